Source: an optimization exercise on an open RTL-to-GDS flow (aim: small area and a short achievable clock period). Production flows keep margins and buffers that such runs may drop.
The RTL was checked by simulation tests, not by an equivalence proof against the original design.
The runs stand in the order in which they began. Some may have run side by side, so a run need not build on the results above it, and the first need not be the original design.
The series may have gaps, and a smaller design here may also do less where the tests do not look.
Power is estimated from default activity; no workload was simulated.

**run.sh**
```bash
#!/bin/bash
# synth_recipe.tcl (not shown) runs the flow's synth.tcl, then flattens the netlist and writes it again
# the make line also repeats each setting of config.mk as NAME=value (left out here)
make -C /OpenROAD-flow-scripts/flow DESIGN_CONFIG=/design/flow/config.mk WORK_HOME=/design/flow/orfs CLKGATE_MAP_FILE= SYNTH_SCRIPT=/design/flow/synth_recipe.tcl finish
```
**config.mk**
```make
export PLATFORM = sky130hd
export DESIGN_NAME = top_riscv_cpu
export DESIGN_NICKNAME = top_riscv_cpu
export VERILOG_FILES = /design/flow/design.v
export SDC_FILE = /design/flow/constraint.sdc
export NUM_CORES = 4
export LEC_CHECK = 0
export CAP_MARGIN = 20
export CORE_MARGIN = 2
export CORE_UTILIZATION = 40
export SETUP_SLACK_MARGIN = 0.3
export SLEW_MARGIN = 20
```
**constraint.sdc**
```tcl
create_clock -name core_clock -period 15.0 [get_ports {clk}]
set_input_delay 3.0000 -clock core_clock [delete_from_list [all_inputs] [get_ports {clk}]]
set_output_delay 3.0000 -clock core_clock [all_outputs]
set_load 0.01 [all_outputs]
```
**design.v**
```verilog
module adder #(parameter WIDTH = 32) (
    input       [WIDTH-1:0] a, b,
    output      [WIDTH-1:0] sum
);
assign sum = a + b;
endmodule
module mux2 #(parameter WIDTH = 8) (
    input       [WIDTH-1:0] d0, d1,
    input       sel,
    output      [WIDTH-1:0] y
);
assign y = sel ? d1 : d0;
endmodule
module mux4 #(parameter WIDTH = 8) (
    input       [WIDTH-1:0] d0, d1, d2, d3,
    input       [1:0] sel,
    output      [WIDTH-1:0] y
);
assign y = sel[1] ? (sel[0] ? d3 : d2) : (sel[0] ? d1 : d0);
endmodule
module reset_ff #(parameter WIDTH = 8) (
    input       clk, rst,
    input       [WIDTH-1:0] d,
    output reg  [WIDTH-1:0] q
);
always @(posedge clk or posedge rst) begin
    if (rst) q <= 0;
    else     q <= d;
end
endmodule
module alu #(parameter WIDTH = 32) (
    input       [WIDTH-1:0] a, b,        
    input       [3:0] alu_ctrl,          
    output reg  [WIDTH-1:0] alu_out,     
    output      zero                     
);
always @(a, b, alu_ctrl) begin
    case (alu_ctrl)
        4'b0000:  alu_out <= a + b;        
        4'b0001:  alu_out <= a + ~b + 1;   
        4'b0010:  alu_out <= a & b;        
        4'b0011:  alu_out <= a | b;        
        4'b0100:  alu_out <= a ^ b;        
        4'b0101:  begin                    
                     if (a[31] != b[31]) alu_out <= a[31] ? 1 : 0;
                     else alu_out <= a < b ? 1 : 0;
                 end
		  4'b0111:  alu_out <= a >> b[4:0];  
        4'b1001: alu_out <= $signed(a) >>> b[4:0]; 
        4'b0110:  alu_out <= a << b[4:0];  
        4'b1000: alu_out <= a < b ? 1 : 0; 
        default: alu_out = 0;
    endcase
end
assign zero = (alu_out == 0) ? 1'b1 : 1'b0;
endmodule
module imm_extend (
    input  [31:7]     instr,
    input  [ 1:0]     immsrc,
    output reg [31:0] immext
);
always @(*) begin
    case(immsrc)
        2'b00:   immext = {{20{instr[31]}}, instr[31:20]};
        2'b01:   immext = {{20{instr[31]}}, instr[31:25], instr[11:7]};
        2'b10:   immext = {{20{instr[31]}}, instr[7], instr[30:25], instr[11:8], 1'b0};
        2'b11:   immext = {{12{instr[31]}}, instr[19:12], instr[20], instr[30:21], 1'b0};
        default: immext = 32'bx;  
    endcase
end
endmodule
module reg_file #(parameter DATA_WIDTH = 32) (
    input       clk,
    input       wr_en,
    input       [4:0] rd_addr1, rd_addr2, wr_addr,
    input       [DATA_WIDTH-1:0] wr_data,
    output      [DATA_WIDTH-1:0] rd_data1, rd_data2
);
reg [DATA_WIDTH-1:0] reg_file_arr [0:31];
always @(posedge clk) begin
    if (wr_en) reg_file_arr[wr_addr] <= wr_data;
end
assign rd_data1 = ( rd_addr1 != 0 ) ? reg_file_arr[rd_addr1] : 0;
assign rd_data2 = ( rd_addr2 != 0 ) ? reg_file_arr[rd_addr2] : 0;
endmodule
module alu_decoder (
    input            opb5,
    input [2:0]      funct3,
    input            funct7b5,
    input [1:0]      ALUOp,
    output reg [3:0] ALUControl
);
always @(*) begin
    case (ALUOp)
        2'b00: ALUControl = 4'b0000;              
        2'b01: ALUControl = 4'b0001;              
        default:
            case (funct3)  
                3'b000: begin
                    if   (funct7b5 & opb5) ALUControl = 4'b0001;  
                    else ALUControl = 4'b0000;  
                end
                3'b010:  ALUControl = 4'b0101;  
					 3'b011:  ALUControl = 4'b1000;  
                3'b110:  ALUControl = 4'b0011;  
                3'b111:  ALUControl = 4'b0010;  
					 3'b100:  ALUControl = 4'b0100;  
                3'b001:  ALUControl = 4'b0110;  
                3'b101: begin if (funct7b5 == 0) ALUControl =  4'b0111; 
                        else ALUControl = 4'b1001;  
                        end
                default: ALUControl = 4'bxxxx;  
            endcase
    endcase
end
endmodule
module main_decoder (
    input  [6:0] op,
	 input [2:0] funct3,
	 input 		 Zero,LtS,LtU,
    output [1:0] ResultSrc,
    output       MemWrite, Branch, ALUSrc,
    output       RegWrite, Jump,Jalr,
    output [1:0] ImmSrc,
    output [1:0] ALUOp
);
reg [10:0] controls;
reg TakeBranch;
always @(*) begin
	 TakeBranch=0;
    casez (op)
        7'b0000011: controls = 11'b1_00_1_0_01_00_0_0;  
        7'b0100011: controls = 11'b0_01_1_1_00_00_0_0;  
        7'b0110011: controls = 11'b1_xx_0_0_00_10_0_0;  
        7'b1100011: begin  
				controls = 11'b0_10_0_0_00_01_0_0;
				case (funct3)
					3'b000:TakeBranch=Zero;
					3'b001:TakeBranch=!Zero;
					3'b100:TakeBranch=LtS;
					3'b101:TakeBranch=!LtS;
					3'b110:TakeBranch=LtU;
					3'b111:TakeBranch=!LtU;
				endcase
				end
        7'b0010011: controls = 11'b1_00_1_0_00_10_0_0;  
        7'b1101111: controls = 11'b1_11_0_0_10_00_1_0;  
		  7'b1100111: controls = 11'b1_00_1_0_10_00_0_1;  
		  7'b0?10111: controls = 11'b1_xx_x_0_11_xx_0_0;  
        default:    controls = 11'bx_xx_x_x_xx_xx_x_x;  
    endcase
end
assign Branch =TakeBranch;
assign {RegWrite, ImmSrc, ALUSrc, MemWrite, ResultSrc, ALUOp, Jump,Jalr} = controls;
endmodule
module controller (
    input [6:0]  op,
    input [2:0]  funct3,
    input        funct7b5,
    input        Zero,LtS,LtU,
    output       [1:0] ResultSrc,
    output       MemWrite,
    output       PCSrc, ALUSrc,
    output       RegWrite, Jump, Jalr,
    output [1:0] ImmSrc,
    output [3:0] ALUControl
);
wire [1:0] ALUOp;
wire       Branch;
main_decoder    md (op, funct3,Zero,LtS,LtU, ResultSrc, MemWrite, Branch,
                    ALUSrc, RegWrite, Jump,Jalr, ImmSrc, ALUOp);
alu_decoder     ad (op[5], funct3, funct7b5, ALUOp, ALUControl);
assign PCSrc = Branch  | Jump;
endmodule
module datapath (
    input         clk, reset,
    input [1:0]   ResultSrc,
    input         PCSrc, ALUSrc,
    input         RegWrite,
    input [1:0]   ImmSrc,
    input [3:0]   ALUControl,
	 input 			Jalr,
    output        Zero,LtS,LtU,
    output [31:0] PC,
    input  [31:0] Instr,
    output [31:0] Mem_WrAddr, Mem_WrData,
    input  [31:0] ReadData,
    output [31:0] Result
);
wire [31:0] PCNext,PCJalr, PCPlus4, PCTarget,AuiPC,lAuiPC;
wire [31:0] ImmExt, SrcA, SrcB, WriteData, ALUResult;
mux2 #(32)     pcmux(PCPlus4, PCTarget, PCSrc, PCNext);
mux2 #(32)     jalrmux(PCNext, ALUResult, Jalr, PCJalr);
reset_ff #(32) pcreg(clk, reset, PCJalr, PC);
adder          pcadd4(PC, 32'd4, PCPlus4);
adder          pcaddbranch(PC, ImmExt, PCTarget);
reg_file       rf (clk, RegWrite & ~reset, Instr[19:15], Instr[24:20], Instr[11:7], Result, SrcA, WriteData);
imm_extend     ext (Instr[31:7], ImmSrc, ImmExt);
mux2 #(32)     srcbmux(WriteData, ImmExt, ALUSrc, SrcB);
alu            alu (SrcA, SrcB, ALUControl, ALUResult, Zero);
adder #(32) auipcadder ({Instr[31:12],12'b0},PC,AuiPC);
mux2 #(32) lauipcmux (AuiPC,{Instr[31:12],12'b0}, Instr[5], lAuiPC);
mux4 #(32)     resultmux(ALUResult, ReadData, PCPlus4,lAuiPC, ResultSrc, Result);
assign LtS = $signed(SrcA) < $signed(SrcB);
assign LtU = SrcA < SrcB;
assign Mem_WrData = WriteData;
assign Mem_WrAddr = ALUResult;
endmodule
module riscv_cpu (
    input         clk, reset,
    output [31:0] PC,
    input  [31:0] Instr,
    output        MemWrite,
    output [31:0] Mem_WrAddr, Mem_WrData,
    input  [31:0] ReadData,
    output [31:0] Result
);
wire        ALUSrc, RegWrite, Jump,Jalr, Zero , LtS, LtU, PCSrc;
wire [1:0]  ResultSrc, ImmSrc;
wire [3:0]  ALUControl;
controller  c   (Instr[6:0], Instr[14:12], Instr[30], Zero,LtS,LtU,
                ResultSrc, MemWrite, PCSrc, ALUSrc, RegWrite, Jump, Jalr,
                ImmSrc, ALUControl);
datapath    dp  (clk, reset, ResultSrc, PCSrc,
                ALUSrc, RegWrite, ImmSrc, ALUControl,Jalr,
                Zero, LtS,LtU,PC, Instr, Mem_WrAddr, Mem_WrData, ReadData, Result);
endmodule
module data_mem #(parameter DATA_WIDTH = 32, ADDR_WIDTH = 32, MEM_SIZE = 64) (
    input       clk, wr_en,
    input 		 [2:0] funct3,
    input       [ADDR_WIDTH-1:0] wr_addr, wr_data,
    output   reg   [DATA_WIDTH-1:0] rd_data_mem
);
reg [DATA_WIDTH-1:0] data_ram [0:MEM_SIZE-1];
wire [ADDR_WIDTH-1:0] word_addr = wr_addr[DATA_WIDTH-1:2]%64;
always @(posedge clk) begin
    if (wr_en) begin
	   case (funct3) 
			3'b000: begin  
					  case (wr_addr[1:0])
							2'b00:data_ram[word_addr][7:0] =wr_data[7:0];
							2'b01:data_ram[word_addr][15:8] =wr_data[7:0];
							2'b10:data_ram[word_addr][23:16] =wr_data[7:0];
							2'b11:data_ram[word_addr][31:24] =wr_data[7:0];
					  endcase
					  end
			3'b010: data_ram[word_addr] <= wr_data;  
			3'b001: begin  
                case (wr_addr[1:0])
                    2'b00: data_ram[word_addr][15:0] = wr_data[15:0]; 
                    2'b10: data_ram[word_addr][31:16] = wr_data[15:0];  
                endcase
                end
		endcase
	end
end
always @ (*) begin
	rd_data_mem = 32'b0;
	case (funct3)
		3'b000: begin  
				case (wr_addr[1:0])
					2'b00:rd_data_mem = {{24{data_ram[word_addr][7]}},data_ram[word_addr][7:0]};
					2'b01:rd_data_mem = {{24{data_ram[word_addr][15]}},data_ram[word_addr][15:8]};
					2'b10:rd_data_mem = {{24{data_ram[word_addr][23]}},data_ram[word_addr][23:16]};
					2'b11:rd_data_mem = {{24{data_ram[word_addr][31]}},data_ram[word_addr][31:24]};
				endcase
				end
		3'b100:begin  
				case (wr_addr[1:0])
					2'b00:rd_data_mem = {24'b0,data_ram[word_addr][7:0]};
					2'b01:rd_data_mem = {24'b0,data_ram[word_addr][15:8]};
					2'b10:rd_data_mem = {24'b0,data_ram[word_addr][23:16]};
					2'b11:rd_data_mem = {24'b0,data_ram[word_addr][31:24]};
					default: rd_data_mem = 32'b0;
				endcase
				end
		3'b010:rd_data_mem=data_ram[word_addr]; 
		3'b001: begin  
            case (wr_addr[1:0])
                2'b00: rd_data_mem = {{16{data_ram[word_addr][15]}}, data_ram[word_addr][15:0]};   
                2'b10: rd_data_mem = {{16{data_ram[word_addr][31]}}, data_ram[word_addr][31:16]};   
                default: rd_data_mem = 32'b0;
            endcase
        end
		3'b101:begin  
				case(wr_addr[1:0])
					2'b00: rd_data_mem = {16'b0,data_ram[word_addr][15:0]};
					2'b10: rd_data_mem = {16'b0,data_ram[word_addr][31:16]};
					default: rd_data_mem=32'b0;
				endcase
				end
		endcase
end
endmodule
module top_riscv_cpu (
    input         clk, reset,
    input         Ext_MemWrite,
    input  [31:0] Ext_WriteData, Ext_DataAdr,
    input  [31:0] Instr,
    output        MemWrite,
    output [31:0] WriteData, DataAdr, ReadData,
    output [31:0] PC, Result
);
wire [31:0] DataAdr_rv32, WriteData_rv32;
wire        MemWrite_rv32;
riscv_cpu rvcpu    (clk, reset, PC, Instr,
                    MemWrite_rv32, DataAdr_rv32,
                    WriteData_rv32, ReadData, Result);
data_mem  datamem  (clk, MemWrite, reset ? 3'b010 : Instr [14:12], DataAdr, WriteData, ReadData);
assign MemWrite  = reset ? Ext_MemWrite : MemWrite_rv32;
assign WriteData = (Ext_MemWrite && reset) ? Ext_WriteData : WriteData_rv32;
assign DataAdr   = reset ? Ext_DataAdr : DataAdr_rv32;
endmodule
```
==> results of run 1 <==
[cells in the final DEF (no fill, tap or decap), types with 90 or more instances in the layout]
master,instances
buf_4,1038
buf_12,130
ha_1,148
mux4_2,433
clkbuf_16,339
mux2i_1,437
nand3_1,165
a211oi_1,95
inv_1,139
clkdlybuf4s50_1,242
nor3_1,178
a22oi_1,147
nand2_1,557
o221ai_1,90
o22ai_1,740
o21ai_0,236
a21oi_1,298
nor2_1,524
edfxtp_1,3072
[worst register-to-register path, delay by kind of cell (launching register included)]
kind                       cells  cell delay (ps)
and+or+nand+nor                6             1650
DFF                            1              400
AOI/OAI and AO/OA             14             4090
muxes                          2              560
adders and majority gates      2              630
buffers and inverters          9             2050
[worst paths after layout]
kind,startpoint,end
hold / removal,rvcpu.dp.pcreg.q[0],rvcpu.dp.pcreg.q[0]
setup reg to reg,rvcpu.dp.rf.reg_file_arr[3][0],datamem.data_ram[34][0]
setup / recovery,Instr[12],Result[25]
max in group asynchronous,reset,rvcpu.dp.pcreg.q[18]
hold reg to reg,rvcpu.dp.pcreg.q[0],rvcpu.dp.pcreg.q[0]
min in group asynchronous,reset,rvcpu.dp.pcreg.q[3]
[area by class of cell]
| class | count | area (µm²) | area share, % |
|---|---|---|---|
| Antenna cell | 26 | 65.1 | 0.0383 |
| Clock buffer | 399 | 8610 | 5.07 |
| Clock inverter | 184 | 1890 | 1.11 |
| Inverter | 161 | 623 | 0.367 |
| Multi-Input combinational cell | 5707 | 46100 | 27.2 |
| Sequential cell | 3104 | 93000 | 54.8 |
| Tap cell | 4730 | 5920 | 3.49 |
| Timing Repair Buffer | 1447 | 13500 | 7.94 |
[power breakdown]
group	switching, mW	total [mW]	internal (mW)
Clock	3.48	8.06	4.57
Sequential	0.139	10.1	10.0
Combinational	4.01	6.26	2.25
Total	7.64	24.5	16.8
[through the flow]
stage / setup WS [ps] / power, mW / util (%) / TNS, ps
after global routing: 291 / 25.0 / 48.1 / 0
after floorplan: 361 / 12.9 / - / 0
after detailed placement: -735 / 16.3 / 44.9 / -23760
final: 316 / 24.5 / 48.1 / 0
after global placement: -908 / 16.3 / 44.9 / -31720
after CTS: 305 / 24.3 / 47.9 / 0
[cell usage after synthesis, drive strengths merged, types with 59 or more instances]
cell	count
nor4	74
nor3	192
mux2	83
a221oi	59
ha	148
a22oi	148
nand3	167
a21oi	314
edfxtp	3072
inv	157
and3	63
and2	63
clkbuf	263
a211oi	101
buf	417
nand4	60
or3	62
nor2	618
o41ai	72
nand2	567
o22ai	752
mux2i	441
mux4	434
a21o	67
o221ai	103
o211ai	59
o21ai	273
[sequential cells by signal, indices dropped and copies added, names as in the netlist]
register	flops
datamem.data_ram	2048
rvcpu.dp.rf.reg_file_arr	1024
rvcpu.dp.pcreg.q	32
[what timing repair did]
item | in CTS | in global routing
cloned | 0 | 6
pin swaps | 5 | 9
resized for setup | 31 | 42
setup buffers | 8 | 6
setup endpoints to repair | 58 | 43
[cells by family after synthesis]
kind of cell | Yosys count | share of synthesized area, %
adders and majority gates | 152 | 1.36
DFF | 3104 | 65.6
muxes | 958 | 10.7
buffers and inverters | 841 | 2.90
and+or+nand+nor | 2058 | 6.92
AOI/OAI and AO/OA | 2459 | 12.1
xor gates and xnor gates | 80 | 0.494
[per-layer routing]
layer / global-route usage, % / wire length (µm) / vias to the layer above
met5: 0 / 159 / -
met4: 21.6 / 47800 / 22
met3: 7.17 / 60600 / 1656
met2: 51.4 / 277000 / 6823
met1: 40.8 / 219000 / 53100
li1: - / - / 41500
==> metrics.md, run 1 <==
| Metric | Value |
|---|---|
| DP HPWL | 422,000 µm |
| Non-Filler Instances | between 15,000 and 20,000 |
| Initial antenna violation count | 38 |
| CTS sink count | 3,104 |
| Area contributors post-synth | edfxtp_1 (65%), mux4_2 (6.9%), o22ai_1 (3.3%), mux2i_1 (3.1%), nor2_1 (1.6%) |
| Worst-margin pin slew | 1280 ps |
| Initial core utilization | ~40% |
| Hold_ws | 739 ps |
| Placed cell areas | 0.158 mm² |
| Min Clock Period, post-route | around 15,000 ps |
| Vias post-DR | 103,000 |
| Asr flop ratio synth | between 1 and 1.5% |
| Worst-Skew Late Latency | 990 ps |
| Final Instance Area | 0.170 mm² |
| Vias in the first global route | about 99,000 |
| Num rows | ~220 |
| CP top delay family | buffers and inverters |
| Worst path max stage delay | between 900 and 1000 ps |
| CTS buffer count | 327 |
| Max VDD drop | 0.119 mV |
| Max FO, Critical Path | 42 |
| Die W | 600 µm |
| Synth warn | 7 |
| ANT nets after route | 0 |
| CTS H-tree depth | 5 |
| Vias per cell | 6.55 |
| GRT Total Usage | 32.7% |
| Drt drc | 0 |
| FILL cells | 30,500 |
| P per Cell Area | between 100 and 150 mW/mm² |
| Required @ worst endpoint | 12,000 ps |
| Rel. slew slack | approximately 15% |
| CTS tree | built |
| RD Place Congestion | approximately 1.1 |
| Core Region | 0.353 mm² |
| FF+latch count, synth | 3,104 |
| I/O Buffers | ~260 |
| Register area share after synthesis | 65.6% |
| Part of the cycle the worst path needs | a little over nine tenths |
| Critical Path Source Type | input port |
| Area grow syn2layout | 19.6% |
| Crit path buf inv count | 11 |
| Final Max Slew Viols | 0 |
| Placed cells | around 15,000 |
| Clock-pin slew on the worst setup and hold paths | 70 ps |
| Post-Syn Instances | 9,652 |
| Crit-path slowest cell | clkdlybuf4s50_1 |
| Clock Skews | a little over 100 ps |
| Final WL | 604,000 µm |
| Most used DFF post-synth | edfxtp_1 |
| Final nets | 11,000 |
| Syn Std Cell Area | 0.142 mm² |
| Avg Inst Size Synth | 14.7 µm² |
| Share of post-route cells with drive strength above 1 | a little under a quarter |
| EDFF count, synth | 3,072 |
| Die Y | 600 µm |
| Yosys cell types | 131 |
| Area share of the largest cell type after synthesis | between 60 and 70% |
| Hold buffers post-CTS | 0 |
| WS Path Type | in2out |
| HP Class | reg2reg |
| WP data arrival | about 12,000 ps |
| R2R depth | 33 |
| Leakage power | 58.3 nW |
| Max_cap viols | 0 |
| Drt initial violations | around 15,000 |
| DRT Pass-1 Iters | 9 |
| Max Root-Sink Buffers | 4 |
| Status | finished clean |
| Area leader, netlist | edfxtp_1 |
| Root buf cell | clkbuf_16 |
| I/O pin cnt | between 200 and 300 |
| Levels on crit path | 27 |
| Area of the die | 0.360 mm² |
| Fmax | 68.1 MHz |
| CP dominant cell by count | buf_4 |
| GRT overflow | 0 |
| R2r setup slk | ~5200 ps |
| RSZ-0062 raised after global routing | yes |
| Largest net degree at the start of global routing | 85 |
| Hold path cells | 2 |
| Final Hold Viols | 0 |
| Routed WL per cell | approximately 38 µm |
| # setup viols final | 0 |
| First-pass GRT wire length | 817,000 µm |
| Critical path endpoint category | output pin |
==> run 2: changes to the inputs <==
==> design.v (replaced) <==
module top_riscv_cpu (
    input         clk, reset,
    input         Ext_MemWrite,
    input  [31:0] Ext_WriteData, Ext_DataAdr,
    input  [31:0] Instr,
    output        MemWrite,
    output [31:0] WriteData, DataAdr, ReadData,
    output [31:0] PC, Result
);
wire [2:0] f3 = Instr[14:12];
wire [4:0] rd = Instr[11:7];
wire [4:0] a1 = Instr[19:15];
wire [4:0] a2 = Instr[24:20];
wire i2 = Instr[2], i3 = Instr[3], i4 = Instr[4], i5 = Instr[5], i6 = Instr[6];
wire is_load   = ~i6 & ~i4 & ~i5;
wire is_store  = ~i6 & ~i4 &  i5;
wire is_alu    = ~i6 &  i4 & ~i2;           
wire is_op     = is_alu & i5;
wire is_lui    = ~i6 &  i4 &  i2 &  i5;
wire is_auipc  = ~i6 &  i4 &  i2 & ~i5;
wire is_branch =  i6 & ~i2;
wire is_jal    =  i6 &  i3;
wire is_jalr   =  i6 &  i2 & ~i3;
wire is_jump   =  i6 &  i2;
wire reg_write = ~is_store & ~is_branch;
wire [31:0] imm_i = {{20{Instr[31]}}, Instr[31:20]};
wire [31:0] imm_s = {{20{Instr[31]}}, Instr[31:25], Instr[11:7]};
wire [31:0] imm_b = {{20{Instr[31]}}, Instr[7], Instr[30:25], Instr[11:8], 1'b0};
wire [31:0] imm_j = {{12{Instr[31]}}, Instr[19:12], Instr[20], Instr[30:21], 1'b0};
wire [31:0] imm_u = {Instr[31:12], 12'b0};
wire [31:0] imm_ls = is_store ? imm_s : imm_i;
reg  [31:0] pc_q;
reg  [31:0] rf   [1:31];
reg  [31:0] dmem [0:63];
wire [31:0] rs1, rs2;
wire [31:1] sel1, sel2;
genvar r, b, w, k;
generate
    for (r = 1; r < 32; r = r + 1) begin : g_rsel
        assign sel1[r] = (a1 == r);
        assign sel2[r] = (a2 == r);
    end
    for (b = 0; b < 32; b = b + 1) begin : g_rread
        wire [31:1] t1, t2;
        for (r = 1; r < 32; r = r + 1) begin : g_t
            assign t1[r] = sel1[r] & rf[r][b];
            assign t2[r] = sel2[r] & rf[r][b];
        end
        assign rs1[b] = |t1;
        assign rs2[b] = |t2;
    end
endgenerate
wire use_rs2 = (i5 & i4) | is_branch;
wire [31:0] opb = use_rs2 ? rs2 : imm_ls;
wire sub = (is_alu & ((f3[2:1] == 2'b01) | (i5 & (f3 == 3'b000) & Instr[30]))) | is_branch;
wire [32:0] sum33 = {1'b0, rs1} + {1'b0, opb ^ {32{sub}}} + {32'b0, sub};
wire [31:0] sum = sum33[31:0];
wire ltu = ~sum33[32];
wire lts = (rs1[31] ^ opb[31]) ? rs1[31] : ltu;
wire eq  = (sum == 32'b0);
wire        sll = ~f3[2];
wire [4:0]  shamt = opb[4:0];
wire [31:0] rs1_rev;
generate
    for (b = 0; b < 32; b = b + 1) begin : g_rev
        assign rs1_rev[b] = rs1[31-b];
    end
endgenerate
wire [31:0] sh_in = sll ? rs1_rev : rs1;
wire        sh_fill = ~sll & Instr[30] & rs1[31];
wire [63:0] sh_ext = {{32{sh_fill}}, sh_in};
wire [31:0] sh_r = sh_ext >> shamt;
wire [31:0] sh_rev;
generate
    for (b = 0; b < 32; b = b + 1) begin : g_rev2
        assign sh_rev[b] = sh_r[31-b];
    end
endgenerate
wire [31:0] sh_out = sll ? sh_rev : sh_r;
reg [31:0] alu_out;
always @(*) begin
    case (f3)
        3'b000: alu_out = sum;
        3'b001: alu_out = sh_out;
        3'b010: alu_out = {31'b0, lts};
        3'b011: alu_out = {31'b0, ltu};
        3'b100: alu_out = rs1 ^ opb;
        3'b101: alu_out = sh_out;
        3'b110: alu_out = rs1 | opb;
        default: alu_out = rs1 & opb;
    endcase
end
wire [31:0] pc4     = pc_q + 32'd4;
wire [31:0] imm_pc  = i2 ? (i3 ? imm_j : imm_u) : imm_b;
wire [31:0] pc_imm  = pc_q + imm_pc;
wire        cmp     = f3[2] ? (f3[1] ? ltu : lts) : eq;
wire        taken   = is_jal | (is_branch & (cmp ^ f3[0]));
wire [31:0] pc_next = is_jalr ? sum : (taken ? pc_imm : pc4);
always @(posedge clk or posedge reset) begin
    if (reset) pc_q <= 32'b0;
    else       pc_q <= pc_next;
end
wire [1:0] alo = rs1[1:0];
wire [1:0] blo = imm_ls[1:0];
wire [1:0] byte_off = alo + blo;
wire       c2 = (alo[1] & blo[1]) | ((alo[1] ^ blo[1]) & alo[0] & blo[0]);
wire [5:0] A = rs1[7:2];
wire [5:0] B = imm_ls[7:2];
wire [63:0] rsel;
generate
    for (w = 0; w < 64; w = w + 1) begin : g_sam
        localparam [5:0] K = w;
        wire [5:0] ok;
        assign ok[0] = (A[0] ^ B[0] ^ K[0]) == c2;
        for (k = 1; k < 6; k = k + 1) begin : g_b
            assign ok[k] = (A[k] ^ B[k] ^ K[k]) ==
                           ((A[k-1] & B[k-1]) | ((A[k-1] | B[k-1]) & ~K[k-1]));
        end
        assign rsel[w] = &ok;
    end
endgenerate
wire [31:0] word;
generate
    for (b = 0; b < 32; b = b + 1) begin : g_mread
        wire [63:0] t;
        for (w = 0; w < 64; w = w + 1) begin : g_t
            assign t[w] = rsel[w] & dmem[w][b];
        end
        assign word[b] = |t;
    end
endgenerate
reg [7:0] ld_byte;
always @(*) begin
    case (byte_off)
        2'b00: ld_byte = word[7:0];
        2'b01: ld_byte = word[15:8];
        2'b10: ld_byte = word[23:16];
        default: ld_byte = word[31:24];
    endcase
end
wire [15:0] ld_half = byte_off[1] ? word[31:16] : word[15:0];
wire        sgn = ~f3[2];
reg  [31:0] ld_data;
always @(*) begin
    if (f3[1])      ld_data = word;
    else if (f3[0]) ld_data = byte_off[0] ? 32'b0 : {{16{sgn & ld_half[15]}}, ld_half};
    else            ld_data = {{24{sgn & ld_byte[7]}}, ld_byte};
end
wire [31:0] wdata = reset ? Ext_WriteData : rs2;
wire [7:0]  lane0 = wdata[7:0];
wire [7:0]  lane1 = (f3[1] | f3[0] | reset) ? wdata[15:8] : wdata[7:0];
wire [7:0]  lane2 = (f3[1] | reset) ? wdata[23:16] : wdata[7:0];
wire [7:0]  lane3 = (f3[1] | reset) ? wdata[31:24] : ((f3[0]) ? wdata[15:8] : wdata[7:0]);
wire [3:0] be_core = f3[1] ? 4'b1111 :
                     f3[0] ? (byte_off == 2'b00 ? 4'b0011 : byte_off == 2'b10 ? 4'b1100 : 4'b0000) :
                             (4'b0001 << byte_off);
wire [5:0] ext_w = Ext_DataAdr[7:2];
generate
    for (w = 0; w < 64; w = w + 1) begin : g_mwrite
        wire wsel_ext  = reset & Ext_MemWrite & (ext_w == w);
        wire wsel_core = ~reset & is_store & rsel[w];
        always @(posedge clk) begin
            if (wsel_ext | (wsel_core & be_core[0])) dmem[w][7:0]   <= lane0;
            if (wsel_ext | (wsel_core & be_core[1])) dmem[w][15:8]  <= lane1;
            if (wsel_ext | (wsel_core & be_core[2])) dmem[w][23:16] <= lane2;
            if (wsel_ext | (wsel_core & be_core[3])) dmem[w][31:24] <= lane3;
        end
    end
endgenerate
reg [31:0] res;
always @(*) begin
    if (is_load)       res = ld_data;
    else if (is_alu)   res = alu_out;
    else if (is_lui)   res = imm_u;
    else if (is_auipc) res = pc_imm;
    else               res = pc4;
end
generate
    for (r = 1; r < 32; r = r + 1) begin : g_rwrite
        always @(posedge clk) begin
            if (~reset & reg_write & (rd == r)) rf[r] <= res;
        end
    end
endgenerate
assign PC        = pc_q;
assign Result    = res;
assign ReadData  = ld_data;
assign MemWrite  = reset ? Ext_MemWrite : is_store;
assign DataAdr   = reset ? Ext_DataAdr : sum;
assign WriteData = reset ? Ext_WriteData : rs2;
endmodule
==> metrics.md, run 2 <==
| Metric | Value |
|---|---|
| Syn Std Cell Area | 0.132 mm² (-6.9%) |
| Max Root-Sink Buffers | 4 (unchanged) |
| Setup ws final | -9.64 ps (-325 ps) |
| CTS H-tree depth | 5 (unchanged) |
| Die Y | 579 µm (-3.5%) |
| Most common cell in the netlist | edfxtp_1 |
| Top post-synthesis cells by count | edfxtp_1 (3,040), a22oi_1 (735), nand2_1 (525) |
| Synth Area in XOR/XNOR | 0.936% (+0.44 points) |
| Synth warn | 3 (-4) |
| Area grow syn2layout | 20.0% |
| EDFF count, synth | 3,040 (-1.0%) |
| SO Viols | setup timing |
| Crit path buf inv count | 8 (-3) |
| Largest family of logic cells by synthesized area | compound AO/OA/AOI/OAI gates |
| Worst R2R End | pc_q[7] |
| RR Startpoint | rf[30][1] |
| Final WL | 705,000 µm (+17%) |
| Commonest non-fill, non-tap cell in the layout | edfxtp_1 |
| Max FO, Critical Path | 22 (-48%) |
| Num rows | 211 (-3.2%) |
| Root buf cell | clkbuf_16 |
| Vias in the first global route | 97,900 (-1.2%) |
| Adder-Cell Fraction of Synth Area | 1.34% (-0.024 points) |
| Crit-path slowest cell | a311oi_4 |
| Final Instance Area | 0.159 mm² (-6.6%) |
| P per Cell Area | 158 mW/mm² (+9.3%) |
| Drt initial violations | 22,000 (+49%) |
| DP HPWL | 470,000 µm (+11%) |
| Die W | 579 µm (-3.5%) |
| Asr flop ratio synth | 1.04% (+0.011 points) |
| Status | complete, but fails checks |
| HP Class | reg2reg |
| Sum Neg Setup Slack | -9.64 ps (-9.64 ps) |
| Critical Path Source Type | input port |
| Clock-pin slew on the worst setup and hold paths | 60 ps (about the same) |
| Total power | 25.0 mW (+2.1%) |
| Max VDD drop | 0.114 mV (-4.4%) |
| Required @ worst endpoint | 12,000 ps (about the same) |
| Post-synthesis mux area share | 1.80% (-8.9 points) |
| Initial antenna violation count | 71 (+87%) |
| Area contributors post-synth | edfxtp_1 (69%), a22oi_1 (4.2%), a22o_1 (2.1%), a221oi_1 (2.1%), o21ai_0 (1.8%) |
| Worst-margin pin slew | 1260 ps (-12.6 ps) |
| Seq. cell area | 0.0921 mm² (-1.0%) |
| Register area share after synthesis | 69.7% (+4.1 points) |
| Final Hold Viols | 0 (unchanged) |
| Worst path max stage delay | 740 ps (-200 ps) |
| # setup viols final | 1 (+1) |
| Most frequent cells in the layout | edfxtp_1 (3,040), buf_4 (939), a22oi_1 (734) |
| Most used DFF post-synth | edfxtp_1 |
| Routed WL per cell | 47.6 µm (+24%) |
| Synth Area in Compound Gates | 15.3% (+3.2 points) |
| CP top delay family | buffers and inverters |
| Final Max Slew Viols | 0 (unchanged) |
| Fmax | 66.6 MHz (-2.2%) |
| Post-Syn Instances | 9,220 (-4.5%) |
| I/O pin cnt | 260 (unchanged) |
| Yosys cell types | 97 (-26%) |
| Hold path cells | 1 (-1) |
| Clock Skews | 90.8 ps (-11.5 ps) |
| GRT Total Usage | 41.0% (+8.3 points) |
| Max_cap viols | 0 (unchanged) |
| Hold Path Origin | pc_q[0] |
| CP dominant cell by count | buf_4 |
| Vias post-DR | 107,000 (+3.4%) |
| Min Clock Period, post-route | 15,010 ps (+325 ps) |
| Area of the die | 0.335 mm² (-6.8%) |
| WS Path Type | in2out |
| Vias per cell | 7.21 (+10%) |
| CTS sink count | 3,072 (-1.0%) |
| Drt drc | 0 (unchanged) |
| WP data arrival | 12,010 ps (+330 ps) |
| CTS tree | built |
| Rel. slew slack | 15.7% (+0.84 points) |
| Area share of the largest cell type after synthesis | 69.1% (+4.1 points) |
| I/O Buffers | 257 (-0.77%) |
| Leakage power | 53.3 nW (-8.6%) |
| Part of the cycle the worst path needs | 100% (+2.2 points) |
| Multi-input gate area | 0.0389 mm² (-16%) |
| Max FFs per register | 2,048 (unchanged) |
| Initial core utilization | 40.1% (-0.13 points) |
| Top Registers | dmem (2048), rf (992), pc_q (32) |
| RSZ-0062 raised after global routing | no |
| Avg Inst Size Synth | 14.3 µm² (-2.5%) |
| Largest net degree at the start of global routing | 66 (-22%) |
| Hold-critical path endpoint | pc_q[0] |
| FILL cells | 28,600 (-6.4%) |
| Area leader, netlist | edfxtp_1 |
| ANT nets after route | 0 (unchanged) |
| Share of post-route cells with drive strength above 1 | 19.1% (-3.6 points) |
| R2r setup slk | 6950 ps (+1770 ps) |
| Placed cell areas | 0.148 mm² (-6.6%) |
| Worst-Skew Late Latency | 990 ps (about the same) |
| Final nets | 10,400 (-5.5%) |
| Critical path endpoint category | output pin |
| First-pass GRT wire length | 917,000 µm (+12%) |
| Core Region | 0.330 mm² (-6.6%) |
| CTS buffer count | 330 (+0.92%) |
| R2R depth | 28 (-15%) |
| FF+latch count, synth | 3,072 (-1.0%) |
| Simple-gate area share of the yosys netlist | 8.53% (+1.6 points) |
| RD Place Congestion | 1.02 (-3.3%) |
| DRT Pass-1 Iters | 9 (unchanged) |
| Top reg by flops | dmem |
| GRT overflow | 0 (unchanged) |
[run 2: cell count changes after synthesis, moves of 234 or more]
cell | before | now
a221oi_1 | 43 | 317
a22o_1 | 29 | 320
a22oi_1 | 147 | 735
mux2i_1 | 439 | 92
mux4_2 | 433 | 31
nand3_1 | 167 | 421
nand4_1 | 59 | 293
nor2_1 | 613 | 276
o22ai_1 | 750 | 15
[run 2: kinds of logic after synthesis]
| logic type | Yosys count |
|---|---|
| AOI/OAI and AO/OA | 2706 |
| DFF | 3072 |
| and+or+nand+nor | 2185 |
| xor gates and xnor gates | 135 |
| muxes | 191 |
| adders and majority gates | 140 |
| buffers and inverters | 791 |
[run 2: layout make-up]
| type | count | share of cell area (%) |
|---|---|---|
| clock buffers | 397 | 5.43 |
| repair buffers | 1280 | 7.13 |
| multi-input cells | 5357 | 24.6 |
| well taps | 4366 | 3.44 |
| clock inverters | 191 | 1.05 |
| diodes | 26 | 0.0410 |
| flip-flops and latches | 3072 | 58.1 |
| inverters | 110 | 0.262 |
[run 2: worst max-delay path by stage]
stage | end | slack, ps | cells past startpoint | from
finish | Result[8] | -10 | 27 | Instr[16]
global route | Result[8] | 310 | 27 | Instr[16]
CTS | Result[4] | 300 | 26 | Instr[19]
detailed placement | Result[4] | -50 | 23 | Instr[17]
global placement | Result[4] | -8 | 25 | Instr[16]
floorplan | Result[0] | 1820 | 29 | Instr[24]
[run 2: power breakdown]
part / total, mW / switching (mW) / internal [mW]
clock: 8.01 / 3.56 / 4.45
sequential: 10.2 / 0.123 / 10.1
combinational: 6.76 / 4.69 / 2.07
[run 2: metrics by stage]
step	util [%]	worst slack, ps	hold WS, ps	instances
after global placement	44.9	-8.19	576	14200
after CTS	48.0	304	602	14800
after floorplan	-	1820	572	9220
final	48.1	-9.64	619	14800
after global routing	48.1	312	643	14800
after detailed placement	44.9	-46.1	589	14200
[run 2: layer usage]
| layer | vias to the layer above | wire length [µm] | track usage, % |
|---|---|---|---|
| met5 | - | 319 | 0 |
| met4 | 32 | 56700 | 26.7 |
| met3 | 2106 | 104000 | 13.2 |
| met2 | 10500 | 291000 | 58.5 |
| met1 | 54100 | 253000 | 53.6 |
| li1 | 40000 | - | - |
[run 2: repair_timing]
action | in CTS | in global routing
buffers inserted | 0 | 0
hold buffers | 0 | 0
gates resized for setup | 13 | 22
pin swaps | 0 | 1
setup endpoints to repair | 27 | 59
==> run 3: changes to the inputs <==
--- a/config.mk
+++ b/config.mk
@@ -9,4 +9,4 @@
 export CORE_MARGIN = 2
 export CORE_UTILIZATION = 40
-export SETUP_SLACK_MARGIN = 0.3
+export SETUP_SLACK_MARGIN = 5
 export SLEW_MARGIN = 20
==> metrics.md, run 3 <==
| Metric | Value |
|---|---|
| RSZ-0062 raised after global routing | yes |
| Worst R2R End | pc_q[31] |
| Simple-gate area share of the yosys netlist | 8.53% (unchanged) |
| CTS H-tree depth | 5 (unchanged) |
| Root buf cell | clkbuf_16 |
| Critical path endpoint category | output pin |
| Vias in the first global route | 102,000 (+4.5%) |
| CTS tree | built |
| CTS buffer count | 329 (-0.30%) |
| Routed WL per cell | 47.2 µm (-0.86%) |
| Final Max Slew Viols | 0 (unchanged) |
| Rel. slew slack | 14.7% (-1.0 points) |
| RR Startpoint | rf[1][0] |
| Area of the die | 0.335 mm² (unchanged) |
| EDFF count, synth | 3,040 (unchanged) |
| Final Hold Viols | 0 (unchanged) |
| Post-Syn Instances | 9,220 (unchanged) |
| Worst-margin pin slew | 1270 ps (+4.52 ps) |
| Area grow syn2layout | 31.5% |
| Crit-path slowest cell | or4_4 |
| Placed cells | 14,200 (-0.23%) |
| Vias per cell | 7.14 (-0.95%) |
| Area contributors post-synth | edfxtp_1 (69%), a22oi_1 (4.2%), a22o_1 (2.1%), a221oi_1 (2.1%), o21ai_0 (1.8%) |
| Initial antenna violation count | 50 (-30%) |
| Hold path cells | 1 (unchanged) |
| DRT Pass-1 Iters | 14 (+5) |
| Max FO, Critical Path | 5 (-77%) |
| Non-Filler Instances | 15,600 (+5.3%) |
| Crit path buf inv count | 14 (+6) |
| Hold buffers post-CTS | 0 (unchanged) |
| Max Root-Sink Buffers | 4 (unchanged) |
| Max_cap viols | 0 (unchanged) |
| Asr flop ratio synth | 1.04% (unchanged) |
| Die Y | 579 µm (unchanged) |
| Commonest non-fill, non-tap cell in the layout | edfxtp_1 |
| GRT overflow | 0 (unchanged) |
| Syn Std Cell Area | 0.132 mm² (unchanged) |
| DP HPWL | 476,000 µm (+1.2%) |
| I/O Buffers | 257 (unchanged) |
| Most frequent cells in the layout | edfxtp_1 (3,040), buf_4 (1,234), a22oi_1 (693) |
| GRT Total Usage | 42.8% (+1.8 points) |
| Top reg by flops | dmem |
| Max VDD drop | 0.116 mV (+2.3%) |
| Area share of the largest cell type after synthesis | 69.1% (unchanged) |
| Most common cell in the netlist | edfxtp_1 |
| Yosys cell types | 97 (unchanged) |
| Core Region | 0.330 mm² (unchanged) |
| Clock Skews | 82.0 ps (-8.71 ps) |
| Final nets | 11,200 (+7.5%) |
| Worst path max stage delay | 610 ps (-130 ps) |
| Vias post-DR | 111,000 (+4.3%) |
| CP dominant cell by count | buf_6 |
| Die W | 579 µm (unchanged) |
| Sum Neg Setup Slack | 0 ps (+9.64 ps) |
| Drt initial violations | 22,100 (+0.23%) |
| Core Util, Final | 52.7% (+4.6 points) |
| Min Clock Period, post-route | 12,510 ps (-2500 ps) |
| Top Registers | dmem (2048), rf (992), pc_q (32) |
| Hold Path Origin | pc_q[0] |
| Largest family of logic cells by synthesized area | compound AO/OA/AOI/OAI gates |
| ANT nets after route | 0 (unchanged) |
| Max FFs per register | 2,048 (unchanged) |
| First-pass GRT wire length | 958,000 µm (+4.5%) |
| Leakage power | 60.1 nW (+13%) |
| Register area share after synthesis | 69.7% (unchanged) |
| Synth Area in XOR/XNOR | 0.936% (unchanged) |
| Fmax | 79.9 MHz (+20%) |
| CP top delay family | simple AND/OR/NAND/NOR gates |
| Post-synthesis mux area share | 1.80% (unchanged) |
| WS Path Type | in2out |
| Avg Inst Size Synth | 14.3 µm² (unchanged) |
| Adder-Cell Fraction of Synth Area | 1.34% (unchanged) |
| Initial core utilization | 40.1% (unchanged) |
| Synth warn | 3 (unchanged) |
| Worst-Skew Late Latency | 1000 ps (about the same) |
| Critical Path Source Type | input port |
| Area leader, netlist | edfxtp_1 |
| R2R depth | 31 (+11%) |
| WP data arrival | 9510 ps (-2500 ps) |
| Clock-pin slew on the worst setup and hold paths | 70 ps (about the same) |
| P per Cell Area | 155 mW/mm² (-1.5%) |
| Hold-critical path endpoint | pc_q[0] |
| Drt drc | 0 (unchanged) |
| FF+latch count, synth | 3,072 (unchanged) |
| Top post-synthesis cells by count | edfxtp_1 (3,040), a22oi_1 (735), nand2_1 (525) |
| CTS sink count | 3,072 (unchanged) |
| Hold_ws | 573 ps (-46.6 ps) |
| R2r setup slk | 7290 ps (+340 ps) |
| HP Class | reg2reg |
| Synth Area in Compound Gates | 15.3% (unchanged) |
| # setup viols final | 0 (-1) |
| Worst Setup SP | Instr[18] |
| Share of post-route cells with drive strength above 1 | 31.0% (+12 points) |
| Part of the cycle the worst path needs | 83.4% (-17 points) |
| Status | finished clean |
| Required @ worst endpoint | 12,000 ps (about the same) |
| Final WL | 736,000 µm (+4.4%) |
| RD Place Congestion | 1.00 (-1.7%) |
| Most used DFF post-synth | edfxtp_1 |
| Largest net degree at the start of global routing | 65 (-1.5%) |
| I/O pin cnt | 260 (unchanged) |
| Num rows | 211 (unchanged) |
[run 3: cell counts after synthesis]
No cell type changed its count.
[run 3: what timing repair did]
action                     4_1_cts  5_1_grt
pin swaps                      352      227
cloned                          37        3
setup endpoints to repair     1151      112
setup buffers                  645      130
resized for setup             1382      325
[run 3: worst reg2reg max path: cells and delay by family (launching register included)]
kind	cells	cell delay, ps
fa+ha+maj	1	270
compound gates	10	2600
xor+xnor	1	190
simple gates	7	1860
mux	3	940
flops	1	460
buf+inv	9	1280
[run 3: logic make-up after synthesis]
| family | Yosys count |
|---|---|
| mux | 191 |
| xor+xnor | 135 |
| flops | 3072 |
| simple gates | 2185 |
| compound gates | 2706 |
| buf+inv | 791 |
| fa+ha+maj | 140 |
[run 3: cell type report]
class                           instances  area [µm²]
Fill cell                           27100      156000
Tap cell                             4366        5460
Clock buffer                          387        8560
Inverter                              110         447
Sequential cell                      3072       92100
Clock inverter                        200        2010
Antenna cell                           31        77.6
Timing Repair Buffer                 2052       21300
Multi-Input combinational cell       5366       43800
[run 3: how the worst max path moves through the flow]
| stage | to | slack, ps | cells past startpoint |
|---|---|---|---|
| final | Result[12] | 2490 | 33 |
| after global routing | Result[12] | 2530 | 34 |
| after CTS | Result[8] | 2740 | 29 |
| after detailed placement | Result[8] | 210 | 24 |
| after global placement | Result[28] | 220 | 25 |
| after floorplan | Result[28] | 3620 | 27 |
[run 3: stage by stage]
step	cell area [µm²]	setup WS, ps	total power, mW
finish	174000	2490	27.0
global placement	149000	217	17.0
CTS	171000	2740	26.2
global route	174000	2530	27.3
detailed placement	149000	213	17.0
floorplan	135000	3620	13.2
[run 3: power breakdown]
| group | leakage [nW] | total, mW | switching [mW] | internal (mW) |
|---|---|---|---|---|
| Sequential | 27.8 | 10.2 | 0.108 | 10.1 |
| Combinational | 27.1 | 8.54 | 5.28 | 3.25 |
| Clock | 5.15 | 8.22 | 3.57 | 4.66 |
[run 3: layer usage]
layer / vias to the layer above / wire length [µm] / track usage, %
met1: 55900 / 250000 / 52.9
met3: 2866 / 99100 / 12.2
met2: 10900 / 313000 / 63.0
met4: 36 / 72700 / 33.7
li1: 41600 / - / -
met5: - / 253 / 0
==> run 4: changes to the inputs <==
--- a/design.v
+++ b/design.v
@@ -34,4 +34,5 @@
 reg  [31:0] dmem [0:63];
 wire [31:0] rs1, rs2;
+wire [7:0]  rs1n_lo;      
 wire [31:1] sel1, sel2;
 genvar r, b, w, k;
@@ -42,11 +43,34 @@
     end
     for (b = 0; b < 32; b = b + 1) begin : g_rread
-        wire [31:1] t1, t2;
-        for (r = 1; r < 32; r = r + 1) begin : g_t
-            assign t1[r] = sel1[r] & rf[r][b];
-            assign t2[r] = sel2[r] & rf[r][b];
+        wire [31:1] c;
+        wire n1, n2;
+        for (r = 1; r < 32; r = r + 1) begin : g_c
+            assign c[r] = rf[r][b];
+        end
+        sel31 u2 (.sel(sel2), .d(c), .yn(n2));
+        assign rs2[b] = ~n2;
+        if (b < 8) begin : g_fast
+            wire [15:0] l1;
+            wire [7:0]  l2;
+            wire [3:0]  l3;
+            wire [1:0]  l4;
+            for (k = 0; k < 16; k = k + 1) begin : g_l1
+                g_mux2i u (.d0(k == 0 ? 1'b0 : c[(k == 0) ? 1 : 2*k]), .d1(c[2*k+1]), .s(a1[0]), .y(l1[k]));
+            end
+            for (k = 0; k < 8; k = k + 1) begin : g_l2
+                g_mux2i u (.d0(l1[2*k]), .d1(l1[2*k+1]), .s(a1[1]), .y(l2[k]));
+            end
+            for (k = 0; k < 4; k = k + 1) begin : g_l3
+                g_mux2i u (.d0(l2[2*k]), .d1(l2[2*k+1]), .s(a1[2]), .y(l3[k]));
+            end
+            for (k = 0; k < 2; k = k + 1) begin : g_l4
+                g_mux2i u (.d0(l3[2*k]), .d1(l3[2*k+1]), .s(a1[3]), .y(l4[k]));
+            end
+            g_mux2i u5 (.d0(l4[0]), .d1(l4[1]), .s(a1[4]), .y(rs1n_lo[b]));
+            assign rs1[b] = ~rs1n_lo[b];
+        end else begin : g_slow
+            sel31 u1 (.sel(sel1), .d(c), .yn(n1));
+            assign rs1[b] = ~n1;
         end
-        assign rs1[b] = |t1;
-        assign rs2[b] = |t2;
     end
 endgenerate
@@ -54,7 +78,8 @@
 wire [31:0] opb = use_rs2 ? rs2 : imm_ls;
 wire sub = (is_alu & ((f3[2:1] == 2'b01) | (i5 & (f3 == 3'b000) & Instr[30]))) | is_branch;
-wire [32:0] sum33 = {1'b0, rs1} + {1'b0, opb ^ {32{sub}}} + {32'b0, sub};
-wire [31:0] sum = sum33[31:0];
-wire ltu = ~sum33[32];
+wire [31:0] sum;
+wire        cout;
+add32 u_add (.a(rs1), .b(opb ^ {32{sub}}), .cin(sub), .s(sum), .cout(cout));
+wire ltu = ~cout;
 wire lts = (rs1[31] ^ opb[31]) ? rs1[31] : ltu;
 wire eq  = (sum == 32'b0);
@@ -78,17 +103,8 @@
 endgenerate
 wire [31:0] sh_out = sll ? sh_rev : sh_r;
-reg [31:0] alu_out;
-always @(*) begin
-    case (f3)
-        3'b000: alu_out = sum;
-        3'b001: alu_out = sh_out;
-        3'b010: alu_out = {31'b0, lts};
-        3'b011: alu_out = {31'b0, ltu};
-        3'b100: alu_out = rs1 ^ opb;
-        3'b101: alu_out = sh_out;
-        3'b110: alu_out = rs1 | opb;
-        default: alu_out = rs1 & opb;
-    endcase
-end
+wire sadd = is_alu & (f3 == 3'b000);
+wire ssh  = is_alu & (f3[1:0] == 2'b01);
+wire sslt = is_alu & (f3[2:1] == 2'b01);
+wire lt   = f3[0] ? ltu : lts;
 wire [31:0] pc4     = pc_q + 32'd4;
 wire [31:0] imm_pc  = i2 ? (i3 ? imm_j : imm_u) : imm_b;
@@ -101,50 +117,86 @@
     else       pc_q <= pc_next;
 end
+wire [31:0] early = ({32{is_alu & (f3 == 3'b100)}} & (rs1 ^ opb)) |
+                    ({32{is_alu & (f3 == 3'b110)}} & (rs1 | opb)) |
+                    ({32{is_alu & (f3 == 3'b111)}} & (rs1 & opb)) |
+                    ({32{is_lui}}   & imm_u) |
+                    ({32{is_auipc}} & pc_imm) |
+                    ({32{is_jump}}  & pc4);
 wire [1:0] alo = rs1[1:0];
 wire [1:0] blo = imm_ls[1:0];
 wire [1:0] byte_off = alo + blo;
-wire       c2 = (alo[1] & blo[1]) | ((alo[1] ^ blo[1]) & alo[0] & blo[0]);
 wire [5:0] A = rs1[7:2];
 wire [5:0] B = imm_ls[7:2];
 wire [63:0] rsel;
+wire [1:0] ok0;
+sam_lo u_samlo (.an(rs1n_lo[2:0]), .b(imm_ls[2:0]), .ok(ok0));
+sam64 u_sam (.An(rs1n_lo[7:2]), .B(B), .Bn(~B), .ok0(ok0), .sel(rsel));
+wire [31:0] word;
 generate
-    for (w = 0; w < 64; w = w + 1) begin : g_sam
-        localparam [5:0] K = w;
-        wire [5:0] ok;
-        assign ok[0] = (A[0] ^ B[0] ^ K[0]) == c2;
-        for (k = 1; k < 6; k = k + 1) begin : g_b
-            assign ok[k] = (A[k] ^ B[k] ^ K[k]) ==
-                           ((A[k-1] & B[k-1]) | ((A[k-1] | B[k-1]) & ~K[k-1]));
+    for (b = 0; b < 32; b = b + 1) begin : g_mread
+        wire [63:0] c;
+        for (w = 0; w < 64; w = w + 1) begin : g_c
+            assign c[w] = dmem[w][b];
         end
-        assign rsel[w] = &ok;
+        sel64 u (.sel(rsel), .d(c), .y(word[b]));
     end
 endgenerate
-wire [31:0] word;
+wire [31:0] res;
+wire        ld  = is_load;
+wire        nld = ~is_load;
+wire        lw  = ld & f3[1];
+wire        lbs = ld & ~f3[1] & ~f3[0] & ~f3[2];    
+wire        lhs = ld & ~f3[1] &  f3[0] & ~f3[2];    
+wire        lb  = ld & ~f3[1] & ~f3[0];             
+wire        lh  = ld & ~f3[1] &  f3[0];             
+wire [3:0]  off = 4'b0001 << byte_off;
+wire s_lo0 = lw | ((lb | lh) & off[0]);
+wire s_lo1 = lb & off[1];
+wire s_lo2 = (lb | lh) & off[2];
+wire s_lo3 = lb & off[3];
+wire s_mi0 = lw | (lh & off[0]);
+wire s_mi2 = lh & off[2];
+wire sb7  = lbs & off[0];
+wire sb15 = lbs & off[1];
+wire sb23 = lbs & off[2];
+wire sb31 = lbs & off[3];
+wire sg7  = lbs & off[0];
+wire sg15 = (lbs & off[1]) | (lhs & off[0]);
+wire sg23 = lbs & off[2];
+wire sg31 = (lbs & off[3]) | (lhs & off[2]);
 generate
-    for (b = 0; b < 32; b = b + 1) begin : g_mread
-        wire [63:0] t;
-        for (w = 0; w < 64; w = w + 1) begin : g_t
-            assign t[w] = rsel[w] & dmem[w][b];
-        end
-        assign word[b] = |t;
+    for (b = 0; b < 8; b = b + 1) begin : g_res0
+        wire p0, p1, p2, p3;
+        g_aoi22  u0 (.a(s_lo0), .b(word[b]),    .c(s_lo1), .d(word[8+b]),  .y(p0));
+        g_aoi22  u1 (.a(s_lo2), .b(word[16+b]), .c(s_lo3), .d(word[24+b]), .y(p1));
+        g_aoi221 u2 (.a1(sadd), .a2(sum[b]), .b1(ssh), .b2(sh_out[b]), .c1(early[b]), .y(p2));
+        if (b == 0) begin : g_slt
+            g_nand2 u3 (.a(sslt), .b(lt), .y(p3));
+        end else begin : g_noslt
+            assign p3 = 1'b1;
+        end
+        if (b == 0) begin : g_n4
+            g_nand4 u4 (.a(p0), .b(p1), .c(p2), .d(p3), .y(res[b]));
+        end else begin : g_n3
+            g_nand3 u4 (.a(p0), .b(p1), .c(p2), .y(res[b]));
+        end
+    end
+    for (b = 8; b < 16; b = b + 1) begin : g_res1
+        wire p0, p1, p2, p3;
+        g_aoi22  u0 (.a(s_mi0), .b(word[b]),  .c(s_mi2), .d(word[16+b]), .y(p0));
+        g_aoi22  u1 (.a(sb7),   .b(word[7]),  .c(sb15),  .d(word[15]),   .y(p1));
+        g_aoi22  u2 (.a(sb23),  .b(word[23]), .c(sb31),  .d(word[31]),   .y(p2));
+        g_aoi221 u3 (.a1(sadd), .a2(sum[b]), .b1(ssh), .b2(sh_out[b]), .c1(early[b]), .y(p3));
+        g_nand4  u4 (.a(p0), .b(p1), .c(p2), .d(p3), .y(res[b]));
+    end
+    for (b = 16; b < 32; b = b + 1) begin : g_res2
+        wire p0, p1, p2, p3;
+        g_aoi22 u0 (.a(lw),   .b(word[b]),  .c(sg7),  .d(word[7]),  .y(p0));
+        g_aoi22 u1 (.a(sg15), .b(word[15]), .c(sg23), .d(word[23]), .y(p1));
+        g_aoi22 u2 (.a(sg31), .b(word[31]), .c(ssh),  .d(sh_out[b]), .y(p2));
+        g_aoi21 u3 (.a1(sadd), .a2(sum[b]), .b1(early[b]), .y(p3));
+        g_nand4 u4 (.a(p0), .b(p1), .c(p2), .d(p3), .y(res[b]));
     end
 endgenerate
-reg [7:0] ld_byte;
-always @(*) begin
-    case (byte_off)
-        2'b00: ld_byte = word[7:0];
-        2'b01: ld_byte = word[15:8];
-        2'b10: ld_byte = word[23:16];
-        default: ld_byte = word[31:24];
-    endcase
-end
-wire [15:0] ld_half = byte_off[1] ? word[31:16] : word[15:0];
-wire        sgn = ~f3[2];
-reg  [31:0] ld_data;
-always @(*) begin
-    if (f3[1])      ld_data = word;
-    else if (f3[0]) ld_data = byte_off[0] ? 32'b0 : {{16{sgn & ld_half[15]}}, ld_half};
-    else            ld_data = {{24{sgn & ld_byte[7]}}, ld_byte};
-end
 wire [31:0] wdata = reset ? Ext_WriteData : rs2;
 wire [7:0]  lane0 = wdata[7:0];
@@ -168,12 +220,4 @@
     end
 endgenerate
-reg [31:0] res;
-always @(*) begin
-    if (is_load)       res = ld_data;
-    else if (is_alu)   res = alu_out;
-    else if (is_lui)   res = imm_u;
-    else if (is_auipc) res = pc_imm;
-    else               res = pc4;
-end
 generate
     for (r = 1; r < 32; r = r + 1) begin : g_rwrite
@@ -185,7 +229,664 @@
 assign PC        = pc_q;
 assign Result    = res;
-assign ReadData  = ld_data;
+assign ReadData  = res;          
 assign MemWrite  = reset ? Ext_MemWrite : is_store;
 assign DataAdr   = reset ? Ext_DataAdr : sum;
 assign WriteData = reset ? Ext_WriteData : rs2;
 endmodule
+module g_nor2 (input a, b, output y);
+assign y = ~(a | b);
+endmodule
+module g_aoi222 (input a, b, c, d, e, f, output y);
+assign y = ~((a & b) | (c & d) | (e & f));
+endmodule
+module g_nand4 (input a, b, c, d, output y);
+assign y = ~(a & b & c & d);
+endmodule
+module g_nand3 (input a, b, c, output y);
+assign y = ~(a & b & c);
+endmodule
+module g_nor3 (input a, b, c, output y);
+assign y = ~(a | b | c);
+endmodule
+module g_nand2 (input a, b, output y);
+assign y = ~(a & b);
+endmodule
+module sel31 (input [31:1] sel, input [31:1] d, output yn);
+wire [10:0] p;
+wire [2:0]  q;
+genvar i;
+generate
+    for (i = 0; i < 10; i = i + 1) begin : g_p
+        g_aoi222 u (.a(sel[3*i+1]), .b(d[3*i+1]), .c(sel[3*i+2]), .d(d[3*i+2]),
+                    .e(sel[3*i+3]), .f(d[3*i+3]), .y(p[i]));
+    end
+endgenerate
+g_nand2 u_p10 (.a(sel[31]), .b(d[31]), .y(p[10]));
+g_nand4 u_q0 (.a(p[0]), .b(p[1]), .c(p[2]), .d(p[3]), .y(q[0]));
+g_nand4 u_q1 (.a(p[4]), .b(p[5]), .c(p[6]), .d(p[7]), .y(q[1]));
+g_nand3 u_q2 (.a(p[8]), .b(p[9]), .c(p[10]), .y(q[2]));
+g_nor3  u_o  (.a(q[0]), .b(q[1]), .c(q[2]), .y(yn));
+endmodule
+module sel64 (input [63:0] sel, input [63:0] d, output y);
+wire [7:0] q;
+wire [3:0] n;
+genvar i;
+generate
+    for (i = 0; i < 8; i = i + 1) begin : g_q
+        ao8 u (.s(sel[8*i+7:8*i]), .d(d[8*i+7:8*i]), .y(q[i]));
+    end
+    for (i = 0; i < 4; i = i + 1) begin : g_n
+        g_nor2 u (.a(q[2*i]), .b(q[2*i+1]), .y(n[i]));
+    end
+endgenerate
+g_nand4 u_o (.a(n[0]), .b(n[1]), .c(n[2]), .d(n[3]), .y(y));
+endmodule
+module ao8 (input [7:0] s, input [7:0] d, output y);
+assign y = |(s & d);
+endmodule
+module g_aoi22 (input a, b, c, d, output y);
+assign y = ~((a & b) | (c & d));
+endmodule
+module g_aoi221 (input a1, a2, b1, b2, c1, output y);
+assign y = ~((a1 & a2) | (b1 & b2) | c1);
+endmodule
+module g_aoi21 (input a1, a2, b1, output y);
+assign y = ~((a1 & a2) | b1);
+endmodule
+module g_oai21 (input a1, a2, b1, output y);
+assign y = ~((a1 | a2) & b1);
+endmodule
+module g_and2 (input a, b, output y);
+assign y = a & b;
+endmodule
+module g_or2 (input a, b, output y);
+assign y = a | b;
+endmodule
+module g_xor2 (input a, b, output y);
+assign y = a ^ b;
+endmodule
+module g_xnor2 (input a, b, output y);
+assign y = ~(a ^ b);
+endmodule
+module g_inv (input a, output y);
+assign y = ~a;
+endmodule
+module g_maj3 (input a, b, c, output y);
+assign y = (a & b) | (a & c) | (b & c);
+endmodule
+module add32 (input [31:0] a, b, input cin, output [31:0] s, output cout);
+    wire n1, n2, n3, n4, n5, n6, n7, n8, n9, n10, n11, n12, n13, n14, n15, n16, n17, n18, n19, n20, n21, n22, n23, n24, n25, n26, n27, n28, n29, n30, n31, n32, n33, n34, n35, n36, n37, n38, n39, n40, n41, n42, n43, n44, n45, n46, n47, n48, n49, n50, n51, n52, n53, n54, n55, n56, n57, n58, n59, n60, n61, n62, n63, n64, n65, n66, n67, n68, n69, n70, n71, n72, n73, n74, n75, n76, n77, n78, n79, n80, n81, n82, n83, n84, n85, n86, n87, n88, n89, n90, n91, n92, n93, n94, n95, n96, n97, n98, n99, n100, n101, n102, n103, n104, n105, n106, n107, n108, n109, n110, n111, n112, n113, n114, n115, n116, n117, n118, n119, n120, n121, n122, n123, n124, n125, n126, n127, n128, n129, n130, n131, n132, n133, n134, n135, n136, n137, n138, n139, n140, n141, n142, n143, n144, n145, n146, n147, n148, n149, n150, n151, n152, n153, n154, n155, n156, n157, n158, n159, n160, n161, n162, n163, n164, n165, n166, n167, n168, n169, n170, n171, n172, n173, n174, n175, n176, n177, n178, n179, n180, n181, n182, n183, n184, n185, n186, n187, n188, n189, n190, n191, n192, n193, n194, n195, n196, n197, n198, n199, n200, n201, n202, n203, n204, n205, n206, n207, n208, n209, n210, n211, n212, n213, n214, n215, n216, n217, n218, n219, n220, n221, n222, n223, n224, n225, n226, n227, n228, n229, n230, n231, n232, n233, n234, n235, n236, n237, n238, n239, n240, n241, n242, n243, n244, n245, n246, n247, n248, n249, n250, n251, n252, n253, n254, n255, n256, n257, n258, n259, n260, n261, n262, n263, n264, n265, n266, n267, n268, n269, n270, n271, n272, n273, n274, n275, n276, n277, n278, n279, n280, n281, n282, n283, n284, n285, n286, n287, n288, n289, n290, n291, n292, n293, n294, n295, n296, n297, n298, n299, n300;
+    g_xor2 u_n1 (.a(a[0]), .b(b[0]), .y(n1));
+    g_xor2 u_n2 (.a(a[1]), .b(b[1]), .y(n2));
+    g_xor2 u_n3 (.a(a[2]), .b(b[2]), .y(n3));
+    g_xor2 u_n4 (.a(a[3]), .b(b[3]), .y(n4));
+    g_xor2 u_n5 (.a(a[4]), .b(b[4]), .y(n5));
+    g_xor2 u_n6 (.a(a[5]), .b(b[5]), .y(n6));
+    g_xor2 u_n7 (.a(a[6]), .b(b[6]), .y(n7));
+    g_xor2 u_n8 (.a(a[7]), .b(b[7]), .y(n8));
+    g_xor2 u_n9 (.a(a[8]), .b(b[8]), .y(n9));
+    g_xor2 u_n10 (.a(a[9]), .b(b[9]), .y(n10));
+    g_xor2 u_n11 (.a(a[10]), .b(b[10]), .y(n11));
+    g_xor2 u_n12 (.a(a[11]), .b(b[11]), .y(n12));
+    g_xor2 u_n13 (.a(a[12]), .b(b[12]), .y(n13));
+    g_xor2 u_n14 (.a(a[13]), .b(b[13]), .y(n14));
+    g_xor2 u_n15 (.a(a[14]), .b(b[14]), .y(n15));
+    g_xor2 u_n16 (.a(a[15]), .b(b[15]), .y(n16));
+    g_xor2 u_n17 (.a(a[16]), .b(b[16]), .y(n17));
+    g_xor2 u_n18 (.a(a[17]), .b(b[17]), .y(n18));
+    g_xor2 u_n19 (.a(a[18]), .b(b[18]), .y(n19));
+    g_xor2 u_n20 (.a(a[19]), .b(b[19]), .y(n20));
+    g_xor2 u_n21 (.a(a[20]), .b(b[20]), .y(n21));
+    g_xor2 u_n22 (.a(a[21]), .b(b[21]), .y(n22));
+    g_xor2 u_n23 (.a(a[22]), .b(b[22]), .y(n23));
+    g_xor2 u_n24 (.a(a[23]), .b(b[23]), .y(n24));
+    g_xor2 u_n25 (.a(a[24]), .b(b[24]), .y(n25));
+    g_xor2 u_n26 (.a(a[25]), .b(b[25]), .y(n26));
+    g_xor2 u_n27 (.a(a[26]), .b(b[26]), .y(n27));
+    g_xor2 u_n28 (.a(a[27]), .b(b[27]), .y(n28));
+    g_xor2 u_n29 (.a(a[28]), .b(b[28]), .y(n29));
+    g_xor2 u_n30 (.a(a[29]), .b(b[29]), .y(n30));
+    g_xor2 u_n31 (.a(a[30]), .b(b[30]), .y(n31));
+    g_xor2 u_n32 (.a(a[31]), .b(b[31]), .y(n32));
+    g_maj3 u_n33 (.a(a[0]), .b(b[0]), .c(cin), .y(n33));
+    g_and2 u_n34 (.a(a[1]), .b(b[1]), .y(n34));
+    g_and2 u_n35 (.a(a[2]), .b(b[2]), .y(n35));
+    g_and2 u_n36 (.a(a[3]), .b(b[3]), .y(n36));
+    g_and2 u_n37 (.a(a[4]), .b(b[4]), .y(n37));
+    g_and2 u_n38 (.a(a[5]), .b(b[5]), .y(n38));
+    g_and2 u_n39 (.a(a[6]), .b(b[6]), .y(n39));
+    g_and2 u_n40 (.a(a[7]), .b(b[7]), .y(n40));
+    g_and2 u_n41 (.a(a[8]), .b(b[8]), .y(n41));
+    g_and2 u_n42 (.a(a[9]), .b(b[9]), .y(n42));
+    g_and2 u_n43 (.a(a[10]), .b(b[10]), .y(n43));
+    g_and2 u_n44 (.a(a[11]), .b(b[11]), .y(n44));
+    g_and2 u_n45 (.a(a[12]), .b(b[12]), .y(n45));
+    g_and2 u_n46 (.a(a[13]), .b(b[13]), .y(n46));
+    g_and2 u_n47 (.a(a[14]), .b(b[14]), .y(n47));
+    g_and2 u_n48 (.a(a[15]), .b(b[15]), .y(n48));
+    g_and2 u_n49 (.a(a[16]), .b(b[16]), .y(n49));
+    g_and2 u_n50 (.a(a[17]), .b(b[17]), .y(n50));
+    g_and2 u_n51 (.a(a[18]), .b(b[18]), .y(n51));
+    g_and2 u_n52 (.a(a[19]), .b(b[19]), .y(n52));
+    g_and2 u_n53 (.a(a[20]), .b(b[20]), .y(n53));
+    g_and2 u_n54 (.a(a[21]), .b(b[21]), .y(n54));
+    g_and2 u_n55 (.a(a[22]), .b(b[22]), .y(n55));
+    g_and2 u_n56 (.a(a[23]), .b(b[23]), .y(n56));
+    g_and2 u_n57 (.a(a[24]), .b(b[24]), .y(n57));
+    g_and2 u_n58 (.a(a[25]), .b(b[25]), .y(n58));
+    g_and2 u_n59 (.a(a[26]), .b(b[26]), .y(n59));
+    g_and2 u_n60 (.a(a[27]), .b(b[27]), .y(n60));
+    g_and2 u_n61 (.a(a[28]), .b(b[28]), .y(n61));
+    g_and2 u_n62 (.a(a[29]), .b(b[29]), .y(n62));
+    g_and2 u_n63 (.a(a[30]), .b(b[30]), .y(n63));
+    g_and2 u_n64 (.a(a[31]), .b(b[31]), .y(n64));
+    g_aoi21 u_n65 (.a1(n2), .a2(n33), .b1(n34), .y(n65));
+    g_aoi21 u_n66 (.a1(n3), .a2(n34), .b1(n35), .y(n66));
+    g_nand2 u_n67 (.a(n3), .b(n2), .y(n67));
+    g_aoi21 u_n68 (.a1(n4), .a2(n35), .b1(n36), .y(n68));
+    g_nand2 u_n69 (.a(n4), .b(n3), .y(n69));
+    g_aoi21 u_n70 (.a1(n5), .a2(n36), .b1(n37), .y(n70));
+    g_nand2 u_n71 (.a(n5), .b(n4), .y(n71));
+    g_aoi21 u_n72 (.a1(n6), .a2(n37), .b1(n38), .y(n72));
+    g_nand2 u_n73 (.a(n6), .b(n5), .y(n73));
+    g_aoi21 u_n74 (.a1(n7), .a2(n38), .b1(n39), .y(n74));
+    g_nand2 u_n75 (.a(n7), .b(n6), .y(n75));
+    g_aoi21 u_n76 (.a1(n8), .a2(n39), .b1(n40), .y(n76));
+    g_nand2 u_n77 (.a(n8), .b(n7), .y(n77));
+    g_aoi21 u_n78 (.a1(n9), .a2(n40), .b1(n41), .y(n78));
+    g_nand2 u_n79 (.a(n9), .b(n8), .y(n79));
+    g_aoi21 u_n80 (.a1(n10), .a2(n41), .b1(n42), .y(n80));
+    g_nand2 u_n81 (.a(n10), .b(n9), .y(n81));
+    g_aoi21 u_n82 (.a1(n11), .a2(n42), .b1(n43), .y(n82));
+    g_nand2 u_n83 (.a(n11), .b(n10), .y(n83));
+    g_aoi21 u_n84 (.a1(n12), .a2(n43), .b1(n44), .y(n84));
+    g_nand2 u_n85 (.a(n12), .b(n11), .y(n85));
+    g_aoi21 u_n86 (.a1(n13), .a2(n44), .b1(n45), .y(n86));
+    g_nand2 u_n87 (.a(n13), .b(n12), .y(n87));
+    g_aoi21 u_n88 (.a1(n14), .a2(n45), .b1(n46), .y(n88));
+    g_nand2 u_n89 (.a(n14), .b(n13), .y(n89));
+    g_aoi21 u_n90 (.a1(n15), .a2(n46), .b1(n47), .y(n90));
+    g_nand2 u_n91 (.a(n15), .b(n14), .y(n91));
+    g_aoi21 u_n92 (.a1(n16), .a2(n47), .b1(n48), .y(n92));
+    g_nand2 u_n93 (.a(n16), .b(n15), .y(n93));
+    g_aoi21 u_n94 (.a1(n17), .a2(n48), .b1(n49), .y(n94));
+    g_nand2 u_n95 (.a(n17), .b(n16), .y(n95));
+    g_aoi21 u_n96 (.a1(n18), .a2(n49), .b1(n50), .y(n96));
+    g_nand2 u_n97 (.a(n18), .b(n17), .y(n97));
+    g_aoi21 u_n98 (.a1(n19), .a2(n50), .b1(n51), .y(n98));
+    g_nand2 u_n99 (.a(n19), .b(n18), .y(n99));
+    g_aoi21 u_n100 (.a1(n20), .a2(n51), .b1(n52), .y(n100));
+    g_nand2 u_n101 (.a(n20), .b(n19), .y(n101));
+    g_aoi21 u_n102 (.a1(n21), .a2(n52), .b1(n53), .y(n102));
+    g_nand2 u_n103 (.a(n21), .b(n20), .y(n103));
+    g_aoi21 u_n104 (.a1(n22), .a2(n53), .b1(n54), .y(n104));
+    g_nand2 u_n105 (.a(n22), .b(n21), .y(n105));
+    g_aoi21 u_n106 (.a1(n23), .a2(n54), .b1(n55), .y(n106));
+    g_nand2 u_n107 (.a(n23), .b(n22), .y(n107));
+    g_aoi21 u_n108 (.a1(n24), .a2(n55), .b1(n56), .y(n108));
+    g_nand2 u_n109 (.a(n24), .b(n23), .y(n109));
+    g_aoi21 u_n110 (.a1(n25), .a2(n56), .b1(n57), .y(n110));
+    g_nand2 u_n111 (.a(n25), .b(n24), .y(n111));
+    g_aoi21 u_n112 (.a1(n26), .a2(n57), .b1(n58), .y(n112));
+    g_nand2 u_n113 (.a(n26), .b(n25), .y(n113));
+    g_aoi21 u_n114 (.a1(n27), .a2(n58), .b1(n59), .y(n114));
+    g_nand2 u_n115 (.a(n27), .b(n26), .y(n115));
+    g_aoi21 u_n116 (.a1(n28), .a2(n59), .b1(n60), .y(n116));
+    g_nand2 u_n117 (.a(n28), .b(n27), .y(n117));
+    g_aoi21 u_n118 (.a1(n29), .a2(n60), .b1(n61), .y(n118));
+    g_nand2 u_n119 (.a(n29), .b(n28), .y(n119));
+    g_aoi21 u_n120 (.a1(n30), .a2(n61), .b1(n62), .y(n120));
+    g_nand2 u_n121 (.a(n30), .b(n29), .y(n121));
+    g_aoi21 u_n122 (.a1(n31), .a2(n62), .b1(n63), .y(n122));
+    g_nand2 u_n123 (.a(n31), .b(n30), .y(n123));
+    g_aoi21 u_n124 (.a1(n32), .a2(n63), .b1(n64), .y(n124));
+    g_nand2 u_n125 (.a(n32), .b(n31), .y(n125));
+    g_inv u_n126 (.a(n33), .y(n126));
+    g_oai21 u_n127 (.a1(n67), .a2(n126), .b1(n66), .y(n127));
+    g_oai21 u_n128 (.a1(n69), .a2(n65), .b1(n68), .y(n128));
+    g_oai21 u_n129 (.a1(n71), .a2(n66), .b1(n70), .y(n129));
+    g_nor2 u_n130 (.a(n71), .b(n67), .y(n130));
+    g_oai21 u_n131 (.a1(n73), .a2(n68), .b1(n72), .y(n131));
+    g_nor2 u_n132 (.a(n73), .b(n69), .y(n132));
+    g_oai21 u_n133 (.a1(n75), .a2(n70), .b1(n74), .y(n133));
+    g_nor2 u_n134 (.a(n75), .b(n71), .y(n134));
+    g_oai21 u_n135 (.a1(n77), .a2(n72), .b1(n76), .y(n135));
+    g_nor2 u_n136 (.a(n77), .b(n73), .y(n136));
+    g_oai21 u_n137 (.a1(n79), .a2(n74), .b1(n78), .y(n137));
+    g_nor2 u_n138 (.a(n79), .b(n75), .y(n138));
+    g_oai21 u_n139 (.a1(n81), .a2(n76), .b1(n80), .y(n139));
+    g_nor2 u_n140 (.a(n81), .b(n77), .y(n140));
+    g_oai21 u_n141 (.a1(n83), .a2(n78), .b1(n82), .y(n141));
+    g_nor2 u_n142 (.a(n83), .b(n79), .y(n142));
+    g_oai21 u_n143 (.a1(n85), .a2(n80), .b1(n84), .y(n143));
+    g_nor2 u_n144 (.a(n85), .b(n81), .y(n144));
+    g_oai21 u_n145 (.a1(n87), .a2(n82), .b1(n86), .y(n145));
+    g_nor2 u_n146 (.a(n87), .b(n83), .y(n146));
+    g_oai21 u_n147 (.a1(n89), .a2(n84), .b1(n88), .y(n147));
+    g_nor2 u_n148 (.a(n89), .b(n85), .y(n148));
+    g_oai21 u_n149 (.a1(n91), .a2(n86), .b1(n90), .y(n149));
+    g_nor2 u_n150 (.a(n91), .b(n87), .y(n150));
+    g_oai21 u_n151 (.a1(n93), .a2(n88), .b1(n92), .y(n151));
+    g_nor2 u_n152 (.a(n93), .b(n89), .y(n152));
+    g_oai21 u_n153 (.a1(n95), .a2(n90), .b1(n94), .y(n153));
+    g_nor2 u_n154 (.a(n95), .b(n91), .y(n154));
+    g_oai21 u_n155 (.a1(n97), .a2(n92), .b1(n96), .y(n155));
+    g_nor2 u_n156 (.a(n97), .b(n93), .y(n156));
+    g_oai21 u_n157 (.a1(n99), .a2(n94), .b1(n98), .y(n157));
+    g_nor2 u_n158 (.a(n99), .b(n95), .y(n158));
+    g_oai21 u_n159 (.a1(n101), .a2(n96), .b1(n100), .y(n159));
+    g_nor2 u_n160 (.a(n101), .b(n97), .y(n160));
+    g_oai21 u_n161 (.a1(n103), .a2(n98), .b1(n102), .y(n161));
+    g_nor2 u_n162 (.a(n103), .b(n99), .y(n162));
+    g_oai21 u_n163 (.a1(n105), .a2(n100), .b1(n104), .y(n163));
+    g_nor2 u_n164 (.a(n105), .b(n101), .y(n164));
+    g_oai21 u_n165 (.a1(n107), .a2(n102), .b1(n106), .y(n165));
+    g_nor2 u_n166 (.a(n107), .b(n103), .y(n166));
+    g_oai21 u_n167 (.a1(n109), .a2(n104), .b1(n108), .y(n167));
+    g_nor2 u_n168 (.a(n109), .b(n105), .y(n168));
+    g_oai21 u_n169 (.a1(n111), .a2(n106), .b1(n110), .y(n169));
+    g_nor2 u_n170 (.a(n111), .b(n107), .y(n170));
+    g_oai21 u_n171 (.a1(n113), .a2(n108), .b1(n112), .y(n171));
+    g_nor2 u_n172 (.a(n113), .b(n109), .y(n172));
+    g_oai21 u_n173 (.a1(n115), .a2(n110), .b1(n114), .y(n173));
+    g_nor2 u_n174 (.a(n115), .b(n111), .y(n174));
+    g_oai21 u_n175 (.a1(n117), .a2(n112), .b1(n116), .y(n175));
+    g_nor2 u_n176 (.a(n117), .b(n113), .y(n176));
+    g_oai21 u_n177 (.a1(n119), .a2(n114), .b1(n118), .y(n177));
+    g_nor2 u_n178 (.a(n119), .b(n115), .y(n178));
+    g_oai21 u_n179 (.a1(n121), .a2(n116), .b1(n120), .y(n179));
+    g_nor2 u_n180 (.a(n121), .b(n117), .y(n180));
+    g_oai21 u_n181 (.a1(n123), .a2(n118), .b1(n122), .y(n181));
+    g_nor2 u_n182 (.a(n123), .b(n119), .y(n182));
+    g_oai21 u_n183 (.a1(n125), .a2(n120), .b1(n124), .y(n183));
+    g_nor2 u_n184 (.a(n125), .b(n121), .y(n184));
+    g_aoi21 u_n185 (.a1(n130), .a2(n33), .b1(n129), .y(n185));
+    g_inv u_n186 (.a(n65), .y(n186));
+    g_aoi21 u_n187 (.a1(n132), .a2(n186), .b1(n131), .y(n187));
+    g_aoi21 u_n188 (.a1(n134), .a2(n127), .b1(n133), .y(n188));
+    g_aoi21 u_n189 (.a1(n136), .a2(n128), .b1(n135), .y(n189));
+    g_aoi21 u_n190 (.a1(n138), .a2(n129), .b1(n137), .y(n190));
+    g_nand2 u_n191 (.a(n138), .b(n130), .y(n191));
+    g_aoi21 u_n192 (.a1(n140), .a2(n131), .b1(n139), .y(n192));
+    g_nand2 u_n193 (.a(n140), .b(n132), .y(n193));
+    g_aoi21 u_n194 (.a1(n142), .a2(n133), .b1(n141), .y(n194));
+    g_nand2 u_n195 (.a(n142), .b(n134), .y(n195));
+    g_aoi21 u_n196 (.a1(n144), .a2(n135), .b1(n143), .y(n196));
+    g_nand2 u_n197 (.a(n144), .b(n136), .y(n197));
+    g_aoi21 u_n198 (.a1(n146), .a2(n137), .b1(n145), .y(n198));
+    g_nand2 u_n199 (.a(n146), .b(n138), .y(n199));
+    g_aoi21 u_n200 (.a1(n148), .a2(n139), .b1(n147), .y(n200));
+    g_nand2 u_n201 (.a(n148), .b(n140), .y(n201));
+    g_aoi21 u_n202 (.a1(n150), .a2(n141), .b1(n149), .y(n202));
+    g_nand2 u_n203 (.a(n150), .b(n142), .y(n203));
+    g_aoi21 u_n204 (.a1(n152), .a2(n143), .b1(n151), .y(n204));
+    g_nand2 u_n205 (.a(n152), .b(n144), .y(n205));
+    g_aoi21 u_n206 (.a1(n154), .a2(n145), .b1(n153), .y(n206));
+    g_nand2 u_n207 (.a(n154), .b(n146), .y(n207));
+    g_aoi21 u_n208 (.a1(n156), .a2(n147), .b1(n155), .y(n208));
+    g_nand2 u_n209 (.a(n156), .b(n148), .y(n209));
+    g_aoi21 u_n210 (.a1(n158), .a2(n149), .b1(n157), .y(n210));
+    g_nand2 u_n211 (.a(n158), .b(n150), .y(n211));
+    g_aoi21 u_n212 (.a1(n160), .a2(n151), .b1(n159), .y(n212));
+    g_nand2 u_n213 (.a(n160), .b(n152), .y(n213));
+    g_aoi21 u_n214 (.a1(n162), .a2(n153), .b1(n161), .y(n214));
+    g_nand2 u_n215 (.a(n162), .b(n154), .y(n215));
+    g_aoi21 u_n216 (.a1(n164), .a2(n155), .b1(n163), .y(n216));
+    g_nand2 u_n217 (.a(n164), .b(n156), .y(n217));
+    g_aoi21 u_n218 (.a1(n166), .a2(n157), .b1(n165), .y(n218));
+    g_nand2 u_n219 (.a(n166), .b(n158), .y(n219));
+    g_aoi21 u_n220 (.a1(n168), .a2(n159), .b1(n167), .y(n220));
+    g_nand2 u_n221 (.a(n168), .b(n160), .y(n221));
+    g_aoi21 u_n222 (.a1(n170), .a2(n161), .b1(n169), .y(n222));
+    g_nand2 u_n223 (.a(n170), .b(n162), .y(n223));
+    g_aoi21 u_n224 (.a1(n172), .a2(n163), .b1(n171), .y(n224));
+    g_nand2 u_n225 (.a(n172), .b(n164), .y(n225));
+    g_aoi21 u_n226 (.a1(n174), .a2(n165), .b1(n173), .y(n226));
+    g_nand2 u_n227 (.a(n174), .b(n166), .y(n227));
+    g_aoi21 u_n228 (.a1(n176), .a2(n167), .b1(n175), .y(n228));
+    g_nand2 u_n229 (.a(n176), .b(n168), .y(n229));
+    g_aoi21 u_n230 (.a1(n178), .a2(n169), .b1(n177), .y(n230));
+    g_nand2 u_n231 (.a(n178), .b(n170), .y(n231));
+    g_aoi21 u_n232 (.a1(n180), .a2(n171), .b1(n179), .y(n232));
+    g_nand2 u_n233 (.a(n180), .b(n172), .y(n233));
+    g_aoi21 u_n234 (.a1(n182), .a2(n173), .b1(n181), .y(n234));
+    g_nand2 u_n235 (.a(n182), .b(n174), .y(n235));
+    g_aoi21 u_n236 (.a1(n184), .a2(n175), .b1(n183), .y(n236));
+    g_nand2 u_n237 (.a(n184), .b(n176), .y(n237));
+    g_oai21 u_n238 (.a1(n191), .a2(n126), .b1(n190), .y(n238));
+    g_oai21 u_n239 (.a1(n193), .a2(n65), .b1(n192), .y(n239));
+    g_inv u_n240 (.a(n127), .y(n240));
+    g_oai21 u_n241 (.a1(n195), .a2(n240), .b1(n194), .y(n241));
+    g_inv u_n242 (.a(n128), .y(n242));
+    g_oai21 u_n243 (.a1(n197), .a2(n242), .b1(n196), .y(n243));
+    g_oai21 u_n244 (.a1(n199), .a2(n185), .b1(n198), .y(n244));
+    g_oai21 u_n245 (.a1(n201), .a2(n187), .b1(n200), .y(n245));
+    g_oai21 u_n246 (.a1(n203), .a2(n188), .b1(n202), .y(n246));
+    g_oai21 u_n247 (.a1(n205), .a2(n189), .b1(n204), .y(n247));
+    g_oai21 u_n248 (.a1(n207), .a2(n190), .b1(n206), .y(n248));
+    g_nor2 u_n249 (.a(n207), .b(n191), .y(n249));
+    g_oai21 u_n250 (.a1(n209), .a2(n192), .b1(n208), .y(n250));
+    g_nor2 u_n251 (.a(n209), .b(n193), .y(n251));
+    g_oai21 u_n252 (.a1(n211), .a2(n194), .b1(n210), .y(n252));
+    g_nor2 u_n253 (.a(n211), .b(n195), .y(n253));
+    g_oai21 u_n254 (.a1(n213), .a2(n196), .b1(n212), .y(n254));
+    g_nor2 u_n255 (.a(n213), .b(n197), .y(n255));
+    g_oai21 u_n256 (.a1(n215), .a2(n198), .b1(n214), .y(n256));
+    g_nor2 u_n257 (.a(n215), .b(n199), .y(n257));
+    g_oai21 u_n258 (.a1(n217), .a2(n200), .b1(n216), .y(n258));
+    g_nor2 u_n259 (.a(n217), .b(n201), .y(n259));
+    g_oai21 u_n260 (.a1(n219), .a2(n202), .b1(n218), .y(n260));
+    g_nor2 u_n261 (.a(n219), .b(n203), .y(n261));
+    g_oai21 u_n262 (.a1(n221), .a2(n204), .b1(n220), .y(n262));
+    g_nor2 u_n263 (.a(n221), .b(n205), .y(n263));
+    g_oai21 u_n264 (.a1(n223), .a2(n206), .b1(n222), .y(n264));
+    g_nor2 u_n265 (.a(n223), .b(n207), .y(n265));
+    g_oai21 u_n266 (.a1(n225), .a2(n208), .b1(n224), .y(n266));
+    g_nor2 u_n267 (.a(n225), .b(n209), .y(n267));
+    g_oai21 u_n268 (.a1(n227), .a2(n210), .b1(n226), .y(n268));
+    g_nor2 u_n269 (.a(n227), .b(n211), .y(n269));
+    g_oai21 u_n270 (.a1(n229), .a2(n212), .b1(n228), .y(n270));
+    g_nor2 u_n271 (.a(n229), .b(n213), .y(n271));
+    g_oai21 u_n272 (.a1(n231), .a2(n214), .b1(n230), .y(n272));
+    g_nor2 u_n273 (.a(n231), .b(n215), .y(n273));
+    g_oai21 u_n274 (.a1(n233), .a2(n216), .b1(n232), .y(n274));
+    g_nor2 u_n275 (.a(n233), .b(n217), .y(n275));
+    g_oai21 u_n276 (.a1(n235), .a2(n218), .b1(n234), .y(n276));
+    g_nor2 u_n277 (.a(n235), .b(n219), .y(n277));
+    g_oai21 u_n278 (.a1(n237), .a2(n220), .b1(n236), .y(n278));
+    g_nor2 u_n279 (.a(n237), .b(n221), .y(n279));
+    g_aoi21 u_n280 (.a1(n249), .a2(n33), .b1(n248), .y(n280));
+    g_aoi21 u_n281 (.a1(n251), .a2(n186), .b1(n250), .y(n281));
+    g_aoi21 u_n282 (.a1(n253), .a2(n127), .b1(n252), .y(n282));
+    g_aoi21 u_n283 (.a1(n255), .a2(n128), .b1(n254), .y(n283));
+    g_inv u_n284 (.a(n185), .y(n284));
+    g_aoi21 u_n285 (.a1(n257), .a2(n284), .b1(n256), .y(n285));
+    g_inv u_n286 (.a(n187), .y(n286));
+    g_aoi21 u_n287 (.a1(n259), .a2(n286), .b1(n258), .y(n287));
+    g_inv u_n288 (.a(n188), .y(n288));
+    g_aoi21 u_n289 (.a1(n261), .a2(n288), .b1(n260), .y(n289));
+    g_inv u_n290 (.a(n189), .y(n290));
+    g_aoi21 u_n291 (.a1(n263), .a2(n290), .b1(n262), .y(n291));
+    g_aoi21 u_n292 (.a1(n265), .a2(n238), .b1(n264), .y(n292));
+    g_aoi21 u_n293 (.a1(n267), .a2(n239), .b1(n266), .y(n293));
+    g_aoi21 u_n294 (.a1(n269), .a2(n241), .b1(n268), .y(n294));
+    g_aoi21 u_n295 (.a1(n271), .a2(n243), .b1(n270), .y(n295));
+    g_aoi21 u_n296 (.a1(n273), .a2(n244), .b1(n272), .y(n296));
+    g_aoi21 u_n297 (.a1(n275), .a2(n245), .b1(n274), .y(n297));
+    g_aoi21 u_n298 (.a1(n277), .a2(n246), .b1(n276), .y(n298));
+    g_aoi21 u_n299 (.a1(n279), .a2(n247), .b1(n278), .y(n299));
+    g_inv u_n300 (.a(n299), .y(n300));
+    g_xor2 u_s0 (.a(n1), .b(cin), .y(s[0]));
+    g_xor2 u_s1 (.a(n2), .b(n33), .y(s[1]));
+    g_xnor2 u_s2 (.a(n3), .b(n65), .y(s[2]));
+    g_xor2 u_s3 (.a(n4), .b(n127), .y(s[3]));
+    g_xor2 u_s4 (.a(n5), .b(n128), .y(s[4]));
+    g_xnor2 u_s5 (.a(n6), .b(n185), .y(s[5]));
+    g_xnor2 u_s6 (.a(n7), .b(n187), .y(s[6]));
+    g_xnor2 u_s7 (.a(n8), .b(n188), .y(s[7]));
+    g_xnor2 u_s8 (.a(n9), .b(n189), .y(s[8]));
+    g_xor2 u_s9 (.a(n10), .b(n238), .y(s[9]));
+    g_xor2 u_s10 (.a(n11), .b(n239), .y(s[10]));
+    g_xor2 u_s11 (.a(n12), .b(n241), .y(s[11]));
+    g_xor2 u_s12 (.a(n13), .b(n243), .y(s[12]));
+    g_xor2 u_s13 (.a(n14), .b(n244), .y(s[13]));
+    g_xor2 u_s14 (.a(n15), .b(n245), .y(s[14]));
+    g_xor2 u_s15 (.a(n16), .b(n246), .y(s[15]));
+    g_xor2 u_s16 (.a(n17), .b(n247), .y(s[16]));
+    g_xnor2 u_s17 (.a(n18), .b(n280), .y(s[17]));
+    g_xnor2 u_s18 (.a(n19), .b(n281), .y(s[18]));
+    g_xnor2 u_s19 (.a(n20), .b(n282), .y(s[19]));
+    g_xnor2 u_s20 (.a(n21), .b(n283), .y(s[20]));
+    g_xnor2 u_s21 (.a(n22), .b(n285), .y(s[21]));
+    g_xnor2 u_s22 (.a(n23), .b(n287), .y(s[22]));
+    g_xnor2 u_s23 (.a(n24), .b(n289), .y(s[23]));
+    g_xnor2 u_s24 (.a(n25), .b(n291), .y(s[24]));
+    g_xnor2 u_s25 (.a(n26), .b(n292), .y(s[25]));
+    g_xnor2 u_s26 (.a(n27), .b(n293), .y(s[26]));
+    g_xnor2 u_s27 (.a(n28), .b(n294), .y(s[27]));
+    g_xnor2 u_s28 (.a(n29), .b(n295), .y(s[28]));
+    g_xnor2 u_s29 (.a(n30), .b(n296), .y(s[29]));
+    g_xnor2 u_s30 (.a(n31), .b(n297), .y(s[30]));
+    g_xnor2 u_s31 (.a(n32), .b(n298), .y(s[31]));
+    assign cout = n300;
+endmodule
+module sam64 (input [5:0] An, B, Bn, input [1:0] ok0, output [63:0] sel);
+    wire n1, n2, n3, n4, n5, n6, n7, n8, n9, n10, n11, n12, n13, n14, n15, n16, n17, n18, n19, n20, n21, n22, n23, n24, n25, n26, n27, n28, n29, n30, n31, n32, n33, n34, n35, n36, n37, n38, n39, n40, n41, n42, n43, n44, n45, n46, n47, n48, n49, n50, n51, n52, n53, n54, n55, n56, n57, n58, n59, n60, n61, n62, n63, n64, n65, n66, n67, n68, n69, n70, n71, n72, n73, n74, n75, n76, n77, n78, n79, n80, n81, n82, n83, n84, n85, n86, n87, n88, n89, n90, n91, n92, n93, n94, n95, n96, n97, n98, n99, n100, n101, n102, n103, n104, n105, n106, n107, n108, n109, n110, n111, n112, n113, n114, n115, n116, n117, n118, n119, n120, n121, n122, n123, n124, n125, n126, n127, n128, n129, n130, n131, n132, n133, n134, n135, n136, n137, n138, n139, n140, n141, n142, n143, n144, n145, n146, n147, n148, n149, n150, n151, n152, n153, n154, n155, n156, n157, n158, n159, n160, n161, n162, n163, n164;
+    g_xnor2 u_n1 (.a(An[0]), .b(B[0]), .y(n1));
+    g_xnor2 u_n2 (.a(An[1]), .b(B[1]), .y(n2));
+    g_xnor2 u_n3 (.a(An[2]), .b(B[2]), .y(n3));
+    g_xnor2 u_n4 (.a(An[3]), .b(B[3]), .y(n4));
+    g_xnor2 u_n5 (.a(An[4]), .b(B[4]), .y(n5));
+    g_xnor2 u_n6 (.a(An[5]), .b(B[5]), .y(n6));
+    g_nor2 u_n7 (.a(An[0]), .b(Bn[0]), .y(n7));
+    g_nand2 u_n8 (.a(An[0]), .b(Bn[0]), .y(n8));
+    g_xnor2 u_n9 (.a(n2), .b(n7), .y(n9));
+    g_xor2 u_n10 (.a(n2), .b(n7), .y(n10));
+    g_xnor2 u_n11 (.a(n2), .b(n8), .y(n11));
+    g_xor2 u_n12 (.a(n2), .b(n8), .y(n12));
+    g_nor2 u_n13 (.a(An[1]), .b(Bn[1]), .y(n13));
+    g_nand2 u_n14 (.a(An[1]), .b(Bn[1]), .y(n14));
+    g_xnor2 u_n15 (.a(n3), .b(n13), .y(n15));
+    g_xor2 u_n16 (.a(n3), .b(n13), .y(n16));
+    g_xnor2 u_n17 (.a(n3), .b(n14), .y(n17));
+    g_xor2 u_n18 (.a(n3), .b(n14), .y(n18));
+    g_nor2 u_n19 (.a(An[2]), .b(Bn[2]), .y(n19));
+    g_nand2 u_n20 (.a(An[2]), .b(Bn[2]), .y(n20));
+    g_xnor2 u_n21 (.a(n4), .b(n19), .y(n21));
+    g_xor2 u_n22 (.a(n4), .b(n19), .y(n22));
+    g_xnor2 u_n23 (.a(n4), .b(n20), .y(n23));
+    g_xor2 u_n24 (.a(n4), .b(n20), .y(n24));
+    g_nor2 u_n25 (.a(An[3]), .b(Bn[3]), .y(n25));
+    g_nand2 u_n26 (.a(An[3]), .b(Bn[3]), .y(n26));
+    g_xnor2 u_n27 (.a(n5), .b(n25), .y(n27));
+    g_xor2 u_n28 (.a(n5), .b(n25), .y(n28));
+    g_xnor2 u_n29 (.a(n5), .b(n26), .y(n29));
+    g_xor2 u_n30 (.a(n5), .b(n26), .y(n30));
+    g_nor2 u_n31 (.a(An[4]), .b(Bn[4]), .y(n31));
+    g_nand2 u_n32 (.a(An[4]), .b(Bn[4]), .y(n32));
+    g_xnor2 u_n33 (.a(n6), .b(n31), .y(n33));
+    g_xor2 u_n34 (.a(n6), .b(n31), .y(n34));
+    g_xnor2 u_n35 (.a(n6), .b(n32), .y(n35));
+    g_xor2 u_n36 (.a(n6), .b(n32), .y(n36));
+    g_nand3 u_n37 (.a(ok0[0]), .b(n11), .c(n17), .y(n37));
+    g_nand3 u_n38 (.a(n23), .b(n29), .c(n35), .y(n38));
+    g_nand3 u_n39 (.a(ok0[1]), .b(n9), .c(n17), .y(n39));
+    g_nand3 u_n40 (.a(n23), .b(n29), .c(n35), .y(n40));
+    g_nand3 u_n41 (.a(ok0[0]), .b(n12), .c(n15), .y(n41));
+    g_nand3 u_n42 (.a(n23), .b(n29), .c(n35), .y(n42));
+    g_nand3 u_n43 (.a(ok0[1]), .b(n10), .c(n15), .y(n43));
+    g_nand3 u_n44 (.a(n23), .b(n29), .c(n35), .y(n44));
+    g_nand3 u_n45 (.a(ok0[0]), .b(n11), .c(n18), .y(n45));
+    g_nand3 u_n46 (.a(n21), .b(n29), .c(n35), .y(n46));
+    g_nand3 u_n47 (.a(ok0[1]), .b(n9), .c(n18), .y(n47));
+    g_nand3 u_n48 (.a(n21), .b(n29), .c(n35), .y(n48));
+    g_nand3 u_n49 (.a(ok0[0]), .b(n12), .c(n16), .y(n49));
+    g_nand3 u_n50 (.a(n21), .b(n29), .c(n35), .y(n50));
+    g_nand3 u_n51 (.a(ok0[1]), .b(n10), .c(n16), .y(n51));
+    g_nand3 u_n52 (.a(n21), .b(n29), .c(n35), .y(n52));
+    g_nand3 u_n53 (.a(ok0[0]), .b(n11), .c(n17), .y(n53));
+    g_nand3 u_n54 (.a(n24), .b(n27), .c(n35), .y(n54));
+    g_nand3 u_n55 (.a(ok0[1]), .b(n9), .c(n17), .y(n55));
+    g_nand3 u_n56 (.a(n24), .b(n27), .c(n35), .y(n56));
+    g_nand3 u_n57 (.a(ok0[0]), .b(n12), .c(n15), .y(n57));
+    g_nand3 u_n58 (.a(n24), .b(n27), .c(n35), .y(n58));
+    g_nand3 u_n59 (.a(ok0[1]), .b(n10), .c(n15), .y(n59));
+    g_nand3 u_n60 (.a(n24), .b(n27), .c(n35), .y(n60));
+    g_nand3 u_n61 (.a(ok0[0]), .b(n11), .c(n18), .y(n61));
+    g_nand3 u_n62 (.a(n22), .b(n27), .c(n35), .y(n62));
+    g_nand3 u_n63 (.a(ok0[1]), .b(n9), .c(n18), .y(n63));
+    g_nand3 u_n64 (.a(n22), .b(n27), .c(n35), .y(n64));
+    g_nand3 u_n65 (.a(ok0[0]), .b(n12), .c(n16), .y(n65));
+    g_nand3 u_n66 (.a(n22), .b(n27), .c(n35), .y(n66));
+    g_nand3 u_n67 (.a(ok0[1]), .b(n10), .c(n16), .y(n67));
+    g_nand3 u_n68 (.a(n22), .b(n27), .c(n35), .y(n68));
+    g_nand3 u_n69 (.a(ok0[0]), .b(n11), .c(n17), .y(n69));
+    g_nand3 u_n70 (.a(n23), .b(n30), .c(n33), .y(n70));
+    g_nand3 u_n71 (.a(ok0[1]), .b(n9), .c(n17), .y(n71));
+    g_nand3 u_n72 (.a(n23), .b(n30), .c(n33), .y(n72));
+    g_nand3 u_n73 (.a(ok0[0]), .b(n12), .c(n15), .y(n73));
+    g_nand3 u_n74 (.a(n23), .b(n30), .c(n33), .y(n74));
+    g_nand3 u_n75 (.a(ok0[1]), .b(n10), .c(n15), .y(n75));
+    g_nand3 u_n76 (.a(n23), .b(n30), .c(n33), .y(n76));
+    g_nand3 u_n77 (.a(ok0[0]), .b(n11), .c(n18), .y(n77));
+    g_nand3 u_n78 (.a(n21), .b(n30), .c(n33), .y(n78));
+    g_nand3 u_n79 (.a(ok0[1]), .b(n9), .c(n18), .y(n79));
+    g_nand3 u_n80 (.a(n21), .b(n30), .c(n33), .y(n80));
+    g_nand3 u_n81 (.a(ok0[0]), .b(n12), .c(n16), .y(n81));
+    g_nand3 u_n82 (.a(n21), .b(n30), .c(n33), .y(n82));
+    g_nand3 u_n83 (.a(ok0[1]), .b(n10), .c(n16), .y(n83));
+    g_nand3 u_n84 (.a(n21), .b(n30), .c(n33), .y(n84));
+    g_nand3 u_n85 (.a(ok0[0]), .b(n11), .c(n17), .y(n85));
+    g_nand3 u_n86 (.a(n24), .b(n28), .c(n33), .y(n86));
+    g_nand3 u_n87 (.a(ok0[1]), .b(n9), .c(n17), .y(n87));
+    g_nand3 u_n88 (.a(n24), .b(n28), .c(n33), .y(n88));
+    g_nand3 u_n89 (.a(ok0[0]), .b(n12), .c(n15), .y(n89));
+    g_nand3 u_n90 (.a(n24), .b(n28), .c(n33), .y(n90));
+    g_nand3 u_n91 (.a(ok0[1]), .b(n10), .c(n15), .y(n91));
+    g_nand3 u_n92 (.a(n24), .b(n28), .c(n33), .y(n92));
+    g_nand3 u_n93 (.a(ok0[0]), .b(n11), .c(n18), .y(n93));
+    g_nand3 u_n94 (.a(n22), .b(n28), .c(n33), .y(n94));
+    g_nand3 u_n95 (.a(ok0[1]), .b(n9), .c(n18), .y(n95));
+    g_nand3 u_n96 (.a(n22), .b(n28), .c(n33), .y(n96));
+    g_nand3 u_n97 (.a(ok0[0]), .b(n12), .c(n16), .y(n97));
+    g_nand3 u_n98 (.a(n22), .b(n28), .c(n33), .y(n98));
+    g_nand3 u_n99 (.a(ok0[1]), .b(n10), .c(n16), .y(n99));
+    g_nand3 u_n100 (.a(n22), .b(n28), .c(n33), .y(n100));
+    g_nand3 u_n101 (.a(ok0[0]), .b(n11), .c(n17), .y(n101));
+    g_nand3 u_n102 (.a(n23), .b(n29), .c(n36), .y(n102));
+    g_nand3 u_n103 (.a(ok0[1]), .b(n9), .c(n17), .y(n103));
+    g_nand3 u_n104 (.a(n23), .b(n29), .c(n36), .y(n104));
+    g_nand3 u_n105 (.a(ok0[0]), .b(n12), .c(n15), .y(n105));
+    g_nand3 u_n106 (.a(n23), .b(n29), .c(n36), .y(n106));
+    g_nand3 u_n107 (.a(ok0[1]), .b(n10), .c(n15), .y(n107));
+    g_nand3 u_n108 (.a(n23), .b(n29), .c(n36), .y(n108));
+    g_nand3 u_n109 (.a(ok0[0]), .b(n11), .c(n18), .y(n109));
+    g_nand3 u_n110 (.a(n21), .b(n29), .c(n36), .y(n110));
+    g_nand3 u_n111 (.a(ok0[1]), .b(n9), .c(n18), .y(n111));
+    g_nand3 u_n112 (.a(n21), .b(n29), .c(n36), .y(n112));
+    g_nand3 u_n113 (.a(ok0[0]), .b(n12), .c(n16), .y(n113));
+    g_nand3 u_n114 (.a(n21), .b(n29), .c(n36), .y(n114));
+    g_nand3 u_n115 (.a(ok0[1]), .b(n10), .c(n16), .y(n115));
+    g_nand3 u_n116 (.a(n21), .b(n29), .c(n36), .y(n116));
+    g_nand3 u_n117 (.a(ok0[0]), .b(n11), .c(n17), .y(n117));
+    g_nand3 u_n118 (.a(n24), .b(n27), .c(n36), .y(n118));
+    g_nand3 u_n119 (.a(ok0[1]), .b(n9), .c(n17), .y(n119));
+    g_nand3 u_n120 (.a(n24), .b(n27), .c(n36), .y(n120));
+    g_nand3 u_n121 (.a(ok0[0]), .b(n12), .c(n15), .y(n121));
+    g_nand3 u_n122 (.a(n24), .b(n27), .c(n36), .y(n122));
+    g_nand3 u_n123 (.a(ok0[1]), .b(n10), .c(n15), .y(n123));
+    g_nand3 u_n124 (.a(n24), .b(n27), .c(n36), .y(n124));
+    g_nand3 u_n125 (.a(ok0[0]), .b(n11), .c(n18), .y(n125));
+    g_nand3 u_n126 (.a(n22), .b(n27), .c(n36), .y(n126));
+    g_nand3 u_n127 (.a(ok0[1]), .b(n9), .c(n18), .y(n127));
+    g_nand3 u_n128 (.a(n22), .b(n27), .c(n36), .y(n128));
+    g_nand3 u_n129 (.a(ok0[0]), .b(n12), .c(n16), .y(n129));
+    g_nand3 u_n130 (.a(n22), .b(n27), .c(n36), .y(n130));
+    g_nand3 u_n131 (.a(ok0[1]), .b(n10), .c(n16), .y(n131));
+    g_nand3 u_n132 (.a(n22), .b(n27), .c(n36), .y(n132));
+    g_nand3 u_n133 (.a(ok0[0]), .b(n11), .c(n17), .y(n133));
+    g_nand3 u_n134 (.a(n23), .b(n30), .c(n34), .y(n134));
+    g_nand3 u_n135 (.a(ok0[1]), .b(n9), .c(n17), .y(n135));
+    g_nand3 u_n136 (.a(n23), .b(n30), .c(n34), .y(n136));
+    g_nand3 u_n137 (.a(ok0[0]), .b(n12), .c(n15), .y(n137));
+    g_nand3 u_n138 (.a(n23), .b(n30), .c(n34), .y(n138));
+    g_nand3 u_n139 (.a(ok0[1]), .b(n10), .c(n15), .y(n139));
+    g_nand3 u_n140 (.a(n23), .b(n30), .c(n34), .y(n140));
+    g_nand3 u_n141 (.a(ok0[0]), .b(n11), .c(n18), .y(n141));
+    g_nand3 u_n142 (.a(n21), .b(n30), .c(n34), .y(n142));
+    g_nand3 u_n143 (.a(ok0[1]), .b(n9), .c(n18), .y(n143));
+    g_nand3 u_n144 (.a(n21), .b(n30), .c(n34), .y(n144));
+    g_nand3 u_n145 (.a(ok0[0]), .b(n12), .c(n16), .y(n145));
+    g_nand3 u_n146 (.a(n21), .b(n30), .c(n34), .y(n146));
+    g_nand3 u_n147 (.a(ok0[1]), .b(n10), .c(n16), .y(n147));
+    g_nand3 u_n148 (.a(n21), .b(n30), .c(n34), .y(n148));
+    g_nand3 u_n149 (.a(ok0[0]), .b(n11), .c(n17), .y(n149));
+    g_nand3 u_n150 (.a(n24), .b(n28), .c(n34), .y(n150));
+    g_nand3 u_n151 (.a(ok0[1]), .b(n9), .c(n17), .y(n151));
+    g_nand3 u_n152 (.a(n24), .b(n28), .c(n34), .y(n152));
+    g_nand3 u_n153 (.a(ok0[0]), .b(n12), .c(n15), .y(n153));
+    g_nand3 u_n154 (.a(n24), .b(n28), .c(n34), .y(n154));
+    g_nand3 u_n155 (.a(ok0[1]), .b(n10), .c(n15), .y(n155));
+    g_nand3 u_n156 (.a(n24), .b(n28), .c(n34), .y(n156));
+    g_nand3 u_n157 (.a(ok0[0]), .b(n11), .c(n18), .y(n157));
+    g_nand3 u_n158 (.a(n22), .b(n28), .c(n34), .y(n158));
+    g_nand3 u_n159 (.a(ok0[1]), .b(n9), .c(n18), .y(n159));
+    g_nand3 u_n160 (.a(n22), .b(n28), .c(n34), .y(n160));
+    g_nand3 u_n161 (.a(ok0[0]), .b(n12), .c(n16), .y(n161));
+    g_nand3 u_n162 (.a(n22), .b(n28), .c(n34), .y(n162));
+    g_nand3 u_n163 (.a(ok0[1]), .b(n10), .c(n16), .y(n163));
+    g_nand3 u_n164 (.a(n22), .b(n28), .c(n34), .y(n164));
+    g_nor2 u_sel0 (.a(n37), .b(n38), .y(sel[0]));
+    g_nor2 u_sel1 (.a(n39), .b(n40), .y(sel[1]));
+    g_nor2 u_sel2 (.a(n41), .b(n42), .y(sel[2]));
+    g_nor2 u_sel3 (.a(n43), .b(n44), .y(sel[3]));
+    g_nor2 u_sel4 (.a(n45), .b(n46), .y(sel[4]));
+    g_nor2 u_sel5 (.a(n47), .b(n48), .y(sel[5]));
+    g_nor2 u_sel6 (.a(n49), .b(n50), .y(sel[6]));
+    g_nor2 u_sel7 (.a(n51), .b(n52), .y(sel[7]));
+    g_nor2 u_sel8 (.a(n53), .b(n54), .y(sel[8]));
+    g_nor2 u_sel9 (.a(n55), .b(n56), .y(sel[9]));
+    g_nor2 u_sel10 (.a(n57), .b(n58), .y(sel[10]));
+    g_nor2 u_sel11 (.a(n59), .b(n60), .y(sel[11]));
+    g_nor2 u_sel12 (.a(n61), .b(n62), .y(sel[12]));
+    g_nor2 u_sel13 (.a(n63), .b(n64), .y(sel[13]));
+    g_nor2 u_sel14 (.a(n65), .b(n66), .y(sel[14]));
+    g_nor2 u_sel15 (.a(n67), .b(n68), .y(sel[15]));
+    g_nor2 u_sel16 (.a(n69), .b(n70), .y(sel[16]));
+    g_nor2 u_sel17 (.a(n71), .b(n72), .y(sel[17]));
+    g_nor2 u_sel18 (.a(n73), .b(n74), .y(sel[18]));
+    g_nor2 u_sel19 (.a(n75), .b(n76), .y(sel[19]));
+    g_nor2 u_sel20 (.a(n77), .b(n78), .y(sel[20]));
+    g_nor2 u_sel21 (.a(n79), .b(n80), .y(sel[21]));
+    g_nor2 u_sel22 (.a(n81), .b(n82), .y(sel[22]));
+    g_nor2 u_sel23 (.a(n83), .b(n84), .y(sel[23]));
+    g_nor2 u_sel24 (.a(n85), .b(n86), .y(sel[24]));
+    g_nor2 u_sel25 (.a(n87), .b(n88), .y(sel[25]));
+    g_nor2 u_sel26 (.a(n89), .b(n90), .y(sel[26]));
+    g_nor2 u_sel27 (.a(n91), .b(n92), .y(sel[27]));
+    g_nor2 u_sel28 (.a(n93), .b(n94), .y(sel[28]));
+    g_nor2 u_sel29 (.a(n95), .b(n96), .y(sel[29]));
+    g_nor2 u_sel30 (.a(n97), .b(n98), .y(sel[30]));
+    g_nor2 u_sel31 (.a(n99), .b(n100), .y(sel[31]));
+    g_nor2 u_sel32 (.a(n101), .b(n102), .y(sel[32]));
+    g_nor2 u_sel33 (.a(n103), .b(n104), .y(sel[33]));
+    g_nor2 u_sel34 (.a(n105), .b(n106), .y(sel[34]));
+    g_nor2 u_sel35 (.a(n107), .b(n108), .y(sel[35]));
+    g_nor2 u_sel36 (.a(n109), .b(n110), .y(sel[36]));
+    g_nor2 u_sel37 (.a(n111), .b(n112), .y(sel[37]));
+    g_nor2 u_sel38 (.a(n113), .b(n114), .y(sel[38]));
+    g_nor2 u_sel39 (.a(n115), .b(n116), .y(sel[39]));
+    g_nor2 u_sel40 (.a(n117), .b(n118), .y(sel[40]));
+    g_nor2 u_sel41 (.a(n119), .b(n120), .y(sel[41]));
+    g_nor2 u_sel42 (.a(n121), .b(n122), .y(sel[42]));
+    g_nor2 u_sel43 (.a(n123), .b(n124), .y(sel[43]));
+    g_nor2 u_sel44 (.a(n125), .b(n126), .y(sel[44]));
+    g_nor2 u_sel45 (.a(n127), .b(n128), .y(sel[45]));
+    g_nor2 u_sel46 (.a(n129), .b(n130), .y(sel[46]));
+    g_nor2 u_sel47 (.a(n131), .b(n132), .y(sel[47]));
+    g_nor2 u_sel48 (.a(n133), .b(n134), .y(sel[48]));
+    g_nor2 u_sel49 (.a(n135), .b(n136), .y(sel[49]));
+    g_nor2 u_sel50 (.a(n137), .b(n138), .y(sel[50]));
+    g_nor2 u_sel51 (.a(n139), .b(n140), .y(sel[51]));
+    g_nor2 u_sel52 (.a(n141), .b(n142), .y(sel[52]));
+    g_nor2 u_sel53 (.a(n143), .b(n144), .y(sel[53]));
+    g_nor2 u_sel54 (.a(n145), .b(n146), .y(sel[54]));
+    g_nor2 u_sel55 (.a(n147), .b(n148), .y(sel[55]));
+    g_nor2 u_sel56 (.a(n149), .b(n150), .y(sel[56]));
+    g_nor2 u_sel57 (.a(n151), .b(n152), .y(sel[57]));
+    g_nor2 u_sel58 (.a(n153), .b(n154), .y(sel[58]));
+    g_nor2 u_sel59 (.a(n155), .b(n156), .y(sel[59]));
+    g_nor2 u_sel60 (.a(n157), .b(n158), .y(sel[60]));
+    g_nor2 u_sel61 (.a(n159), .b(n160), .y(sel[61]));
+    g_nor2 u_sel62 (.a(n161), .b(n162), .y(sel[62]));
+    g_nor2 u_sel63 (.a(n163), .b(n164), .y(sel[63]));
+endmodule
+module g_mux2i (input d0, d1, s, output y);
+assign y = ~(s ? d1 : d0);
+endmodule
+module sam_lo (input [2:0] an, input [2:0] b, output [1:0] ok);
+wire [2:0] a = ~an;
+wire c2 = (a[1] & b[1]) | ((a[1] | b[1]) & a[0] & b[0]);
+assign ok[0] = ~(a[2] ^ b[2] ^ c2);
+assign ok[1] =  (a[2] ^ b[2] ^ c2);
+endmodule
==> flow/run.sh (new file) <==
#!/bin/bash
# Standard ORFS layout (standard.sh) with three changes:
#  - ports buffered with buf_2 instead of the default delay-buffer cell,
#  - CTS with larger sink clusters and no dummy loads,
#  - resizer free to swap cells of different footprints.
set -uo pipefail
cat >> config.mk <<'EOF'
export BUFFER_PORTS_ARGS = -buffer_cell sky130_fd_sc_hd__buf_2
export CTS_ARGS = -sink_clustering_enable -repair_clock_nets -dont_use_dummy_load -buf_list sky130_fd_sc_hd__clkbuf_16 -sink_clustering_size 20 -sink_clustering_max_diameter 100
EOF
sed -E 's#"\$\{@:-finish\}"#MATCH_CELL_FOOTPRINT=0 "${@:-finish}"#' standard.sh > my_standard.sh
bash my_standard.sh > flow_make.log 2>&1
==> standard.sh (new file) <==
#!/bin/bash
# synth_recipe.tcl (not shown) runs the flow's synth.tcl, then flattens the netlist and writes it again
# the make line also repeats each setting of config.mk as NAME=value (left out here)
make -C /OpenROAD-flow-scripts/flow DESIGN_CONFIG=/design/flow/config.mk WORK_HOME=/design/flow/orfs CLKGATE_MAP_FILE= SYNTH_SCRIPT=/design/flow/synth_recipe.tcl "${@:-finish}"
--- a/config.mk
+++ b/config.mk
@@ -8,5 +8,8 @@
 export CAP_MARGIN = 20
 export CORE_MARGIN = 2
-export CORE_UTILIZATION = 40
+export CORE_UTILIZATION = 55
 export SETUP_SLACK_MARGIN = 5
 export SLEW_MARGIN = 20
+export SYNTH_HIERARCHICAL = 1
+export BUFFER_PORTS_ARGS = -buffer_cell sky130_fd_sc_hd__buf_2
+export CTS_ARGS = -sink_clustering_enable -repair_clock_nets -dont_use_dummy_load -buf_list sky130_fd_sc_hd__clkbuf_16 -sink_clustering_size 20 -sink_clustering_max_diameter 100
removed: run.sh
==> metrics.md, run 4 <==
| Metric | Value |
|---|---|
| Status | finished clean |
| CTS tree | built |
| Levels on crit path | 24 (-27%) |
| Clock-pin slew on the worst setup and hold paths | 80 ps (about the same) |
| Hold_ws | 621 ps (+47.9 ps) |
| GRT Total Usage | 42.8% (about the same) |
| Critical Path Source Type | input port |
| Routed WL per cell | 39.5 µm (-16%) |
| Placed cell areas | 0.140 mm² (-6.2%) |
| Most common cell in the netlist | edfxtp_1 |
| CTS sink count | 3,072 (unchanged) |
| Fmax | 89.1 MHz (+11%) |
| Post-Syn Instances | 8,434 (-8.5%) |
| GRT overflow | 0 (unchanged) |
| RR Startpoint | rf[19][1] |
| CP Cell Sequence | buf_16 -> buf_12 -> mux2i_1 -> mux2i_1 -> mux2i_1 -> mux2i_4 -> nor2b_4 -> maj3_4 -> xor2_4 -> clkbuf_16 -> buf_4 -> nand3_1 -> nor2_4 -> buf_4 -> a22oi_1 -> nand4_1 -> nor2_1 -> nand4_1 -> buf_6 -> buf_12 -> a22oi_2 -> nand4_1 -> buf_6 -> buf_2 |
| Final Hold Viols | 0 (unchanged) |
| Total power | 22.2 mW (-18%) |
| DP Worst Slack | 1460 ps (+1240 ps) |
| Max VDD drop | 0.124 mV (+6.8%) |
| R2r setup slk | 5910 ps (-1380 ps) |
| Top post-synthesis cells by count | edfxtp_1 (3,040), a22oi_1 (1,037), a222oi_1 (579) |
| Max_cap viols | 0 (unchanged) |
| Avg Inst Size Synth | 15.4 µm² (+7.1%) |
| Most used DFF post-synth | edfxtp_1 |
| # setup viols final | 0 (unchanged) |
| CP top delay family | buffers and inverters |
| Critical path endpoint category | output pin |
| Vias post-DR | 97,200 (-13%) |
| R2R depth | 53 (+71%) |
| CTS H-tree depth | 4 (-1) |
| Drt drc | 0 (unchanged) |
| Setup ws final | 3780 ps (+1290 ps) |
| I/O Buffers | 257 (unchanged) |
| Largest net degree at the start of global routing | 70 (+7.7%) |
| P per Cell Area | 140 mW/mm² (-9.7%) |
| Crit-path slowest cell | a22oi_2 |
| Area grow syn2layout | 22.2% |
| Rel. slew slack | 15.2% (+0.50 points) |
| Hold buffers post-CTS | 0 (unchanged) |
| Synth warn | 9 (+6) |
| Top Registers | dmem (2048), rf (992), pc_q (32) |
| ANT nets after route | 0 (unchanged) |
| Initial core utilization | 55.2% (+15 points) |
| Vias per cell | 7.33 (+2.6%) |
| RD Place Congestion | 1.03 (+2.6%) |
| Part of the cycle the worst path needs | 74.8% (-8.6 points) |
| Core Region | 0.235 mm² (-29%) |
| Max Root-Sink Buffers | 3 (-1) |
| Min Clock Period, post-route | 11,220 ps (-1290 ps) |
| Area contributors post-synth | edfxtp_1 (71%), a22oi_1 (6.0%), a222oi_1 (4.5%), mux2i_1 (2.6%), nand4_1 (2.1%) |
| EDFF count, synth | 3,040 (unchanged) |
| Asr flop ratio synth | 1.04% (unchanged) |
| WP data arrival | 8220 ps (-1290 ps) |
| Non-Filler Instances | 13,300 (-15%) |
| Yosys cell types | 85 (-12%) |
| Die W | 489 µm (-15%) |
| Area share of the largest cell type after synthesis | 70.5% (+1.4 points) |
| Worst path max stage delay | 640 ps (+30 ps) |
| DRT Pass-1 Iters | 13 (-1) |
| Vias in the first global route | 89,300 (-13%) |
| First-pass GRT wire length | 706,000 µm (-26%) |
| Syn Std Cell Area | 0.129 mm² (-2.0%) |
| Leakage power | 52.5 nW (-13%) |
| WS Path Type | in2out |
| Most frequent cells in the layout | edfxtp_1 (3,040), buf_4 (1,016), a22oi_1 (950) |
| Worst R2R End | rf[6][3] |
| Max FO, Critical Path | 7 (+2) |
| Hold-critical path endpoint | pc_q[1] |
| Area leader, netlist | edfxtp_1 |
| Final nets | 10,300 (-8.0%) |
| Commonest non-fill, non-tap cell in the layout | edfxtp_1 |
| Final Instance Area | 0.158 mm² (-8.9%) |
| Die Y | 489 µm (-15%) |
| DP HPWL | 334,000 µm (-30%) |
| Required @ worst endpoint | 12,000 ps (about the same) |
| Hold Path Origin | pc_q[1] |
| Root buf cell | clkbuf_16 |
| Worst-margin pin slew | 1270 ps (+2.99 ps) |
| FILL cells | 16,600 (-39%) |
| Final Max Slew Viols | 0 (unchanged) |
| Register area share after synthesis | 71.1% (+1.5 points) |
| Max FFs per register | 2,048 (unchanged) |
| HP Class | reg2reg |
| Placed cells | 12,200 (-14%) |
| Area of the die | 0.239 mm² (-29%) |
| Sum Neg Setup Slack | 0 ps (unchanged) |
| RSZ-0062 raised after global routing | yes |
| I/O pin cnt | 260 (unchanged) |
| Initial antenna violation count | 47 (-6.0%) |
| Top reg by flops | dmem |
| Hold path cells | 2 (+1) |
| Clock Skews | 138 ps (+56.1 ps) |
| Final WL | 524,000 µm (-29%) |
| CTS buffer count | 174 (-47%) |
| Share of post-route cells with drive strength above 1 | 28.5% (-2.5 points) |
| Num rows | 178 (-16%) |
| Core Util, Final | 67.4% (+15 points) |
| FF+latch count, synth | 3,072 (unchanged) |
| Crit path buf inv count | 9 (-5) |
| Drt initial violations | 18,600 (-16%) |
| Worst-Skew Late Latency | 910 ps (-90 ps) |
run 4: worst max path at each step:
stage                         start  slack, ps            to
after floorplan            Instr[5]       4080    Result[28]
after global placement    Instr[15]       1550  ReadData[24]
after detailed placement  Instr[15]       1460  ReadData[24]
after CTS                 Instr[20]       4190  ReadData[15]
after global routing      Instr[20]       3790  ReadData[15]
final                     Instr[16]       3780  ReadData[19]
run 4: worst register-to-register path, delay by kind of cell (launching register included):
family	cells	cell delay, ps
buf+inv	38	4800
simple gates	6	1410
mux	5	980
compound gates	2	580
flops	1	430
fa+ha+maj	1	390
xor+xnor	1	250
run 4: layout make-up:
class / instances / area [µm²] / area share [%]
inverters: 108 / 460 / 0.291
repair inverters: 3 / 25.0 / 0.0158
diodes: 42 / 105 / 0.0664
repair buffers: 1618 / 15000 / 9.49
well taps: 3150 / 3940 / 2.49
clock buffers: 174 / 4350 / 2.75
multi-input cells: 5099 / 42300 / 26.7
flip-flops and latches: 3072 / 92100 / 58.2
run 4: repair_timing:
action / in CTS / in global routing
setup buffers: 646 / 110
setup endpoints to repair: 176 / 110
gates resized for setup: 1066 / 213
pin swaps: 438 / 215
cloned: 65 / 4
run 4: kinds of logic after synthesis:
group                      Yosys count  synth area share, %
DFF                               3072                 71.1
AOI/OAI and AO/OA                 2556                 15.5
and+or+nand+nor                   1837                 7.00
muxes                              393                 3.19
buffers and inverters              293                0.992
xor gates and xnor gates           182                 1.23
adders and majority gates          100                0.970
other                                1              0.00290
run 4: power by group:
group / internal (mW) / switching, mW / leakage, nW / total [mW]
clock network: 2.05 / 2.65 / 2.14 / 4.70
registers: 9.95 / 0.103 / 28.0 / 10.0
logic: 2.60 / 4.80 / 22.3 / 7.41
run 4: metal layers:
| layer | GRT usage, % | part of all wire [%] | wire, µm |
|---|---|---|---|
| met1 | 58.9 | 36 | 190000 |
| met2 | 60.8 | 42 | 220000 |
| met5 | 0.201 | 0.053 | 280 |
| met4 | 21.9 | 6.6 | 34400 |
| met3 | 14.1 | 15 | 78400 |
run 4: per-module statistics from Yosys (local to each module, per instance), excerpt:
| module | area [µm²] | flops+latches | copies in the design |
|---|---|---|---|
| g_and2 | 6.26 | 0 | 31 |
| g_oai21 | 5.00 | 0 | 54 |
| g_aoi221 | 15.0 | 0 | 16 |
| g_nor2 | 3.75 | 0 | 241 |
| g_inv | 3.75 | 0 | 9 |
| g_mux2i | 10.0 | 0 | 248 |
| sam_lo | 55.1 | 0 | 1 |
| g_aoi222 | 10.0 | 0 | 560 |
| g_aoi22 | 12.5 | 0 | 88 |
| g_xor2 | 8.76 | 0 | 54 |
| g_nand4 | 6.26 | 0 | 169 |
| top_riscv_cpu | 105000 | 3072 | 1 |
| ao8 | 36.3 | 0 | 256 |
| g_aoi21 | 8.76 | 0 | 91 |
| g_maj3 | 11.3 | 0 | 1 |
==> run 5: changes to the inputs <==
--- a/design.v
+++ b/design.v
@@ -36,10 +36,9 @@
 wire [7:0]  rs1n_lo;      
 wire [31:1] sel1, sel2;
+wire [31:0] rs2n;           
+dec31 u_dec1 (.a(a1), .sel(sel1));
+dec31 u_dec2 (.a(a2), .sel(sel2));
 genvar r, b, w, k;
 generate
-    for (r = 1; r < 32; r = r + 1) begin : g_rsel
-        assign sel1[r] = (a1 == r);
-        assign sel2[r] = (a2 == r);
-    end
     for (b = 0; b < 32; b = b + 1) begin : g_rread
         wire [31:1] c;
@@ -50,4 +49,5 @@
         sel31 u2 (.sel(sel2), .d(c), .yn(n2));
         assign rs2[b] = ~n2;
+        assign rs2n[b] = n2;
         if (b < 8) begin : g_fast
             wire [15:0] l1;
@@ -80,5 +80,12 @@
 wire [31:0] sum;
 wire        cout;
-add32 u_add (.a(rs1), .b(opb ^ {32{sub}}), .cin(sub), .s(sum), .cout(cout));
+wire [31:0] bx;              
+wire [31:0] immx = imm_ls ^ {32{sub}};
+generate
+    for (b = 0; b < 32; b = b + 1) begin : g_bx
+        g_bsel u (.s(use_rs2), .yn(rs2n[b]), .sub(sub), .d(immx[b]), .y(bx[b]));
+    end
+endgenerate
+add32 u_add (.a(rs1), .b(bx), .cin(sub), .s(sum), .cout(cout));
 wire ltu = ~cout;
 wire lts = (rs1[31] ^ opb[31]) ? rs1[31] : ltu;
@@ -129,8 +136,10 @@
 wire [5:0] B = imm_ls[7:2];
 wire [63:0] rsel;
-wire [1:0] ok0;
-sam_lo u_samlo (.an(rs1n_lo[2:0]), .b(imm_ls[2:0]), .ok(ok0));
-sam64 u_sam (.An(rs1n_lo[7:2]), .B(B), .Bn(~B), .ok0(ok0), .sel(rsel));
+wire [1:0] ok0a, ok0b;
+sam_lo u_samlo_a (.an(rs1n_lo[2:0]), .b(imm_ls[2:0]), .ok(ok0a));
+sam_lo u_samlo_b (.an(rs1n_lo[2:0]), .b(imm_ls[2:0]), .ok(ok0b));
+sam64 u_sam (.An(rs1n_lo[7:2]), .B(B), .Bn(~B), .ok0a(ok0a), .ok0b(ok0b), .sel(rsel));
 wire [31:0] word;
+wire [3:0]  wsg1, wsg2;      
 generate
     for (b = 0; b < 32; b = b + 1) begin : g_mread
@@ -139,5 +148,9 @@
             assign c[w] = dmem[w][b];
         end
-        sel64 u (.sel(rsel), .d(c), .y(word[b]));
+        if (b % 8 == 7) begin : g_sgn
+            sel64x u (.sel(rsel), .d(c), .y(word[b]), .y2(wsg1[b/8]), .y3(wsg2[b/8]));
+        end else begin : g_plain
+            sel64 u (.sel(rsel), .d(c), .y(word[b]));
+        end
     end
 endgenerate
@@ -185,6 +198,6 @@
         wire p0, p1, p2, p3;
         g_aoi22  u0 (.a(s_mi0), .b(word[b]),  .c(s_mi2), .d(word[16+b]), .y(p0));
-        g_aoi22  u1 (.a(sb7),   .b(word[7]),  .c(sb15),  .d(word[15]),   .y(p1));
-        g_aoi22  u2 (.a(sb23),  .b(word[23]), .c(sb31),  .d(word[31]),   .y(p2));
+        g_aoi22  u1 (.a(sb7),   .b(wsg1[0]),  .c(sb15),  .d(wsg1[1]),   .y(p1));
+        g_aoi22  u2 (.a(sb23),  .b(wsg1[2]),  .c(sb31),  .d(wsg1[3]),   .y(p2));
         g_aoi221 u3 (.a1(sadd), .a2(sum[b]), .b1(ssh), .b2(sh_out[b]), .c1(early[b]), .y(p3));
         g_nand4  u4 (.a(p0), .b(p1), .c(p2), .d(p3), .y(res[b]));
@@ -192,7 +205,7 @@
     for (b = 16; b < 32; b = b + 1) begin : g_res2
         wire p0, p1, p2, p3;
-        g_aoi22 u0 (.a(lw),   .b(word[b]),  .c(sg7),  .d(word[7]),  .y(p0));
-        g_aoi22 u1 (.a(sg15), .b(word[15]), .c(sg23), .d(word[23]), .y(p1));
-        g_aoi22 u2 (.a(sg31), .b(word[31]), .c(ssh),  .d(sh_out[b]), .y(p2));
+        g_aoi22 u0 (.a(lw),   .b(word[b]),  .c(sg7),  .d(wsg2[0]),  .y(p0));
+        g_aoi22 u1 (.a(sg15), .b(wsg2[1]),  .c(sg23), .d(wsg2[2]),  .y(p1));
+        g_aoi22 u2 (.a(sg31), .b(wsg2[3]),  .c(ssh),  .d(sh_out[b]), .y(p2));
         g_aoi21 u3 (.a1(sadd), .a2(sum[b]), .b1(early[b]), .y(p3));
         g_nand4 u4 (.a(p0), .b(p1), .c(p2), .d(p3), .y(res[b]));
@@ -253,20 +266,26 @@
 endmodule
 module sel31 (input [31:1] sel, input [31:1] d, output yn);
-wire [10:0] p;
-wire [2:0]  q;
+wire [3:0] q;
+ao8 u0 (.s({sel[7:1], 1'b0}), .d({d[7:1], 1'b0}), .y(q[0]));
+ao8 u1 (.s(sel[15:8]),  .d(d[15:8]),  .y(q[1]));
+ao8 u2 (.s(sel[23:16]), .d(d[23:16]), .y(q[2]));
+ao8 u3 (.s(sel[31:24]), .d(d[31:24]), .y(q[3]));
+g_nor4 u_o (.a(q[0]), .b(q[1]), .c(q[2]), .d(q[3]), .y(yn));
+endmodule
+module sel64 (input [63:0] sel, input [63:0] d, output y);
+wire [7:0] q;
+wire [3:0] n;
 genvar i;
 generate
-    for (i = 0; i < 10; i = i + 1) begin : g_p
-        g_aoi222 u (.a(sel[3*i+1]), .b(d[3*i+1]), .c(sel[3*i+2]), .d(d[3*i+2]),
-                    .e(sel[3*i+3]), .f(d[3*i+3]), .y(p[i]));
+    for (i = 0; i < 8; i = i + 1) begin : g_q
+        ao8 u (.s(sel[8*i+7:8*i]), .d(d[8*i+7:8*i]), .y(q[i]));
+    end
+    for (i = 0; i < 4; i = i + 1) begin : g_n
+        g_nor2 u (.a(q[2*i]), .b(q[2*i+1]), .y(n[i]));
     end
 endgenerate
-g_nand2 u_p10 (.a(sel[31]), .b(d[31]), .y(p[10]));
-g_nand4 u_q0 (.a(p[0]), .b(p[1]), .c(p[2]), .d(p[3]), .y(q[0]));
-g_nand4 u_q1 (.a(p[4]), .b(p[5]), .c(p[6]), .d(p[7]), .y(q[1]));
-g_nand3 u_q2 (.a(p[8]), .b(p[9]), .c(p[10]), .y(q[2]));
-g_nor3  u_o  (.a(q[0]), .b(q[1]), .c(q[2]), .y(yn));
+g_nand4 u_o (.a(n[0]), .b(n[1]), .c(n[2]), .d(n[3]), .y(y));
 endmodule
-module sel64 (input [63:0] sel, input [63:0] d, output y);
+module sel64x (input [63:0] sel, input [63:0] d, output y, y2, y3);
 wire [7:0] q;
 wire [3:0] n;
@@ -280,5 +299,7 @@
     end
 endgenerate
-g_nand4 u_o (.a(n[0]), .b(n[1]), .c(n[2]), .d(n[3]), .y(y));
+g_nand4 u_o  (.a(n[0]), .b(n[1]), .c(n[2]), .d(n[3]), .y(y));
+g_nand4 u_o2 (.a(n[0]), .b(n[1]), .c(n[2]), .d(n[3]), .y(y2));
+g_nand4 u_o3 (.a(n[0]), .b(n[1]), .c(n[2]), .d(n[3]), .y(y3));
 endmodule
 module ao8 (input [7:0] s, input [7:0] d, output y);
@@ -651,5 +672,5 @@
     assign cout = n300;
 endmodule
-module sam64 (input [5:0] An, B, Bn, input [1:0] ok0, output [63:0] sel);
+module sam64 (input [5:0] An, B, Bn, input [1:0] ok0a, ok0b, output [63:0] sel);
     wire n1, n2, n3, n4, n5, n6, n7, n8, n9, n10, n11, n12, n13, n14, n15, n16, n17, n18, n19, n20, n21, n22, n23, n24, n25, n26, n27, n28, n29, n30, n31, n32, n33, n34, n35, n36, n37, n38, n39, n40, n41, n42, n43, n44, n45, n46, n47, n48, n49, n50, n51, n52, n53, n54, n55, n56, n57, n58, n59, n60, n61, n62, n63, n64, n65, n66, n67, n68, n69, n70, n71, n72, n73, n74, n75, n76, n77, n78, n79, n80, n81, n82, n83, n84, n85, n86, n87, n88, n89, n90, n91, n92, n93, n94, n95, n96, n97, n98, n99, n100, n101, n102, n103, n104, n105, n106, n107, n108, n109, n110, n111, n112, n113, n114, n115, n116, n117, n118, n119, n120, n121, n122, n123, n124, n125, n126, n127, n128, n129, n130, n131, n132, n133, n134, n135, n136, n137, n138, n139, n140, n141, n142, n143, n144, n145, n146, n147, n148, n149, n150, n151, n152, n153, n154, n155, n156, n157, n158, n159, n160, n161, n162, n163, n164;
     g_xnor2 u_n1 (.a(An[0]), .b(B[0]), .y(n1));
@@ -689,131 +710,131 @@
     g_xnor2 u_n35 (.a(n6), .b(n32), .y(n35));
     g_xor2 u_n36 (.a(n6), .b(n32), .y(n36));
-    g_nand3 u_n37 (.a(ok0[0]), .b(n11), .c(n17), .y(n37));
+    g_nand3 u_n37 (.a(ok0a[0]), .b(n11), .c(n17), .y(n37));
     g_nand3 u_n38 (.a(n23), .b(n29), .c(n35), .y(n38));
-    g_nand3 u_n39 (.a(ok0[1]), .b(n9), .c(n17), .y(n39));
+    g_nand3 u_n39 (.a(ok0a[1]), .b(n9), .c(n17), .y(n39));
     g_nand3 u_n40 (.a(n23), .b(n29), .c(n35), .y(n40));
-    g_nand3 u_n41 (.a(ok0[0]), .b(n12), .c(n15), .y(n41));
+    g_nand3 u_n41 (.a(ok0a[0]), .b(n12), .c(n15), .y(n41));
     g_nand3 u_n42 (.a(n23), .b(n29), .c(n35), .y(n42));
-    g_nand3 u_n43 (.a(ok0[1]), .b(n10), .c(n15), .y(n43));
+    g_nand3 u_n43 (.a(ok0a[1]), .b(n10), .c(n15), .y(n43));
     g_nand3 u_n44 (.a(n23), .b(n29), .c(n35), .y(n44));
-    g_nand3 u_n45 (.a(ok0[0]), .b(n11), .c(n18), .y(n45));
+    g_nand3 u_n45 (.a(ok0a[0]), .b(n11), .c(n18), .y(n45));
     g_nand3 u_n46 (.a(n21), .b(n29), .c(n35), .y(n46));
-    g_nand3 u_n47 (.a(ok0[1]), .b(n9), .c(n18), .y(n47));
+    g_nand3 u_n47 (.a(ok0a[1]), .b(n9), .c(n18), .y(n47));
     g_nand3 u_n48 (.a(n21), .b(n29), .c(n35), .y(n48));
-    g_nand3 u_n49 (.a(ok0[0]), .b(n12), .c(n16), .y(n49));
+    g_nand3 u_n49 (.a(ok0a[0]), .b(n12), .c(n16), .y(n49));
     g_nand3 u_n50 (.a(n21), .b(n29), .c(n35), .y(n50));
-    g_nand3 u_n51 (.a(ok0[1]), .b(n10), .c(n16), .y(n51));
+    g_nand3 u_n51 (.a(ok0a[1]), .b(n10), .c(n16), .y(n51));
     g_nand3 u_n52 (.a(n21), .b(n29), .c(n35), .y(n52));
-    g_nand3 u_n53 (.a(ok0[0]), .b(n11), .c(n17), .y(n53));
+    g_nand3 u_n53 (.a(ok0a[0]), .b(n11), .c(n17), .y(n53));
     g_nand3 u_n54 (.a(n24), .b(n27), .c(n35), .y(n54));
-    g_nand3 u_n55 (.a(ok0[1]), .b(n9), .c(n17), .y(n55));
+    g_nand3 u_n55 (.a(ok0a[1]), .b(n9), .c(n17), .y(n55));
     g_nand3 u_n56 (.a(n24), .b(n27), .c(n35), .y(n56));
-    g_nand3 u_n57 (.a(ok0[0]), .b(n12), .c(n15), .y(n57));
+    g_nand3 u_n57 (.a(ok0a[0]), .b(n12), .c(n15), .y(n57));
     g_nand3 u_n58 (.a(n24), .b(n27), .c(n35), .y(n58));
-    g_nand3 u_n59 (.a(ok0[1]), .b(n10), .c(n15), .y(n59));
+    g_nand3 u_n59 (.a(ok0a[1]), .b(n10), .c(n15), .y(n59));
     g_nand3 u_n60 (.a(n24), .b(n27), .c(n35), .y(n60));
-    g_nand3 u_n61 (.a(ok0[0]), .b(n11), .c(n18), .y(n61));
+    g_nand3 u_n61 (.a(ok0a[0]), .b(n11), .c(n18), .y(n61));
     g_nand3 u_n62 (.a(n22), .b(n27), .c(n35), .y(n62));
-    g_nand3 u_n63 (.a(ok0[1]), .b(n9), .c(n18), .y(n63));
+    g_nand3 u_n63 (.a(ok0a[1]), .b(n9), .c(n18), .y(n63));
     g_nand3 u_n64 (.a(n22), .b(n27), .c(n35), .y(n64));
-    g_nand3 u_n65 (.a(ok0[0]), .b(n12), .c(n16), .y(n65));
+    g_nand3 u_n65 (.a(ok0a[0]), .b(n12), .c(n16), .y(n65));
     g_nand3 u_n66 (.a(n22), .b(n27), .c(n35), .y(n66));
-    g_nand3 u_n67 (.a(ok0[1]), .b(n10), .c(n16), .y(n67));
+    g_nand3 u_n67 (.a(ok0a[1]), .b(n10), .c(n16), .y(n67));
     g_nand3 u_n68 (.a(n22), .b(n27), .c(n35), .y(n68));
-    g_nand3 u_n69 (.a(ok0[0]), .b(n11), .c(n17), .y(n69));
+    g_nand3 u_n69 (.a(ok0a[0]), .b(n11), .c(n17), .y(n69));
     g_nand3 u_n70 (.a(n23), .b(n30), .c(n33), .y(n70));
-    g_nand3 u_n71 (.a(ok0[1]), .b(n9), .c(n17), .y(n71));
+    g_nand3 u_n71 (.a(ok0a[1]), .b(n9), .c(n17), .y(n71));
     g_nand3 u_n72 (.a(n23), .b(n30), .c(n33), .y(n72));
-    g_nand3 u_n73 (.a(ok0[0]), .b(n12), .c(n15), .y(n73));
+    g_nand3 u_n73 (.a(ok0a[0]), .b(n12), .c(n15), .y(n73));
     g_nand3 u_n74 (.a(n23), .b(n30), .c(n33), .y(n74));
-    g_nand3 u_n75 (.a(ok0[1]), .b(n10), .c(n15), .y(n75));
+    g_nand3 u_n75 (.a(ok0a[1]), .b(n10), .c(n15), .y(n75));
     g_nand3 u_n76 (.a(n23), .b(n30), .c(n33), .y(n76));
-    g_nand3 u_n77 (.a(ok0[0]), .b(n11), .c(n18), .y(n77));
+    g_nand3 u_n77 (.a(ok0a[0]), .b(n11), .c(n18), .y(n77));
     g_nand3 u_n78 (.a(n21), .b(n30), .c(n33), .y(n78));
-    g_nand3 u_n79 (.a(ok0[1]), .b(n9), .c(n18), .y(n79));
+    g_nand3 u_n79 (.a(ok0a[1]), .b(n9), .c(n18), .y(n79));
     g_nand3 u_n80 (.a(n21), .b(n30), .c(n33), .y(n80));
-    g_nand3 u_n81 (.a(ok0[0]), .b(n12), .c(n16), .y(n81));
+    g_nand3 u_n81 (.a(ok0a[0]), .b(n12), .c(n16), .y(n81));
     g_nand3 u_n82 (.a(n21), .b(n30), .c(n33), .y(n82));
-    g_nand3 u_n83 (.a(ok0[1]), .b(n10), .c(n16), .y(n83));
+    g_nand3 u_n83 (.a(ok0a[1]), .b(n10), .c(n16), .y(n83));
     g_nand3 u_n84 (.a(n21), .b(n30), .c(n33), .y(n84));
-    g_nand3 u_n85 (.a(ok0[0]), .b(n11), .c(n17), .y(n85));
+    g_nand3 u_n85 (.a(ok0a[0]), .b(n11), .c(n17), .y(n85));
     g_nand3 u_n86 (.a(n24), .b(n28), .c(n33), .y(n86));
-    g_nand3 u_n87 (.a(ok0[1]), .b(n9), .c(n17), .y(n87));
+    g_nand3 u_n87 (.a(ok0a[1]), .b(n9), .c(n17), .y(n87));
     g_nand3 u_n88 (.a(n24), .b(n28), .c(n33), .y(n88));
-    g_nand3 u_n89 (.a(ok0[0]), .b(n12), .c(n15), .y(n89));
+    g_nand3 u_n89 (.a(ok0a[0]), .b(n12), .c(n15), .y(n89));
     g_nand3 u_n90 (.a(n24), .b(n28), .c(n33), .y(n90));
-    g_nand3 u_n91 (.a(ok0[1]), .b(n10), .c(n15), .y(n91));
+    g_nand3 u_n91 (.a(ok0a[1]), .b(n10), .c(n15), .y(n91));
     g_nand3 u_n92 (.a(n24), .b(n28), .c(n33), .y(n92));
-    g_nand3 u_n93 (.a(ok0[0]), .b(n11), .c(n18), .y(n93));
+    g_nand3 u_n93 (.a(ok0a[0]), .b(n11), .c(n18), .y(n93));
     g_nand3 u_n94 (.a(n22), .b(n28), .c(n33), .y(n94));
-    g_nand3 u_n95 (.a(ok0[1]), .b(n9), .c(n18), .y(n95));
+    g_nand3 u_n95 (.a(ok0a[1]), .b(n9), .c(n18), .y(n95));
     g_nand3 u_n96 (.a(n22), .b(n28), .c(n33), .y(n96));
-    g_nand3 u_n97 (.a(ok0[0]), .b(n12), .c(n16), .y(n97));
+    g_nand3 u_n97 (.a(ok0a[0]), .b(n12), .c(n16), .y(n97));
     g_nand3 u_n98 (.a(n22), .b(n28), .c(n33), .y(n98));
-    g_nand3 u_n99 (.a(ok0[1]), .b(n10), .c(n16), .y(n99));
+    g_nand3 u_n99 (.a(ok0a[1]), .b(n10), .c(n16), .y(n99));
     g_nand3 u_n100 (.a(n22), .b(n28), .c(n33), .y(n100));
-    g_nand3 u_n101 (.a(ok0[0]), .b(n11), .c(n17), .y(n101));
+    g_nand3 u_n101 (.a(ok0b[0]), .b(n11), .c(n17), .y(n101));
     g_nand3 u_n102 (.a(n23), .b(n29), .c(n36), .y(n102));
-    g_nand3 u_n103 (.a(ok0[1]), .b(n9), .c(n17), .y(n103));
+    g_nand3 u_n103 (.a(ok0b[1]), .b(n9), .c(n17), .y(n103));
     g_nand3 u_n104 (.a(n23), .b(n29), .c(n36), .y(n104));
-    g_nand3 u_n105 (.a(ok0[0]), .b(n12), .c(n15), .y(n105));
+    g_nand3 u_n105 (.a(ok0b[0]), .b(n12), .c(n15), .y(n105));
     g_nand3 u_n106 (.a(n23), .b(n29), .c(n36), .y(n106));
-    g_nand3 u_n107 (.a(ok0[1]), .b(n10), .c(n15), .y(n107));
+    g_nand3 u_n107 (.a(ok0b[1]), .b(n10), .c(n15), .y(n107));
     g_nand3 u_n108 (.a(n23), .b(n29), .c(n36), .y(n108));
-    g_nand3 u_n109 (.a(ok0[0]), .b(n11), .c(n18), .y(n109));
+    g_nand3 u_n109 (.a(ok0b[0]), .b(n11), .c(n18), .y(n109));
     g_nand3 u_n110 (.a(n21), .b(n29), .c(n36), .y(n110));
-    g_nand3 u_n111 (.a(ok0[1]), .b(n9), .c(n18), .y(n111));
+    g_nand3 u_n111 (.a(ok0b[1]), .b(n9), .c(n18), .y(n111));
     g_nand3 u_n112 (.a(n21), .b(n29), .c(n36), .y(n112));
-    g_nand3 u_n113 (.a(ok0[0]), .b(n12), .c(n16), .y(n113));
+    g_nand3 u_n113 (.a(ok0b[0]), .b(n12), .c(n16), .y(n113));
     g_nand3 u_n114 (.a(n21), .b(n29), .c(n36), .y(n114));
-    g_nand3 u_n115 (.a(ok0[1]), .b(n10), .c(n16), .y(n115));
+    g_nand3 u_n115 (.a(ok0b[1]), .b(n10), .c(n16), .y(n115));
     g_nand3 u_n116 (.a(n21), .b(n29), .c(n36), .y(n116));
-    g_nand3 u_n117 (.a(ok0[0]), .b(n11), .c(n17), .y(n117));
+    g_nand3 u_n117 (.a(ok0b[0]), .b(n11), .c(n17), .y(n117));
     g_nand3 u_n118 (.a(n24), .b(n27), .c(n36), .y(n118));
-    g_nand3 u_n119 (.a(ok0[1]), .b(n9), .c(n17), .y(n119));
+    g_nand3 u_n119 (.a(ok0b[1]), .b(n9), .c(n17), .y(n119));
     g_nand3 u_n120 (.a(n24), .b(n27), .c(n36), .y(n120));
-    g_nand3 u_n121 (.a(ok0[0]), .b(n12), .c(n15), .y(n121));
+    g_nand3 u_n121 (.a(ok0b[0]), .b(n12), .c(n15), .y(n121));
     g_nand3 u_n122 (.a(n24), .b(n27), .c(n36), .y(n122));
-    g_nand3 u_n123 (.a(ok0[1]), .b(n10), .c(n15), .y(n123));
+    g_nand3 u_n123 (.a(ok0b[1]), .b(n10), .c(n15), .y(n123));
     g_nand3 u_n124 (.a(n24), .b(n27), .c(n36), .y(n124));
-    g_nand3 u_n125 (.a(ok0[0]), .b(n11), .c(n18), .y(n125));
+    g_nand3 u_n125 (.a(ok0b[0]), .b(n11), .c(n18), .y(n125));
     g_nand3 u_n126 (.a(n22), .b(n27), .c(n36), .y(n126));
-    g_nand3 u_n127 (.a(ok0[1]), .b(n9), .c(n18), .y(n127));
+    g_nand3 u_n127 (.a(ok0b[1]), .b(n9), .c(n18), .y(n127));
     g_nand3 u_n128 (.a(n22), .b(n27), .c(n36), .y(n128));
-    g_nand3 u_n129 (.a(ok0[0]), .b(n12), .c(n16), .y(n129));
+    g_nand3 u_n129 (.a(ok0b[0]), .b(n12), .c(n16), .y(n129));
     g_nand3 u_n130 (.a(n22), .b(n27), .c(n36), .y(n130));
-    g_nand3 u_n131 (.a(ok0[1]), .b(n10), .c(n16), .y(n131));
+    g_nand3 u_n131 (.a(ok0b[1]), .b(n10), .c(n16), .y(n131));
     g_nand3 u_n132 (.a(n22), .b(n27), .c(n36), .y(n132));
-    g_nand3 u_n133 (.a(ok0[0]), .b(n11), .c(n17), .y(n133));
+    g_nand3 u_n133 (.a(ok0b[0]), .b(n11), .c(n17), .y(n133));
     g_nand3 u_n134 (.a(n23), .b(n30), .c(n34), .y(n134));
-    g_nand3 u_n135 (.a(ok0[1]), .b(n9), .c(n17), .y(n135));
+    g_nand3 u_n135 (.a(ok0b[1]), .b(n9), .c(n17), .y(n135));
     g_nand3 u_n136 (.a(n23), .b(n30), .c(n34), .y(n136));
-    g_nand3 u_n137 (.a(ok0[0]), .b(n12), .c(n15), .y(n137));
+    g_nand3 u_n137 (.a(ok0b[0]), .b(n12), .c(n15), .y(n137));
     g_nand3 u_n138 (.a(n23), .b(n30), .c(n34), .y(n138));
-    g_nand3 u_n139 (.a(ok0[1]), .b(n10), .c(n15), .y(n139));
+    g_nand3 u_n139 (.a(ok0b[1]), .b(n10), .c(n15), .y(n139));
     g_nand3 u_n140 (.a(n23), .b(n30), .c(n34), .y(n140));
-    g_nand3 u_n141 (.a(ok0[0]), .b(n11), .c(n18), .y(n141));
+    g_nand3 u_n141 (.a(ok0b[0]), .b(n11), .c(n18), .y(n141));
     g_nand3 u_n142 (.a(n21), .b(n30), .c(n34), .y(n142));
-    g_nand3 u_n143 (.a(ok0[1]), .b(n9), .c(n18), .y(n143));
+    g_nand3 u_n143 (.a(ok0b[1]), .b(n9), .c(n18), .y(n143));
     g_nand3 u_n144 (.a(n21), .b(n30), .c(n34), .y(n144));
-    g_nand3 u_n145 (.a(ok0[0]), .b(n12), .c(n16), .y(n145));
+    g_nand3 u_n145 (.a(ok0b[0]), .b(n12), .c(n16), .y(n145));
     g_nand3 u_n146 (.a(n21), .b(n30), .c(n34), .y(n146));
-    g_nand3 u_n147 (.a(ok0[1]), .b(n10), .c(n16), .y(n147));
+    g_nand3 u_n147 (.a(ok0b[1]), .b(n10), .c(n16), .y(n147));
     g_nand3 u_n148 (.a(n21), .b(n30), .c(n34), .y(n148));
-    g_nand3 u_n149 (.a(ok0[0]), .b(n11), .c(n17), .y(n149));
+    g_nand3 u_n149 (.a(ok0b[0]), .b(n11), .c(n17), .y(n149));
     g_nand3 u_n150 (.a(n24), .b(n28), .c(n34), .y(n150));
-    g_nand3 u_n151 (.a(ok0[1]), .b(n9), .c(n17), .y(n151));
+    g_nand3 u_n151 (.a(ok0b[1]), .b(n9), .c(n17), .y(n151));
     g_nand3 u_n152 (.a(n24), .b(n28), .c(n34), .y(n152));
-    g_nand3 u_n153 (.a(ok0[0]), .b(n12), .c(n15), .y(n153));
+    g_nand3 u_n153 (.a(ok0b[0]), .b(n12), .c(n15), .y(n153));
     g_nand3 u_n154 (.a(n24), .b(n28), .c(n34), .y(n154));
-    g_nand3 u_n155 (.a(ok0[1]), .b(n10), .c(n15), .y(n155));
+    g_nand3 u_n155 (.a(ok0b[1]), .b(n10), .c(n15), .y(n155));
     g_nand3 u_n156 (.a(n24), .b(n28), .c(n34), .y(n156));
-    g_nand3 u_n157 (.a(ok0[0]), .b(n11), .c(n18), .y(n157));
+    g_nand3 u_n157 (.a(ok0b[0]), .b(n11), .c(n18), .y(n157));
     g_nand3 u_n158 (.a(n22), .b(n28), .c(n34), .y(n158));
-    g_nand3 u_n159 (.a(ok0[1]), .b(n9), .c(n18), .y(n159));
+    g_nand3 u_n159 (.a(ok0b[1]), .b(n9), .c(n18), .y(n159));
     g_nand3 u_n160 (.a(n22), .b(n28), .c(n34), .y(n160));
-    g_nand3 u_n161 (.a(ok0[0]), .b(n12), .c(n16), .y(n161));
+    g_nand3 u_n161 (.a(ok0b[0]), .b(n12), .c(n16), .y(n161));
     g_nand3 u_n162 (.a(n22), .b(n28), .c(n34), .y(n162));
-    g_nand3 u_n163 (.a(ok0[1]), .b(n10), .c(n16), .y(n163));
+    g_nand3 u_n163 (.a(ok0b[1]), .b(n10), .c(n16), .y(n163));
     g_nand3 u_n164 (.a(n22), .b(n28), .c(n34), .y(n164));
     g_nor2 u_sel0 (.a(n37), .b(n38), .y(sel[0]));
@@ -891,2 +912,28 @@
 assign ok[1] =  (a[2] ^ b[2] ^ c2);
 endmodule
+module g_bsel (input s, yn, sub, d, output y);
+assign y = s ? ~(yn ^ sub) : d;
+endmodule
+module dec31 (input [4:0] a, output [31:1] sel);
+wire [4:0] an;
+wire [3:0] ln;
+wire [7:0] hn;
+genvar i;
+generate
+    for (i = 0; i < 5; i = i + 1) begin : g_i
+        g_inv u (.a(a[i]), .y(an[i]));
+    end
+    for (i = 0; i < 4; i = i + 1) begin : g_l
+        g_nand2 u (.a((i % 2) ? a[0] : an[0]), .b(((i / 2) % 2) ? a[1] : an[1]), .y(ln[i]));
+    end
+    for (i = 0; i < 8; i = i + 1) begin : g_h
+        g_nand3 u (.a((i % 2) ? a[2] : an[2]), .b(((i / 2) % 2) ? a[3] : an[3]), .c(((i / 4) % 2) ? a[4] : an[4]), .y(hn[i]));
+    end
+    for (i = 1; i < 32; i = i + 1) begin : g_s
+        g_nor2 u (.a(ln[i % 4]), .b(hn[i / 4]), .y(sel[i]));
+    end
+endgenerate
+endmodule
+module g_nor4 (input a, b, c, d, output y);
+assign y = ~(a | b | c | d);
+endmodule
==> metrics.md, run 5 <==
| Metric | Value |
|---|---|
| Status | finished clean |
| Gate power share | 34.0% (+0.6 points) |
| Die Y | 494 µm (+0.95%) |
| Clk pwr share | 20.9% (-0.3 points) |
| I/O pin cnt | 260 (unchanged) |
| CTS sink count | 3,072 (unchanged) |
| FILL cells | 16,400 (-1.2%) |
| Switching share of total power | 34.7% (+0.64 points) |
| Most common cell in the netlist | edfxtp_1 |
| Area leader, netlist | edfxtp_1 |
| Final Max Slew Viols | 0 (unchanged) |
| ANT nets after route | 0 (unchanged) |
| Most used DFF post-synth | edfxtp_1 |
| Worst path max stage delay | 490 ps (-150 ps) |
| Top reg by flops | dmem |
| Multi-input gate area | 0.0469 mm² (+11%) |
| Share of total power in sequential cells | 45.1% (-0.3 points) |
| Switch Pwr | 7.74 mW (+2.5%) |
| Area of the die | 0.244 mm² (+1.9%) |
| GRT overflow | 0 (unchanged) |
| Part of the cycle the worst path needs | 74.3% (-0.49 points) |
| Max FO, Critical Path | 7 (unchanged) |
| GRT Total Usage | 42.1% (-0.63 points) |
| CP dominant cell by count | mux2i_1 |
| Max VDD drop | 0.119 mV (-4.4%) |
| Avg Inst Size Synth | 14.8 µm² (-3.6%) |
| Hold path cells | 2 (unchanged) |
| Num rows | 179 (+0.56%) |
| CTS H-tree depth | 4 (unchanged) |
| Max_cap viols | 0 (unchanged) |
| DRT Pass-1 Iters | 8 (-5) |
| WS Path Type | in2out |
| Crit-path slowest cell | nand4_1 |
| Clock-pin slew on the worst setup and hold paths | 70 ps (about the same) |
| RSZ-0062 raised after global routing | yes |
| I/O Buffers | 257 (unchanged) |
| R2r setup slk | 8280 ps (+2370 ps) |
| Placed cells | 12,800 (+4.4%) |
| Area contributors post-synth | edfxtp_1 (69%), a22oi_1 (11%), nand4_1 (2.6%), mux2i_1 (2.3%), o21ai_0 (1.6%) |
| Hold Path Origin | pc_q[0] |
| Synth warn | 9 (unchanged) |
| CP top delay family | buffers and inverters |
| Yosys cell types | 91 (+7.1%) |
| FF+latch count, synth | 3,072 (unchanged) |
| Crit path buf inv count | 10 (+1) |
| Seq. cell area | 0.0921 mm² (unchanged) |
| CTS buffer count | 173 (-0.57%) |
| Syn Std Cell Area | 0.132 mm² (+1.9%) |
| Routed WL per cell | 38.3 µm (-3.0%) |
| RD Place Congestion | 1.03 (about the same) |
| Leakage power | 53.5 nW (+1.9%) |
| Worst R2R End | pc_q[18] |
| Area grow syn2layout | 24.0% |
| Most frequent cells in the layout | edfxtp_1 (3,040), a22oi_1 (1,779), buf_4 (962) |
| Vias in the first global route | 91,100 (+2.1%) |
| HP Class | reg2reg |
| Drt initial violations | 16,800 (-9.6%) |
| First-pass GRT wire length | 712,000 µm (+0.92%) |
| Commonest non-fill, non-tap cell in the layout | edfxtp_1 |
| Final WL | 530,000 µm (+1.2%) |
| Clock Skews | 99.0 ps (-39.2 ps) |
| # setup viols final | 0 (unchanged) |
| Hold-critical path endpoint | pc_q[0] |
| Max Root-Sink Buffers | 3 (unchanged) |
| Critical path endpoint category | output pin |
| R2R depth | 28 (-47%) |
| Drt drc | 0 (unchanged) |
| Required @ worst endpoint | 12,000 ps (about the same) |
| RR Startpoint | rf[10][0] |
| Top post-synthesis cells by count | edfxtp_1 (3,040), a22oi_1 (1,929), nand4_1 (554) |
| Final nets | 10,800 (+5.5%) |
| Largest net degree at the start of global routing | 67 (-4.3%) |
| Sum Neg Setup Slack | 0 ps (unchanged) |
| DP HPWL | 342,000 µm (+2.4%) |
| Vias post-DR | 99,400 (+2.2%) |
| Area share of the largest cell type after synthesis | 69.2% (-1.3 points) |
| Critical Path Source Type | input port |
| Share of post-route cells with drive strength above 1 | 29.5% (+1.0 points) |
| Root buf cell | clkbuf_16 |
| Core Region | 0.238 mm² (+1.5%) |
| Initial core utilization | 55.4% (+0.22 points) |
| Vias per cell | 7.18 (-2.0%) |
| Max FFs per register | 2,048 (unchanged) |
| P per Cell Area | 136 mW/mm² (-2.7%) |
| Worst-margin pin slew | 1310 ps (+40.1 ps) |
| Rel. slew slack | 11.6% (-3.6 points) |
| Power Internal | 14.6 mW (-0.36%) |
| CTS tree | built |
| Top Registers | dmem (2048), rf (992), pc_q (32) |
| Final Hold Viols | 0 (unchanged) |
| Register area share after synthesis | 69.8% (-1.3 points) |
| Non-Filler Instances | 13,800 (+4.3%) |
| Fmax | 89.7 MHz (+0.66%) |
| Min Clock Period, post-route | 11,150 ps (-73.5 ps) |
| Die W | 494 µm (+0.95%) |
| Post-Syn Instances | 8,914 (+5.7%) |
| Asr flop ratio synth | 1.04% (unchanged) |
| EDFF count, synth | 3,040 (unchanged) |
| Initial antenna violation count | 53 (+13%) |
| WP data arrival | 8150 ps (-70 ps) |
| Worst-Skew Late Latency | 890 ps (-20 ps) |
-- run 5: power groups by stage --
stage | Sequential (mW) | Clock, mW | Combinational, mW
floorplan | 10.3 | 0 | 2.68
global placement | 10.2 | 0 | 5.19
detailed placement | 10.2 | 0 | 5.25
CTS | 10.0 | 4.66 | 6.72
global route | 10.1 | 4.94 | 7.66
finish | 10.1 | 4.66 | 7.58
-- run 5: routing by layer --
layer | share of wire, % | vias up | track usage, %
li1 | - | 40400 | -
met1 | 37 | 50200 | 58.5
met2 | 42 | 7494 | 59.9
met3 | 16 | 1259 | 16.1
met4 | 5.2 | 40 | 16.8
met5 | 0.12 | - | 0.548
-- run 5: worst max path at each step --
stage	start	to	slack [ps]	cells after the start
final	Instr[15]	Result[1]	3850	25
after global routing	Instr[15]	ReadData[22]	3900	25
after CTS	Instr[15]	Result[13]	4200	24
after detailed placement	Instr[17]	Result[22]	970	18
after global placement	Instr[17]	Result[22]	1070	18
after floorplan	Instr[6]	Result[15]	4250	18
-- run 5: worst register-to-register path, delay by kind of cell, from the launching register on --
kind                       cells  cell delay, ps
DFF                            1             420
xor gates and xnor gates       3             340
AOI/OAI and AO/OA              8            1490
adders and majority gates      1             420
and+or+nand+nor                6            1820
muxes                          2             560
buffers and inverters          8            1520
-- run 5: what timing repair did --
item,CTS,global route
hold buffers,0,0
setup endpoints to repair,564,92
buffers inserted,591,193
pin swaps,435,337
cloned,63,18
resized for setup,1115,439
-- run 5: stage by stage --
step	util (%)	hold WS, ps	power [mW]	setup WS, ps	cell area [µm²]
3_5_place_dp	60.2	547	15.5	966	143000
5_1_grt	68.7	598	22.7	3900	164000
4_1_cts	66.9	565	21.4	4200	159000
6_report	68.7	579	22.3	3850	164000
3_3_place_gp	60.2	537	15.4	1070	143000
2_1_floorplan	-	527	12.9	4250	134000
-- run 5: logic make-up after synthesis --
| family | after synthesis | share of synthesized area [%] |
|---|---|---|
| buf+inv | 292 | 0.977 |
| flops | 3072 | 69.8 |
| compound gates | 2944 | 16.3 |
| fa+ha+maj | 101 | 0.960 |
| other cells | 57 | 0.162 |
| simple gates | 1848 | 7.21 |
| mux | 401 | 3.31 |
| xor+xnor | 199 | 1.32 |
-- run 5: Yosys stat by module, one instance, submodules excluded, excerpt --
module / copies in the design / area, µm² / flip-flops and latches / cells
sel31: 56 / 3.75 / 0 / 1
g_inv: 19 / 3.75 / 0 / 1
g_bsel: 32 / 23.8 / 0 / 2
g_nor2: 303 / 3.75 / 0 / 1
g_mux2i: 248 / 10.0 / 0 / 1
g_aoi221: 16 / 15.0 / 0 / 1
g_xnor2: 35 / 8.76 / 0 / 1
g_nand4: 65 / 6.26 / 0 / 1
g_nand2: 68 / 3.75 / 0 / 1
g_aoi22: 88 / 12.5 / 0 / 1
g_oai21: 54 / 5.00 / 0 / 1
g_xor2: 54 / 8.76 / 0 / 1
-- run 5: layout make-up --
type                       instances  area share (%)
sequential                      3072            56.3
antenna                           32          0.0489
inverter                         114           0.326
timing repair buffer            1640            9.63
timing repair inverter             2         0.00917
multi-input combinational       5636            28.7
clock buffer                     173            2.64
tap                             3167            2.42
==> run 6: changes to the inputs <==
--- a/design.v
+++ b/design.v
@@ -266,10 +266,18 @@
 endmodule
 module sel31 (input [31:1] sel, input [31:1] d, output yn);
-wire [3:0] q;
-ao8 u0 (.s({sel[7:1], 1'b0}), .d({d[7:1], 1'b0}), .y(q[0]));
-ao8 u1 (.s(sel[15:8]),  .d(d[15:8]),  .y(q[1]));
-ao8 u2 (.s(sel[23:16]), .d(d[23:16]), .y(q[2]));
-ao8 u3 (.s(sel[31:24]), .d(d[31:24]), .y(q[3]));
-g_nor4 u_o (.a(q[0]), .b(q[1]), .c(q[2]), .d(q[3]), .y(yn));
+wire [10:0] p;
+wire [2:0]  q;
+genvar i;
+generate
+    for (i = 0; i < 10; i = i + 1) begin : g_p
+        g_aoi222 u (.a(sel[3*i+1]), .b(d[3*i+1]), .c(sel[3*i+2]), .d(d[3*i+2]),
+                    .e(sel[3*i+3]), .f(d[3*i+3]), .y(p[i]));
+    end
+endgenerate
+g_nand2 u_p10 (.a(sel[31]), .b(d[31]), .y(p[10]));
+g_nand4 u_q0 (.a(p[0]), .b(p[1]), .c(p[2]), .d(p[3]), .y(q[0]));
+g_nand4 u_q1 (.a(p[4]), .b(p[5]), .c(p[6]), .d(p[7]), .y(q[1]));
+g_nand3 u_q2 (.a(p[8]), .b(p[9]), .c(p[10]), .y(q[2]));
+g_nor3  u_o  (.a(q[0]), .b(q[1]), .c(q[2]), .y(yn));
 endmodule
 module sel64 (input [63:0] sel, input [63:0] d, output y);
@@ -935,5 +943,2 @@
 endgenerate
 endmodule
-module g_nor4 (input a, b, c, d, output y);
-assign y = ~(a | b | c | d);
-endmodule
==> metrics.md, run 6 <==
| Metric | Value |
|---|---|
| CTS buffer count | 174 (+0.58%) |
| Gate power share | 32.6% (-1.4 points) |
| Top sig layer | met5 |
| Register area share after synthesis | 70.7% (+0.90 points) |
| GRT overflow | 0 (unchanged) |
| Area leader, netlist | edfxtp_1 |
| Vias in the first global route | 90,000 (-1.3%) |
| Max FFs per register | 2,048 (unchanged) |
| Root buf cell | clkbuf_16 |
| Part of the cycle the worst path needs | 78.5% (+4.2 points) |
| Initial core utilization | 55.3% (about the same) |
| I/O Buffers | 257 (unchanged) |
| DRT Pass-1 Iters | 14 (+6) |
| Drt initial violations | 19,200 (+14%) |
| Placed cells | 12,300 (-3.7%) |
| Largest net degree at the start of global routing | 79 (+18%) |
| Final nets | 10,200 (-6.0%) |
| Seq. cell area | 0.0921 mm² (unchanged) |
| Die W | 491 µm (-0.63%) |
| Sum Neg Setup Slack | 0 ps (unchanged) |
| FF+latch count, synth | 3,072 (unchanged) |
| Clock-pin slew on the worst setup and hold paths | 80 ps (about the same) |
| WS Path Type | in2out |
| Avg Inst Size Synth | 15.3 µm² (+3.3%) |
| Asr flop ratio synth | 1.04% (unchanged) |
| Clock Skews | 129 ps (+30.2 ps) |
| Initial antenna violation count | 51 (-3.8%) |
| Area of the die | 0.241 mm² (-1.3%) |
| Most common cell in the netlist | edfxtp_1 |
| Area contributors post-synth | edfxtp_1 (70%), a22oi_1 (6.0%), a222oi_1 (4.4%), mux2i_1 (2.3%), nand4_1 (2.1%) |
| Die Y | 491 µm (-0.63%) |
| EDFF count, synth | 3,040 (unchanged) |
| Final Hold Viols | 0 (unchanged) |
| I/O pin cnt | 260 (unchanged) |
| Non-Filler Instances | 13,200 (-4.9%) |
| Final Max Slew Viols | 0 (unchanged) |
| Post-Syn Instances | 8,522 (-4.4%) |
| Syn Std Cell Area | 0.130 mm² (-1.3%) |
| Power Internal | 14.3 mW (-1.5%) |
| Rel. slew slack | 4.56% (-7.1 points) |
| Most frequent cells in the layout | edfxtp_1 (3,040), a22oi_1 (1,019), buf_4 (915) |
| Fmax | 84.9 MHz (-5.3%) |
| M1 WL | 191,000 µm (-2.1%) |
| Vias post-DR | 97,700 (-1.7%) |
| Clk pwr share | 21.4% (+0.5 points) |
| Most used DFF post-synth | edfxtp_1 |
| Max VDD drop | 0.112 mV (-5.8%) |
| Max_cap viols | 0 (unchanged) |
| Multi-input gate area | 0.0433 mm² (-7.6%) |
| Final WL | 530,000 µm (about the same) |
| Top Registers | dmem (2048), rf (992), pc_q (32) |
| CTS sink count | 3,072 (unchanged) |
| Max FO, Critical Path | 4 (-3) |
| Met2 wire length | 214,000 µm (-3.9%) |
| Yosys cell types | 91 (unchanged) |
| RSZ-0062 raised after global routing | yes |
| Routed WL per cell | 40.2 µm (+5.1%) |
| CTS H-tree depth | 4 (unchanged) |
| HP Class | reg2reg |
| WP data arrival | 8780 ps (+630 ps) |
| # setup viols final | 0 (unchanged) |
| Met3 wire len | 90,700 µm (+8.2%) |
| P per Cell Area | 139 mW/mm² (+2.2%) |
| Commonest non-fill, non-tap cell in the layout | edfxtp_1 |
| Required @ worst endpoint | 12,000 ps (about the same) |
| Worst-margin pin slew | 1420 ps (+105 ps) |
| Core Region | 0.235 mm² (-1.2%) |
| Vias per cell | 7.42 (+3.3%) |
| Min Clock Period, post-route | 11,780 ps (+625 ps) |
| Drt drc | 0 (unchanged) |
| Switching share of total power | 34.5% (-0.26 points) |
| Num rows | 178 (-0.56%) |
| ANT nets after route | 0 (unchanged) |
| Status | finished clean |
| Top post-synthesis cells by count | edfxtp_1 (3,040), a22oi_1 (1,033), a222oi_1 (578) |
| Switch Pwr | 7.54 mW (-2.6%) |
| Area share of the largest cell type after synthesis | 70.1% (+0.89 points) |
| DP HPWL | 340,000 µm (-0.47%) |
| Critical path endpoint category | output pin |
| GRT Total Usage | 42.8% (+0.69 points) |
| Share of total power in sequential cells | 46.0% (+0.9 points) |
| CTS tree | built |
| Max Root-Sink Buffers | 3 (unchanged) |
| Leakage power | 51.5 nW (-3.7%) |
| Worst-Skew Late Latency | 890 ps (about the same) |
| RD Place Congestion | 1.00 (-2.6%) |
| Hold buffers post-CTS | 0 (unchanged) |
| Synth warn | 9 (unchanged) |
| Share of post-route cells with drive strength above 1 | 26.6% (-2.9 points) |
| Top reg by flops | dmem |
| FILL cells | 16,700 (+1.6%) |
| First-pass GRT wire length | 715,000 µm (+0.37%) |
| Critical Path Source Type | input port |
| Area grow syn2layout | 20.6% |
## run 6: cell count changes in the layout (fill, tap and decap cells not counted), moves of 35 or more
cell | previous run | this run
a222oi_1 | 18 | 578
a22oi_1 | 1779 | 1019
a22oi_2 | 238 | 102
buf_12 | 139 | 102
buf_4 | 962 | 915
buf_6 | 227 | 175
conb_1 | 120 | 8
nand2_1 | 334 | 405
nand3_1 | 84 | 177
nand4_1 | 554 | 442
nor4_2 | 35 | 0
o21ai_0 | 241 | 293
## run 6: cell type report
type	count	area share (%)
antenna	23	0.0366
clock buffer	174	2.77
inverter	114	0.334
multi-input combinational	5201	27.6
sequential	3072	58.6
tap	3150	2.51
timing repair buffer	1427	8.16
timing repair inverter	1	0.00319
## run 6: timing repair
| item | in CTS | in global routing |
|---|---|---|
| endpoints found under the setup margin | 412 | 94 |
| setup buffers | 498 | 108 |
| gates resized for setup | 811 | 167 |
| pin swaps | 359 | 167 |
| gates cloned | 56 | 2 |
## run 6: cell families (layout without fill, tap and decap cells)
| kind of cell | Yosys count | in the layout | share of synthesized area, % |
|---|---|---|---|
| flops | 3072 | 3072 | 70.7 |
| compound gates | 2608 | 2608 | 15.6 |
| simple gates | 1848 | 1878 | 7.04 |
| mux | 401 | 401 | 3.36 |
| buf+inv | 292 | 1716 | 0.989 |
| xor+xnor | 199 | 205 | 1.34 |
| fa+ha+maj | 101 | 101 | 0.973 |
| other cells | 1 | 31 | 0.00288 |
## run 6: path summary, 6_finish.rpt
kind	startpoint	endpoint	slack [ps]	depth (start not counted)
hold reg to reg	pc_q[0]	pc_q[0]	580	2
setup / recovery	Instr[24]	Result[13]	3220	20
setup reg to reg	rf[13][6]	pc_q[18]	7410	26
min in group asynchronous	reset	pc_q[25]	3110	4
max in group asynchronous	reset	pc_q[0]	11480	4
hold / removal	pc_q[0]	pc_q[0]	580	2
## run 6: through the flow
stage	hold slack (ps)	utilization (%)	power, mW	instance area, µm²	setup slack [ps]
after detailed placement	563	60.2	15.5	142000	1180
final	578	66.7	21.9	157000	3220
after floorplan	527	-	12.9	132000	4260
after global routing	605	66.7	22.2	157000	3440
after global placement	552	60.2	15.4	142000	1230
after CTS	581	66.0	21.2	155000	3910
## run 6: metal layers
| metal | GRT usage, % | vias up |
|---|---|---|
| li1 | - | 39100 |
| met1 | 59.4 | 48800 |
| met2 | 58.5 | 8177 |
| met3 | 17.5 | 1499 |
| met4 | 20.6 | 54 |
| met5 | 0.139 | - |
## run 6: modules after synthesis, one instance, submodules excluded, a selection
module	flops+latches	copies in the design	cells	cell area, µm²
top_riscv_cpu	3072	1	5102	104000
sam_lo	0	2	6	55.1
g_bsel	0	32	2	23.8
g_aoi221	0	16	1	15.0
g_aoi22	0	88	1	12.5
g_maj3	0	1	1	11.3
g_aoi222	0	560	1	10.0
g_mux2i	0	248	1	10.0
g_nor3	0	56	1	10.0
g_xor2	0	54	1	8.76
g_nand4	0	177	1	6.26
g_and2	0	31	1	6.26
g_nand3	0	207	1	5.00
## run 6: critical path, cell delays in order
cell and delay, ps:
buf_16 140, clkinvlp_4 150, nand3_4 180, nor2_4 80
a222oi_1 1080, nand4_1 730, nor3_4 360, buf_6 190
xnor2_2 70, mux2_4 320, xor2_4 210, a21oi_4 250
o21ai_4 110, a21oi_4 210, o21ai_4 120, xor2_4 190
a221oi_4 610, nand4_1 320, buf_12 250, buf_6 130
## run 6: power groups by stage
stage / logic (mW) / clock network (mW) / registers (mW)
6_report: 7.13 / 4.67 / 10.1
4_1_cts: 6.46 / 4.67 / 10.1
2_1_floorplan: 2.67 / 0 / 10.3
3_3_place_gp: 5.15 / 0 / 10.2
5_1_grt: 7.21 / 4.95 / 10.1
3_5_place_dp: 5.22 / 0 / 10.3
==> run 7: changes to the inputs <==
==> design.v: back to that of run 4 <==
--- a/flow/run.sh
+++ b/flow/run.sh
@@ -7,5 +7,5 @@
 cat >> config.mk <<'EOF'
 export BUFFER_PORTS_ARGS = -buffer_cell sky130_fd_sc_hd__buf_2
-export CTS_ARGS = -sink_clustering_enable -repair_clock_nets -dont_use_dummy_load -buf_list sky130_fd_sc_hd__clkbuf_16 -sink_clustering_size 20 -sink_clustering_max_diameter 100
+export CTS_ARGS = -sink_clustering_enable -repair_clock_nets -dont_use_dummy_load -buf_list sky130_fd_sc_hd__clkbuf_16 -sink_clustering_size 24 -sink_clustering_max_diameter 110
 EOF
 sed -E 's#"\$\{@:-finish\}"#MATCH_CELL_FOOTPRINT=0 "${@:-finish}"#' standard.sh > my_standard.sh
--- a/config.mk
+++ b/config.mk
@@ -13,3 +13,3 @@
 export SYNTH_HIERARCHICAL = 1
 export BUFFER_PORTS_ARGS = -buffer_cell sky130_fd_sc_hd__buf_2
-export CTS_ARGS = -sink_clustering_enable -repair_clock_nets -dont_use_dummy_load -buf_list sky130_fd_sc_hd__clkbuf_16 -sink_clustering_size 20 -sink_clustering_max_diameter 100
+export CTS_ARGS = -sink_clustering_enable -repair_clock_nets -dont_use_dummy_load -buf_list sky130_fd_sc_hd__clkbuf_16 -sink_clustering_size 24 -sink_clustering_max_diameter 110
==> metrics.md, run 7 <==
| Metric | Value |
|---|---|
| RSZ-0062 raised after global routing | yes |
| Area contributors post-synth | edfxtp_1 (71%), a22oi_1 (6.0%), a222oi_1 (4.5%), mux2i_1 (2.6%), nand4_1 (2.1%) |
| Drt drc | 0 (unchanged) |
| Avg Inst Size Synth | 15.4 µm² (+0.41%) |
| ANT nets after route | 0 (unchanged) |
| Worst Setup SP | Instr[20] |
| Top Registers | dmem (2048), rf (992), pc_q (32) |
| P per Cell Area | 138 mW/mm² (-0.78%) |
| Most used DFF post-synth | edfxtp_1 |
| I/O pin cnt | 260 (unchanged) |
| Switch Pwr | 7.37 mW (-2.3%) |
| # setup viols final | 0 (unchanged) |
| Top post-synthesis cells by count | edfxtp_1 (3,040), a22oi_1 (1,037), a222oi_1 (579) |
| CP dominant cell by count | buf_12 |
| Status | finished clean |
| Critical Path Source Type | input port |
| Vias in the first global route | 88,200 (-1.9%) |
| Hold buffers post-CTS | 0 (unchanged) |
| Max FFs per register | 2,048 (unchanged) |
| DP HPWL | 334,000 µm (-1.9%) |
| M1 WL | 188,000 µm (-1.5%) |
| Max FO, Critical Path | 5 (+1) |
| GRT overflow | 0 (unchanged) |
| Root buf cell | clkbuf_16 |
| Met3 wire len | 78,000 µm (-14%) |
| WS Path Type | in2out |
| HP Class | reg2reg |
| Hold Path Origin | pc_q[1] |
| First-pass GRT wire length | 698,000 µm (-2.4%) |
| I/O Buffers | 257 (unchanged) |
| Core Region | 0.235 mm² (-0.28%) |
| Max Root-Sink Buffers | 3 (unchanged) |
| Routed WL per cell | 39.4 µm (-2.1%) |
| CTS H-tree depth | 4 (unchanged) |
| Post-Syn Instances | 8,434 (-1.0%) |
| Max_cap viols | 0 (unchanged) |
| Max VDD drop | 0.128 mV (+15%) |
| Sum Neg Setup Slack | 0 ps (unchanged) |
| Critical path endpoint category | output pin |
| Die W | 489 µm (-0.31%) |
| Final nets | 10,100 (-0.78%) |
| Vias per cell | 7.34 (-1.0%) |
| Placed cell areas | 0.140 mm² (-1.1%) |
| Power Internal | 14.1 mW (-1.3%) |
| Synth warn | 9 (unchanged) |
| Switching share of total power | 34.3% (-0.21 points) |
| Leakage power | 51.2 nW (-0.53%) |
| Die Y | 489 µm (-0.31%) |
| Vias post-DR | 96,200 (-1.5%) |
| Syn Std Cell Area | 0.129 mm² (-0.62%) |
| FF+latch count, synth | 3,072 (unchanged) |
| CTS sink count | 3,072 (unchanged) |
| Top sig layer | met5 |
| EDFF count, synth | 3,040 (unchanged) |
| Non-Filler Instances | 13,100 (-0.49%) |
| Initial antenna violation count | 48 (-5.9%) |
| Area grow syn2layout | 20.3% |
| Initial core utilization | 55.2% (-0.19 points) |
| Hold_ws | 628 ps (+49.9 ps) |
| Final Max Slew Viols | 0 (unchanged) |
| Share of total power in sequential cells | 46.7% (+0.7 points) |
| Drt initial violations | 17,800 (-7.2%) |
| Worst-margin pin slew | 1260 ps (-152 ps) |
| Part of the cycle the worst path needs | 76.2% (-2.3 points) |
| Worst-Skew Late Latency | 870 ps (-20 ps) |
| Clock-pin slew on the worst setup and hold paths | 100 ps (+20 ps) |
| CTS buffer count | 147 (-16%) |
| Most common cell in the netlist | edfxtp_1 |
| Final WL | 516,000 µm (-2.5%) |
| Most frequent cells in the layout | edfxtp_1 (3,040), a22oi_1 (976), buf_4 (919) |
| GRT Total Usage | 42.2% (-0.60 points) |
| Asr flop ratio synth | 1.04% (unchanged) |
| CTS tree | built |
| Largest net degree at the start of global routing | 70 (-11%) |
| Area leader, netlist | edfxtp_1 |
| DRT Pass-1 Iters | 14 (unchanged) |
| Yosys cell types | 85 (-6.6%) |
| Min Clock Period, post-route | 11,430 ps (-350 ps) |
| Area share of the largest cell type after synthesis | 70.5% (+0.44 points) |
| Final Instance Area | 0.156 mm² (-0.89%) |
| Fmax | 87.5 MHz (+3.1%) |
| Area of the die | 0.239 mm² (-0.62%) |
| Clk pwr share | 20.0% (-1.4 points) |
| Top reg by flops | dmem |
| WP data arrival | 8430 ps (-350 ps) |
| RD Place Congestion | 1.03 (+2.7%) |
| Required @ worst endpoint | 12,000 ps (about the same) |
| RR Startpoint | rf[13][6] |
| Final Hold Viols | 0 (unchanged) |
| Worst path max stage delay | 700 ps (-380 ps) |
| Share of post-route cells with drive strength above 1 | 26.9% (+0.24 points) |
| Clock Skews | 110 ps (-19.0 ps) |
| Gate power share | 33.3% (+0.7 points) |
| Placed cells | 12,200 (-0.59%) |
| Crit-path slowest cell | a221oi_4 |
| Rel. slew slack | 15.7% (+11 points) |
| Num rows | 178 (unchanged) |
| Commonest non-fill, non-tap cell in the layout | edfxtp_1 |
| Register area share after synthesis | 71.1% (+0.44 points) |
| Met2 wire length | 217,000 µm (+1.2%) |
==> run 7: cell count changes after synthesis, sizes merged, moves of 11 or more <==
| cell | before | now |
|---|---|---|
| a211oi | 11 | 25 |
| mux2i | 305 | 335 |
| a31oi | 11 | 30 |
| nand3 | 245 | 233 |
| nor2 | 495 | 458 |
| nand2 | 440 | 474 |
| mux2 | 88 | 50 |
| clkbuf | 109 | 122 |
| a21oi | 218 | 186 |
| xnor2 | 110 | 84 |
| o21ai | 478 | 456 |
| nand2b | 12 | 23 |
| o32ai | 24 | 0 |
==> run 7: cells by family after synthesis <==
logic type               count (synthesis)  share of synthesized area (%)
buffers and inverters                  293                          0.992
multiplexers                           393                           3.19
flip-flops                            3072                           71.1
adder cells (fa/ha/maj)                100                          0.970
other                                    1                        0.00290
AND/OR/NAND/NOR                       1837                           7.00
AO/OA/AOI/OAI                         2556                           15.5
XOR/XNOR                               182                           1.23
==> run 7: final timing paths <==
path / depth (start not counted) / slack [ps] / endpoint
worst min register to register: 2 / 630 / pc_q[1]
max in group asynchronous: 4 / 11410 / pc_q[26]
worst max register to register: 29 / 7590 / pc_q[25]
worst max-delay path: 25 / 3570 / Result[12]
min in group asynchronous: 4 / 3120 / pc_q[16]
worst min-delay path: 2 / 630 / pc_q[1]
==> run 7: power groups by stage <==
stage                     clock network (mW)  registers, mW  logic (mW)
after floorplan                            0           10.3        2.50
after global placement                     0           10.2        4.96
after detailed placement                   0           10.2        5.03
after CTS                               4.30           10.0        6.54
after global routing                    4.56           10.1        7.23
final                                   4.30           10.0        7.16
==> run 7: what timing repair did <==
| item | 4_1_cts | 5_1_grt |
|---|---|---|
| setup endpoints to repair | 176 | 95 |
| resized for setup | 963 | 154 |
| pin swaps | 396 | 136 |
| hold endpoints to repair | 0 | 0 |
| setup buffers | 533 | 93 |
| cloned | 61 | 1 |
==> run 7: layer usage <==
layer | vias to the layer above | global-route usage, %
met5 | - | 0
met3 | 1336 | 14.5
met2 | 7565 | 59.8
li1 | 38700 | -
met1 | 48500 | 57.9
met4 | 30 | 21.9
==> run 7: Yosys stat by module, one instance, submodules excluded, a selection <==
| module | flip-flops and latches | cells inside | times used |
|---|---|---|---|
| g_nor2 | 0 | 1 | 241 |
| g_aoi21 | 0 | 1 | 91 |
| g_xor2 | 0 | 1 | 54 |
| top_riscv_cpu | 3072 | 5188 | 1 |
| g_oai21 | 0 | 1 | 54 |
| g_nor3 | 0 | 1 | 56 |
| g_aoi22 | 0 | 1 | 88 |
| g_nand2 | 0 | 1 | 116 |
| g_xnor2 | 0 | 1 | 35 |
| g_inv | 0 | 1 | 9 |
| g_nand3 | 0 | 1 | 191 |
| g_maj3 | 0 | 1 | 1 |
| g_and2 | 0 | 1 | 31 |
==> run 7: stage by stage <==
step / util [%] / total power [mW] / setup WS [ps]
after global placement: 59.7 / 15.2 / 1550
after CTS: 65.7 / 20.9 / 4170
final: 66.3 / 21.5 / 3570
after floorplan: - / 12.8 / 4080
after detailed placement: 59.7 / 15.3 / 1460
after global routing: 66.3 / 21.9 / 3670
==> run 7: cell type report <==
class,instances,area (µm²)
Fill cell,16800,79000
Inverter,108,459
Timing Repair Buffer,1481,13500
Timing Repair inverter,3,30.0
Clock buffer,147,3680
Tap cell,3150,3940
Antenna cell,38,95.1
Sequential cell,3072,92100
Multi-Input combinational cell,5099,41900
==> run 7: critical path: cells and delay by family <==
kind                   cells  cell delay (ps)
AO/OA/AOI/OAI              7             2260
buffers and inverters      8             1230
AND/OR/NAND/NOR            7             1220
XOR/XNOR                   3              650

-- static timing again, ports no longer ideal --
The flow's constraints put no driver on any port. The routed layouts listed below were extracted and timed again, unchanged, in two steps. Step 1 assumes that a clkbuf_16 drives the clock port and a buf_2 every other input. Step 2 times the ports against the registers' clock, not the clock port: input delays grow and output delays shrink by t, the midpoint of the rising clock arrivals with the driver on. Slacks: ideal / step 1 / step 2; pairs: ideal / step 1.
run	t, ns	slack for setup (ns)	hold slack, ns	worst slew at a driven data input, ns
run 1	1.049	0.316 / -0.007 / -0.007	0.739 / 0.739 / 0.739	0.42
run 2	1.064	-0.010 / -0.049 / -0.049	0.619 / 0.619 / 0.619	0.23
run 3	1.068	2.488 / 2.319 / 2.319	0.573 / 0.573 / 0.573	0.21
run 4	0.941	3.775 / 3.412 / 2.754	0.621 / 0.621 / 0.621	0.44
run 5	0.934	3.849 / 3.346 / 3.346	0.579 / 0.579 / 0.579	0.57
run 6	0.928	3.224 / 3.123 / 3.123	0.578 / 0.578 / 0.578	0.60
run 7	0.909	3.574 / 3.284 / 3.284	0.628 / 0.628 / 0.628	0.44
Met with ideal ports but missed after step 2: setup timing in run 1. For run 4, which loses most, drivers alone change the setup slack by -0.363 ns; drivers and shift together by -1.021 ns.
